Context: an optimization exercise on an open-source flow, tuned for small area and a short achievable clock period. The choices shown serve that exercise and are no tape-out recipe.
At most, simulation tests tie the RTL to the original design; equivalence was not proved.
Order is by start time. A run may have started before the one above it ended, and the first run may already hold edits.
Not every run is shown, and edits may drop behaviour that the tests do not exercise.
Function not checked in runs 2 and 4: the RTL went through the layout flow alone.

$ cat design/flow/design.v
module floating_multiplier(input [31:0] ain, input [31:0] bin, output [31:0] result);
wire  productsign;      
wire [47:0] product;    
wire [48:0] norm_product;
wire [22:0] product_trimmed;
wire [8:0] final_exponent, exponentnormal;
wire over_exp; 
wire zero1; 
assign productsign = ain[31]^bin[31];  
assign product = {1'b1,ain[22:0]} * {1'b1,bin[22:0]};  
assign norm_product = ( product[47] == 1) ? product >> 1 : product;
assign product_trimmed = norm_product[45:23]; 
assign exponentnormal = ((ain[30:23] + bin[30:23])); 
assign final_exponent = (exponentnormal - (9'b001111111)) + {8'b0, product[47]}; 
assign over_exp = (&ain[30:23]) | (&bin[30:23]);
wire overflow; 
assign overflow = ((final_exponent[8] & !final_exponent[7]) & !zero1);
wire underflow; 
assign underflow = ((final_exponent[8] & final_exponent[7]) & !zero1) ? 1'b1 : 1'b0; 
assign zero1 = over_exp ? 1'b0 : (product_trimmed == 23'd0) ? 1'b1 : 1'b0;
assign result = (ain == 32'h0 || bin == 32'h0) ? 32'b0 : over_exp ? 32'b0 : zero1 ? {productsign, final_exponent[7:0], 23'b0} : overflow ? {productsign,8'b1,23'b0} : underflow ? {productsign,31'b0} :{productsign,final_exponent[7:0],product_trimmed};
endmodule
module floating_add_sub(
		input [31:0] dataa,			
        input [31:0] datab,			
        output [31:0] result);
wire [7:0] big_exp;
wire [7:0] small_exp;
wire [23:0] big_mant;
wire [23:0] small_mant;
wire [7:0] exp_diff_abs;
wire [8:0] exp_diff_with_carry;
wire [24:0]final_tmp;
wire [24:0]add_tmp;
wire [24:0]sub_tmp;
wire operation;
wire is_big_mant_large;
wire is_both_mant_equal;
wire output_sign;
wire [7:0]new_exp;
wire [24:0]new_mantisa;
assign exp_diff_with_carry = dataa[30:23] - datab[30:23];
assign exp_diff_abs = (exp_diff_with_carry[8] == 1'b1)? ~exp_diff_with_carry+ 1'b1: exp_diff_with_carry;
assign {big_exp, big_mant} = (exp_diff_with_carry[8] == 0)? 
                                {dataa[30:23], 1'b1, dataa[22:0]}: 
                                {datab[30:23], ({1'b1,dataa[22:0]} >> exp_diff_abs)};
assign {small_exp, small_mant} = (exp_diff_with_carry[8] == 0)? 
                                {dataa[30:23], ({1'b1,datab[22:0]} >> exp_diff_abs)} : 
                                {datab[30:23], 1'b1, datab[22:0]};
assign operation = dataa[31] ^ datab[31];
assign is_big_mant_large = big_mant > small_mant;
assign is_both_mant_equal = (big_mant == small_mant)? 1'b1 :1'b0;
assign add_tmp = !operation? {1'b0,big_mant} + {1'b0,small_mant} : 24'b0; 
assign sub_tmp = operation? is_big_mant_large? {1'b0,big_mant} - {1'b0,small_mant} : {1'b0,small_mant} - {1'b0,big_mant}: 24'b0;
assign final_tmp = add_tmp + sub_tmp;
assign output_sign = (is_both_mant_equal & operation)? 1'b0:
                     (dataa[31] & datab[31]) | (dataa[31] & is_big_mant_large) | (!dataa[31] & datab[31] & !is_big_mant_large); 
highbit_pos m1(big_exp, final_tmp, new_exp, new_mantisa);
assign result = (big_exp == 8'b11111111)? 32'b0:{output_sign, new_exp, new_mantisa[22:0]};
endmodule
module highbit_pos(input [7:0]old_exp, input [0:24]old_mantisa, output reg [7:0]new_exp, output reg [24:0]new_mantisa);
always @(*)
begin
casex (old_mantisa)
    25'b0000000000000000000000000 : begin 
                                        new_mantisa = old_mantisa; 
                                        new_exp = 8'b00000000;   
                                    end 
    25'b1xxxxxxxxxxxxxxxxxxxxxxxx : begin 
                                        if(old_exp == 8'b00000000)
                                        begin
                                            new_mantisa = old_mantisa; 
                                            new_exp = old_exp;
                                        end    
                                        else
                                        begin
                                            new_mantisa = old_mantisa >> 1; 
                                            new_exp = old_exp + 1; 
                                        end
                                    end 
    25'b01xxxxxxxxxxxxxxxxxxxxxxx :  begin 
                                        new_mantisa = old_mantisa >> 0; 
                                        new_exp = old_exp + 0; 
                                    end 
    25'b001xxxxxxxxxxxxxxxxxxxxxx :  begin 
                                        new_mantisa = old_mantisa << 1; 
                                        new_exp = old_exp - 1; 
                                    end 
    25'b0001xxxxxxxxxxxxxxxxxxxxx :  begin 
                                        new_mantisa = old_mantisa << 2; 
                                        new_exp = old_exp - 2; 
                                    end 
    25'b00001xxxxxxxxxxxxxxxxxxxx :  begin 
                                        new_mantisa = old_mantisa << 3; 
                                        new_exp = old_exp - 3; 
                                    end 
    25'b000001xxxxxxxxxxxxxxxxxxx :  begin 
                                        new_mantisa = old_mantisa << 4; 
                                        new_exp = old_exp - 4; 
                                    end 
    25'b0000001xxxxxxxxxxxxxxxxxx :  begin 
                                        new_mantisa = old_mantisa << 5; 
                                        new_exp = old_exp - 5; 
                                    end 
    25'b00000001xxxxxxxxxxxxxxxxx :  begin 
                                        new_mantisa = old_mantisa << 6; 
                                        new_exp = old_exp - 6; 
                                    end 
    25'b000000001xxxxxxxxxxxxxxxx :  begin 
                                        new_mantisa = old_mantisa << 7; 
                                        new_exp = old_exp - 7; 
                                    end 
    25'b0000000001xxxxxxxxxxxxxxx :  begin 
                                        new_mantisa = old_mantisa << 8; 
                                        new_exp = old_exp - 8; 
                                    end 
    25'b00000000001xxxxxxxxxxxxxx :  begin 
                                        new_mantisa = old_mantisa << 9; 
                                        new_exp = old_exp - 9; 
                                    end 
    25'b000000000001xxxxxxxxxxxxx :  begin 
                                        new_mantisa = old_mantisa << 10; 
                                        new_exp = old_exp - 10; 
                                    end 
    25'b0000000000001xxxxxxxxxxxx :  begin 
                                        new_mantisa = old_mantisa << 11; 
                                        new_exp = old_exp - 11; 
                                    end 
    25'b00000000000001xxxxxxxxxxx :  begin 
                                        new_mantisa = old_mantisa << 12; 
                                        new_exp = old_exp - 12; 
                                    end 
    25'b000000000000001xxxxxxxxxx :  begin 
                                        new_mantisa = old_mantisa << 13; 
                                        new_exp = old_exp - 13; 
                                    end 
    25'b0000000000000001xxxxxxxxx :  begin 
                                        new_mantisa = old_mantisa << 14; 
                                        new_exp = old_exp - 14; 
                                    end 
    25'b00000000000000001xxxxxxxx :  begin 
                                        new_mantisa = old_mantisa << 15; 
                                        new_exp = old_exp - 15; 
                                    end 
    25'b000000000000000001xxxxxxx :  begin 
                                        new_mantisa = old_mantisa << 16; 
                                        new_exp = old_exp - 16; 
                                    end 
    25'b0000000000000000001xxxxxx :  begin 
                                        new_mantisa = old_mantisa << 17; 
                                        new_exp = old_exp - 17; 
                                    end 
    25'b00000000000000000001xxxxx :  begin 
                                        new_mantisa = old_mantisa << 18; 
                                        new_exp = old_exp - 18; 
                                    end 
    25'b000000000000000000001xxxx :  begin 
                                        new_mantisa = old_mantisa << 19; 
                                        new_exp = old_exp - 19; 
                                    end 
    25'b0000000000000000000001xxx :  begin 
                                        new_mantisa = old_mantisa << 20; 
                                        new_exp = old_exp - 20; 
                                    end 
    25'b00000000000000000000001xx :  begin 
                                        new_mantisa = old_mantisa << 21; 
                                        new_exp = old_exp - 21; 
                                    end 
    25'b000000000000000000000001x :  begin 
                                        new_mantisa = old_mantisa << 22; 
                                        new_exp = old_exp - 22; 
                                    end 
    25'b0000000000000000000000001 :  begin 
                                        new_mantisa = old_mantisa << 23; 
                                        new_exp = old_exp - 23; 
                                    end 
endcase
end
endmodule
module vector_dot_dma(
				clk,
				reset,
				address,
				writedata,
				write,
				read,
				readdata,
                b_data);
input clk;				 
input reset;			 
input [1:0]address;  	 
input [31:0] writedata;  
input write;			 
input read;				 
input b_data;				
output reg [31:0] readdata;	 
localparam INPUT_BUFF_SIZE = 5;
integer i;
reg [31:0] in_data[INPUT_BUFF_SIZE-1:0];
reg [31:0] mull_in[1:0];	
reg [31:0] add_in_reg;	
reg [31:0] add_in_out_fb;
wire [31:0] mul_out;
wire [31:0] add_out;
floating_multiplier m1(mull_in[0], mull_in[1], mul_out);
floating_add_sub a1(add_in_reg, add_in_out_fb, add_out);
always @ (posedge clk)
begin
    if(reset == 1'b1)
    begin
        readdata <= 32'b0;
        {mull_in[0], mull_in[1]} <= {2{32'd0}};
        {add_in_reg, add_in_out_fb} <= {2{32'd0}};
        for(i=0; i < INPUT_BUFF_SIZE; i=i+1)
        begin
            in_data[i]<= 32'b0;
        end
    end    
    else
    begin    
        if (read == 1'b1 )
        begin
            readdata <= add_out;
            {mull_in[0], mull_in[1]} <= {2{32'd0}};
            {add_in_reg, add_in_out_fb} <= {2{32'd0}};
            for(i=0; i < INPUT_BUFF_SIZE; i=i+1)
            begin
                in_data[i]<= 32'd0;
            end
        end
        else if(write == 1'b1)
        begin
            if(b_data == 0)
                in_data[address] <= writedata; 
            else if(b_data == 1)
            begin
                mull_in[0]<= writedata;
                mull_in[1]<= in_data[address];
                add_in_reg <= mul_out; 
                add_in_out_fb <= add_out; 
            end
        end     
    end    
end	
endmodule
$ cat design/flow/run.sh
#!/bin/bash
# synth_recipe.tcl (not shown) runs the flow's synth.tcl, then flattens the netlist and writes it again
# the make line also repeats each setting of config.mk as NAME=value (left out here)
make -C /OpenROAD-flow-scripts/flow DESIGN_CONFIG=/design/flow/config.mk WORK_HOME=/design/flow/orfs CLKGATE_MAP_FILE= SYNTH_SCRIPT=/design/flow/synth_recipe.tcl finish
$ cat design/flow/config.mk
export PLATFORM = sky130hd
export DESIGN_NAME = vector_dot_dma
export DESIGN_NICKNAME = vector_dot_dma
export VERILOG_FILES = /design/flow/design.v
export SDC_FILE = /design/flow/constraint.sdc
export NUM_CORES = 4
export LEC_CHECK = 0
export CAP_MARGIN = 20
export CORE_MARGIN = 2
export CORE_UTILIZATION = 40
export SLEW_MARGIN = 20
$ cat design/flow/constraint.sdc
create_clock -name core_clock -period 11.0 [get_ports {clk}]
set_input_delay 2.2000 -clock core_clock [delete_from_list [all_inputs] [get_ports {clk}]]
set_output_delay 2.2000 -clock core_clock [all_outputs]
set_load 0.01 [all_outputs]
==> metrics.cfg, run 1 <==
[status]
status = complete, no violations

[placement]
finalWeightedCongestion = 1.03
dp.cells = 6395
hpwlAfterDp_um = 120000
io_buffers = 70

[timing]
fin_skew_ns = 0.00880
rsz0062_at_grt = no
fmax_ghz = 0.0966
tightest_slew_ns = 1.15
finalCritPeriodShare_pct = 94.1
hold_viol_final = 0
relSlewSlack_pct = 22.8
setup_viol = 0
whs_ns = 0.456
fin_crit_ns = 10.35
slew_viol_final = 0
final.setup.tns_ns = 0

[die]
design.core.area_um2 = 105000
num_rows = 119
die_w_um = 329
start_util_pct = 40.2
die-area_um2 = 108000
ios = 71
die_h_um = 329

[logic_synthesis]
syn-mean-instance-area_um2 = 8.46
synth_common_cells = 712 x nand2_1, 649 x inv_1, 489 x fa_1, 331 x and2_1, 281 x ha_1
post-synth-top-count-cell = nand2_1
yosys_register_bits = 288
synthCells = 4995
synth-async-reset-ratio_pct = 0
synth_top_area_share_pct = 23.2
ys_top_cells_by_area = fa_1 23%, edfxtp_1 9.1%, ha_1 8.3%, dfxtp_1 7.6%, nand2_1 6.3%
syn_nets = 5804
syn_area_um2 = 42300
seq_area_frac_synth_pct = 16.7
ys_dominant_reg_cell = dfxtp_1
synth_edf_count = 128
ys.warnings.count = 4
ys_types = 122
yosysTopAreaCell = fa_1

[cells_and_area]
largest_reg_flops = 128
drive_gt1_share_pct = 9.96
regArea_um2 = 7080
final_cells = 6460
multi_input_area_um2 = 31600
final_nets = 5851
fillers = 10616
reg_top3 = in_data: 128 flops, mull_in: 64 flops
fin_util_pct = 44.6
syn_to_final_growth_pct = 10.9
top_register = in_data
num_antenna_cells = 0

[setup_path]
required_ns = 11.44
criticalPathCategory = flip-flop to flip-flop
slowest_delay_ns = 0.49
crit_slowest_cell = fa_1
crit_fanout = 24
crit_path_start_kind = flip-flop
worstPathArrival_ns = 10.78
end_kind = flip-flop

[clocking]
h-tree-depth = 2
numClockSinks = 288
cts_tree = done
cts-buffers-inserted = 35
clk_pin_slew_worst_paths_ns = 0.06
clock-root-buffer = clkbuf_16
clockBufferDepth = 3
clkLatencyLatePin_ns = 0.55
ctsHoldBuffers = 0

[routing]
wirelength_um = 151000
via_count = 37668
drc = 0
drtIter0Drc = 3500
ant_nets = 0
dr.pass1.iters = 6
wl_per_cell_um = 23.4
via_per_inst = 5.83

[global_route]
grt.overflow.total = 0
grt_pass1_wl_um = 232000
grt_antenna_before_repair = 2
track_usage_pct = 27.7
grt_start_max_net_pins = 82
grt_pass1_vias = 37884

[flow_run]
drv_cap = 0

[worst_hold_path]
hold_class = flip-flop to flip-flop

==> final timing paths <==
kind / startpoint / endpoint / slack [ns] / cells past startpoint
worst min register to register: add_in_out_fb[24] / add_in_out_fb[24] / 0.46 / 2
worst max-delay path: add_in_reg[23] / add_in_out_fb[30] / 0.65 / 46
worst max register to register: add_in_reg[23] / add_in_out_fb[30] / 0.65 / 46
worst min-delay path: add_in_out_fb[24] / add_in_out_fb[24] / 0.46 / 2
==> routing by layer <==
metal	vias to the layer above	GRT usage [%]	routed length, um
met5	-	0	23
met4	4	7.76	4940
met2	1556	45.5	69800
met3	291	3.80	10600
met1	18888	38.0	65800
li1	16929	-	-
==> area by class of cell <==
class	count	area share [%]
clock buffers	45	2.04
flip-flops and latches	288	15.1
repair buffers	341	5.96
clock inverters	19	0.488
well taps	1391	3.71
multi-input cells	3723	67.5
inverters	653	5.23
==> placed cells by master (no fill, tap or decap), drive strengths merged, types with 33 or more instances in the layout <==
master and instances:
a211oi 39, a21o 63, a21oi 278, a22o 33, a22oi 34, and2 333
and3 62, buf 273, clkbuf 45, clkdlybuf4s50 68, dfxtp 160, edfxtp 128
fa 489, ha 281, inv 655, mux2i 121, mux4 37, nand2 714
nand2b 33, nand3 78, nand4 47, nor2 223, nor3 70, nor4 49
o21ai 165, xnor2 58
==> cell families (layout without fill, tap and decap cells) <==
kind of cell | count (synthesis) | in the layout | synth area share, %
AND/OR/NAND/NOR | 1728 | 1728 | 20.1
buffers and inverters | 984 | 1058 | 8.95
AO/OA/AOI/OAI | 972 | 972 | 15.8
adder cells (fa/ha/maj) | 770 | 770 | 31.5
flip-flops | 288 | 288 | 16.7
multiplexers | 170 | 170 | 5.19
XOR/XNOR | 82 | 82 | 1.81
other | 1 | 1 | 0.00887
==> per-stage QoR <==
| step | setup slack [ns] | cell area [um^2] |
|---|---|---|
| after floorplan | 0.759 | 42300 |
| after global placement | -0.0621 | 45600 |
| after detailed placement | -0.0669 | 45600 |
| after CTS | 0.0160 | 46800 |
| after global routing | 0.00656 | 46900 |
| final | 0.653 | 46900 |
==> critical path, delay by kind of cell (launching register included) <==
family          cells  cell delay [ns]
compound gates     20             4.15
fa+ha+maj           6             1.96
buf+inv             8             1.03
flops               1             0.36
mux                 3             0.59
simple gates        9             2.14
==> repair_timing <==
item,CTS,global route
pin swaps,0,3
gates resized for setup,3,44
setup buffers,0,1
setup endpoints to repair,11,47
Power of run 1 is left out: the tool's default activity adds up to more than one toggle a clock period on the data nets, which glitch-free logic cannot reach.
==> run 2, diff against run 1 <==
==> design/flow/design.v (replaced) <==
module floating_multiplier(
    input         s,
    input  [22:0] fa,
    input  [22:0] fb,
    input  [8:0]  fe0,
    input         z,
    output [31:0] result);
wire [47:0] product;
mant_mul mm({1'b1, fa}, {1'b1, fb}, product);
wire        p47 = product[47];
wire [22:0] trimmed = p47 ? product[46:24] : product[45:23];
wire [8:0]  fe = fe0 + {8'b0, p47};
wire        zero1 = (trimmed == 23'd0);
wire        overflow = fe[8] & ~fe[7] & ~zero1;
wire        underflow = fe[8] & fe[7] & ~zero1;
assign result = z         ? 32'b0 :
                overflow  ? {s, 8'h01, 23'b0} :
                underflow ? {s, 31'b0} :
                            {s, fe[7:0], trimmed};
endmodule
module mant_mul(input [23:0] x, input [23:0] y, output [47:0] p);
wire one1;
wire two2;
wire neg3;
wire bp4;
wire bp5;
wire bp6;
wire bp7;
wire bp8;
wire bp9;
wire bp10;
wire bp11;
wire bp12;
wire bp13;
wire bp14;
wire bp15;
wire bp16;
wire bp17;
wire bp18;
wire bp19;
wire bp20;
wire bp21;
wire bp22;
wire bp23;
wire bp24;
wire bp25;
wire bp26;
wire bp27;
wire bp28;
wire nn29;
wire one30;
wire two31;
wire neg32;
wire bp33;
wire bp34;
wire bp35;
wire bp36;
wire bp37;
wire bp38;
wire bp39;
wire bp40;
wire bp41;
wire bp42;
wire bp43;
wire bp44;
wire bp45;
wire bp46;
wire bp47;
wire bp48;
wire bp49;
wire bp50;
wire bp51;
wire bp52;
wire bp53;
wire bp54;
wire bp55;
wire bp56;
wire bp57;
wire nn58;
wire one59;
wire two60;
wire neg61;
wire bp62;
wire bp63;
wire bp64;
wire bp65;
wire bp66;
wire bp67;
wire bp68;
wire bp69;
wire bp70;
wire bp71;
wire bp72;
wire bp73;
wire bp74;
wire bp75;
wire bp76;
wire bp77;
wire bp78;
wire bp79;
wire bp80;
wire bp81;
wire bp82;
wire bp83;
wire bp84;
wire bp85;
wire bp86;
wire nn87;
wire one88;
wire two89;
wire neg90;
wire bp91;
wire bp92;
wire bp93;
wire bp94;
wire bp95;
wire bp96;
wire bp97;
wire bp98;
wire bp99;
wire bp100;
wire bp101;
wire bp102;
wire bp103;
wire bp104;
wire bp105;
wire bp106;
wire bp107;
wire bp108;
wire bp109;
wire bp110;
wire bp111;
wire bp112;
wire bp113;
wire bp114;
wire bp115;
wire nn116;
wire one117;
wire two118;
wire neg119;
wire bp120;
wire bp121;
wire bp122;
wire bp123;
wire bp124;
wire bp125;
wire bp126;
wire bp127;
wire bp128;
wire bp129;
wire bp130;
wire bp131;
wire bp132;
wire bp133;
wire bp134;
wire bp135;
wire bp136;
wire bp137;
wire bp138;
wire bp139;
wire bp140;
wire bp141;
wire bp142;
wire bp143;
wire bp144;
wire nn145;
wire one146;
wire two147;
wire neg148;
wire bp149;
wire bp150;
wire bp151;
wire bp152;
wire bp153;
wire bp154;
wire bp155;
wire bp156;
wire bp157;
wire bp158;
wire bp159;
wire bp160;
wire bp161;
wire bp162;
wire bp163;
wire bp164;
wire bp165;
wire bp166;
wire bp167;
wire bp168;
wire bp169;
wire bp170;
wire bp171;
wire bp172;
wire bp173;
wire nn174;
wire one175;
wire two176;
wire neg177;
wire bp178;
wire bp179;
wire bp180;
wire bp181;
wire bp182;
wire bp183;
wire bp184;
wire bp185;
wire bp186;
wire bp187;
wire bp188;
wire bp189;
wire bp190;
wire bp191;
wire bp192;
wire bp193;
wire bp194;
wire bp195;
wire bp196;
wire bp197;
wire bp198;
wire bp199;
wire bp200;
wire bp201;
wire bp202;
wire nn203;
wire one204;
wire two205;
wire neg206;
wire bp207;
wire bp208;
wire bp209;
wire bp210;
wire bp211;
wire bp212;
wire bp213;
wire bp214;
wire bp215;
wire bp216;
wire bp217;
wire bp218;
wire bp219;
wire bp220;
wire bp221;
wire bp222;
wire bp223;
wire bp224;
wire bp225;
wire bp226;
wire bp227;
wire bp228;
wire bp229;
wire bp230;
wire bp231;
wire nn232;
wire one233;
wire two234;
wire neg235;
wire bp236;
wire bp237;
wire bp238;
wire bp239;
wire bp240;
wire bp241;
wire bp242;
wire bp243;
wire bp244;
wire bp245;
wire bp246;
wire bp247;
wire bp248;
wire bp249;
wire bp250;
wire bp251;
wire bp252;
wire bp253;
wire bp254;
wire bp255;
wire bp256;
wire bp257;
wire bp258;
wire bp259;
wire bp260;
wire nn261;
wire one262;
wire two263;
wire neg264;
wire bp265;
wire bp266;
wire bp267;
wire bp268;
wire bp269;
wire bp270;
wire bp271;
wire bp272;
wire bp273;
wire bp274;
wire bp275;
wire bp276;
wire bp277;
wire bp278;
wire bp279;
wire bp280;
wire bp281;
wire bp282;
wire bp283;
wire bp284;
wire bp285;
wire bp286;
wire bp287;
wire bp288;
wire bp289;
wire nn290;
wire one291;
wire two292;
wire neg293;
wire bp294;
wire bp295;
wire bp296;
wire bp297;
wire bp298;
wire bp299;
wire bp300;
wire bp301;
wire bp302;
wire bp303;
wire bp304;
wire bp305;
wire bp306;
wire bp307;
wire bp308;
wire bp309;
wire bp310;
wire bp311;
wire bp312;
wire bp313;
wire bp314;
wire bp315;
wire bp316;
wire bp317;
wire bp318;
wire nn319;
wire one320;
wire two321;
wire neg322;
wire bp323;
wire bp324;
wire bp325;
wire bp326;
wire bp327;
wire bp328;
wire bp329;
wire bp330;
wire bp331;
wire bp332;
wire bp333;
wire bp334;
wire bp335;
wire bp336;
wire bp337;
wire bp338;
wire bp339;
wire bp340;
wire bp341;
wire bp342;
wire bp343;
wire bp344;
wire bp345;
wire bp346;
wire bp347;
wire nn348;
wire k349;
wire k350;
wire k351;
wire k352;
wire k353;
wire k354;
wire k355;
wire k356;
wire k357;
wire k358;
wire k359;
wire k360;
wire k361;
wire s362;
wire c363;
wire s364;
wire c365;
wire s366;
wire c367;
wire s368;
wire c369;
wire s370;
wire c371;
wire s372;
wire c373;
wire s374;
wire c375;
wire s376;
wire c377;
wire s378;
wire c379;
wire s380;
wire c381;
wire s382;
wire c383;
wire s384;
wire c385;
wire s386;
wire c387;
wire s388;
wire c389;
wire s390;
wire c391;
wire s392;
wire c393;
wire s394;
wire c395;
wire s396;
wire c397;
wire s398;
wire c399;
wire s400;
wire c401;
wire s402;
wire c403;
wire s404;
wire c405;
wire s406;
wire c407;
wire s408;
wire c409;
wire s410;
wire c411;
wire s412;
wire c413;
wire s414;
wire c415;
wire s416;
wire c417;
wire s418;
wire c419;
wire s420;
wire c421;
wire s422;
wire c423;
wire s424;
wire c425;
wire s426;
wire c427;
wire s428;
wire c429;
wire s430;
wire c431;
wire s432;
wire c433;
wire s434;
wire c435;
wire s436;
wire c437;
wire s438;
wire c439;
wire s440;
wire c441;
wire s442;
wire c443;
wire s444;
wire c445;
wire s446;
wire c447;
wire s448;
wire c449;
wire s450;
wire c451;
wire s452;
wire c453;
wire s454;
wire c455;
wire s456;
wire c457;
wire s458;
wire c459;
wire s460;
wire c461;
wire s462;
wire c463;
wire s464;
wire c465;
wire s466;
wire c467;
wire s468;
wire c469;
wire s470;
wire c471;
wire s472;
wire c473;
wire s474;
wire c475;
wire s476;
wire c477;
wire s478;
wire c479;
wire s480;
wire c481;
wire s482;
wire c483;
wire s484;
wire c485;
wire s486;
wire c487;
wire s488;
wire c489;
wire s490;
wire c491;
wire s492;
wire c493;
wire s494;
wire c495;
wire s496;
wire c497;
wire s498;
wire c499;
wire s500;
wire c501;
wire s502;
wire c503;
wire s504;
wire c505;
wire s506;
wire c507;
wire s508;
wire c509;
wire s510;
wire c511;
wire s512;
wire c513;
wire s514;
wire c515;
wire s516;
wire c517;
wire s518;
wire c519;
wire s520;
wire c521;
wire s522;
wire c523;
wire s524;
wire c525;
wire s526;
wire c527;
wire s528;
wire c529;
wire s530;
wire c531;
wire s532;
wire c533;
wire s534;
wire c535;
wire s536;
wire c537;
wire s538;
wire c539;
wire s540;
wire c541;
wire s542;
wire c543;
wire s544;
wire c545;
wire s546;
wire c547;
wire s548;
wire c549;
wire s550;
wire c551;
wire s552;
wire c553;
wire s554;
wire c555;
wire s556;
wire c557;
wire s558;
wire c559;
wire s560;
wire c561;
wire s562;
wire c563;
wire s564;
wire c565;
wire s566;
wire c567;
wire s568;
wire c569;
wire s570;
wire c571;
wire s572;
wire c573;
wire s574;
wire c575;
wire s576;
wire c577;
wire s578;
wire c579;
wire s580;
wire c581;
wire s582;
wire c583;
wire s584;
wire c585;
wire s586;
wire c587;
wire s588;
wire c589;
wire s590;
wire c591;
wire s592;
wire c593;
wire s594;
wire c595;
wire s596;
wire c597;
wire s598;
wire c599;
wire s600;
wire c601;
wire s602;
wire c603;
wire s604;
wire c605;
wire s606;
wire c607;
wire s608;
wire c609;
wire s610;
wire c611;
wire s612;
wire c613;
wire s614;
wire c615;
wire s616;
wire c617;
wire s618;
wire c619;
wire s620;
wire c621;
wire s622;
wire c623;
wire s624;
wire c625;
wire s626;
wire c627;
wire s628;
wire c629;
wire s630;
wire c631;
wire s632;
wire c633;
wire s634;
wire c635;
wire s636;
wire c637;
wire s638;
wire c639;
wire s640;
wire c641;
wire s642;
wire c643;
wire s644;
wire c645;
wire s646;
wire c647;
wire s648;
wire c649;
wire s650;
wire c651;
wire s652;
wire c653;
wire s654;
wire c655;
wire s656;
wire c657;
wire s658;
wire c659;
wire s660;
wire c661;
wire s662;
wire c663;
wire s664;
wire c665;
wire s666;
wire c667;
wire s668;
wire c669;
wire s670;
wire c671;
wire s672;
wire c673;
wire s674;
wire c675;
wire s676;
wire c677;
wire s678;
wire c679;
wire s680;
wire c681;
wire s682;
wire c683;
wire s684;
wire c685;
wire s686;
wire c687;
wire s688;
wire c689;
wire s690;
wire c691;
wire s692;
wire c693;
wire s694;
wire c695;
wire s696;
wire c697;
wire s698;
wire c699;
wire s700;
wire c701;
wire s702;
wire c703;
wire s704;
wire c705;
wire s706;
wire c707;
wire s708;
wire c709;
wire s710;
wire c711;
wire s712;
wire c713;
wire s714;
wire c715;
wire s716;
wire c717;
wire s718;
wire c719;
wire s720;
wire c721;
wire s722;
wire c723;
wire s724;
wire c725;
wire s726;
wire c727;
wire s728;
wire c729;
wire s730;
wire c731;
wire s732;
wire c733;
wire s734;
wire c735;
wire s736;
wire c737;
wire s738;
wire c739;
wire s740;
wire c741;
wire s742;
wire c743;
wire s744;
wire c745;
wire s746;
wire c747;
wire s748;
wire c749;
wire s750;
wire c751;
wire s752;
wire c753;
wire s754;
wire c755;
wire s756;
wire c757;
wire s758;
wire c759;
wire s760;
wire c761;
wire s762;
wire c763;
wire s764;
wire c765;
wire s766;
wire c767;
wire s768;
wire c769;
wire s770;
wire c771;
wire s772;
wire c773;
wire s774;
wire c775;
wire s776;
wire c777;
wire s778;
wire c779;
wire s780;
wire c781;
wire s782;
wire c783;
wire s784;
wire c785;
wire s786;
wire c787;
wire s788;
wire c789;
wire s790;
wire c791;
wire s792;
wire c793;
wire s794;
wire c795;
wire s796;
wire c797;
wire s798;
wire c799;
wire s800;
wire c801;
wire s802;
wire c803;
wire s804;
wire c805;
wire s806;
wire c807;
wire s808;
wire c809;
wire s810;
wire c811;
wire s812;
wire c813;
wire s814;
wire c815;
wire s816;
wire c817;
wire s818;
wire c819;
wire s820;
wire c821;
wire s822;
wire c823;
wire s824;
wire c825;
wire s826;
wire c827;
wire s828;
wire c829;
wire s830;
wire c831;
wire s832;
wire c833;
wire s834;
wire c835;
wire s836;
wire c837;
wire s838;
wire c839;
wire s840;
wire c841;
wire s842;
wire c843;
wire s844;
wire c845;
wire s846;
wire c847;
wire s848;
wire c849;
wire s850;
wire c851;
wire s852;
wire c853;
wire s854;
wire c855;
wire s856;
wire c857;
wire s858;
wire c859;
wire s860;
wire c861;
wire s862;
wire c863;
wire s864;
wire c865;
wire s866;
wire c867;
wire s868;
wire c869;
wire s870;
wire c871;
wire s872;
wire c873;
wire s874;
wire c875;
wire s876;
wire c877;
wire s878;
wire c879;
wire s880;
wire c881;
wire s882;
wire c883;
wire s884;
wire c885;
wire s886;
wire c887;
wire s888;
wire c889;
wire s890;
wire c891;
wire s892;
wire c893;
wire s894;
wire c895;
wire s896;
wire c897;
wire s898;
wire c899;
wire s900;
wire c901;
wire s902;
wire c903;
wire s904;
wire c905;
wire s906;
wire c907;
wire s908;
wire c909;
wire s910;
wire c911;
wire s912;
wire c913;
wire s914;
wire c915;
wire s916;
wire c917;
wire s918;
wire c919;
wire s920;
wire c921;
wire s922;
wire c923;
wire s924;
wire c925;
wire s926;
wire c927;
wire s928;
wire c929;
wire s930;
wire c931;
wire s932;
wire c933;
assign one1 = y[0] ^ 1'b0;
assign two2 = (y[1] & ~y[0] & ~1'b0) | (~y[1] & y[0] & 1'b0);
assign neg3 = y[1];
assign bp4 = ((one1 & x[0]) | (two2 & 1'b0)) ^ neg3;
assign bp5 = ((one1 & x[1]) | (two2 & x[0])) ^ neg3;
assign bp6 = ((one1 & x[2]) | (two2 & x[1])) ^ neg3;
assign bp7 = ((one1 & x[3]) | (two2 & x[2])) ^ neg3;
assign bp8 = ((one1 & x[4]) | (two2 & x[3])) ^ neg3;
assign bp9 = ((one1 & x[5]) | (two2 & x[4])) ^ neg3;
assign bp10 = ((one1 & x[6]) | (two2 & x[5])) ^ neg3;
assign bp11 = ((one1 & x[7]) | (two2 & x[6])) ^ neg3;
assign bp12 = ((one1 & x[8]) | (two2 & x[7])) ^ neg3;
assign bp13 = ((one1 & x[9]) | (two2 & x[8])) ^ neg3;
assign bp14 = ((one1 & x[10]) | (two2 & x[9])) ^ neg3;
assign bp15 = ((one1 & x[11]) | (two2 & x[10])) ^ neg3;
assign bp16 = ((one1 & x[12]) | (two2 & x[11])) ^ neg3;
assign bp17 = ((one1 & x[13]) | (two2 & x[12])) ^ neg3;
assign bp18 = ((one1 & x[14]) | (two2 & x[13])) ^ neg3;
assign bp19 = ((one1 & x[15]) | (two2 & x[14])) ^ neg3;
assign bp20 = ((one1 & x[16]) | (two2 & x[15])) ^ neg3;
assign bp21 = ((one1 & x[17]) | (two2 & x[16])) ^ neg3;
assign bp22 = ((one1 & x[18]) | (two2 & x[17])) ^ neg3;
assign bp23 = ((one1 & x[19]) | (two2 & x[18])) ^ neg3;
assign bp24 = ((one1 & x[20]) | (two2 & x[19])) ^ neg3;
assign bp25 = ((one1 & x[21]) | (two2 & x[20])) ^ neg3;
assign bp26 = ((one1 & x[22]) | (two2 & x[21])) ^ neg3;
assign bp27 = ((one1 & x[23]) | (two2 & x[22])) ^ neg3;
assign bp28 = ((one1 & 1'b0) | (two2 & x[23])) ^ neg3;
assign nn29 = ~neg3;
assign one30 = y[2] ^ y[1];
assign two31 = (y[3] & ~y[2] & ~y[1]) | (~y[3] & y[2] & y[1]);
assign neg32 = y[3];
assign bp33 = ((one30 & x[0]) | (two31 & 1'b0)) ^ neg32;
assign bp34 = ((one30 & x[1]) | (two31 & x[0])) ^ neg32;
assign bp35 = ((one30 & x[2]) | (two31 & x[1])) ^ neg32;
assign bp36 = ((one30 & x[3]) | (two31 & x[2])) ^ neg32;
assign bp37 = ((one30 & x[4]) | (two31 & x[3])) ^ neg32;
assign bp38 = ((one30 & x[5]) | (two31 & x[4])) ^ neg32;
assign bp39 = ((one30 & x[6]) | (two31 & x[5])) ^ neg32;
assign bp40 = ((one30 & x[7]) | (two31 & x[6])) ^ neg32;
assign bp41 = ((one30 & x[8]) | (two31 & x[7])) ^ neg32;
assign bp42 = ((one30 & x[9]) | (two31 & x[8])) ^ neg32;
assign bp43 = ((one30 & x[10]) | (two31 & x[9])) ^ neg32;
assign bp44 = ((one30 & x[11]) | (two31 & x[10])) ^ neg32;
assign bp45 = ((one30 & x[12]) | (two31 & x[11])) ^ neg32;
assign bp46 = ((one30 & x[13]) | (two31 & x[12])) ^ neg32;
assign bp47 = ((one30 & x[14]) | (two31 & x[13])) ^ neg32;
assign bp48 = ((one30 & x[15]) | (two31 & x[14])) ^ neg32;
assign bp49 = ((one30 & x[16]) | (two31 & x[15])) ^ neg32;
assign bp50 = ((one30 & x[17]) | (two31 & x[16])) ^ neg32;
assign bp51 = ((one30 & x[18]) | (two31 & x[17])) ^ neg32;
assign bp52 = ((one30 & x[19]) | (two31 & x[18])) ^ neg32;
assign bp53 = ((one30 & x[20]) | (two31 & x[19])) ^ neg32;
assign bp54 = ((one30 & x[21]) | (two31 & x[20])) ^ neg32;
assign bp55 = ((one30 & x[22]) | (two31 & x[21])) ^ neg32;
assign bp56 = ((one30 & x[23]) | (two31 & x[22])) ^ neg32;
assign bp57 = ((one30 & 1'b0) | (two31 & x[23])) ^ neg32;
assign nn58 = ~neg32;
assign one59 = y[4] ^ y[3];
assign two60 = (y[5] & ~y[4] & ~y[3]) | (~y[5] & y[4] & y[3]);
assign neg61 = y[5];
assign bp62 = ((one59 & x[0]) | (two60 & 1'b0)) ^ neg61;
assign bp63 = ((one59 & x[1]) | (two60 & x[0])) ^ neg61;
assign bp64 = ((one59 & x[2]) | (two60 & x[1])) ^ neg61;
assign bp65 = ((one59 & x[3]) | (two60 & x[2])) ^ neg61;
assign bp66 = ((one59 & x[4]) | (two60 & x[3])) ^ neg61;
assign bp67 = ((one59 & x[5]) | (two60 & x[4])) ^ neg61;
assign bp68 = ((one59 & x[6]) | (two60 & x[5])) ^ neg61;
assign bp69 = ((one59 & x[7]) | (two60 & x[6])) ^ neg61;
assign bp70 = ((one59 & x[8]) | (two60 & x[7])) ^ neg61;
assign bp71 = ((one59 & x[9]) | (two60 & x[8])) ^ neg61;
assign bp72 = ((one59 & x[10]) | (two60 & x[9])) ^ neg61;
assign bp73 = ((one59 & x[11]) | (two60 & x[10])) ^ neg61;
assign bp74 = ((one59 & x[12]) | (two60 & x[11])) ^ neg61;
assign bp75 = ((one59 & x[13]) | (two60 & x[12])) ^ neg61;
assign bp76 = ((one59 & x[14]) | (two60 & x[13])) ^ neg61;
assign bp77 = ((one59 & x[15]) | (two60 & x[14])) ^ neg61;
assign bp78 = ((one59 & x[16]) | (two60 & x[15])) ^ neg61;
assign bp79 = ((one59 & x[17]) | (two60 & x[16])) ^ neg61;
assign bp80 = ((one59 & x[18]) | (two60 & x[17])) ^ neg61;
assign bp81 = ((one59 & x[19]) | (two60 & x[18])) ^ neg61;
assign bp82 = ((one59 & x[20]) | (two60 & x[19])) ^ neg61;
assign bp83 = ((one59 & x[21]) | (two60 & x[20])) ^ neg61;
assign bp84 = ((one59 & x[22]) | (two60 & x[21])) ^ neg61;
assign bp85 = ((one59 & x[23]) | (two60 & x[22])) ^ neg61;
assign bp86 = ((one59 & 1'b0) | (two60 & x[23])) ^ neg61;
assign nn87 = ~neg61;
assign one88 = y[6] ^ y[5];
assign two89 = (y[7] & ~y[6] & ~y[5]) | (~y[7] & y[6] & y[5]);
assign neg90 = y[7];
assign bp91 = ((one88 & x[0]) | (two89 & 1'b0)) ^ neg90;
assign bp92 = ((one88 & x[1]) | (two89 & x[0])) ^ neg90;
assign bp93 = ((one88 & x[2]) | (two89 & x[1])) ^ neg90;
assign bp94 = ((one88 & x[3]) | (two89 & x[2])) ^ neg90;
assign bp95 = ((one88 & x[4]) | (two89 & x[3])) ^ neg90;
assign bp96 = ((one88 & x[5]) | (two89 & x[4])) ^ neg90;
assign bp97 = ((one88 & x[6]) | (two89 & x[5])) ^ neg90;
assign bp98 = ((one88 & x[7]) | (two89 & x[6])) ^ neg90;
assign bp99 = ((one88 & x[8]) | (two89 & x[7])) ^ neg90;
assign bp100 = ((one88 & x[9]) | (two89 & x[8])) ^ neg90;
assign bp101 = ((one88 & x[10]) | (two89 & x[9])) ^ neg90;
assign bp102 = ((one88 & x[11]) | (two89 & x[10])) ^ neg90;
assign bp103 = ((one88 & x[12]) | (two89 & x[11])) ^ neg90;
assign bp104 = ((one88 & x[13]) | (two89 & x[12])) ^ neg90;
assign bp105 = ((one88 & x[14]) | (two89 & x[13])) ^ neg90;
assign bp106 = ((one88 & x[15]) | (two89 & x[14])) ^ neg90;
assign bp107 = ((one88 & x[16]) | (two89 & x[15])) ^ neg90;
assign bp108 = ((one88 & x[17]) | (two89 & x[16])) ^ neg90;
assign bp109 = ((one88 & x[18]) | (two89 & x[17])) ^ neg90;
assign bp110 = ((one88 & x[19]) | (two89 & x[18])) ^ neg90;
assign bp111 = ((one88 & x[20]) | (two89 & x[19])) ^ neg90;
assign bp112 = ((one88 & x[21]) | (two89 & x[20])) ^ neg90;
assign bp113 = ((one88 & x[22]) | (two89 & x[21])) ^ neg90;
assign bp114 = ((one88 & x[23]) | (two89 & x[22])) ^ neg90;
assign bp115 = ((one88 & 1'b0) | (two89 & x[23])) ^ neg90;
assign nn116 = ~neg90;
assign one117 = y[8] ^ y[7];
assign two118 = (y[9] & ~y[8] & ~y[7]) | (~y[9] & y[8] & y[7]);
assign neg119 = y[9];
assign bp120 = ((one117 & x[0]) | (two118 & 1'b0)) ^ neg119;
assign bp121 = ((one117 & x[1]) | (two118 & x[0])) ^ neg119;
assign bp122 = ((one117 & x[2]) | (two118 & x[1])) ^ neg119;
assign bp123 = ((one117 & x[3]) | (two118 & x[2])) ^ neg119;
assign bp124 = ((one117 & x[4]) | (two118 & x[3])) ^ neg119;
assign bp125 = ((one117 & x[5]) | (two118 & x[4])) ^ neg119;
assign bp126 = ((one117 & x[6]) | (two118 & x[5])) ^ neg119;
assign bp127 = ((one117 & x[7]) | (two118 & x[6])) ^ neg119;
assign bp128 = ((one117 & x[8]) | (two118 & x[7])) ^ neg119;
assign bp129 = ((one117 & x[9]) | (two118 & x[8])) ^ neg119;
assign bp130 = ((one117 & x[10]) | (two118 & x[9])) ^ neg119;
assign bp131 = ((one117 & x[11]) | (two118 & x[10])) ^ neg119;
assign bp132 = ((one117 & x[12]) | (two118 & x[11])) ^ neg119;
assign bp133 = ((one117 & x[13]) | (two118 & x[12])) ^ neg119;
assign bp134 = ((one117 & x[14]) | (two118 & x[13])) ^ neg119;
assign bp135 = ((one117 & x[15]) | (two118 & x[14])) ^ neg119;
assign bp136 = ((one117 & x[16]) | (two118 & x[15])) ^ neg119;
assign bp137 = ((one117 & x[17]) | (two118 & x[16])) ^ neg119;
assign bp138 = ((one117 & x[18]) | (two118 & x[17])) ^ neg119;
assign bp139 = ((one117 & x[19]) | (two118 & x[18])) ^ neg119;
assign bp140 = ((one117 & x[20]) | (two118 & x[19])) ^ neg119;
assign bp141 = ((one117 & x[21]) | (two118 & x[20])) ^ neg119;
assign bp142 = ((one117 & x[22]) | (two118 & x[21])) ^ neg119;
assign bp143 = ((one117 & x[23]) | (two118 & x[22])) ^ neg119;
assign bp144 = ((one117 & 1'b0) | (two118 & x[23])) ^ neg119;
assign nn145 = ~neg119;
assign one146 = y[10] ^ y[9];
assign two147 = (y[11] & ~y[10] & ~y[9]) | (~y[11] & y[10] & y[9]);
assign neg148 = y[11];
assign bp149 = ((one146 & x[0]) | (two147 & 1'b0)) ^ neg148;
assign bp150 = ((one146 & x[1]) | (two147 & x[0])) ^ neg148;
assign bp151 = ((one146 & x[2]) | (two147 & x[1])) ^ neg148;
assign bp152 = ((one146 & x[3]) | (two147 & x[2])) ^ neg148;
assign bp153 = ((one146 & x[4]) | (two147 & x[3])) ^ neg148;
assign bp154 = ((one146 & x[5]) | (two147 & x[4])) ^ neg148;
assign bp155 = ((one146 & x[6]) | (two147 & x[5])) ^ neg148;
assign bp156 = ((one146 & x[7]) | (two147 & x[6])) ^ neg148;
assign bp157 = ((one146 & x[8]) | (two147 & x[7])) ^ neg148;
assign bp158 = ((one146 & x[9]) | (two147 & x[8])) ^ neg148;
assign bp159 = ((one146 & x[10]) | (two147 & x[9])) ^ neg148;
assign bp160 = ((one146 & x[11]) | (two147 & x[10])) ^ neg148;
assign bp161 = ((one146 & x[12]) | (two147 & x[11])) ^ neg148;
assign bp162 = ((one146 & x[13]) | (two147 & x[12])) ^ neg148;
assign bp163 = ((one146 & x[14]) | (two147 & x[13])) ^ neg148;
assign bp164 = ((one146 & x[15]) | (two147 & x[14])) ^ neg148;
assign bp165 = ((one146 & x[16]) | (two147 & x[15])) ^ neg148;
assign bp166 = ((one146 & x[17]) | (two147 & x[16])) ^ neg148;
assign bp167 = ((one146 & x[18]) | (two147 & x[17])) ^ neg148;
assign bp168 = ((one146 & x[19]) | (two147 & x[18])) ^ neg148;
assign bp169 = ((one146 & x[20]) | (two147 & x[19])) ^ neg148;
assign bp170 = ((one146 & x[21]) | (two147 & x[20])) ^ neg148;
assign bp171 = ((one146 & x[22]) | (two147 & x[21])) ^ neg148;
assign bp172 = ((one146 & x[23]) | (two147 & x[22])) ^ neg148;
assign bp173 = ((one146 & 1'b0) | (two147 & x[23])) ^ neg148;
assign nn174 = ~neg148;
assign one175 = y[12] ^ y[11];
assign two176 = (y[13] & ~y[12] & ~y[11]) | (~y[13] & y[12] & y[11]);
assign neg177 = y[13];
assign bp178 = ((one175 & x[0]) | (two176 & 1'b0)) ^ neg177;
assign bp179 = ((one175 & x[1]) | (two176 & x[0])) ^ neg177;
assign bp180 = ((one175 & x[2]) | (two176 & x[1])) ^ neg177;
assign bp181 = ((one175 & x[3]) | (two176 & x[2])) ^ neg177;
assign bp182 = ((one175 & x[4]) | (two176 & x[3])) ^ neg177;
assign bp183 = ((one175 & x[5]) | (two176 & x[4])) ^ neg177;
assign bp184 = ((one175 & x[6]) | (two176 & x[5])) ^ neg177;
assign bp185 = ((one175 & x[7]) | (two176 & x[6])) ^ neg177;
assign bp186 = ((one175 & x[8]) | (two176 & x[7])) ^ neg177;
assign bp187 = ((one175 & x[9]) | (two176 & x[8])) ^ neg177;
assign bp188 = ((one175 & x[10]) | (two176 & x[9])) ^ neg177;
assign bp189 = ((one175 & x[11]) | (two176 & x[10])) ^ neg177;
assign bp190 = ((one175 & x[12]) | (two176 & x[11])) ^ neg177;
assign bp191 = ((one175 & x[13]) | (two176 & x[12])) ^ neg177;
assign bp192 = ((one175 & x[14]) | (two176 & x[13])) ^ neg177;
assign bp193 = ((one175 & x[15]) | (two176 & x[14])) ^ neg177;
assign bp194 = ((one175 & x[16]) | (two176 & x[15])) ^ neg177;
assign bp195 = ((one175 & x[17]) | (two176 & x[16])) ^ neg177;
assign bp196 = ((one175 & x[18]) | (two176 & x[17])) ^ neg177;
assign bp197 = ((one175 & x[19]) | (two176 & x[18])) ^ neg177;
assign bp198 = ((one175 & x[20]) | (two176 & x[19])) ^ neg177;
assign bp199 = ((one175 & x[21]) | (two176 & x[20])) ^ neg177;
assign bp200 = ((one175 & x[22]) | (two176 & x[21])) ^ neg177;
assign bp201 = ((one175 & x[23]) | (two176 & x[22])) ^ neg177;
assign bp202 = ((one175 & 1'b0) | (two176 & x[23])) ^ neg177;
assign nn203 = ~neg177;
assign one204 = y[14] ^ y[13];
assign two205 = (y[15] & ~y[14] & ~y[13]) | (~y[15] & y[14] & y[13]);
assign neg206 = y[15];
assign bp207 = ((one204 & x[0]) | (two205 & 1'b0)) ^ neg206;
assign bp208 = ((one204 & x[1]) | (two205 & x[0])) ^ neg206;
assign bp209 = ((one204 & x[2]) | (two205 & x[1])) ^ neg206;
assign bp210 = ((one204 & x[3]) | (two205 & x[2])) ^ neg206;
assign bp211 = ((one204 & x[4]) | (two205 & x[3])) ^ neg206;
assign bp212 = ((one204 & x[5]) | (two205 & x[4])) ^ neg206;
assign bp213 = ((one204 & x[6]) | (two205 & x[5])) ^ neg206;
assign bp214 = ((one204 & x[7]) | (two205 & x[6])) ^ neg206;
assign bp215 = ((one204 & x[8]) | (two205 & x[7])) ^ neg206;
assign bp216 = ((one204 & x[9]) | (two205 & x[8])) ^ neg206;
assign bp217 = ((one204 & x[10]) | (two205 & x[9])) ^ neg206;
assign bp218 = ((one204 & x[11]) | (two205 & x[10])) ^ neg206;
assign bp219 = ((one204 & x[12]) | (two205 & x[11])) ^ neg206;
assign bp220 = ((one204 & x[13]) | (two205 & x[12])) ^ neg206;
assign bp221 = ((one204 & x[14]) | (two205 & x[13])) ^ neg206;
assign bp222 = ((one204 & x[15]) | (two205 & x[14])) ^ neg206;
assign bp223 = ((one204 & x[16]) | (two205 & x[15])) ^ neg206;
assign bp224 = ((one204 & x[17]) | (two205 & x[16])) ^ neg206;
assign bp225 = ((one204 & x[18]) | (two205 & x[17])) ^ neg206;
assign bp226 = ((one204 & x[19]) | (two205 & x[18])) ^ neg206;
assign bp227 = ((one204 & x[20]) | (two205 & x[19])) ^ neg206;
assign bp228 = ((one204 & x[21]) | (two205 & x[20])) ^ neg206;
assign bp229 = ((one204 & x[22]) | (two205 & x[21])) ^ neg206;
assign bp230 = ((one204 & x[23]) | (two205 & x[22])) ^ neg206;
assign bp231 = ((one204 & 1'b0) | (two205 & x[23])) ^ neg206;
assign nn232 = ~neg206;
assign one233 = y[16] ^ y[15];
assign two234 = (y[17] & ~y[16] & ~y[15]) | (~y[17] & y[16] & y[15]);
assign neg235 = y[17];
assign bp236 = ((one233 & x[0]) | (two234 & 1'b0)) ^ neg235;
assign bp237 = ((one233 & x[1]) | (two234 & x[0])) ^ neg235;
assign bp238 = ((one233 & x[2]) | (two234 & x[1])) ^ neg235;
assign bp239 = ((one233 & x[3]) | (two234 & x[2])) ^ neg235;
assign bp240 = ((one233 & x[4]) | (two234 & x[3])) ^ neg235;
assign bp241 = ((one233 & x[5]) | (two234 & x[4])) ^ neg235;
assign bp242 = ((one233 & x[6]) | (two234 & x[5])) ^ neg235;
assign bp243 = ((one233 & x[7]) | (two234 & x[6])) ^ neg235;
assign bp244 = ((one233 & x[8]) | (two234 & x[7])) ^ neg235;
assign bp245 = ((one233 & x[9]) | (two234 & x[8])) ^ neg235;
assign bp246 = ((one233 & x[10]) | (two234 & x[9])) ^ neg235;
assign bp247 = ((one233 & x[11]) | (two234 & x[10])) ^ neg235;
assign bp248 = ((one233 & x[12]) | (two234 & x[11])) ^ neg235;
assign bp249 = ((one233 & x[13]) | (two234 & x[12])) ^ neg235;
assign bp250 = ((one233 & x[14]) | (two234 & x[13])) ^ neg235;
assign bp251 = ((one233 & x[15]) | (two234 & x[14])) ^ neg235;
assign bp252 = ((one233 & x[16]) | (two234 & x[15])) ^ neg235;
assign bp253 = ((one233 & x[17]) | (two234 & x[16])) ^ neg235;
assign bp254 = ((one233 & x[18]) | (two234 & x[17])) ^ neg235;
assign bp255 = ((one233 & x[19]) | (two234 & x[18])) ^ neg235;
assign bp256 = ((one233 & x[20]) | (two234 & x[19])) ^ neg235;
assign bp257 = ((one233 & x[21]) | (two234 & x[20])) ^ neg235;
assign bp258 = ((one233 & x[22]) | (two234 & x[21])) ^ neg235;
assign bp259 = ((one233 & x[23]) | (two234 & x[22])) ^ neg235;
assign bp260 = ((one233 & 1'b0) | (two234 & x[23])) ^ neg235;
assign nn261 = ~neg235;
assign one262 = y[18] ^ y[17];
assign two263 = (y[19] & ~y[18] & ~y[17]) | (~y[19] & y[18] & y[17]);
assign neg264 = y[19];
assign bp265 = ((one262 & x[0]) | (two263 & 1'b0)) ^ neg264;
assign bp266 = ((one262 & x[1]) | (two263 & x[0])) ^ neg264;
assign bp267 = ((one262 & x[2]) | (two263 & x[1])) ^ neg264;
assign bp268 = ((one262 & x[3]) | (two263 & x[2])) ^ neg264;
assign bp269 = ((one262 & x[4]) | (two263 & x[3])) ^ neg264;
assign bp270 = ((one262 & x[5]) | (two263 & x[4])) ^ neg264;
assign bp271 = ((one262 & x[6]) | (two263 & x[5])) ^ neg264;
assign bp272 = ((one262 & x[7]) | (two263 & x[6])) ^ neg264;
assign bp273 = ((one262 & x[8]) | (two263 & x[7])) ^ neg264;
assign bp274 = ((one262 & x[9]) | (two263 & x[8])) ^ neg264;
assign bp275 = ((one262 & x[10]) | (two263 & x[9])) ^ neg264;
assign bp276 = ((one262 & x[11]) | (two263 & x[10])) ^ neg264;
assign bp277 = ((one262 & x[12]) | (two263 & x[11])) ^ neg264;
assign bp278 = ((one262 & x[13]) | (two263 & x[12])) ^ neg264;
assign bp279 = ((one262 & x[14]) | (two263 & x[13])) ^ neg264;
assign bp280 = ((one262 & x[15]) | (two263 & x[14])) ^ neg264;
assign bp281 = ((one262 & x[16]) | (two263 & x[15])) ^ neg264;
assign bp282 = ((one262 & x[17]) | (two263 & x[16])) ^ neg264;
assign bp283 = ((one262 & x[18]) | (two263 & x[17])) ^ neg264;
assign bp284 = ((one262 & x[19]) | (two263 & x[18])) ^ neg264;
assign bp285 = ((one262 & x[20]) | (two263 & x[19])) ^ neg264;
assign bp286 = ((one262 & x[21]) | (two263 & x[20])) ^ neg264;
assign bp287 = ((one262 & x[22]) | (two263 & x[21])) ^ neg264;
assign bp288 = ((one262 & x[23]) | (two263 & x[22])) ^ neg264;
assign bp289 = ((one262 & 1'b0) | (two263 & x[23])) ^ neg264;
assign nn290 = ~neg264;
assign one291 = y[20] ^ y[19];
assign two292 = (y[21] & ~y[20] & ~y[19]) | (~y[21] & y[20] & y[19]);
assign neg293 = y[21];
assign bp294 = ((one291 & x[0]) | (two292 & 1'b0)) ^ neg293;
assign bp295 = ((one291 & x[1]) | (two292 & x[0])) ^ neg293;
assign bp296 = ((one291 & x[2]) | (two292 & x[1])) ^ neg293;
assign bp297 = ((one291 & x[3]) | (two292 & x[2])) ^ neg293;
assign bp298 = ((one291 & x[4]) | (two292 & x[3])) ^ neg293;
assign bp299 = ((one291 & x[5]) | (two292 & x[4])) ^ neg293;
assign bp300 = ((one291 & x[6]) | (two292 & x[5])) ^ neg293;
assign bp301 = ((one291 & x[7]) | (two292 & x[6])) ^ neg293;
assign bp302 = ((one291 & x[8]) | (two292 & x[7])) ^ neg293;
assign bp303 = ((one291 & x[9]) | (two292 & x[8])) ^ neg293;
assign bp304 = ((one291 & x[10]) | (two292 & x[9])) ^ neg293;
assign bp305 = ((one291 & x[11]) | (two292 & x[10])) ^ neg293;
assign bp306 = ((one291 & x[12]) | (two292 & x[11])) ^ neg293;
assign bp307 = ((one291 & x[13]) | (two292 & x[12])) ^ neg293;
assign bp308 = ((one291 & x[14]) | (two292 & x[13])) ^ neg293;
assign bp309 = ((one291 & x[15]) | (two292 & x[14])) ^ neg293;
assign bp310 = ((one291 & x[16]) | (two292 & x[15])) ^ neg293;
assign bp311 = ((one291 & x[17]) | (two292 & x[16])) ^ neg293;
assign bp312 = ((one291 & x[18]) | (two292 & x[17])) ^ neg293;
assign bp313 = ((one291 & x[19]) | (two292 & x[18])) ^ neg293;
assign bp314 = ((one291 & x[20]) | (two292 & x[19])) ^ neg293;
assign bp315 = ((one291 & x[21]) | (two292 & x[20])) ^ neg293;
assign bp316 = ((one291 & x[22]) | (two292 & x[21])) ^ neg293;
assign bp317 = ((one291 & x[23]) | (two292 & x[22])) ^ neg293;
assign bp318 = ((one291 & 1'b0) | (two292 & x[23])) ^ neg293;
assign nn319 = ~neg293;
assign one320 = y[22] ^ y[21];
assign two321 = (y[23] & ~y[22] & ~y[21]) | (~y[23] & y[22] & y[21]);
assign neg322 = y[23];
assign bp323 = ((one320 & x[0]) | (two321 & 1'b0)) ^ neg322;
assign bp324 = ((one320 & x[1]) | (two321 & x[0])) ^ neg322;
assign bp325 = ((one320 & x[2]) | (two321 & x[1])) ^ neg322;
assign bp326 = ((one320 & x[3]) | (two321 & x[2])) ^ neg322;
assign bp327 = ((one320 & x[4]) | (two321 & x[3])) ^ neg322;
assign bp328 = ((one320 & x[5]) | (two321 & x[4])) ^ neg322;
assign bp329 = ((one320 & x[6]) | (two321 & x[5])) ^ neg322;
assign bp330 = ((one320 & x[7]) | (two321 & x[6])) ^ neg322;
assign bp331 = ((one320 & x[8]) | (two321 & x[7])) ^ neg322;
assign bp332 = ((one320 & x[9]) | (two321 & x[8])) ^ neg322;
assign bp333 = ((one320 & x[10]) | (two321 & x[9])) ^ neg322;
assign bp334 = ((one320 & x[11]) | (two321 & x[10])) ^ neg322;
assign bp335 = ((one320 & x[12]) | (two321 & x[11])) ^ neg322;
assign bp336 = ((one320 & x[13]) | (two321 & x[12])) ^ neg322;
assign bp337 = ((one320 & x[14]) | (two321 & x[13])) ^ neg322;
assign bp338 = ((one320 & x[15]) | (two321 & x[14])) ^ neg322;
assign bp339 = ((one320 & x[16]) | (two321 & x[15])) ^ neg322;
assign bp340 = ((one320 & x[17]) | (two321 & x[16])) ^ neg322;
assign bp341 = ((one320 & x[18]) | (two321 & x[17])) ^ neg322;
assign bp342 = ((one320 & x[19]) | (two321 & x[18])) ^ neg322;
assign bp343 = ((one320 & x[20]) | (two321 & x[19])) ^ neg322;
assign bp344 = ((one320 & x[21]) | (two321 & x[20])) ^ neg322;
assign bp345 = ((one320 & x[22]) | (two321 & x[21])) ^ neg322;
assign bp346 = ((one320 & x[23]) | (two321 & x[22])) ^ neg322;
assign bp347 = ((one320 & 1'b0) | (two321 & x[23])) ^ neg322;
assign nn348 = ~neg322;
assign k349 = ~nn29;
assign k350 = ~x[2];
assign k351 = ~x[4];
assign k352 = ~x[6];
assign k353 = ~x[8];
assign k354 = ~x[10];
assign k355 = ~x[12];
assign k356 = ~x[14];
assign k357 = ~x[16];
assign k358 = ~x[18];
assign k359 = ~x[20];
assign k360 = ~x[22];
assign k361 = ~nn348;
assign s362 = neg235 ^ bp20;
assign c363 = neg235 & bp20;
assign s364 = bp21 ^ bp48;
assign c365 = bp21 & bp48;
assign s366 = neg264 ^ bp22 ^ bp49;
assign c367 = (neg264 & bp22) | (neg264 & bp49) | (bp22 & bp49);
assign s368 = bp76 ^ bp103;
assign c369 = bp76 & bp103;
assign s370 = bp23 ^ bp50 ^ bp77;
assign c371 = (bp23 & bp50) | (bp23 & bp77) | (bp50 & bp77);
assign s372 = bp104 ^ bp131;
assign c373 = bp104 & bp131;
assign s374 = neg293 ^ bp24 ^ bp51;
assign c375 = (neg293 & bp24) | (neg293 & bp51) | (bp24 & bp51);
assign s376 = bp78 ^ bp105 ^ bp132;
assign c377 = (bp78 & bp105) | (bp78 & bp132) | (bp105 & bp132);
assign s378 = bp159 ^ bp186;
assign c379 = bp159 & bp186;
assign s380 = bp25 ^ bp52 ^ bp79;
assign c381 = (bp25 & bp52) | (bp25 & bp79) | (bp52 & bp79);
assign s382 = bp106 ^ bp133 ^ bp160;
assign c383 = (bp106 & bp133) | (bp106 & bp160) | (bp133 & bp160);
assign s384 = bp187 ^ bp214;
assign c385 = bp187 & bp214;
assign s386 = neg322 ^ bp26 ^ bp53;
assign c387 = (neg322 & bp26) | (neg322 & bp53) | (bp26 & bp53);
assign s388 = bp80 ^ bp107 ^ bp134;
assign c389 = (bp80 & bp107) | (bp80 & bp134) | (bp107 & bp134);
assign s390 = bp161 ^ bp188 ^ bp215;
assign c391 = (bp161 & bp188) | (bp161 & bp215) | (bp188 & bp215);
assign s392 = bp242 ^ bp269;
assign c393 = bp242 & bp269;
assign s394 = bp27 ^ bp54 ^ bp81;
assign c395 = (bp27 & bp54) | (bp27 & bp81) | (bp54 & bp81);
assign s396 = bp108 ^ bp135 ^ bp162;
assign c397 = (bp108 & bp135) | (bp108 & bp162) | (bp135 & bp162);
assign s398 = bp189 ^ bp216 ^ bp243;
assign c399 = (bp189 & bp216) | (bp189 & bp243) | (bp216 & bp243);
assign s400 = bp270 ^ bp297;
assign c401 = bp270 & bp297;
assign s402 = x[0] ^ bp28 ^ bp55;
assign c403 = (x[0] & bp28) | (x[0] & bp55) | (bp28 & bp55);
assign s404 = bp82 ^ bp109 ^ bp136;
assign c405 = (bp82 & bp109) | (bp82 & bp136) | (bp109 & bp136);
assign s406 = bp163 ^ bp190 ^ bp217;
assign c407 = (bp163 & bp190) | (bp163 & bp217) | (bp190 & bp217);
assign s408 = bp244 ^ bp271 ^ bp298;
assign c409 = (bp244 & bp271) | (bp244 & bp298) | (bp271 & bp298);
assign s410 = x[1] ^ k349 ^ bp56;
assign c411 = (x[1] & k349) | (x[1] & bp56) | (k349 & bp56);
assign s412 = bp83 ^ bp110 ^ bp137;
assign c413 = (bp83 & bp110) | (bp83 & bp137) | (bp110 & bp137);
assign s414 = bp164 ^ bp191 ^ bp218;
assign c415 = (bp164 & bp191) | (bp164 & bp218) | (bp191 & bp218);
assign s416 = bp245 ^ bp272 ^ bp299;
assign c417 = (bp245 & bp272) | (bp245 & bp299) | (bp272 & bp299);
assign s418 = k350 ^ nn29 ^ bp57;
assign c419 = (k350 & nn29) | (k350 & bp57) | (nn29 & bp57);
assign s420 = bp84 ^ bp111 ^ bp138;
assign c421 = (bp84 & bp111) | (bp84 & bp138) | (bp111 & bp138);
assign s422 = bp165 ^ bp192 ^ bp219;
assign c423 = (bp165 & bp192) | (bp165 & bp219) | (bp192 & bp219);
assign s424 = bp246 ^ bp273 ^ bp300;
assign c425 = (bp246 & bp273) | (bp246 & bp300) | (bp273 & bp300);
assign s426 = x[3] ^ x[2] ^ nn58;
assign c427 = (x[3] & x[2]) | (x[3] & nn58) | (x[2] & nn58);
assign s428 = bp85 ^ bp112 ^ bp139;
assign c429 = (bp85 & bp112) | (bp85 & bp139) | (bp112 & bp139);
assign s430 = bp166 ^ bp193 ^ bp220;
assign c431 = (bp166 & bp193) | (bp166 & bp220) | (bp193 & bp220);
assign s432 = bp247 ^ bp274 ^ bp301;
assign c433 = (bp247 & bp274) | (bp247 & bp301) | (bp274 & bp301);
assign s434 = k351 ^ bp86 ^ bp113;
assign c435 = (k351 & bp86) | (k351 & bp113) | (bp86 & bp113);
assign s436 = bp140 ^ bp167 ^ bp194;
assign c437 = (bp140 & bp167) | (bp140 & bp194) | (bp167 & bp194);
assign s438 = bp221 ^ bp248 ^ bp275;
assign c439 = (bp221 & bp248) | (bp221 & bp275) | (bp248 & bp275);
assign s440 = x[5] ^ x[4] ^ nn87;
assign c441 = (x[5] & x[4]) | (x[5] & nn87) | (x[4] & nn87);
assign s442 = bp114 ^ bp141 ^ bp168;
assign c443 = (bp114 & bp141) | (bp114 & bp168) | (bp141 & bp168);
assign s444 = bp195 ^ bp222 ^ bp249;
assign c445 = (bp195 & bp222) | (bp195 & bp249) | (bp222 & bp249);
assign s446 = k352 ^ bp115 ^ bp142;
assign c447 = (k352 & bp115) | (k352 & bp142) | (bp115 & bp142);
assign s448 = bp169 ^ bp196 ^ bp223;
assign c449 = (bp169 & bp196) | (bp169 & bp223) | (bp196 & bp223);
assign s450 = x[7] ^ x[6] ^ nn116;
assign c451 = (x[7] & x[6]) | (x[7] & nn116) | (x[6] & nn116);
assign s452 = bp143 ^ bp170 ^ bp197;
assign c453 = (bp143 & bp170) | (bp143 & bp197) | (bp170 & bp197);
assign s454 = k353 ^ bp144 ^ bp171;
assign c455 = (k353 & bp144) | (k353 & bp171) | (bp144 & bp171);
assign s456 = x[9] ^ x[8] ^ nn145;
assign c457 = (x[9] & x[8]) | (x[9] & nn145) | (x[8] & nn145);
assign s458 = neg148 ^ bp14;
assign c459 = neg148 & bp14;
assign s460 = bp15 ^ bp42;
assign c461 = bp15 & bp42;
assign s462 = neg177 ^ bp16 ^ bp43;
assign c463 = (neg177 & bp16) | (neg177 & bp43) | (bp16 & bp43);
assign s464 = bp70 ^ bp97;
assign c465 = bp70 & bp97;
assign s466 = bp17 ^ bp44 ^ bp71;
assign c467 = (bp17 & bp44) | (bp17 & bp71) | (bp44 & bp71);
assign s468 = bp98 ^ bp125;
assign c469 = bp98 & bp125;
assign s470 = neg206 ^ bp18 ^ bp45;
assign c471 = (neg206 & bp18) | (neg206 & bp45) | (bp18 & bp45);
assign s472 = bp72 ^ bp99 ^ bp126;
assign c473 = (bp72 & bp99) | (bp72 & bp126) | (bp99 & bp126);
assign s474 = bp153 ^ bp180;
assign c475 = bp153 & bp180;
assign s476 = bp19 ^ bp46 ^ bp73;
assign c477 = (bp19 & bp46) | (bp19 & bp73) | (bp46 & bp73);
assign s478 = bp100 ^ bp127 ^ bp154;
assign c479 = (bp100 & bp127) | (bp100 & bp154) | (bp127 & bp154);
assign s480 = bp181 ^ bp208;
assign c481 = bp181 & bp208;
assign s482 = bp47 ^ bp74 ^ bp101;
assign c483 = (bp47 & bp74) | (bp47 & bp101) | (bp74 & bp101);
assign s484 = bp128 ^ bp155 ^ bp182;
assign c485 = (bp128 & bp155) | (bp128 & bp182) | (bp155 & bp182);
assign s486 = bp209 ^ bp236 ^ s362;
assign c487 = (bp209 & bp236) | (bp209 & s362) | (bp236 & s362);
assign s488 = bp75 ^ bp102 ^ bp129;
assign c489 = (bp75 & bp102) | (bp75 & bp129) | (bp102 & bp129);
assign s490 = bp156 ^ bp183 ^ bp210;
assign c491 = (bp156 & bp183) | (bp156 & bp210) | (bp183 & bp210);
assign s492 = bp237 ^ c363 ^ s364;
assign c493 = (bp237 & c363) | (bp237 & s364) | (c363 & s364);
assign s494 = bp130 ^ bp157 ^ bp184;
assign c495 = (bp130 & bp157) | (bp130 & bp184) | (bp157 & bp184);
assign s496 = bp211 ^ bp238 ^ bp265;
assign c497 = (bp211 & bp238) | (bp211 & bp265) | (bp238 & bp265);
assign s498 = c365 ^ s368 ^ s366;
assign c499 = (c365 & s368) | (c365 & s366) | (s368 & s366);
assign s500 = bp158 ^ bp185 ^ bp212;
assign c501 = (bp158 & bp185) | (bp158 & bp212) | (bp185 & bp212);
assign s502 = bp239 ^ bp266 ^ c369;
assign c503 = (bp239 & bp266) | (bp239 & c369) | (bp266 & c369);
assign s504 = s372 ^ c367 ^ s370;
assign c505 = (s372 & c367) | (s372 & s370) | (c367 & s370);
assign s506 = bp213 ^ bp240 ^ bp267;
assign c507 = (bp213 & bp240) | (bp213 & bp267) | (bp240 & bp267);
assign s508 = bp294 ^ c373 ^ s378;
assign c509 = (bp294 & c373) | (bp294 & s378) | (c373 & s378);
assign s510 = c371 ^ s374 ^ s376;
assign c511 = (c371 & s374) | (c371 & s376) | (s374 & s376);
assign s512 = bp241 ^ bp268 ^ bp295;
assign c513 = (bp241 & bp268) | (bp241 & bp295) | (bp268 & bp295);
assign s514 = c379 ^ s384 ^ c375;
assign c515 = (c379 & s384) | (c379 & c375) | (s384 & c375);
assign s516 = c377 ^ s380 ^ s382;
assign c517 = (c377 & s380) | (c377 & s382) | (s380 & s382);
assign s518 = bp296 ^ bp323 ^ c385;
assign c519 = (bp296 & bp323) | (bp296 & c385) | (bp323 & c385);
assign s520 = s392 ^ c381 ^ c383;
assign c521 = (s392 & c381) | (s392 & c383) | (c381 & c383);
assign s522 = s386 ^ s388 ^ s390;
assign c523 = (s386 & s388) | (s386 & s390) | (s388 & s390);
assign s524 = bp324 ^ c393 ^ s400;
assign c525 = (bp324 & c393) | (bp324 & s400) | (c393 & s400);
assign s526 = c387 ^ c389 ^ c391;
assign c527 = (c387 & c389) | (c387 & c391) | (c389 & c391);
assign s528 = s394 ^ s396 ^ s398;
assign c529 = (s394 & s396) | (s394 & s398) | (s396 & s398);
assign s530 = bp325 ^ c401 ^ c395;
assign c531 = (bp325 & c401) | (bp325 & c395) | (c401 & c395);
assign s532 = c397 ^ c399 ^ s402;
assign c533 = (c397 & c399) | (c397 & s402) | (c399 & s402);
assign s534 = s404 ^ s406 ^ s408;
assign c535 = (s404 & s406) | (s404 & s408) | (s406 & s408);
assign s536 = bp326 ^ c403 ^ c405;
assign c537 = (bp326 & c403) | (bp326 & c405) | (c403 & c405);
assign s538 = c407 ^ c409 ^ s410;
assign c539 = (c407 & c409) | (c407 & s410) | (c409 & s410);
assign s540 = s412 ^ s414 ^ s416;
assign c541 = (s412 & s414) | (s412 & s416) | (s414 & s416);
assign s542 = bp327 ^ c411 ^ c413;
assign c543 = (bp327 & c411) | (bp327 & c413) | (c411 & c413);
assign s544 = c415 ^ c417 ^ s418;
assign c545 = (c415 & c417) | (c415 & s418) | (c417 & s418);
assign s546 = s420 ^ s422 ^ s424;
assign c547 = (s420 & s422) | (s420 & s424) | (s422 & s424);
assign s548 = s426 ^ bp328 ^ c419;
assign c549 = (s426 & bp328) | (s426 & c419) | (bp328 & c419);
assign s550 = c421 ^ c423 ^ c425;
assign c551 = (c421 & c423) | (c421 & c425) | (c423 & c425);
assign s552 = s428 ^ s430 ^ s432;
assign c553 = (s428 & s430) | (s428 & s432) | (s430 & s432);
assign s554 = c427 ^ bp302 ^ bp329;
assign c555 = (c427 & bp302) | (c427 & bp329) | (bp302 & bp329);
assign s556 = c429 ^ c431 ^ c433;
assign c557 = (c429 & c431) | (c429 & c433) | (c431 & c433);
assign s558 = s434 ^ s436 ^ s438;
assign c559 = (s434 & s436) | (s434 & s438) | (s436 & s438);
assign s560 = s440 ^ bp276 ^ bp303;
assign c561 = (s440 & bp276) | (s440 & bp303) | (bp276 & bp303);
assign s562 = bp330 ^ c435 ^ c437;
assign c563 = (bp330 & c435) | (bp330 & c437) | (c435 & c437);
assign s564 = c439 ^ s442 ^ s444;
assign c565 = (c439 & s442) | (c439 & s444) | (s442 & s444);
assign s566 = c441 ^ bp250 ^ bp277;
assign c567 = (c441 & bp250) | (c441 & bp277) | (bp250 & bp277);
assign s568 = bp304 ^ bp331 ^ c443;
assign c569 = (bp304 & bp331) | (bp304 & c443) | (bp331 & c443);
assign s570 = c445 ^ s446 ^ s448;
assign c571 = (c445 & s446) | (c445 & s448) | (s446 & s448);
assign s572 = s450 ^ bp224 ^ bp251;
assign c573 = (s450 & bp224) | (s450 & bp251) | (bp224 & bp251);
assign s574 = bp278 ^ bp305 ^ bp332;
assign c575 = (bp278 & bp305) | (bp278 & bp332) | (bp305 & bp332);
assign s576 = c447 ^ c449 ^ s452;
assign c577 = (c447 & c449) | (c447 & s452) | (c449 & s452);
assign s578 = c451 ^ bp198 ^ bp225;
assign c579 = (c451 & bp198) | (c451 & bp225) | (bp198 & bp225);
assign s580 = bp252 ^ bp279 ^ bp306;
assign c581 = (bp252 & bp279) | (bp252 & bp306) | (bp279 & bp306);
assign s582 = bp333 ^ c453 ^ s454;
assign c583 = (bp333 & c453) | (bp333 & s454) | (c453 & s454);
assign s584 = s456 ^ bp172 ^ bp199;
assign c585 = (s456 & bp172) | (s456 & bp199) | (bp172 & bp199);
assign s586 = bp226 ^ bp253 ^ bp280;
assign c587 = (bp226 & bp253) | (bp226 & bp280) | (bp253 & bp280);
assign s588 = bp307 ^ bp334 ^ c455;
assign c589 = (bp307 & bp334) | (bp307 & c455) | (bp334 & c455);
assign s590 = k354 ^ c457 ^ bp173;
assign c591 = (k354 & c457) | (k354 & bp173) | (c457 & bp173);
assign s592 = bp200 ^ bp227 ^ bp254;
assign c593 = (bp200 & bp227) | (bp200 & bp254) | (bp227 & bp254);
assign s594 = bp281 ^ bp308 ^ bp335;
assign c595 = (bp281 & bp308) | (bp281 & bp335) | (bp308 & bp335);
assign s596 = x[11] ^ x[10] ^ nn174;
assign c597 = (x[11] & x[10]) | (x[11] & nn174) | (x[10] & nn174);
assign s598 = bp201 ^ bp228 ^ bp255;
assign c599 = (bp201 & bp228) | (bp201 & bp255) | (bp228 & bp255);
assign s600 = bp282 ^ bp309 ^ bp336;
assign c601 = (bp282 & bp309) | (bp282 & bp336) | (bp309 & bp336);
assign s602 = k355 ^ bp202 ^ bp229;
assign c603 = (k355 & bp202) | (k355 & bp229) | (bp202 & bp229);
assign s604 = bp256 ^ bp283 ^ bp310;
assign c605 = (bp256 & bp283) | (bp256 & bp310) | (bp283 & bp310);
assign s606 = x[13] ^ x[12] ^ nn203;
assign c607 = (x[13] & x[12]) | (x[13] & nn203) | (x[12] & nn203);
assign s608 = bp230 ^ bp257 ^ bp284;
assign c609 = (bp230 & bp257) | (bp230 & bp284) | (bp257 & bp284);
assign s610 = k356 ^ bp231 ^ bp258;
assign c611 = (k356 & bp231) | (k356 & bp258) | (bp231 & bp258);
assign s612 = x[15] ^ x[14] ^ nn232;
assign c613 = (x[15] & x[14]) | (x[15] & nn232) | (x[14] & nn232);
assign s614 = neg90 ^ bp10;
assign c615 = neg90 & bp10;
assign s616 = bp11 ^ bp38;
assign c617 = bp11 & bp38;
assign s618 = neg119 ^ bp12 ^ bp39;
assign c619 = (neg119 & bp12) | (neg119 & bp39) | (bp12 & bp39);
assign s620 = bp66 ^ bp93;
assign c621 = bp66 & bp93;
assign s622 = bp13 ^ bp40 ^ bp67;
assign c623 = (bp13 & bp40) | (bp13 & bp67) | (bp40 & bp67);
assign s624 = bp94 ^ bp121;
assign c625 = bp94 & bp121;
assign s626 = bp41 ^ bp68 ^ bp95;
assign c627 = (bp41 & bp68) | (bp41 & bp95) | (bp68 & bp95);
assign s628 = bp122 ^ bp149 ^ s458;
assign c629 = (bp122 & bp149) | (bp122 & s458) | (bp149 & s458);
assign s630 = bp69 ^ bp96 ^ bp123;
assign c631 = (bp69 & bp96) | (bp69 & bp123) | (bp96 & bp123);
assign s632 = bp150 ^ c459 ^ s460;
assign c633 = (bp150 & c459) | (bp150 & s460) | (c459 & s460);
assign s634 = bp124 ^ bp151 ^ bp178;
assign c635 = (bp124 & bp151) | (bp124 & bp178) | (bp151 & bp178);
assign s636 = c461 ^ s464 ^ s462;
assign c637 = (c461 & s464) | (c461 & s462) | (s464 & s462);
assign s638 = bp152 ^ bp179 ^ c465;
assign c639 = (bp152 & bp179) | (bp152 & c465) | (bp179 & c465);
assign s640 = s468 ^ c463 ^ s466;
assign c641 = (s468 & c463) | (s468 & s466) | (c463 & s466);
assign s642 = bp207 ^ c469 ^ s474;
assign c643 = (bp207 & c469) | (bp207 & s474) | (c469 & s474);
assign s644 = c467 ^ s470 ^ s472;
assign c645 = (c467 & s470) | (c467 & s472) | (s470 & s472);
assign s646 = c475 ^ s480 ^ c471;
assign c647 = (c475 & s480) | (c475 & c471) | (s480 & c471);
assign s648 = c473 ^ s476 ^ s478;
assign c649 = (c473 & s476) | (c473 & s478) | (s476 & s478);
assign s650 = c481 ^ c477 ^ c479;
assign c651 = (c481 & c477) | (c481 & c479) | (c477 & c479);
assign s652 = s482 ^ s484 ^ s486;
assign c653 = (s482 & s484) | (s482 & s486) | (s484 & s486);
assign s654 = c483 ^ c485 ^ s488;
assign c655 = (c483 & c485) | (c483 & s488) | (c485 & s488);
assign s656 = s490 ^ c487 ^ s492;
assign c657 = (s490 & c487) | (s490 & s492) | (c487 & s492);
assign s658 = c489 ^ c491 ^ s494;
assign c659 = (c489 & c491) | (c489 & s494) | (c491 & s494);
assign s660 = s496 ^ c493 ^ s498;
assign c661 = (s496 & c493) | (s496 & s498) | (c493 & s498);
assign s662 = c495 ^ c497 ^ s500;
assign c663 = (c495 & c497) | (c495 & s500) | (c497 & s500);
assign s664 = s502 ^ c499 ^ s504;
assign c665 = (s502 & c499) | (s502 & s504) | (c499 & s504);
assign s666 = c501 ^ s506 ^ c503;
assign c667 = (c501 & s506) | (c501 & c503) | (s506 & c503);
assign s668 = s508 ^ c505 ^ s510;
assign c669 = (s508 & c505) | (s508 & s510) | (c505 & s510);
assign s670 = c507 ^ s512 ^ c509;
assign c671 = (c507 & s512) | (c507 & c509) | (s512 & c509);
assign s672 = c511 ^ s514 ^ s516;
assign c673 = (c511 & s514) | (c511 & s516) | (s514 & s516);
assign s674 = c513 ^ s518 ^ c515;
assign c675 = (c513 & s518) | (c513 & c515) | (s518 & c515);
assign s676 = c517 ^ s520 ^ s522;
assign c677 = (c517 & s520) | (c517 & s522) | (s520 & s522);
assign s678 = c519 ^ s524 ^ c521;
assign c679 = (c519 & s524) | (c519 & c521) | (s524 & c521);
assign s680 = c523 ^ s526 ^ s528;
assign c681 = (c523 & s526) | (c523 & s528) | (s526 & s528);
assign s682 = c525 ^ c527 ^ c529;
assign c683 = (c525 & c527) | (c525 & c529) | (c527 & c529);
assign s684 = s530 ^ s532 ^ s534;
assign c685 = (s530 & s532) | (s530 & s534) | (s532 & s534);
assign s686 = c531 ^ c533 ^ c535;
assign c687 = (c531 & c533) | (c531 & c535) | (c533 & c535);
assign s688 = s536 ^ s538 ^ s540;
assign c689 = (s536 & s538) | (s536 & s540) | (s538 & s540);
assign s690 = c537 ^ c539 ^ c541;
assign c691 = (c537 & c539) | (c537 & c541) | (c539 & c541);
assign s692 = s542 ^ s544 ^ s546;
assign c693 = (s542 & s544) | (s542 & s546) | (s544 & s546);
assign s694 = c543 ^ c545 ^ c547;
assign c695 = (c543 & c545) | (c543 & c547) | (c545 & c547);
assign s696 = s548 ^ s550 ^ s552;
assign c697 = (s548 & s550) | (s548 & s552) | (s550 & s552);
assign s698 = s554 ^ c549 ^ c551;
assign c699 = (s554 & c549) | (s554 & c551) | (c549 & c551);
assign s700 = c553 ^ s556 ^ s558;
assign c701 = (c553 & s556) | (c553 & s558) | (s556 & s558);
assign s702 = c555 ^ s560 ^ c557;
assign c703 = (c555 & s560) | (c555 & c557) | (s560 & c557);
assign s704 = c559 ^ s562 ^ s564;
assign c705 = (c559 & s562) | (c559 & s564) | (s562 & s564);
assign s706 = c561 ^ s566 ^ c563;
assign c707 = (c561 & s566) | (c561 & c563) | (s566 & c563);
assign s708 = c565 ^ s568 ^ s570;
assign c709 = (c565 & s568) | (c565 & s570) | (s568 & s570);
assign s710 = c567 ^ s572 ^ s574;
assign c711 = (c567 & s572) | (c567 & s574) | (s572 & s574);
assign s712 = c569 ^ c571 ^ s576;
assign c713 = (c569 & c571) | (c569 & s576) | (c571 & s576);
assign s714 = c573 ^ c575 ^ s578;
assign c715 = (c573 & c575) | (c573 & s578) | (c575 & s578);
assign s716 = s580 ^ c577 ^ s582;
assign c717 = (s580 & c577) | (s580 & s582) | (c577 & s582);
assign s718 = c579 ^ c581 ^ s584;
assign c719 = (c579 & c581) | (c579 & s584) | (c581 & s584);
assign s720 = s586 ^ c583 ^ s588;
assign c721 = (s586 & c583) | (s586 & s588) | (c583 & s588);
assign s722 = c585 ^ c587 ^ s590;
assign c723 = (c585 & c587) | (c585 & s590) | (c587 & s590);
assign s724 = s592 ^ s594 ^ c589;
assign c725 = (s592 & s594) | (s592 & c589) | (s594 & c589);
assign s726 = s596 ^ c591 ^ c593;
assign c727 = (s596 & c591) | (s596 & c593) | (c591 & c593);
assign s728 = c595 ^ s598 ^ s600;
assign c729 = (c595 & s598) | (c595 & s600) | (s598 & s600);
assign s730 = c597 ^ bp337 ^ c599;
assign c731 = (c597 & bp337) | (c597 & c599) | (bp337 & c599);
assign s732 = c601 ^ s602 ^ s604;
assign c733 = (c601 & s602) | (c601 & s604) | (s602 & s604);
assign s734 = s606 ^ bp311 ^ bp338;
assign c735 = (s606 & bp311) | (s606 & bp338) | (bp311 & bp338);
assign s736 = c603 ^ c605 ^ s608;
assign c737 = (c603 & c605) | (c603 & s608) | (c605 & s608);
assign s738 = c607 ^ bp285 ^ bp312;
assign c739 = (c607 & bp285) | (c607 & bp312) | (bp285 & bp312);
assign s740 = bp339 ^ c609 ^ s610;
assign c741 = (bp339 & c609) | (bp339 & s610) | (c609 & s610);
assign s742 = s612 ^ bp259 ^ bp286;
assign c743 = (s612 & bp259) | (s612 & bp286) | (bp259 & bp286);
assign s744 = bp313 ^ bp340 ^ c611;
assign c745 = (bp313 & bp340) | (bp313 & c611) | (bp340 & c611);
assign s746 = k357 ^ c613 ^ bp260;
assign c747 = (k357 & c613) | (k357 & bp260) | (c613 & bp260);
assign s748 = bp287 ^ bp314 ^ bp341;
assign c749 = (bp287 & bp314) | (bp287 & bp341) | (bp314 & bp341);
assign s750 = x[17] ^ x[16] ^ nn261;
assign c751 = (x[17] & x[16]) | (x[17] & nn261) | (x[16] & nn261);
assign s752 = bp288 ^ bp315 ^ bp342;
assign c753 = (bp288 & bp315) | (bp288 & bp342) | (bp315 & bp342);
assign s754 = k358 ^ bp289 ^ bp316;
assign c755 = (k358 & bp289) | (k358 & bp316) | (bp289 & bp316);
assign s756 = x[19] ^ x[18] ^ nn290;
assign c757 = (x[19] & x[18]) | (x[19] & nn290) | (x[18] & nn290);
assign s758 = neg61 ^ bp8;
assign c759 = neg61 & bp8;
assign s760 = bp9 ^ bp36;
assign c761 = bp9 & bp36;
assign s762 = bp37 ^ bp64 ^ bp91;
assign c763 = (bp37 & bp64) | (bp37 & bp91) | (bp64 & bp91);
assign s764 = bp65 ^ bp92 ^ c615;
assign c765 = (bp65 & bp92) | (bp65 & c615) | (bp92 & c615);
assign s766 = bp120 ^ c617 ^ s620;
assign c767 = (bp120 & c617) | (bp120 & s620) | (c617 & s620);
assign s768 = c621 ^ s624 ^ c619;
assign c769 = (c621 & s624) | (c621 & c619) | (s624 & c619);
assign s770 = c625 ^ c623 ^ s626;
assign c771 = (c625 & c623) | (c625 & s626) | (c623 & s626);
assign s772 = c627 ^ s630 ^ c629;
assign c773 = (c627 & s630) | (c627 & c629) | (s630 & c629);
assign s774 = c631 ^ s634 ^ c633;
assign c775 = (c631 & s634) | (c631 & c633) | (s634 & c633);
assign s776 = c635 ^ s638 ^ c637;
assign c777 = (c635 & s638) | (c635 & c637) | (s638 & c637);
assign s778 = c639 ^ s642 ^ c641;
assign c779 = (c639 & s642) | (c639 & c641) | (s642 & c641);
assign s780 = c643 ^ c645 ^ s646;
assign c781 = (c643 & c645) | (c643 & s646) | (c645 & s646);
assign s782 = c647 ^ c649 ^ s650;
assign c783 = (c647 & c649) | (c647 & s650) | (c649 & s650);
assign s784 = c651 ^ s654 ^ c653;
assign c785 = (c651 & s654) | (c651 & c653) | (s654 & c653);
assign s786 = c655 ^ s658 ^ c657;
assign c787 = (c655 & s658) | (c655 & c657) | (s658 & c657);
assign s788 = c659 ^ s662 ^ c661;
assign c789 = (c659 & s662) | (c659 & c661) | (s662 & c661);
assign s790 = c663 ^ s666 ^ c665;
assign c791 = (c663 & s666) | (c663 & c665) | (s666 & c665);
assign s792 = c667 ^ s670 ^ c669;
assign c793 = (c667 & s670) | (c667 & c669) | (s670 & c669);
assign s794 = c671 ^ c673 ^ s674;
assign c795 = (c671 & c673) | (c671 & s674) | (c673 & s674);
assign s796 = c675 ^ c677 ^ s678;
assign c797 = (c675 & c677) | (c675 & s678) | (c677 & s678);
assign s798 = c679 ^ c681 ^ s682;
assign c799 = (c679 & c681) | (c679 & s682) | (c681 & s682);
assign s800 = c683 ^ c685 ^ s686;
assign c801 = (c683 & c685) | (c683 & s686) | (c685 & s686);
assign s802 = c687 ^ c689 ^ s690;
assign c803 = (c687 & c689) | (c687 & s690) | (c689 & s690);
assign s804 = c691 ^ c693 ^ s694;
assign c805 = (c691 & c693) | (c691 & s694) | (c693 & s694);
assign s806 = c695 ^ c697 ^ s698;
assign c807 = (c695 & c697) | (c695 & s698) | (c697 & s698);
assign s808 = c699 ^ c701 ^ s702;
assign c809 = (c699 & c701) | (c699 & s702) | (c701 & s702);
assign s810 = c703 ^ c705 ^ s706;
assign c811 = (c703 & c705) | (c703 & s706) | (c705 & s706);
assign s812 = s710 ^ c707 ^ c709;
assign c813 = (s710 & c707) | (s710 & c709) | (c707 & c709);
assign s814 = c711 ^ s714 ^ c713;
assign c815 = (c711 & s714) | (c711 & c713) | (s714 & c713);
assign s816 = c715 ^ s718 ^ c717;
assign c817 = (c715 & s718) | (c715 & c717) | (s718 & c717);
assign s818 = c719 ^ s722 ^ c721;
assign c819 = (c719 & s722) | (c719 & c721) | (s722 & c721);
assign s820 = c723 ^ s726 ^ s728;
assign c821 = (c723 & s726) | (c723 & s728) | (s726 & s728);
assign s822 = c727 ^ c729 ^ s730;
assign c823 = (c727 & c729) | (c727 & s730) | (c729 & s730);
assign s824 = s734 ^ c731 ^ c733;
assign c825 = (s734 & c731) | (s734 & c733) | (c731 & c733);
assign s826 = c735 ^ s738 ^ c737;
assign c827 = (c735 & s738) | (c735 & c737) | (s738 & c737);
assign s828 = c739 ^ s742 ^ c741;
assign c829 = (c739 & s742) | (c739 & c741) | (s742 & c741);
assign s830 = c743 ^ s746 ^ s748;
assign c831 = (c743 & s746) | (c743 & s748) | (s746 & s748);
assign s832 = s750 ^ c747 ^ c749;
assign c833 = (s750 & c747) | (s750 & c749) | (c747 & c749);
assign s834 = c751 ^ bp343 ^ c753;
assign c835 = (c751 & bp343) | (c751 & c753) | (bp343 & c753);
assign s836 = s756 ^ bp317 ^ bp344;
assign c837 = (s756 & bp317) | (s756 & bp344) | (bp317 & bp344);
assign s838 = k359 ^ c757 ^ bp318;
assign c839 = (k359 & c757) | (k359 & bp318) | (c757 & bp318);
assign s840 = x[21] ^ x[20] ^ nn319;
assign c841 = (x[21] & x[20]) | (x[21] & nn319) | (x[20] & nn319);
assign s842 = neg32 ^ bp6;
assign c843 = neg32 & bp6;
assign s844 = bp7 ^ bp34;
assign c845 = bp7 & bp34;
assign s846 = bp35 ^ bp62 ^ s758;
assign c847 = (bp35 & bp62) | (bp35 & s758) | (bp62 & s758);
assign s848 = bp63 ^ c759 ^ s760;
assign c849 = (bp63 & c759) | (bp63 & s760) | (c759 & s760);
assign s850 = c761 ^ s614 ^ s762;
assign c851 = (c761 & s614) | (c761 & s762) | (s614 & s762);
assign s852 = s616 ^ c763 ^ s764;
assign c853 = (s616 & c763) | (s616 & s764) | (c763 & s764);
assign s854 = s618 ^ c765 ^ s766;
assign c855 = (s618 & c765) | (s618 & s766) | (c765 & s766);
assign s856 = s622 ^ c767 ^ s768;
assign c857 = (s622 & c767) | (s622 & s768) | (c767 & s768);
assign s858 = s628 ^ c769 ^ s770;
assign c859 = (s628 & c769) | (s628 & s770) | (c769 & s770);
assign s860 = s632 ^ c771 ^ s772;
assign c861 = (s632 & c771) | (s632 & s772) | (c771 & s772);
assign s862 = s636 ^ c773 ^ s774;
assign c863 = (s636 & c773) | (s636 & s774) | (c773 & s774);
assign s864 = s640 ^ c775 ^ s776;
assign c865 = (s640 & c775) | (s640 & s776) | (c775 & s776);
assign s866 = s644 ^ c777 ^ s778;
assign c867 = (s644 & c777) | (s644 & s778) | (c777 & s778);
assign s868 = s648 ^ c779 ^ s780;
assign c869 = (s648 & c779) | (s648 & s780) | (c779 & s780);
assign s870 = s652 ^ c781 ^ s782;
assign c871 = (s652 & c781) | (s652 & s782) | (c781 & s782);
assign s872 = s656 ^ c783 ^ s784;
assign c873 = (s656 & c783) | (s656 & s784) | (c783 & s784);
assign s874 = s660 ^ c785 ^ s786;
assign c875 = (s660 & c785) | (s660 & s786) | (c785 & s786);
assign s876 = s664 ^ c787 ^ s788;
assign c877 = (s664 & c787) | (s664 & s788) | (c787 & s788);
assign s878 = s668 ^ c789 ^ s790;
assign c879 = (s668 & c789) | (s668 & s790) | (c789 & s790);
assign s880 = s672 ^ c791 ^ s792;
assign c881 = (s672 & c791) | (s672 & s792) | (c791 & s792);
assign s882 = s676 ^ c793 ^ s794;
assign c883 = (s676 & c793) | (s676 & s794) | (c793 & s794);
assign s884 = s680 ^ c795 ^ s796;
assign c885 = (s680 & c795) | (s680 & s796) | (c795 & s796);
assign s886 = s684 ^ c797 ^ s798;
assign c887 = (s684 & c797) | (s684 & s798) | (c797 & s798);
assign s888 = s688 ^ c799 ^ s800;
assign c889 = (s688 & c799) | (s688 & s800) | (c799 & s800);
assign s890 = s692 ^ c801 ^ s802;
assign c891 = (s692 & c801) | (s692 & s802) | (c801 & s802);
assign s892 = s696 ^ c803 ^ s804;
assign c893 = (s696 & c803) | (s696 & s804) | (c803 & s804);
assign s894 = s700 ^ c805 ^ s806;
assign c895 = (s700 & c805) | (s700 & s806) | (c805 & s806);
assign s896 = s704 ^ c807 ^ s808;
assign c897 = (s704 & c807) | (s704 & s808) | (c807 & s808);
assign s898 = s708 ^ c809 ^ s810;
assign c899 = (s708 & c809) | (s708 & s810) | (c809 & s810);
assign s900 = s712 ^ c811 ^ s812;
assign c901 = (s712 & c811) | (s712 & s812) | (c811 & s812);
assign s902 = s716 ^ c813 ^ s814;
assign c903 = (s716 & c813) | (s716 & s814) | (c813 & s814);
assign s904 = s720 ^ c815 ^ s816;
assign c905 = (s720 & c815) | (s720 & s816) | (c815 & s816);
assign s906 = s724 ^ c817 ^ s818;
assign c907 = (s724 & c817) | (s724 & s818) | (c817 & s818);
assign s908 = s820 ^ c725 ^ c819;
assign c909 = (s820 & c725) | (s820 & c819) | (c725 & c819);
assign s910 = s732 ^ c821 ^ s822;
assign c911 = (s732 & c821) | (s732 & s822) | (c821 & s822);
assign s912 = s736 ^ c823 ^ s824;
assign c913 = (s736 & c823) | (s736 & s824) | (c823 & s824);
assign s914 = s740 ^ c825 ^ s826;
assign c915 = (s740 & c825) | (s740 & s826) | (c825 & s826);
assign s916 = s744 ^ c827 ^ s828;
assign c917 = (s744 & c827) | (s744 & s828) | (c827 & s828);
assign s918 = s830 ^ c745 ^ c829;
assign c919 = (s830 & c745) | (s830 & c829) | (c745 & c829);
assign s920 = s752 ^ c831 ^ s832;
assign c921 = (s752 & c831) | (s752 & s832) | (c831 & s832);
assign s922 = s754 ^ c833 ^ s834;
assign c923 = (s754 & c833) | (s754 & s834) | (c833 & s834);
assign s924 = s836 ^ c755 ^ c835;
assign c925 = (s836 & c755) | (s836 & c835) | (c755 & c835);
assign s926 = bp345 ^ c837 ^ s838;
assign c927 = (bp345 & c837) | (bp345 & s838) | (c837 & s838);
assign s928 = s840 ^ bp346 ^ c839;
assign c929 = (s840 & bp346) | (s840 & c839) | (bp346 & c839);
assign s930 = k360 ^ c841 ^ bp347;
assign c931 = (k360 & c841) | (k360 & bp347) | (c841 & bp347);
assign s932 = x[22] ^ k361;
assign c933 = x[22] & k361;
wire [47:0] ra = {c931, c929, c927, c925, c923, c921, c919, c917, c915, c913, c911, c909, c907, c905, c903, c901, c899, c897, c895, c893, c891, c889, c887, c885, c883, c881, c879, c877, c875, c873, c871, c869, c867, c865, c863, c861, c859, c857, c855, c853, c851, c849, c847, c845, c843, s842, bp5, neg3};
wire [47:0] rb = {s932, s930, s928, s926, s924, s922, s920, s918, s916, s914, s912, s910, s908, s906, s904, s902, s900, s898, s896, s894, s892, s890, s888, s886, s884, s882, s880, s878, s876, s874, s872, s870, s868, s866, s864, s862, s860, s858, s856, s854, s852, s850, s848, s846, s844, bp33, 1'b0, bp4};
assign p = ra + rb;
endmodule
module floating_add_sub(
    input  [31:0] dataa,
    input  [31:0] datab,
    output [31:0] result);
wire        sa = dataa[31];
wire        sb = datab[31];
wire [7:0]  ea = dataa[30:23];
wire [7:0]  eb = datab[30:23];
wire [23:0] ma = {1'b1, dataa[22:0]};
wire [23:0] mb = {1'b1, datab[22:0]};
wire        op = sa ^ sb;
wire [8:0]  dab = {1'b0, ea} - {1'b0, eb};
wire [8:0]  dba = {1'b0, eb} - {1'b0, ea};
wire        a_ge = ~dab[8];
wire [7:0]  dabs = a_ge ? dab[7:0] : dba[7:0];
wire [7:0]  E = a_ge ? ea : eb;
wire        e_max = (E == 8'hff);
wire        d0 = (ea == eb);
wire        d1a = (dab[7:0] == 8'd1) & a_ge;      
wire        d1b = (dba[7:0] == 8'd1) & ~a_ge;     
wire        near = op & (d0 | d1a | d1b);
wire [23:0] fl = a_ge ? ma : mb;
wire [23:0] fs0 = a_ge ? mb : ma;
wire [23:0] fs = (dabs >= 8'd24) ? 24'd0 : (fs0 >> dabs[4:0]);
wire [24:0] fsum = op ? ({1'b0, fl} - {1'b0, fs}) : ({1'b0, fl} + {1'b0, fs});
reg  [7:0]  f_exp;
reg  [22:0] f_man;
always @(*) begin
    if (fsum[24]) begin
        if (E == 8'd0) begin
            f_exp = 8'd0;
            f_man = fsum[22:0];
        end else begin
            f_exp = E + 8'd1;
            f_man = fsum[23:1];
        end
    end else if (fsum[23]) begin
        f_exp = E;
        f_man = fsum[22:0];
    end else begin
        f_exp = E - 8'd1;
        f_man = {fsum[21:0], 1'b0};
    end
end
wire        f_sign = op ? (a_ge ? sa : sb) : sa;
wire [24:0] n_ab0 = {1'b0, ma} - {1'b0, mb};
wire [24:0] n_ba0 = {1'b0, mb} - {1'b0, ma};
wire [23:0] n_ab1 = ma - {1'b0, mb[23:1]};
wire [23:0] n_ba1 = mb - {1'b0, ma[23:1]};
wire        a_gt = ~n_ab0[24] & (n_ab0[23:0] != 24'd0);
wire        m_eq = (n_ab0[23:0] == 24'd0);
wire [23:0] nd = d1a ? n_ab1 :
                 d1b ? n_ba1 :
                 n_ab0[24] ? n_ba0[23:0] : n_ab0[23:0];
wire        n_sign = d1a ? sa : d1b ? sb : (m_eq ? 1'b0 : (a_gt ? sa : sb));
reg  [4:0]  lz;
integer     i;
always @(*) begin
    lz = 5'd0;
    for (i = 0; i < 24; i = i + 1)
        if (nd[i]) lz = 5'd23 - i[4:0];
end
wire [23:0] n_sh = nd << lz;
wire        n_zero = (nd == 24'd0);
wire [7:0]  n_exp = n_zero ? 8'd0 : E - {3'b0, lz};
wire [22:0] n_man = n_sh[22:0];
assign result = e_max ? 32'b0 :
                near  ? {n_sign, n_exp, n_man} :
                        {f_sign, f_exp, f_man};
endmodule
module vector_dot_dma(
				clk,
				reset,
				address,
				writedata,
				write,
				read,
				readdata,
                b_data);
input clk;
input reset;                 
input [1:0] address;
input [31:0] writedata;
input write;
input read;
input b_data;                
output reg [31:0] readdata;
reg [31:0] a_buf [0:3];
reg [3:0]  a_valid;
reg        m_s;
reg [22:0] m_fa;
reg [22:0] m_fb;
reg [8:0]  m_fe0;
reg        m_z;
reg [31:0] p;       
reg [31:0] acc;     
wire clr   = reset | read;
wire a_wr  = write & ~b_data;
wire b_wr  = write & b_data;
wire [31:0] a_sel = a_buf[address];
wire        a_ok  = a_valid[address];
wire [31:0] mul_out;
wire [31:0] add_out;
floating_multiplier m1(m_s, m_fa, m_fb, m_fe0, m_z, mul_out);
floating_add_sub a1(p, acc, add_out);
wire [8:0] e_sum = {1'b0, writedata[30:23]} + {1'b0, a_sel[30:23]} - 9'd127;
wire       z_in  = ~a_ok | (writedata == 32'd0) | (a_sel == 32'd0) |
                   (&writedata[30:23]) | (&a_sel[30:23]);
always @(posedge clk) begin
    if (reset)
        readdata <= 32'b0;
    else if (read)
        readdata <= add_out;
    if (clr)
        a_valid <= 4'b0;
    else if (a_wr)
        a_valid[address] <= 1'b1;
    if (a_wr)
        a_buf[address] <= writedata;
    if (clr)
        m_z <= 1'b1;
    else if (b_wr)
        m_z <= z_in;
    if (b_wr) begin
        m_s   <= writedata[31] ^ a_sel[31];
        m_fa  <= writedata[22:0];
        m_fb  <= a_sel[22:0];
        m_fe0 <= e_sum;
    end
    if (clr) begin
        p   <= 32'b0;
        acc <= 32'b0;
    end else if (b_wr) begin
        p   <= mul_out;
        acc <= add_out;
    end
end
endmodule
--- a/design/flow/config.mk
+++ b/design/flow/config.mk
@@ -5,6 +5,7 @@
 export SDC_FILE = /design/flow/constraint.sdc
 export NUM_CORES = 4
 export LEC_CHECK = 0
+export ABC_AREA = 1
 export CAP_MARGIN = 20
 export CORE_MARGIN = 2
 export CORE_UTILIZATION = 40
==> run 2 against run 1 <==
  * Still clean
  * Global-route usage shrank 1.6 points
  * Clock-buffer cell count down 1
  * Non-clock buffer count fell by 206
  * Cell area decreased by 16%
  * Wire length decreased by 18%
  * Sequential share of layout area rose by 4.0 points
  * Synthesized cell count down 1.8%
  * Worst hold slack improved by 0.00087 ns
  * Critical path depth decreased by 7
  * Clock skew increased by 0.026 ns
  * Highest routed layer unchanged
==> metrics.cfg, run 2 <==
[timing]
fin_skew_ns = 0.0351
rsz0062_at_grt = no
fin_crit_ns = 9.72
slew_viol_final = 0
worst_slack_ns = 1.28
finalCritPeriodShare_pct = 88.3
setup_viol = 0
tightest_slew_ns = 1.09
fmax_ghz = 0.103
hold_viol_final = 0
relSlewSlack_pct = 26.4
final.setup.tns_ns = 0

[logic_synthesis]
synth-async-reset-ratio_pct = 0
syn_nets = 5437
ys.warnings.count = 2
yosys_register_bits = 285
ys_top_cells_by_area = edfxtp_1 15%, fa_1 15%, nand2_1 9.9%, xor2_1 8.8%, ha_1 7.7%
synth_edf_count = 184
synth_top_area_share_pct = 15.1
syn-mean-instance-area_um2 = 7.45
ys_dominant_reg_cell = edfxtp_1
synthCells = 4903
seq_area_frac_synth_pct = 20.7
syn_area_um2 = 36500
synth_common_cells = 959 x nand2_1, 652 x inv_1, 368 x xor2_1, 283 x o21ai_0, 282 x nor2_1
ys_types = 63
yosysTopAreaCell = edfxtp_1
post-synth-top-count-cell = nand2_1

[routing]
dr.pass1.iters = 6
wl_per_cell_um = 20.6
ant_nets = 0
via_count = 33706
drtIter0Drc = 3430
wirelength_um = 124000
via_per_inst = 5.60
drc = 0

[cells_and_area]
top_register = a_buf
drive_gt1_share_pct = 4.46
final_nets = 5344
fin_util_pct = 43.7
final_cells = 6014
layout_common_cells = 957 x nand2_1, 651 x inv_1, 367 x xor2_1
regArea_um2 = 7550
fillers = 9235
num_antenna_cells = 0
largest_reg_flops = 128
multi_input_area_um2 = 25300
layout_commonest_cell = nand2_1
syn_to_final_growth_pct = 7.94

[placement]
hpwlAfterDp_um = 96000
pre_cts_slack_ns = 1.16
dp.cells = 5943
io_buffers = 70
finalWeightedCongestion = 0.978

[clocking]
numClockSinks = 285
cts_tree = done
ctsHoldBuffers = 0
clock-root-buffer = clkbuf_16
clockBufferDepth = 3
cts-buffers-inserted = 36
clkLatencyLatePin_ns = 0.58
cts.repair.resized = 0
post-cts-setup-buffers = 0
h-tree-depth = 2
clk_pin_slew_worst_paths_ns = 0.06

[die]
design.core.area_um2 = 90300
start_util_pct = 40.5
die_h_um = 306
die_w_um = 306
ios = 71
num_rows = 110
die-area_um2 = 93800

[global_route]
track_usage_pct = 26.1
grt_util_met2_pct = 39.5
use_met3_pct = 3.93
grt_pass1_vias = 31954
grt_start_max_net_pins = 86
grt_antenna_before_repair = 2
use_met1_pct = 38.3
grt.overflow.total = 0
grt_pass1_wl_um = 191000
busiest_layer = met2

[setup_path]
worstPathArrival_ns = 10.14
required_ns = 11.43
critPathMostFrequentCell = nand2_1
crit_fanout = 30
crit_slowest_cell = edfxtp_1
slowest_delay_ns = 0.85
crit_path_start_kind = flip-flop
criticalPathCategory = flip-flop to flip-flop
end_kind = flip-flop

[worst_hold_path]
hold_class = flip-flop to flip-flop

[status]
status = complete, no violations

[flow_run]
drv_cap = 0

-- run 2: cells by family (layout without fill, tap and decap cells) --
kind of cell / count (synthesis) / after routing / synth area share, %
compound gates: 1125 / 1125 / 17.8
xor+xnor: 409 / 409 / 9.80
fa+ha+maj: 495 / 495 / 22.5
buf+inv: 951 / 886 / 10.3
flops: 285 / 285 / 20.7
mux: 4 / 4 / 0.120
simple gates: 1634 / 1634 / 18.8
-- run 2: stage by stage --
stage | hold WS (ns) | instance area (um^2)
2_1_floorplan | 0.440 | 36500
3_3_place_gp | 0.443 | 38000
3_5_place_dp | 0.451 | 38000
4_1_cts | 0.460 | 39300
5_1_grt | 0.480 | 39400
6_report | 0.457 | 39400
-- run 2: worst paths after layout --
kind                                    from  cells after the start           end  slack [ns]
worst max-delay path                 m_fb[5]                     39          p[4]        1.28
worst min register to register  readdata[10]                      2  readdata[10]        0.46
worst max register to register       m_fb[5]                     39          p[4]        1.28
worst min-delay path            readdata[10]                      2  readdata[10]        0.46
-- run 2: area by class of cell --
| type | count | area share [%] |
|---|---|---|
| clock inverters | 22 | 0.673 |
| flip-flops and latches | 285 | 19.1 |
| multi-input cells | 3667 | 64.2 |
| inverters | 685 | 6.54 |
| clock buffers | 44 | 2.52 |
| repair buffers | 135 | 3.20 |
| well taps | 1176 | 3.73 |
-- run 2: worst max-delay path: cells and delay by family (launching register included) --
| family | cells | cell delay, ns |
|---|---|---|
| and+or+nand+nor | 15 | 2.88 |
| DFF | 1 | 0.85 |
| adders and majority gates | 8 | 2.82 |
| buffers and inverters | 6 | 1.04 |
| xor gates and xnor gates | 3 | 0.61 |
| AOI/OAI and AO/OA | 7 | 1.36 |
-- run 2: per-layer routing --
metal / vias to the layer above / routed length (um)
met4: 2 / 3580
met3: 210 / 10400
li1: 16127 / -
met1: 15968 / 56400
met2: 1399 / 53300
met5: - / 13
Power of run 2 is left out for the same reason.
==> run 3, diff against run 2 <==
==> design/flow/design.v (replaced) <==
module floating_multiplier(
    input         s,
    input  [22:0] fa,
    input  [11:0] bone,
    input  [11:0] btwo,
    input  [10:0] bneg,
    input  [8:0]  fe0,
    input         z,
    output [31:0] result);
wire [47:0] product;
mant_mul mm({1'b1, fa}, bone, btwo, bneg, product);
wire        p47 = product[47];
wire [22:0] trimmed = p47 ? product[46:24] : product[45:23];
wire [8:0]  fe1 = fe0 + 9'd1;
wire [8:0]  fe = p47 ? fe1 : fe0;
wire        zero1 = (product[47:23] == 25'h0800000) | (product[47:24] == 24'h800000);
wire        special = fe[8] & ~zero1;
wire [7:0]  r_exp = special ? {7'b0, ~fe[7]} : fe[7:0];
wire [22:0] r_man = fe[8] ? 23'b0 : trimmed;
assign result = z ? 32'b0 : {s, r_exp, r_man};
endmodule
module mant_mul(input [23:0] x, input [11:0] bone, input [11:0] btwo, input [10:0] bneg, output [47:0] p);
wire bp1;
wire bp2;
wire bp3;
wire bp4;
wire bp5;
wire bp6;
wire bp7;
wire bp8;
wire bp9;
wire bp10;
wire bp11;
wire bp12;
wire bp13;
wire bp14;
wire bp15;
wire bp16;
wire bp17;
wire bp18;
wire bp19;
wire bp20;
wire bp21;
wire bp22;
wire bp23;
wire bp24;
wire bp25;
wire nn26;
wire bp27;
wire bp28;
wire bp29;
wire bp30;
wire bp31;
wire bp32;
wire bp33;
wire bp34;
wire bp35;
wire bp36;
wire bp37;
wire bp38;
wire bp39;
wire bp40;
wire bp41;
wire bp42;
wire bp43;
wire bp44;
wire bp45;
wire bp46;
wire bp47;
wire bp48;
wire bp49;
wire bp50;
wire bp51;
wire nn52;
wire bp53;
wire bp54;
wire bp55;
wire bp56;
wire bp57;
wire bp58;
wire bp59;
wire bp60;
wire bp61;
wire bp62;
wire bp63;
wire bp64;
wire bp65;
wire bp66;
wire bp67;
wire bp68;
wire bp69;
wire bp70;
wire bp71;
wire bp72;
wire bp73;
wire bp74;
wire bp75;
wire bp76;
wire bp77;
wire nn78;
wire bp79;
wire bp80;
wire bp81;
wire bp82;
wire bp83;
wire bp84;
wire bp85;
wire bp86;
wire bp87;
wire bp88;
wire bp89;
wire bp90;
wire bp91;
wire bp92;
wire bp93;
wire bp94;
wire bp95;
wire bp96;
wire bp97;
wire bp98;
wire bp99;
wire bp100;
wire bp101;
wire bp102;
wire bp103;
wire nn104;
wire bp105;
wire bp106;
wire bp107;
wire bp108;
wire bp109;
wire bp110;
wire bp111;
wire bp112;
wire bp113;
wire bp114;
wire bp115;
wire bp116;
wire bp117;
wire bp118;
wire bp119;
wire bp120;
wire bp121;
wire bp122;
wire bp123;
wire bp124;
wire bp125;
wire bp126;
wire bp127;
wire bp128;
wire bp129;
wire nn130;
wire bp131;
wire bp132;
wire bp133;
wire bp134;
wire bp135;
wire bp136;
wire bp137;
wire bp138;
wire bp139;
wire bp140;
wire bp141;
wire bp142;
wire bp143;
wire bp144;
wire bp145;
wire bp146;
wire bp147;
wire bp148;
wire bp149;
wire bp150;
wire bp151;
wire bp152;
wire bp153;
wire bp154;
wire bp155;
wire nn156;
wire bp157;
wire bp158;
wire bp159;
wire bp160;
wire bp161;
wire bp162;
wire bp163;
wire bp164;
wire bp165;
wire bp166;
wire bp167;
wire bp168;
wire bp169;
wire bp170;
wire bp171;
wire bp172;
wire bp173;
wire bp174;
wire bp175;
wire bp176;
wire bp177;
wire bp178;
wire bp179;
wire bp180;
wire bp181;
wire nn182;
wire bp183;
wire bp184;
wire bp185;
wire bp186;
wire bp187;
wire bp188;
wire bp189;
wire bp190;
wire bp191;
wire bp192;
wire bp193;
wire bp194;
wire bp195;
wire bp196;
wire bp197;
wire bp198;
wire bp199;
wire bp200;
wire bp201;
wire bp202;
wire bp203;
wire bp204;
wire bp205;
wire bp206;
wire bp207;
wire nn208;
wire bp209;
wire bp210;
wire bp211;
wire bp212;
wire bp213;
wire bp214;
wire bp215;
wire bp216;
wire bp217;
wire bp218;
wire bp219;
wire bp220;
wire bp221;
wire bp222;
wire bp223;
wire bp224;
wire bp225;
wire bp226;
wire bp227;
wire bp228;
wire bp229;
wire bp230;
wire bp231;
wire bp232;
wire bp233;
wire nn234;
wire bp235;
wire bp236;
wire bp237;
wire bp238;
wire bp239;
wire bp240;
wire bp241;
wire bp242;
wire bp243;
wire bp244;
wire bp245;
wire bp246;
wire bp247;
wire bp248;
wire bp249;
wire bp250;
wire bp251;
wire bp252;
wire bp253;
wire bp254;
wire bp255;
wire bp256;
wire bp257;
wire bp258;
wire bp259;
wire nn260;
wire bp261;
wire bp262;
wire bp263;
wire bp264;
wire bp265;
wire bp266;
wire bp267;
wire bp268;
wire bp269;
wire bp270;
wire bp271;
wire bp272;
wire bp273;
wire bp274;
wire bp275;
wire bp276;
wire bp277;
wire bp278;
wire bp279;
wire bp280;
wire bp281;
wire bp282;
wire bp283;
wire bp284;
wire bp285;
wire nn286;
wire bp287;
wire bp288;
wire bp289;
wire bp290;
wire bp291;
wire bp292;
wire bp293;
wire bp294;
wire bp295;
wire bp296;
wire bp297;
wire bp298;
wire bp299;
wire bp300;
wire bp301;
wire bp302;
wire bp303;
wire bp304;
wire bp305;
wire bp306;
wire bp307;
wire bp308;
wire bp309;
wire bp310;
wire bp311;
wire nn312;
wire k313;
wire k314;
wire k315;
wire k316;
wire k317;
wire k318;
wire k319;
wire k320;
wire k321;
wire k322;
wire k323;
wire k324;
wire k325;
wire s326;
wire c327;
wire s328;
wire c329;
wire s330;
wire c331;
wire s332;
wire c333;
wire s334;
wire c335;
wire s336;
wire c337;
wire s338;
wire c339;
wire s340;
wire c341;
wire s342;
wire c343;
wire s344;
wire c345;
wire s346;
wire c347;
wire s348;
wire c349;
wire s350;
wire c351;
wire s352;
wire c353;
wire s354;
wire c355;
wire s356;
wire c357;
wire s358;
wire c359;
wire s360;
wire c361;
wire s362;
wire c363;
wire s364;
wire c365;
wire s366;
wire c367;
wire s368;
wire c369;
wire s370;
wire c371;
wire s372;
wire c373;
wire s374;
wire c375;
wire s376;
wire c377;
wire s378;
wire c379;
wire s380;
wire c381;
wire s382;
wire c383;
wire s384;
wire c385;
wire s386;
wire c387;
wire s388;
wire c389;
wire s390;
wire c391;
wire s392;
wire c393;
wire s394;
wire c395;
wire s396;
wire c397;
wire s398;
wire c399;
wire s400;
wire c401;
wire s402;
wire c403;
wire s404;
wire c405;
wire s406;
wire c407;
wire s408;
wire c409;
wire s410;
wire c411;
wire s412;
wire c413;
wire s414;
wire c415;
wire s416;
wire c417;
wire s418;
wire c419;
wire s420;
wire c421;
wire s422;
wire c423;
wire s424;
wire c425;
wire s426;
wire c427;
wire s428;
wire c429;
wire s430;
wire c431;
wire s432;
wire c433;
wire s434;
wire c435;
wire s436;
wire c437;
wire s438;
wire c439;
wire s440;
wire c441;
wire s442;
wire c443;
wire s444;
wire c445;
wire s446;
wire c447;
wire s448;
wire c449;
wire s450;
wire c451;
wire s452;
wire c453;
wire s454;
wire c455;
wire s456;
wire c457;
wire s458;
wire c459;
wire s460;
wire c461;
wire s462;
wire c463;
wire s464;
wire c465;
wire s466;
wire c467;
wire s468;
wire c469;
wire s470;
wire c471;
wire s472;
wire c473;
wire s474;
wire c475;
wire s476;
wire c477;
wire s478;
wire c479;
wire s480;
wire c481;
wire s482;
wire c483;
wire s484;
wire c485;
wire s486;
wire c487;
wire s488;
wire c489;
wire s490;
wire c491;
wire s492;
wire c493;
wire s494;
wire c495;
wire s496;
wire c497;
wire s498;
wire c499;
wire s500;
wire c501;
wire s502;
wire c503;
wire s504;
wire c505;
wire s506;
wire c507;
wire s508;
wire c509;
wire s510;
wire c511;
wire s512;
wire c513;
wire s514;
wire c515;
wire s516;
wire c517;
wire s518;
wire c519;
wire s520;
wire c521;
wire s522;
wire c523;
wire s524;
wire c525;
wire s526;
wire c527;
wire s528;
wire c529;
wire s530;
wire c531;
wire s532;
wire c533;
wire s534;
wire c535;
wire s536;
wire c537;
wire s538;
wire c539;
wire s540;
wire c541;
wire s542;
wire c543;
wire s544;
wire c545;
wire s546;
wire c547;
wire s548;
wire c549;
wire s550;
wire c551;
wire s552;
wire c553;
wire s554;
wire c555;
wire s556;
wire c557;
wire s558;
wire c559;
wire s560;
wire c561;
wire s562;
wire c563;
wire s564;
wire c565;
wire s566;
wire c567;
wire s568;
wire c569;
wire s570;
wire c571;
wire s572;
wire c573;
wire s574;
wire c575;
wire s576;
wire c577;
wire s578;
wire c579;
wire s580;
wire c581;
wire s582;
wire c583;
wire s584;
wire c585;
wire s586;
wire c587;
wire s588;
wire c589;
wire s590;
wire c591;
wire s592;
wire c593;
wire s594;
wire c595;
wire s596;
wire c597;
wire s598;
wire c599;
wire s600;
wire c601;
wire s602;
wire c603;
wire s604;
wire c605;
wire s606;
wire c607;
wire s608;
wire c609;
wire s610;
wire c611;
wire s612;
wire c613;
wire s614;
wire c615;
wire s616;
wire c617;
wire s618;
wire c619;
wire s620;
wire c621;
wire s622;
wire c623;
wire s624;
wire c625;
wire s626;
wire c627;
wire s628;
wire c629;
wire s630;
wire c631;
wire s632;
wire c633;
wire s634;
wire c635;
wire s636;
wire c637;
wire s638;
wire c639;
wire s640;
wire c641;
wire s642;
wire c643;
wire s644;
wire c645;
wire s646;
wire c647;
wire s648;
wire c649;
wire s650;
wire c651;
wire s652;
wire c653;
wire s654;
wire c655;
wire s656;
wire c657;
wire s658;
wire c659;
wire s660;
wire c661;
wire s662;
wire c663;
wire s664;
wire c665;
wire s666;
wire c667;
wire s668;
wire c669;
wire s670;
wire c671;
wire s672;
wire c673;
wire s674;
wire c675;
wire s676;
wire c677;
wire s678;
wire c679;
wire s680;
wire c681;
wire s682;
wire c683;
wire s684;
wire c685;
wire s686;
wire c687;
wire s688;
wire c689;
wire s690;
wire c691;
wire s692;
wire c693;
wire s694;
wire c695;
wire s696;
wire c697;
wire s698;
wire c699;
wire s700;
wire c701;
wire s702;
wire c703;
wire s704;
wire c705;
wire s706;
wire c707;
wire s708;
wire c709;
wire s710;
wire c711;
wire s712;
wire c713;
wire s714;
wire c715;
wire s716;
wire c717;
wire s718;
wire c719;
wire s720;
wire c721;
wire s722;
wire c723;
wire s724;
wire c725;
wire s726;
wire c727;
wire s728;
wire c729;
wire s730;
wire c731;
wire s732;
wire c733;
wire s734;
wire c735;
wire s736;
wire c737;
wire s738;
wire c739;
wire s740;
wire c741;
wire s742;
wire c743;
wire s744;
wire c745;
wire s746;
wire c747;
wire s748;
wire c749;
wire s750;
wire c751;
wire s752;
wire c753;
wire s754;
wire c755;
wire s756;
wire c757;
wire s758;
wire c759;
wire s760;
wire c761;
wire s762;
wire c763;
wire s764;
wire c765;
wire s766;
wire c767;
wire s768;
wire c769;
wire s770;
wire c771;
wire s772;
wire c773;
wire s774;
wire c775;
wire s776;
wire c777;
wire s778;
wire c779;
wire s780;
wire c781;
wire s782;
wire c783;
wire s784;
wire c785;
wire s786;
wire c787;
wire s788;
wire c789;
wire s790;
wire c791;
wire s792;
wire c793;
wire s794;
wire c795;
wire s796;
wire c797;
wire s798;
wire c799;
wire s800;
wire c801;
wire s802;
wire c803;
wire s804;
wire c805;
wire s806;
wire c807;
wire s808;
wire c809;
wire s810;
wire c811;
wire s812;
wire c813;
wire s814;
wire c815;
wire s816;
wire c817;
wire s818;
wire c819;
wire s820;
wire c821;
wire s822;
wire c823;
wire s824;
wire c825;
wire s826;
wire c827;
wire s828;
wire c829;
wire s830;
wire c831;
wire s832;
wire c833;
wire s834;
wire c835;
wire s836;
wire c837;
wire s838;
wire c839;
wire s840;
wire c841;
wire s842;
wire c843;
wire s844;
wire c845;
wire s846;
wire c847;
wire s848;
wire c849;
wire s850;
wire c851;
wire s852;
wire c853;
wire s854;
wire c855;
wire s856;
wire c857;
wire s858;
wire c859;
wire s860;
wire c861;
wire s862;
wire c863;
wire s864;
wire c865;
wire s866;
wire c867;
wire s868;
wire c869;
wire s870;
wire c871;
wire s872;
wire c873;
wire s874;
wire c875;
wire s876;
wire c877;
wire s878;
wire c879;
wire s880;
wire c881;
wire s882;
wire c883;
wire s884;
wire c885;
wire s886;
wire c887;
wire s888;
wire c889;
wire s890;
wire c891;
wire s892;
wire c893;
wire s894;
wire c895;
wire s896;
wire c897;
assign bp1 = ((bone[0] & x[0]) | (btwo[0] & 1'b0)) ^ bneg[0];
assign bp2 = ((bone[0] & x[1]) | (btwo[0] & x[0])) ^ bneg[0];
assign bp3 = ((bone[0] & x[2]) | (btwo[0] & x[1])) ^ bneg[0];
assign bp4 = ((bone[0] & x[3]) | (btwo[0] & x[2])) ^ bneg[0];
assign bp5 = ((bone[0] & x[4]) | (btwo[0] & x[3])) ^ bneg[0];
assign bp6 = ((bone[0] & x[5]) | (btwo[0] & x[4])) ^ bneg[0];
assign bp7 = ((bone[0] & x[6]) | (btwo[0] & x[5])) ^ bneg[0];
assign bp8 = ((bone[0] & x[7]) | (btwo[0] & x[6])) ^ bneg[0];
assign bp9 = ((bone[0] & x[8]) | (btwo[0] & x[7])) ^ bneg[0];
assign bp10 = ((bone[0] & x[9]) | (btwo[0] & x[8])) ^ bneg[0];
assign bp11 = ((bone[0] & x[10]) | (btwo[0] & x[9])) ^ bneg[0];
assign bp12 = ((bone[0] & x[11]) | (btwo[0] & x[10])) ^ bneg[0];
assign bp13 = ((bone[0] & x[12]) | (btwo[0] & x[11])) ^ bneg[0];
assign bp14 = ((bone[0] & x[13]) | (btwo[0] & x[12])) ^ bneg[0];
assign bp15 = ((bone[0] & x[14]) | (btwo[0] & x[13])) ^ bneg[0];
assign bp16 = ((bone[0] & x[15]) | (btwo[0] & x[14])) ^ bneg[0];
assign bp17 = ((bone[0] & x[16]) | (btwo[0] & x[15])) ^ bneg[0];
assign bp18 = ((bone[0] & x[17]) | (btwo[0] & x[16])) ^ bneg[0];
assign bp19 = ((bone[0] & x[18]) | (btwo[0] & x[17])) ^ bneg[0];
assign bp20 = ((bone[0] & x[19]) | (btwo[0] & x[18])) ^ bneg[0];
assign bp21 = ((bone[0] & x[20]) | (btwo[0] & x[19])) ^ bneg[0];
assign bp22 = ((bone[0] & x[21]) | (btwo[0] & x[20])) ^ bneg[0];
assign bp23 = ((bone[0] & x[22]) | (btwo[0] & x[21])) ^ bneg[0];
assign bp24 = ((bone[0] & x[23]) | (btwo[0] & x[22])) ^ bneg[0];
assign bp25 = ((bone[0] & 1'b0) | (btwo[0] & x[23])) ^ bneg[0];
assign nn26 = ~bneg[0];
assign bp27 = ((bone[1] & x[0]) | (btwo[1] & 1'b0)) ^ bneg[1];
assign bp28 = ((bone[1] & x[1]) | (btwo[1] & x[0])) ^ bneg[1];
assign bp29 = ((bone[1] & x[2]) | (btwo[1] & x[1])) ^ bneg[1];
assign bp30 = ((bone[1] & x[3]) | (btwo[1] & x[2])) ^ bneg[1];
assign bp31 = ((bone[1] & x[4]) | (btwo[1] & x[3])) ^ bneg[1];
assign bp32 = ((bone[1] & x[5]) | (btwo[1] & x[4])) ^ bneg[1];
assign bp33 = ((bone[1] & x[6]) | (btwo[1] & x[5])) ^ bneg[1];
assign bp34 = ((bone[1] & x[7]) | (btwo[1] & x[6])) ^ bneg[1];
assign bp35 = ((bone[1] & x[8]) | (btwo[1] & x[7])) ^ bneg[1];
assign bp36 = ((bone[1] & x[9]) | (btwo[1] & x[8])) ^ bneg[1];
assign bp37 = ((bone[1] & x[10]) | (btwo[1] & x[9])) ^ bneg[1];
assign bp38 = ((bone[1] & x[11]) | (btwo[1] & x[10])) ^ bneg[1];
assign bp39 = ((bone[1] & x[12]) | (btwo[1] & x[11])) ^ bneg[1];
assign bp40 = ((bone[1] & x[13]) | (btwo[1] & x[12])) ^ bneg[1];
assign bp41 = ((bone[1] & x[14]) | (btwo[1] & x[13])) ^ bneg[1];
assign bp42 = ((bone[1] & x[15]) | (btwo[1] & x[14])) ^ bneg[1];
assign bp43 = ((bone[1] & x[16]) | (btwo[1] & x[15])) ^ bneg[1];
assign bp44 = ((bone[1] & x[17]) | (btwo[1] & x[16])) ^ bneg[1];
assign bp45 = ((bone[1] & x[18]) | (btwo[1] & x[17])) ^ bneg[1];
assign bp46 = ((bone[1] & x[19]) | (btwo[1] & x[18])) ^ bneg[1];
assign bp47 = ((bone[1] & x[20]) | (btwo[1] & x[19])) ^ bneg[1];
assign bp48 = ((bone[1] & x[21]) | (btwo[1] & x[20])) ^ bneg[1];
assign bp49 = ((bone[1] & x[22]) | (btwo[1] & x[21])) ^ bneg[1];
assign bp50 = ((bone[1] & x[23]) | (btwo[1] & x[22])) ^ bneg[1];
assign bp51 = ((bone[1] & 1'b0) | (btwo[1] & x[23])) ^ bneg[1];
assign nn52 = ~bneg[1];
assign bp53 = ((bone[2] & x[0]) | (btwo[2] & 1'b0)) ^ bneg[2];
assign bp54 = ((bone[2] & x[1]) | (btwo[2] & x[0])) ^ bneg[2];
assign bp55 = ((bone[2] & x[2]) | (btwo[2] & x[1])) ^ bneg[2];
assign bp56 = ((bone[2] & x[3]) | (btwo[2] & x[2])) ^ bneg[2];
assign bp57 = ((bone[2] & x[4]) | (btwo[2] & x[3])) ^ bneg[2];
assign bp58 = ((bone[2] & x[5]) | (btwo[2] & x[4])) ^ bneg[2];
assign bp59 = ((bone[2] & x[6]) | (btwo[2] & x[5])) ^ bneg[2];
assign bp60 = ((bone[2] & x[7]) | (btwo[2] & x[6])) ^ bneg[2];
assign bp61 = ((bone[2] & x[8]) | (btwo[2] & x[7])) ^ bneg[2];
assign bp62 = ((bone[2] & x[9]) | (btwo[2] & x[8])) ^ bneg[2];
assign bp63 = ((bone[2] & x[10]) | (btwo[2] & x[9])) ^ bneg[2];
assign bp64 = ((bone[2] & x[11]) | (btwo[2] & x[10])) ^ bneg[2];
assign bp65 = ((bone[2] & x[12]) | (btwo[2] & x[11])) ^ bneg[2];
assign bp66 = ((bone[2] & x[13]) | (btwo[2] & x[12])) ^ bneg[2];
assign bp67 = ((bone[2] & x[14]) | (btwo[2] & x[13])) ^ bneg[2];
assign bp68 = ((bone[2] & x[15]) | (btwo[2] & x[14])) ^ bneg[2];
assign bp69 = ((bone[2] & x[16]) | (btwo[2] & x[15])) ^ bneg[2];
assign bp70 = ((bone[2] & x[17]) | (btwo[2] & x[16])) ^ bneg[2];
assign bp71 = ((bone[2] & x[18]) | (btwo[2] & x[17])) ^ bneg[2];
assign bp72 = ((bone[2] & x[19]) | (btwo[2] & x[18])) ^ bneg[2];
assign bp73 = ((bone[2] & x[20]) | (btwo[2] & x[19])) ^ bneg[2];
assign bp74 = ((bone[2] & x[21]) | (btwo[2] & x[20])) ^ bneg[2];
assign bp75 = ((bone[2] & x[22]) | (btwo[2] & x[21])) ^ bneg[2];
assign bp76 = ((bone[2] & x[23]) | (btwo[2] & x[22])) ^ bneg[2];
assign bp77 = ((bone[2] & 1'b0) | (btwo[2] & x[23])) ^ bneg[2];
assign nn78 = ~bneg[2];
assign bp79 = ((bone[3] & x[0]) | (btwo[3] & 1'b0)) ^ bneg[3];
assign bp80 = ((bone[3] & x[1]) | (btwo[3] & x[0])) ^ bneg[3];
assign bp81 = ((bone[3] & x[2]) | (btwo[3] & x[1])) ^ bneg[3];
assign bp82 = ((bone[3] & x[3]) | (btwo[3] & x[2])) ^ bneg[3];
assign bp83 = ((bone[3] & x[4]) | (btwo[3] & x[3])) ^ bneg[3];
assign bp84 = ((bone[3] & x[5]) | (btwo[3] & x[4])) ^ bneg[3];
assign bp85 = ((bone[3] & x[6]) | (btwo[3] & x[5])) ^ bneg[3];
assign bp86 = ((bone[3] & x[7]) | (btwo[3] & x[6])) ^ bneg[3];
assign bp87 = ((bone[3] & x[8]) | (btwo[3] & x[7])) ^ bneg[3];
assign bp88 = ((bone[3] & x[9]) | (btwo[3] & x[8])) ^ bneg[3];
assign bp89 = ((bone[3] & x[10]) | (btwo[3] & x[9])) ^ bneg[3];
assign bp90 = ((bone[3] & x[11]) | (btwo[3] & x[10])) ^ bneg[3];
assign bp91 = ((bone[3] & x[12]) | (btwo[3] & x[11])) ^ bneg[3];
assign bp92 = ((bone[3] & x[13]) | (btwo[3] & x[12])) ^ bneg[3];
assign bp93 = ((bone[3] & x[14]) | (btwo[3] & x[13])) ^ bneg[3];
assign bp94 = ((bone[3] & x[15]) | (btwo[3] & x[14])) ^ bneg[3];
assign bp95 = ((bone[3] & x[16]) | (btwo[3] & x[15])) ^ bneg[3];
assign bp96 = ((bone[3] & x[17]) | (btwo[3] & x[16])) ^ bneg[3];
assign bp97 = ((bone[3] & x[18]) | (btwo[3] & x[17])) ^ bneg[3];
assign bp98 = ((bone[3] & x[19]) | (btwo[3] & x[18])) ^ bneg[3];
assign bp99 = ((bone[3] & x[20]) | (btwo[3] & x[19])) ^ bneg[3];
assign bp100 = ((bone[3] & x[21]) | (btwo[3] & x[20])) ^ bneg[3];
assign bp101 = ((bone[3] & x[22]) | (btwo[3] & x[21])) ^ bneg[3];
assign bp102 = ((bone[3] & x[23]) | (btwo[3] & x[22])) ^ bneg[3];
assign bp103 = ((bone[3] & 1'b0) | (btwo[3] & x[23])) ^ bneg[3];
assign nn104 = ~bneg[3];
assign bp105 = ((bone[4] & x[0]) | (btwo[4] & 1'b0)) ^ bneg[4];
assign bp106 = ((bone[4] & x[1]) | (btwo[4] & x[0])) ^ bneg[4];
assign bp107 = ((bone[4] & x[2]) | (btwo[4] & x[1])) ^ bneg[4];
assign bp108 = ((bone[4] & x[3]) | (btwo[4] & x[2])) ^ bneg[4];
assign bp109 = ((bone[4] & x[4]) | (btwo[4] & x[3])) ^ bneg[4];
assign bp110 = ((bone[4] & x[5]) | (btwo[4] & x[4])) ^ bneg[4];
assign bp111 = ((bone[4] & x[6]) | (btwo[4] & x[5])) ^ bneg[4];
assign bp112 = ((bone[4] & x[7]) | (btwo[4] & x[6])) ^ bneg[4];
assign bp113 = ((bone[4] & x[8]) | (btwo[4] & x[7])) ^ bneg[4];
assign bp114 = ((bone[4] & x[9]) | (btwo[4] & x[8])) ^ bneg[4];
assign bp115 = ((bone[4] & x[10]) | (btwo[4] & x[9])) ^ bneg[4];
assign bp116 = ((bone[4] & x[11]) | (btwo[4] & x[10])) ^ bneg[4];
assign bp117 = ((bone[4] & x[12]) | (btwo[4] & x[11])) ^ bneg[4];
assign bp118 = ((bone[4] & x[13]) | (btwo[4] & x[12])) ^ bneg[4];
assign bp119 = ((bone[4] & x[14]) | (btwo[4] & x[13])) ^ bneg[4];
assign bp120 = ((bone[4] & x[15]) | (btwo[4] & x[14])) ^ bneg[4];
assign bp121 = ((bone[4] & x[16]) | (btwo[4] & x[15])) ^ bneg[4];
assign bp122 = ((bone[4] & x[17]) | (btwo[4] & x[16])) ^ bneg[4];
assign bp123 = ((bone[4] & x[18]) | (btwo[4] & x[17])) ^ bneg[4];
assign bp124 = ((bone[4] & x[19]) | (btwo[4] & x[18])) ^ bneg[4];
assign bp125 = ((bone[4] & x[20]) | (btwo[4] & x[19])) ^ bneg[4];
assign bp126 = ((bone[4] & x[21]) | (btwo[4] & x[20])) ^ bneg[4];
assign bp127 = ((bone[4] & x[22]) | (btwo[4] & x[21])) ^ bneg[4];
assign bp128 = ((bone[4] & x[23]) | (btwo[4] & x[22])) ^ bneg[4];
assign bp129 = ((bone[4] & 1'b0) | (btwo[4] & x[23])) ^ bneg[4];
assign nn130 = ~bneg[4];
assign bp131 = ((bone[5] & x[0]) | (btwo[5] & 1'b0)) ^ bneg[5];
assign bp132 = ((bone[5] & x[1]) | (btwo[5] & x[0])) ^ bneg[5];
assign bp133 = ((bone[5] & x[2]) | (btwo[5] & x[1])) ^ bneg[5];
assign bp134 = ((bone[5] & x[3]) | (btwo[5] & x[2])) ^ bneg[5];
assign bp135 = ((bone[5] & x[4]) | (btwo[5] & x[3])) ^ bneg[5];
assign bp136 = ((bone[5] & x[5]) | (btwo[5] & x[4])) ^ bneg[5];
assign bp137 = ((bone[5] & x[6]) | (btwo[5] & x[5])) ^ bneg[5];
assign bp138 = ((bone[5] & x[7]) | (btwo[5] & x[6])) ^ bneg[5];
assign bp139 = ((bone[5] & x[8]) | (btwo[5] & x[7])) ^ bneg[5];
assign bp140 = ((bone[5] & x[9]) | (btwo[5] & x[8])) ^ bneg[5];
assign bp141 = ((bone[5] & x[10]) | (btwo[5] & x[9])) ^ bneg[5];
assign bp142 = ((bone[5] & x[11]) | (btwo[5] & x[10])) ^ bneg[5];
assign bp143 = ((bone[5] & x[12]) | (btwo[5] & x[11])) ^ bneg[5];
assign bp144 = ((bone[5] & x[13]) | (btwo[5] & x[12])) ^ bneg[5];
assign bp145 = ((bone[5] & x[14]) | (btwo[5] & x[13])) ^ bneg[5];
assign bp146 = ((bone[5] & x[15]) | (btwo[5] & x[14])) ^ bneg[5];
assign bp147 = ((bone[5] & x[16]) | (btwo[5] & x[15])) ^ bneg[5];
assign bp148 = ((bone[5] & x[17]) | (btwo[5] & x[16])) ^ bneg[5];
assign bp149 = ((bone[5] & x[18]) | (btwo[5] & x[17])) ^ bneg[5];
assign bp150 = ((bone[5] & x[19]) | (btwo[5] & x[18])) ^ bneg[5];
assign bp151 = ((bone[5] & x[20]) | (btwo[5] & x[19])) ^ bneg[5];
assign bp152 = ((bone[5] & x[21]) | (btwo[5] & x[20])) ^ bneg[5];
assign bp153 = ((bone[5] & x[22]) | (btwo[5] & x[21])) ^ bneg[5];
assign bp154 = ((bone[5] & x[23]) | (btwo[5] & x[22])) ^ bneg[5];
assign bp155 = ((bone[5] & 1'b0) | (btwo[5] & x[23])) ^ bneg[5];
assign nn156 = ~bneg[5];
assign bp157 = ((bone[6] & x[0]) | (btwo[6] & 1'b0)) ^ bneg[6];
assign bp158 = ((bone[6] & x[1]) | (btwo[6] & x[0])) ^ bneg[6];
assign bp159 = ((bone[6] & x[2]) | (btwo[6] & x[1])) ^ bneg[6];
assign bp160 = ((bone[6] & x[3]) | (btwo[6] & x[2])) ^ bneg[6];
assign bp161 = ((bone[6] & x[4]) | (btwo[6] & x[3])) ^ bneg[6];
assign bp162 = ((bone[6] & x[5]) | (btwo[6] & x[4])) ^ bneg[6];
assign bp163 = ((bone[6] & x[6]) | (btwo[6] & x[5])) ^ bneg[6];
assign bp164 = ((bone[6] & x[7]) | (btwo[6] & x[6])) ^ bneg[6];
assign bp165 = ((bone[6] & x[8]) | (btwo[6] & x[7])) ^ bneg[6];
assign bp166 = ((bone[6] & x[9]) | (btwo[6] & x[8])) ^ bneg[6];
assign bp167 = ((bone[6] & x[10]) | (btwo[6] & x[9])) ^ bneg[6];
assign bp168 = ((bone[6] & x[11]) | (btwo[6] & x[10])) ^ bneg[6];
assign bp169 = ((bone[6] & x[12]) | (btwo[6] & x[11])) ^ bneg[6];
assign bp170 = ((bone[6] & x[13]) | (btwo[6] & x[12])) ^ bneg[6];
assign bp171 = ((bone[6] & x[14]) | (btwo[6] & x[13])) ^ bneg[6];
assign bp172 = ((bone[6] & x[15]) | (btwo[6] & x[14])) ^ bneg[6];
assign bp173 = ((bone[6] & x[16]) | (btwo[6] & x[15])) ^ bneg[6];
assign bp174 = ((bone[6] & x[17]) | (btwo[6] & x[16])) ^ bneg[6];
assign bp175 = ((bone[6] & x[18]) | (btwo[6] & x[17])) ^ bneg[6];
assign bp176 = ((bone[6] & x[19]) | (btwo[6] & x[18])) ^ bneg[6];
assign bp177 = ((bone[6] & x[20]) | (btwo[6] & x[19])) ^ bneg[6];
assign bp178 = ((bone[6] & x[21]) | (btwo[6] & x[20])) ^ bneg[6];
assign bp179 = ((bone[6] & x[22]) | (btwo[6] & x[21])) ^ bneg[6];
assign bp180 = ((bone[6] & x[23]) | (btwo[6] & x[22])) ^ bneg[6];
assign bp181 = ((bone[6] & 1'b0) | (btwo[6] & x[23])) ^ bneg[6];
assign nn182 = ~bneg[6];
assign bp183 = ((bone[7] & x[0]) | (btwo[7] & 1'b0)) ^ bneg[7];
assign bp184 = ((bone[7] & x[1]) | (btwo[7] & x[0])) ^ bneg[7];
assign bp185 = ((bone[7] & x[2]) | (btwo[7] & x[1])) ^ bneg[7];
assign bp186 = ((bone[7] & x[3]) | (btwo[7] & x[2])) ^ bneg[7];
assign bp187 = ((bone[7] & x[4]) | (btwo[7] & x[3])) ^ bneg[7];
assign bp188 = ((bone[7] & x[5]) | (btwo[7] & x[4])) ^ bneg[7];
assign bp189 = ((bone[7] & x[6]) | (btwo[7] & x[5])) ^ bneg[7];
assign bp190 = ((bone[7] & x[7]) | (btwo[7] & x[6])) ^ bneg[7];
assign bp191 = ((bone[7] & x[8]) | (btwo[7] & x[7])) ^ bneg[7];
assign bp192 = ((bone[7] & x[9]) | (btwo[7] & x[8])) ^ bneg[7];
assign bp193 = ((bone[7] & x[10]) | (btwo[7] & x[9])) ^ bneg[7];
assign bp194 = ((bone[7] & x[11]) | (btwo[7] & x[10])) ^ bneg[7];
assign bp195 = ((bone[7] & x[12]) | (btwo[7] & x[11])) ^ bneg[7];
assign bp196 = ((bone[7] & x[13]) | (btwo[7] & x[12])) ^ bneg[7];
assign bp197 = ((bone[7] & x[14]) | (btwo[7] & x[13])) ^ bneg[7];
assign bp198 = ((bone[7] & x[15]) | (btwo[7] & x[14])) ^ bneg[7];
assign bp199 = ((bone[7] & x[16]) | (btwo[7] & x[15])) ^ bneg[7];
assign bp200 = ((bone[7] & x[17]) | (btwo[7] & x[16])) ^ bneg[7];
assign bp201 = ((bone[7] & x[18]) | (btwo[7] & x[17])) ^ bneg[7];
assign bp202 = ((bone[7] & x[19]) | (btwo[7] & x[18])) ^ bneg[7];
assign bp203 = ((bone[7] & x[20]) | (btwo[7] & x[19])) ^ bneg[7];
assign bp204 = ((bone[7] & x[21]) | (btwo[7] & x[20])) ^ bneg[7];
assign bp205 = ((bone[7] & x[22]) | (btwo[7] & x[21])) ^ bneg[7];
assign bp206 = ((bone[7] & x[23]) | (btwo[7] & x[22])) ^ bneg[7];
assign bp207 = ((bone[7] & 1'b0) | (btwo[7] & x[23])) ^ bneg[7];
assign nn208 = ~bneg[7];
assign bp209 = ((bone[8] & x[0]) | (btwo[8] & 1'b0)) ^ bneg[8];
assign bp210 = ((bone[8] & x[1]) | (btwo[8] & x[0])) ^ bneg[8];
assign bp211 = ((bone[8] & x[2]) | (btwo[8] & x[1])) ^ bneg[8];
assign bp212 = ((bone[8] & x[3]) | (btwo[8] & x[2])) ^ bneg[8];
assign bp213 = ((bone[8] & x[4]) | (btwo[8] & x[3])) ^ bneg[8];
assign bp214 = ((bone[8] & x[5]) | (btwo[8] & x[4])) ^ bneg[8];
assign bp215 = ((bone[8] & x[6]) | (btwo[8] & x[5])) ^ bneg[8];
assign bp216 = ((bone[8] & x[7]) | (btwo[8] & x[6])) ^ bneg[8];
assign bp217 = ((bone[8] & x[8]) | (btwo[8] & x[7])) ^ bneg[8];
assign bp218 = ((bone[8] & x[9]) | (btwo[8] & x[8])) ^ bneg[8];
assign bp219 = ((bone[8] & x[10]) | (btwo[8] & x[9])) ^ bneg[8];
assign bp220 = ((bone[8] & x[11]) | (btwo[8] & x[10])) ^ bneg[8];
assign bp221 = ((bone[8] & x[12]) | (btwo[8] & x[11])) ^ bneg[8];
assign bp222 = ((bone[8] & x[13]) | (btwo[8] & x[12])) ^ bneg[8];
assign bp223 = ((bone[8] & x[14]) | (btwo[8] & x[13])) ^ bneg[8];
assign bp224 = ((bone[8] & x[15]) | (btwo[8] & x[14])) ^ bneg[8];
assign bp225 = ((bone[8] & x[16]) | (btwo[8] & x[15])) ^ bneg[8];
assign bp226 = ((bone[8] & x[17]) | (btwo[8] & x[16])) ^ bneg[8];
assign bp227 = ((bone[8] & x[18]) | (btwo[8] & x[17])) ^ bneg[8];
assign bp228 = ((bone[8] & x[19]) | (btwo[8] & x[18])) ^ bneg[8];
assign bp229 = ((bone[8] & x[20]) | (btwo[8] & x[19])) ^ bneg[8];
assign bp230 = ((bone[8] & x[21]) | (btwo[8] & x[20])) ^ bneg[8];
assign bp231 = ((bone[8] & x[22]) | (btwo[8] & x[21])) ^ bneg[8];
assign bp232 = ((bone[8] & x[23]) | (btwo[8] & x[22])) ^ bneg[8];
assign bp233 = ((bone[8] & 1'b0) | (btwo[8] & x[23])) ^ bneg[8];
assign nn234 = ~bneg[8];
assign bp235 = ((bone[9] & x[0]) | (btwo[9] & 1'b0)) ^ bneg[9];
assign bp236 = ((bone[9] & x[1]) | (btwo[9] & x[0])) ^ bneg[9];
assign bp237 = ((bone[9] & x[2]) | (btwo[9] & x[1])) ^ bneg[9];
assign bp238 = ((bone[9] & x[3]) | (btwo[9] & x[2])) ^ bneg[9];
assign bp239 = ((bone[9] & x[4]) | (btwo[9] & x[3])) ^ bneg[9];
assign bp240 = ((bone[9] & x[5]) | (btwo[9] & x[4])) ^ bneg[9];
assign bp241 = ((bone[9] & x[6]) | (btwo[9] & x[5])) ^ bneg[9];
assign bp242 = ((bone[9] & x[7]) | (btwo[9] & x[6])) ^ bneg[9];
assign bp243 = ((bone[9] & x[8]) | (btwo[9] & x[7])) ^ bneg[9];
assign bp244 = ((bone[9] & x[9]) | (btwo[9] & x[8])) ^ bneg[9];
assign bp245 = ((bone[9] & x[10]) | (btwo[9] & x[9])) ^ bneg[9];
assign bp246 = ((bone[9] & x[11]) | (btwo[9] & x[10])) ^ bneg[9];
assign bp247 = ((bone[9] & x[12]) | (btwo[9] & x[11])) ^ bneg[9];
assign bp248 = ((bone[9] & x[13]) | (btwo[9] & x[12])) ^ bneg[9];
assign bp249 = ((bone[9] & x[14]) | (btwo[9] & x[13])) ^ bneg[9];
assign bp250 = ((bone[9] & x[15]) | (btwo[9] & x[14])) ^ bneg[9];
assign bp251 = ((bone[9] & x[16]) | (btwo[9] & x[15])) ^ bneg[9];
assign bp252 = ((bone[9] & x[17]) | (btwo[9] & x[16])) ^ bneg[9];
assign bp253 = ((bone[9] & x[18]) | (btwo[9] & x[17])) ^ bneg[9];
assign bp254 = ((bone[9] & x[19]) | (btwo[9] & x[18])) ^ bneg[9];
assign bp255 = ((bone[9] & x[20]) | (btwo[9] & x[19])) ^ bneg[9];
assign bp256 = ((bone[9] & x[21]) | (btwo[9] & x[20])) ^ bneg[9];
assign bp257 = ((bone[9] & x[22]) | (btwo[9] & x[21])) ^ bneg[9];
assign bp258 = ((bone[9] & x[23]) | (btwo[9] & x[22])) ^ bneg[9];
assign bp259 = ((bone[9] & 1'b0) | (btwo[9] & x[23])) ^ bneg[9];
assign nn260 = ~bneg[9];
assign bp261 = ((bone[10] & x[0]) | (btwo[10] & 1'b0)) ^ bneg[10];
assign bp262 = ((bone[10] & x[1]) | (btwo[10] & x[0])) ^ bneg[10];
assign bp263 = ((bone[10] & x[2]) | (btwo[10] & x[1])) ^ bneg[10];
assign bp264 = ((bone[10] & x[3]) | (btwo[10] & x[2])) ^ bneg[10];
assign bp265 = ((bone[10] & x[4]) | (btwo[10] & x[3])) ^ bneg[10];
assign bp266 = ((bone[10] & x[5]) | (btwo[10] & x[4])) ^ bneg[10];
assign bp267 = ((bone[10] & x[6]) | (btwo[10] & x[5])) ^ bneg[10];
assign bp268 = ((bone[10] & x[7]) | (btwo[10] & x[6])) ^ bneg[10];
assign bp269 = ((bone[10] & x[8]) | (btwo[10] & x[7])) ^ bneg[10];
assign bp270 = ((bone[10] & x[9]) | (btwo[10] & x[8])) ^ bneg[10];
assign bp271 = ((bone[10] & x[10]) | (btwo[10] & x[9])) ^ bneg[10];
assign bp272 = ((bone[10] & x[11]) | (btwo[10] & x[10])) ^ bneg[10];
assign bp273 = ((bone[10] & x[12]) | (btwo[10] & x[11])) ^ bneg[10];
assign bp274 = ((bone[10] & x[13]) | (btwo[10] & x[12])) ^ bneg[10];
assign bp275 = ((bone[10] & x[14]) | (btwo[10] & x[13])) ^ bneg[10];
assign bp276 = ((bone[10] & x[15]) | (btwo[10] & x[14])) ^ bneg[10];
assign bp277 = ((bone[10] & x[16]) | (btwo[10] & x[15])) ^ bneg[10];
assign bp278 = ((bone[10] & x[17]) | (btwo[10] & x[16])) ^ bneg[10];
assign bp279 = ((bone[10] & x[18]) | (btwo[10] & x[17])) ^ bneg[10];
assign bp280 = ((bone[10] & x[19]) | (btwo[10] & x[18])) ^ bneg[10];
assign bp281 = ((bone[10] & x[20]) | (btwo[10] & x[19])) ^ bneg[10];
assign bp282 = ((bone[10] & x[21]) | (btwo[10] & x[20])) ^ bneg[10];
assign bp283 = ((bone[10] & x[22]) | (btwo[10] & x[21])) ^ bneg[10];
assign bp284 = ((bone[10] & x[23]) | (btwo[10] & x[22])) ^ bneg[10];
assign bp285 = ((bone[10] & 1'b0) | (btwo[10] & x[23])) ^ bneg[10];
assign nn286 = ~bneg[10];
assign bp287 = ((bone[11] & x[0]) | (btwo[11] & 1'b0)) ^ 1'b1;
assign bp288 = ((bone[11] & x[1]) | (btwo[11] & x[0])) ^ 1'b1;
assign bp289 = ((bone[11] & x[2]) | (btwo[11] & x[1])) ^ 1'b1;
assign bp290 = ((bone[11] & x[3]) | (btwo[11] & x[2])) ^ 1'b1;
assign bp291 = ((bone[11] & x[4]) | (btwo[11] & x[3])) ^ 1'b1;
assign bp292 = ((bone[11] & x[5]) | (btwo[11] & x[4])) ^ 1'b1;
assign bp293 = ((bone[11] & x[6]) | (btwo[11] & x[5])) ^ 1'b1;
assign bp294 = ((bone[11] & x[7]) | (btwo[11] & x[6])) ^ 1'b1;
assign bp295 = ((bone[11] & x[8]) | (btwo[11] & x[7])) ^ 1'b1;
assign bp296 = ((bone[11] & x[9]) | (btwo[11] & x[8])) ^ 1'b1;
assign bp297 = ((bone[11] & x[10]) | (btwo[11] & x[9])) ^ 1'b1;
assign bp298 = ((bone[11] & x[11]) | (btwo[11] & x[10])) ^ 1'b1;
assign bp299 = ((bone[11] & x[12]) | (btwo[11] & x[11])) ^ 1'b1;
assign bp300 = ((bone[11] & x[13]) | (btwo[11] & x[12])) ^ 1'b1;
assign bp301 = ((bone[11] & x[14]) | (btwo[11] & x[13])) ^ 1'b1;
assign bp302 = ((bone[11] & x[15]) | (btwo[11] & x[14])) ^ 1'b1;
assign bp303 = ((bone[11] & x[16]) | (btwo[11] & x[15])) ^ 1'b1;
assign bp304 = ((bone[11] & x[17]) | (btwo[11] & x[16])) ^ 1'b1;
assign bp305 = ((bone[11] & x[18]) | (btwo[11] & x[17])) ^ 1'b1;
assign bp306 = ((bone[11] & x[19]) | (btwo[11] & x[18])) ^ 1'b1;
assign bp307 = ((bone[11] & x[20]) | (btwo[11] & x[19])) ^ 1'b1;
assign bp308 = ((bone[11] & x[21]) | (btwo[11] & x[20])) ^ 1'b1;
assign bp309 = ((bone[11] & x[22]) | (btwo[11] & x[21])) ^ 1'b1;
assign bp310 = ((bone[11] & x[23]) | (btwo[11] & x[22])) ^ 1'b1;
assign bp311 = ((bone[11] & 1'b0) | (btwo[11] & x[23])) ^ 1'b1;
assign nn312 = ~1'b1;
assign k313 = ~nn26;
assign k314 = ~x[2];
assign k315 = ~x[4];
assign k316 = ~x[6];
assign k317 = ~x[8];
assign k318 = ~x[10];
assign k319 = ~x[12];
assign k320 = ~x[14];
assign k321 = ~x[16];
assign k322 = ~x[18];
assign k323 = ~x[20];
assign k324 = ~x[22];
assign k325 = ~nn312;
assign s326 = bneg[8] ^ bp17;
assign c327 = bneg[8] & bp17;
assign s328 = bp18 ^ bp42;
assign c329 = bp18 & bp42;
assign s330 = bneg[9] ^ bp19 ^ bp43;
assign c331 = (bneg[9] & bp19) | (bneg[9] & bp43) | (bp19 & bp43);
assign s332 = bp67 ^ bp91;
assign c333 = bp67 & bp91;
assign s334 = bp20 ^ bp44 ^ bp68;
assign c335 = (bp20 & bp44) | (bp20 & bp68) | (bp44 & bp68);
assign s336 = bp92 ^ bp116;
assign c337 = bp92 & bp116;
assign s338 = bneg[10] ^ bp21 ^ bp45;
assign c339 = (bneg[10] & bp21) | (bneg[10] & bp45) | (bp21 & bp45);
assign s340 = bp69 ^ bp93 ^ bp117;
assign c341 = (bp69 & bp93) | (bp69 & bp117) | (bp93 & bp117);
assign s342 = bp141 ^ bp165;
assign c343 = bp141 & bp165;
assign s344 = bp22 ^ bp46 ^ bp70;
assign c345 = (bp22 & bp46) | (bp22 & bp70) | (bp46 & bp70);
assign s346 = bp94 ^ bp118 ^ bp142;
assign c347 = (bp94 & bp118) | (bp94 & bp142) | (bp118 & bp142);
assign s348 = bp166 ^ bp190;
assign c349 = bp166 & bp190;
assign s350 = 1'b1 ^ bp23 ^ bp47;
assign c351 = (1'b1 & bp23) | (1'b1 & bp47) | (bp23 & bp47);
assign s352 = bp71 ^ bp95 ^ bp119;
assign c353 = (bp71 & bp95) | (bp71 & bp119) | (bp95 & bp119);
assign s354 = bp143 ^ bp167 ^ bp191;
assign c355 = (bp143 & bp167) | (bp143 & bp191) | (bp167 & bp191);
assign s356 = bp215 ^ bp239;
assign c357 = bp215 & bp239;
assign s358 = bp24 ^ bp48 ^ bp72;
assign c359 = (bp24 & bp48) | (bp24 & bp72) | (bp48 & bp72);
assign s360 = bp96 ^ bp120 ^ bp144;
assign c361 = (bp96 & bp120) | (bp96 & bp144) | (bp120 & bp144);
assign s362 = bp168 ^ bp192 ^ bp216;
assign c363 = (bp168 & bp192) | (bp168 & bp216) | (bp192 & bp216);
assign s364 = bp240 ^ bp264;
assign c365 = bp240 & bp264;
assign s366 = x[0] ^ bp25 ^ bp49;
assign c367 = (x[0] & bp25) | (x[0] & bp49) | (bp25 & bp49);
assign s368 = bp73 ^ bp97 ^ bp121;
assign c369 = (bp73 & bp97) | (bp73 & bp121) | (bp97 & bp121);
assign s370 = bp145 ^ bp169 ^ bp193;
assign c371 = (bp145 & bp169) | (bp145 & bp193) | (bp169 & bp193);
assign s372 = bp217 ^ bp241 ^ bp265;
assign c373 = (bp217 & bp241) | (bp217 & bp265) | (bp241 & bp265);
assign s374 = x[1] ^ k313 ^ bp50;
assign c375 = (x[1] & k313) | (x[1] & bp50) | (k313 & bp50);
assign s376 = bp74 ^ bp98 ^ bp122;
assign c377 = (bp74 & bp98) | (bp74 & bp122) | (bp98 & bp122);
assign s378 = bp146 ^ bp170 ^ bp194;
assign c379 = (bp146 & bp170) | (bp146 & bp194) | (bp170 & bp194);
assign s380 = bp218 ^ bp242 ^ bp266;
assign c381 = (bp218 & bp242) | (bp218 & bp266) | (bp242 & bp266);
assign s382 = k314 ^ nn26 ^ bp51;
assign c383 = (k314 & nn26) | (k314 & bp51) | (nn26 & bp51);
assign s384 = bp75 ^ bp99 ^ bp123;
assign c385 = (bp75 & bp99) | (bp75 & bp123) | (bp99 & bp123);
assign s386 = bp147 ^ bp171 ^ bp195;
assign c387 = (bp147 & bp171) | (bp147 & bp195) | (bp171 & bp195);
assign s388 = bp219 ^ bp243 ^ bp267;
assign c389 = (bp219 & bp243) | (bp219 & bp267) | (bp243 & bp267);
assign s390 = x[3] ^ x[2] ^ nn52;
assign c391 = (x[3] & x[2]) | (x[3] & nn52) | (x[2] & nn52);
assign s392 = bp76 ^ bp100 ^ bp124;
assign c393 = (bp76 & bp100) | (bp76 & bp124) | (bp100 & bp124);
assign s394 = bp148 ^ bp172 ^ bp196;
assign c395 = (bp148 & bp172) | (bp148 & bp196) | (bp172 & bp196);
assign s396 = bp220 ^ bp244 ^ bp268;
assign c397 = (bp220 & bp244) | (bp220 & bp268) | (bp244 & bp268);
assign s398 = k315 ^ bp77 ^ bp101;
assign c399 = (k315 & bp77) | (k315 & bp101) | (bp77 & bp101);
assign s400 = bp125 ^ bp149 ^ bp173;
assign c401 = (bp125 & bp149) | (bp125 & bp173) | (bp149 & bp173);
assign s402 = bp197 ^ bp221 ^ bp245;
assign c403 = (bp197 & bp221) | (bp197 & bp245) | (bp221 & bp245);
assign s404 = x[5] ^ x[4] ^ nn78;
assign c405 = (x[5] & x[4]) | (x[5] & nn78) | (x[4] & nn78);
assign s406 = bp102 ^ bp126 ^ bp150;
assign c407 = (bp102 & bp126) | (bp102 & bp150) | (bp126 & bp150);
assign s408 = bp174 ^ bp198 ^ bp222;
assign c409 = (bp174 & bp198) | (bp174 & bp222) | (bp198 & bp222);
assign s410 = k316 ^ bp103 ^ bp127;
assign c411 = (k316 & bp103) | (k316 & bp127) | (bp103 & bp127);
assign s412 = bp151 ^ bp175 ^ bp199;
assign c413 = (bp151 & bp175) | (bp151 & bp199) | (bp175 & bp199);
assign s414 = x[7] ^ x[6] ^ nn104;
assign c415 = (x[7] & x[6]) | (x[7] & nn104) | (x[6] & nn104);
assign s416 = bp128 ^ bp152 ^ bp176;
assign c417 = (bp128 & bp152) | (bp128 & bp176) | (bp152 & bp176);
assign s418 = k317 ^ bp129 ^ bp153;
assign c419 = (k317 & bp129) | (k317 & bp153) | (bp129 & bp153);
assign s420 = x[9] ^ x[8] ^ nn130;
assign c421 = (x[9] & x[8]) | (x[9] & nn130) | (x[8] & nn130);
assign s422 = bneg[5] ^ bp11;
assign c423 = bneg[5] & bp11;
assign s424 = bp12 ^ bp36;
assign c425 = bp12 & bp36;
assign s426 = bneg[6] ^ bp13 ^ bp37;
assign c427 = (bneg[6] & bp13) | (bneg[6] & bp37) | (bp13 & bp37);
assign s428 = bp61 ^ bp85;
assign c429 = bp61 & bp85;
assign s430 = bp14 ^ bp38 ^ bp62;
assign c431 = (bp14 & bp38) | (bp14 & bp62) | (bp38 & bp62);
assign s432 = bp86 ^ bp110;
assign c433 = bp86 & bp110;
assign s434 = bneg[7] ^ bp15 ^ bp39;
assign c435 = (bneg[7] & bp15) | (bneg[7] & bp39) | (bp15 & bp39);
assign s436 = bp63 ^ bp87 ^ bp111;
assign c437 = (bp63 & bp87) | (bp63 & bp111) | (bp87 & bp111);
assign s438 = bp135 ^ bp159;
assign c439 = bp135 & bp159;
assign s440 = bp16 ^ bp40 ^ bp64;
assign c441 = (bp16 & bp40) | (bp16 & bp64) | (bp40 & bp64);
assign s442 = bp88 ^ bp112 ^ bp136;
assign c443 = (bp88 & bp112) | (bp88 & bp136) | (bp112 & bp136);
assign s444 = bp160 ^ bp184;
assign c445 = bp160 & bp184;
assign s446 = bp41 ^ bp65 ^ bp89;
assign c447 = (bp41 & bp65) | (bp41 & bp89) | (bp65 & bp89);
assign s448 = bp113 ^ bp137 ^ bp161;
assign c449 = (bp113 & bp137) | (bp113 & bp161) | (bp137 & bp161);
assign s450 = bp185 ^ bp209 ^ s326;
assign c451 = (bp185 & bp209) | (bp185 & s326) | (bp209 & s326);
assign s452 = bp66 ^ bp90 ^ bp114;
assign c453 = (bp66 & bp90) | (bp66 & bp114) | (bp90 & bp114);
assign s454 = bp138 ^ bp162 ^ bp186;
assign c455 = (bp138 & bp162) | (bp138 & bp186) | (bp162 & bp186);
assign s456 = bp210 ^ c327 ^ s328;
assign c457 = (bp210 & c327) | (bp210 & s328) | (c327 & s328);
assign s458 = bp115 ^ bp139 ^ bp163;
assign c459 = (bp115 & bp139) | (bp115 & bp163) | (bp139 & bp163);
assign s460 = bp187 ^ bp211 ^ bp235;
assign c461 = (bp187 & bp211) | (bp187 & bp235) | (bp211 & bp235);
assign s462 = c329 ^ s332 ^ s330;
assign c463 = (c329 & s332) | (c329 & s330) | (s332 & s330);
assign s464 = bp140 ^ bp164 ^ bp188;
assign c465 = (bp140 & bp164) | (bp140 & bp188) | (bp164 & bp188);
assign s466 = bp212 ^ bp236 ^ c333;
assign c467 = (bp212 & bp236) | (bp212 & c333) | (bp236 & c333);
assign s468 = s336 ^ c331 ^ s334;
assign c469 = (s336 & c331) | (s336 & s334) | (c331 & s334);
assign s470 = bp189 ^ bp213 ^ bp237;
assign c471 = (bp189 & bp213) | (bp189 & bp237) | (bp213 & bp237);
assign s472 = bp261 ^ c337 ^ s342;
assign c473 = (bp261 & c337) | (bp261 & s342) | (c337 & s342);
assign s474 = c335 ^ s338 ^ s340;
assign c475 = (c335 & s338) | (c335 & s340) | (s338 & s340);
assign s476 = bp214 ^ bp238 ^ bp262;
assign c477 = (bp214 & bp238) | (bp214 & bp262) | (bp238 & bp262);
assign s478 = c343 ^ s348 ^ c339;
assign c479 = (c343 & s348) | (c343 & c339) | (s348 & c339);
assign s480 = c341 ^ s344 ^ s346;
assign c481 = (c341 & s344) | (c341 & s346) | (s344 & s346);
assign s482 = bp263 ^ bp287 ^ c349;
assign c483 = (bp263 & bp287) | (bp263 & c349) | (bp287 & c349);
assign s484 = s356 ^ c345 ^ c347;
assign c485 = (s356 & c345) | (s356 & c347) | (c345 & c347);
assign s486 = s350 ^ s352 ^ s354;
assign c487 = (s350 & s352) | (s350 & s354) | (s352 & s354);
assign s488 = bp288 ^ c357 ^ s364;
assign c489 = (bp288 & c357) | (bp288 & s364) | (c357 & s364);
assign s490 = c351 ^ c353 ^ c355;
assign c491 = (c351 & c353) | (c351 & c355) | (c353 & c355);
assign s492 = s358 ^ s360 ^ s362;
assign c493 = (s358 & s360) | (s358 & s362) | (s360 & s362);
assign s494 = bp289 ^ c365 ^ c359;
assign c495 = (bp289 & c365) | (bp289 & c359) | (c365 & c359);
assign s496 = c361 ^ c363 ^ s366;
assign c497 = (c361 & c363) | (c361 & s366) | (c363 & s366);
assign s498 = s368 ^ s370 ^ s372;
assign c499 = (s368 & s370) | (s368 & s372) | (s370 & s372);
assign s500 = bp290 ^ c367 ^ c369;
assign c501 = (bp290 & c367) | (bp290 & c369) | (c367 & c369);
assign s502 = c371 ^ c373 ^ s374;
assign c503 = (c371 & c373) | (c371 & s374) | (c373 & s374);
assign s504 = s376 ^ s378 ^ s380;
assign c505 = (s376 & s378) | (s376 & s380) | (s378 & s380);
assign s506 = bp291 ^ c375 ^ c377;
assign c507 = (bp291 & c375) | (bp291 & c377) | (c375 & c377);
assign s508 = c379 ^ c381 ^ s382;
assign c509 = (c379 & c381) | (c379 & s382) | (c381 & s382);
assign s510 = s384 ^ s386 ^ s388;
assign c511 = (s384 & s386) | (s384 & s388) | (s386 & s388);
assign s512 = s390 ^ bp292 ^ c383;
assign c513 = (s390 & bp292) | (s390 & c383) | (bp292 & c383);
assign s514 = c385 ^ c387 ^ c389;
assign c515 = (c385 & c387) | (c385 & c389) | (c387 & c389);
assign s516 = s392 ^ s394 ^ s396;
assign c517 = (s392 & s394) | (s392 & s396) | (s394 & s396);
assign s518 = c391 ^ bp269 ^ bp293;
assign c519 = (c391 & bp269) | (c391 & bp293) | (bp269 & bp293);
assign s520 = c393 ^ c395 ^ c397;
assign c521 = (c393 & c395) | (c393 & c397) | (c395 & c397);
assign s522 = s398 ^ s400 ^ s402;
assign c523 = (s398 & s400) | (s398 & s402) | (s400 & s402);
assign s524 = s404 ^ bp246 ^ bp270;
assign c525 = (s404 & bp246) | (s404 & bp270) | (bp246 & bp270);
assign s526 = bp294 ^ c399 ^ c401;
assign c527 = (bp294 & c399) | (bp294 & c401) | (c399 & c401);
assign s528 = c403 ^ s406 ^ s408;
assign c529 = (c403 & s406) | (c403 & s408) | (s406 & s408);
assign s530 = c405 ^ bp223 ^ bp247;
assign c531 = (c405 & bp223) | (c405 & bp247) | (bp223 & bp247);
assign s532 = bp271 ^ bp295 ^ c407;
assign c533 = (bp271 & bp295) | (bp271 & c407) | (bp295 & c407);
assign s534 = c409 ^ s410 ^ s412;
assign c535 = (c409 & s410) | (c409 & s412) | (s410 & s412);
assign s536 = s414 ^ bp200 ^ bp224;
assign c537 = (s414 & bp200) | (s414 & bp224) | (bp200 & bp224);
assign s538 = bp248 ^ bp272 ^ bp296;
assign c539 = (bp248 & bp272) | (bp248 & bp296) | (bp272 & bp296);
assign s540 = c411 ^ c413 ^ s416;
assign c541 = (c411 & c413) | (c411 & s416) | (c413 & s416);
assign s542 = c415 ^ bp177 ^ bp201;
assign c543 = (c415 & bp177) | (c415 & bp201) | (bp177 & bp201);
assign s544 = bp225 ^ bp249 ^ bp273;
assign c545 = (bp225 & bp249) | (bp225 & bp273) | (bp249 & bp273);
assign s546 = bp297 ^ c417 ^ s418;
assign c547 = (bp297 & c417) | (bp297 & s418) | (c417 & s418);
assign s548 = s420 ^ bp154 ^ bp178;
assign c549 = (s420 & bp154) | (s420 & bp178) | (bp154 & bp178);
assign s550 = bp202 ^ bp226 ^ bp250;
assign c551 = (bp202 & bp226) | (bp202 & bp250) | (bp226 & bp250);
assign s552 = bp274 ^ bp298 ^ c419;
assign c553 = (bp274 & bp298) | (bp274 & c419) | (bp298 & c419);
assign s554 = k318 ^ c421 ^ bp155;
assign c555 = (k318 & c421) | (k318 & bp155) | (c421 & bp155);
assign s556 = bp179 ^ bp203 ^ bp227;
assign c557 = (bp179 & bp203) | (bp179 & bp227) | (bp203 & bp227);
assign s558 = bp251 ^ bp275 ^ bp299;
assign c559 = (bp251 & bp275) | (bp251 & bp299) | (bp275 & bp299);
assign s560 = x[11] ^ x[10] ^ nn156;
assign c561 = (x[11] & x[10]) | (x[11] & nn156) | (x[10] & nn156);
assign s562 = bp180 ^ bp204 ^ bp228;
assign c563 = (bp180 & bp204) | (bp180 & bp228) | (bp204 & bp228);
assign s564 = bp252 ^ bp276 ^ bp300;
assign c565 = (bp252 & bp276) | (bp252 & bp300) | (bp276 & bp300);
assign s566 = k319 ^ bp181 ^ bp205;
assign c567 = (k319 & bp181) | (k319 & bp205) | (bp181 & bp205);
assign s568 = bp229 ^ bp253 ^ bp277;
assign c569 = (bp229 & bp253) | (bp229 & bp277) | (bp253 & bp277);
assign s570 = x[13] ^ x[12] ^ nn182;
assign c571 = (x[13] & x[12]) | (x[13] & nn182) | (x[12] & nn182);
assign s572 = bp206 ^ bp230 ^ bp254;
assign c573 = (bp206 & bp230) | (bp206 & bp254) | (bp230 & bp254);
assign s574 = k320 ^ bp207 ^ bp231;
assign c575 = (k320 & bp207) | (k320 & bp231) | (bp207 & bp231);
assign s576 = x[15] ^ x[14] ^ nn208;
assign c577 = (x[15] & x[14]) | (x[15] & nn208) | (x[14] & nn208);
assign s578 = bneg[3] ^ bp7;
assign c579 = bneg[3] & bp7;
assign s580 = bp8 ^ bp32;
assign c581 = bp8 & bp32;
assign s582 = bneg[4] ^ bp9 ^ bp33;
assign c583 = (bneg[4] & bp9) | (bneg[4] & bp33) | (bp9 & bp33);
assign s584 = bp57 ^ bp81;
assign c585 = bp57 & bp81;
assign s586 = bp10 ^ bp34 ^ bp58;
assign c587 = (bp10 & bp34) | (bp10 & bp58) | (bp34 & bp58);
assign s588 = bp82 ^ bp106;
assign c589 = bp82 & bp106;
assign s590 = bp35 ^ bp59 ^ bp83;
assign c591 = (bp35 & bp59) | (bp35 & bp83) | (bp59 & bp83);
assign s592 = bp107 ^ bp131 ^ s422;
assign c593 = (bp107 & bp131) | (bp107 & s422) | (bp131 & s422);
assign s594 = bp60 ^ bp84 ^ bp108;
assign c595 = (bp60 & bp84) | (bp60 & bp108) | (bp84 & bp108);
assign s596 = bp132 ^ c423 ^ s424;
assign c597 = (bp132 & c423) | (bp132 & s424) | (c423 & s424);
assign s598 = bp109 ^ bp133 ^ bp157;
assign c599 = (bp109 & bp133) | (bp109 & bp157) | (bp133 & bp157);
assign s600 = c425 ^ s428 ^ s426;
assign c601 = (c425 & s428) | (c425 & s426) | (s428 & s426);
assign s602 = bp134 ^ bp158 ^ c429;
assign c603 = (bp134 & bp158) | (bp134 & c429) | (bp158 & c429);
assign s604 = s432 ^ c427 ^ s430;
assign c605 = (s432 & c427) | (s432 & s430) | (c427 & s430);
assign s606 = bp183 ^ c433 ^ s438;
assign c607 = (bp183 & c433) | (bp183 & s438) | (c433 & s438);
assign s608 = c431 ^ s434 ^ s436;
assign c609 = (c431 & s434) | (c431 & s436) | (s434 & s436);
assign s610 = c439 ^ s444 ^ c435;
assign c611 = (c439 & s444) | (c439 & c435) | (s444 & c435);
assign s612 = c437 ^ s440 ^ s442;
assign c613 = (c437 & s440) | (c437 & s442) | (s440 & s442);
assign s614 = c445 ^ c441 ^ c443;
assign c615 = (c445 & c441) | (c445 & c443) | (c441 & c443);
assign s616 = s446 ^ s448 ^ s450;
assign c617 = (s446 & s448) | (s446 & s450) | (s448 & s450);
assign s618 = c447 ^ c449 ^ s452;
assign c619 = (c447 & c449) | (c447 & s452) | (c449 & s452);
assign s620 = s454 ^ c451 ^ s456;
assign c621 = (s454 & c451) | (s454 & s456) | (c451 & s456);
assign s622 = c453 ^ c455 ^ s458;
assign c623 = (c453 & c455) | (c453 & s458) | (c455 & s458);
assign s624 = s460 ^ c457 ^ s462;
assign c625 = (s460 & c457) | (s460 & s462) | (c457 & s462);
assign s626 = c459 ^ c461 ^ s464;
assign c627 = (c459 & c461) | (c459 & s464) | (c461 & s464);
assign s628 = s466 ^ c463 ^ s468;
assign c629 = (s466 & c463) | (s466 & s468) | (c463 & s468);
assign s630 = c465 ^ s470 ^ c467;
assign c631 = (c465 & s470) | (c465 & c467) | (s470 & c467);
assign s632 = s472 ^ c469 ^ s474;
assign c633 = (s472 & c469) | (s472 & s474) | (c469 & s474);
assign s634 = c471 ^ s476 ^ c473;
assign c635 = (c471 & s476) | (c471 & c473) | (s476 & c473);
assign s636 = c475 ^ s478 ^ s480;
assign c637 = (c475 & s478) | (c475 & s480) | (s478 & s480);
assign s638 = c477 ^ s482 ^ c479;
assign c639 = (c477 & s482) | (c477 & c479) | (s482 & c479);
assign s640 = c481 ^ s484 ^ s486;
assign c641 = (c481 & s484) | (c481 & s486) | (s484 & s486);
assign s642 = c483 ^ s488 ^ c485;
assign c643 = (c483 & s488) | (c483 & c485) | (s488 & c485);
assign s644 = c487 ^ s490 ^ s492;
assign c645 = (c487 & s490) | (c487 & s492) | (s490 & s492);
assign s646 = c489 ^ c491 ^ c493;
assign c647 = (c489 & c491) | (c489 & c493) | (c491 & c493);
assign s648 = s494 ^ s496 ^ s498;
assign c649 = (s494 & s496) | (s494 & s498) | (s496 & s498);
assign s650 = c495 ^ c497 ^ c499;
assign c651 = (c495 & c497) | (c495 & c499) | (c497 & c499);
assign s652 = s500 ^ s502 ^ s504;
assign c653 = (s500 & s502) | (s500 & s504) | (s502 & s504);
assign s654 = c501 ^ c503 ^ c505;
assign c655 = (c501 & c503) | (c501 & c505) | (c503 & c505);
assign s656 = s506 ^ s508 ^ s510;
assign c657 = (s506 & s508) | (s506 & s510) | (s508 & s510);
assign s658 = c507 ^ c509 ^ c511;
assign c659 = (c507 & c509) | (c507 & c511) | (c509 & c511);
assign s660 = s512 ^ s514 ^ s516;
assign c661 = (s512 & s514) | (s512 & s516) | (s514 & s516);
assign s662 = s518 ^ c513 ^ c515;
assign c663 = (s518 & c513) | (s518 & c515) | (c513 & c515);
assign s664 = c517 ^ s520 ^ s522;
assign c665 = (c517 & s520) | (c517 & s522) | (s520 & s522);
assign s666 = c519 ^ s524 ^ c521;
assign c667 = (c519 & s524) | (c519 & c521) | (s524 & c521);
assign s668 = c523 ^ s526 ^ s528;
assign c669 = (c523 & s526) | (c523 & s528) | (s526 & s528);
assign s670 = c525 ^ s530 ^ c527;
assign c671 = (c525 & s530) | (c525 & c527) | (s530 & c527);
assign s672 = c529 ^ s532 ^ s534;
assign c673 = (c529 & s532) | (c529 & s534) | (s532 & s534);
assign s674 = c531 ^ s536 ^ s538;
assign c675 = (c531 & s536) | (c531 & s538) | (s536 & s538);
assign s676 = c533 ^ c535 ^ s540;
assign c677 = (c533 & c535) | (c533 & s540) | (c535 & s540);
assign s678 = c537 ^ c539 ^ s542;
assign c679 = (c537 & c539) | (c537 & s542) | (c539 & s542);
assign s680 = s544 ^ c541 ^ s546;
assign c681 = (s544 & c541) | (s544 & s546) | (c541 & s546);
assign s682 = c543 ^ c545 ^ s548;
assign c683 = (c543 & c545) | (c543 & s548) | (c545 & s548);
assign s684 = s550 ^ c547 ^ s552;
assign c685 = (s550 & c547) | (s550 & s552) | (c547 & s552);
assign s686 = c549 ^ c551 ^ s554;
assign c687 = (c549 & c551) | (c549 & s554) | (c551 & s554);
assign s688 = s556 ^ s558 ^ c553;
assign c689 = (s556 & s558) | (s556 & c553) | (s558 & c553);
assign s690 = s560 ^ c555 ^ c557;
assign c691 = (s560 & c555) | (s560 & c557) | (c555 & c557);
assign s692 = c559 ^ s562 ^ s564;
assign c693 = (c559 & s562) | (c559 & s564) | (s562 & s564);
assign s694 = c561 ^ bp301 ^ c563;
assign c695 = (c561 & bp301) | (c561 & c563) | (bp301 & c563);
assign s696 = c565 ^ s566 ^ s568;
assign c697 = (c565 & s566) | (c565 & s568) | (s566 & s568);
assign s698 = s570 ^ bp278 ^ bp302;
assign c699 = (s570 & bp278) | (s570 & bp302) | (bp278 & bp302);
assign s700 = c567 ^ c569 ^ s572;
assign c701 = (c567 & c569) | (c567 & s572) | (c569 & s572);
assign s702 = c571 ^ bp255 ^ bp279;
assign c703 = (c571 & bp255) | (c571 & bp279) | (bp255 & bp279);
assign s704 = bp303 ^ c573 ^ s574;
assign c705 = (bp303 & c573) | (bp303 & s574) | (c573 & s574);
assign s706 = s576 ^ bp232 ^ bp256;
assign c707 = (s576 & bp232) | (s576 & bp256) | (bp232 & bp256);
assign s708 = bp280 ^ bp304 ^ c575;
assign c709 = (bp280 & bp304) | (bp280 & c575) | (bp304 & c575);
assign s710 = k321 ^ c577 ^ bp233;
assign c711 = (k321 & c577) | (k321 & bp233) | (c577 & bp233);
assign s712 = bp257 ^ bp281 ^ bp305;
assign c713 = (bp257 & bp281) | (bp257 & bp305) | (bp281 & bp305);
assign s714 = x[17] ^ x[16] ^ nn234;
assign c715 = (x[17] & x[16]) | (x[17] & nn234) | (x[16] & nn234);
assign s716 = bp258 ^ bp282 ^ bp306;
assign c717 = (bp258 & bp282) | (bp258 & bp306) | (bp282 & bp306);
assign s718 = k322 ^ bp259 ^ bp283;
assign c719 = (k322 & bp259) | (k322 & bp283) | (bp259 & bp283);
assign s720 = x[19] ^ x[18] ^ nn260;
assign c721 = (x[19] & x[18]) | (x[19] & nn260) | (x[18] & nn260);
assign s722 = bneg[2] ^ bp5;
assign c723 = bneg[2] & bp5;
assign s724 = bp6 ^ bp30;
assign c725 = bp6 & bp30;
assign s726 = bp31 ^ bp55 ^ bp79;
assign c727 = (bp31 & bp55) | (bp31 & bp79) | (bp55 & bp79);
assign s728 = bp56 ^ bp80 ^ c579;
assign c729 = (bp56 & bp80) | (bp56 & c579) | (bp80 & c579);
assign s730 = bp105 ^ c581 ^ s584;
assign c731 = (bp105 & c581) | (bp105 & s584) | (c581 & s584);
assign s732 = c585 ^ s588 ^ c583;
assign c733 = (c585 & s588) | (c585 & c583) | (s588 & c583);
assign s734 = c589 ^ c587 ^ s590;
assign c735 = (c589 & c587) | (c589 & s590) | (c587 & s590);
assign s736 = c591 ^ s594 ^ c593;
assign c737 = (c591 & s594) | (c591 & c593) | (s594 & c593);
assign s738 = c595 ^ s598 ^ c597;
assign c739 = (c595 & s598) | (c595 & c597) | (s598 & c597);
assign s740 = c599 ^ s602 ^ c601;
assign c741 = (c599 & s602) | (c599 & c601) | (s602 & c601);
assign s742 = c603 ^ s606 ^ c605;
assign c743 = (c603 & s606) | (c603 & c605) | (s606 & c605);
assign s744 = c607 ^ c609 ^ s610;
assign c745 = (c607 & c609) | (c607 & s610) | (c609 & s610);
assign s746 = c611 ^ c613 ^ s614;
assign c747 = (c611 & c613) | (c611 & s614) | (c613 & s614);
assign s748 = c615 ^ s618 ^ c617;
assign c749 = (c615 & s618) | (c615 & c617) | (s618 & c617);
assign s750 = c619 ^ s622 ^ c621;
assign c751 = (c619 & s622) | (c619 & c621) | (s622 & c621);
assign s752 = c623 ^ s626 ^ c625;
assign c753 = (c623 & s626) | (c623 & c625) | (s626 & c625);
assign s754 = c627 ^ s630 ^ c629;
assign c755 = (c627 & s630) | (c627 & c629) | (s630 & c629);
assign s756 = c631 ^ s634 ^ c633;
assign c757 = (c631 & s634) | (c631 & c633) | (s634 & c633);
assign s758 = c635 ^ c637 ^ s638;
assign c759 = (c635 & c637) | (c635 & s638) | (c637 & s638);
assign s760 = c639 ^ c641 ^ s642;
assign c761 = (c639 & c641) | (c639 & s642) | (c641 & s642);
assign s762 = c643 ^ c645 ^ s646;
assign c763 = (c643 & c645) | (c643 & s646) | (c645 & s646);
assign s764 = c647 ^ c649 ^ s650;
assign c765 = (c647 & c649) | (c647 & s650) | (c649 & s650);
assign s766 = c651 ^ c653 ^ s654;
assign c767 = (c651 & c653) | (c651 & s654) | (c653 & s654);
assign s768 = c655 ^ c657 ^ s658;
assign c769 = (c655 & c657) | (c655 & s658) | (c657 & s658);
assign s770 = c659 ^ c661 ^ s662;
assign c771 = (c659 & c661) | (c659 & s662) | (c661 & s662);
assign s772 = c663 ^ c665 ^ s666;
assign c773 = (c663 & c665) | (c663 & s666) | (c665 & s666);
assign s774 = c667 ^ c669 ^ s670;
assign c775 = (c667 & c669) | (c667 & s670) | (c669 & s670);
assign s776 = s674 ^ c671 ^ c673;
assign c777 = (s674 & c671) | (s674 & c673) | (c671 & c673);
assign s778 = c675 ^ s678 ^ c677;
assign c779 = (c675 & s678) | (c675 & c677) | (s678 & c677);
assign s780 = c679 ^ s682 ^ c681;
assign c781 = (c679 & s682) | (c679 & c681) | (s682 & c681);
assign s782 = c683 ^ s686 ^ c685;
assign c783 = (c683 & s686) | (c683 & c685) | (s686 & c685);
assign s784 = c687 ^ s690 ^ s692;
assign c785 = (c687 & s690) | (c687 & s692) | (s690 & s692);
assign s786 = c691 ^ c693 ^ s694;
assign c787 = (c691 & c693) | (c691 & s694) | (c693 & s694);
assign s788 = s698 ^ c695 ^ c697;
assign c789 = (s698 & c695) | (s698 & c697) | (c695 & c697);
assign s790 = c699 ^ s702 ^ c701;
assign c791 = (c699 & s702) | (c699 & c701) | (s702 & c701);
assign s792 = c703 ^ s706 ^ c705;
assign c793 = (c703 & s706) | (c703 & c705) | (s706 & c705);
assign s794 = c707 ^ s710 ^ s712;
assign c795 = (c707 & s710) | (c707 & s712) | (s710 & s712);
assign s796 = s714 ^ c711 ^ c713;
assign c797 = (s714 & c711) | (s714 & c713) | (c711 & c713);
assign s798 = c715 ^ bp307 ^ c717;
assign c799 = (c715 & bp307) | (c715 & c717) | (bp307 & c717);
assign s800 = s720 ^ bp284 ^ bp308;
assign c801 = (s720 & bp284) | (s720 & bp308) | (bp284 & bp308);
assign s802 = k323 ^ c721 ^ bp285;
assign c803 = (k323 & c721) | (k323 & bp285) | (c721 & bp285);
assign s804 = x[21] ^ x[20] ^ nn286;
assign c805 = (x[21] & x[20]) | (x[21] & nn286) | (x[20] & nn286);
assign s806 = bneg[1] ^ bp3;
assign c807 = bneg[1] & bp3;
assign s808 = bp4 ^ bp28;
assign c809 = bp4 & bp28;
assign s810 = bp29 ^ bp53 ^ s722;
assign c811 = (bp29 & bp53) | (bp29 & s722) | (bp53 & s722);
assign s812 = bp54 ^ c723 ^ s724;
assign c813 = (bp54 & c723) | (bp54 & s724) | (c723 & s724);
assign s814 = c725 ^ s578 ^ s726;
assign c815 = (c725 & s578) | (c725 & s726) | (s578 & s726);
assign s816 = s580 ^ c727 ^ s728;
assign c817 = (s580 & c727) | (s580 & s728) | (c727 & s728);
assign s818 = s582 ^ c729 ^ s730;
assign c819 = (s582 & c729) | (s582 & s730) | (c729 & s730);
assign s820 = s586 ^ c731 ^ s732;
assign c821 = (s586 & c731) | (s586 & s732) | (c731 & s732);
assign s822 = s592 ^ c733 ^ s734;
assign c823 = (s592 & c733) | (s592 & s734) | (c733 & s734);
assign s824 = s596 ^ c735 ^ s736;
assign c825 = (s596 & c735) | (s596 & s736) | (c735 & s736);
assign s826 = s600 ^ c737 ^ s738;
assign c827 = (s600 & c737) | (s600 & s738) | (c737 & s738);
assign s828 = s604 ^ c739 ^ s740;
assign c829 = (s604 & c739) | (s604 & s740) | (c739 & s740);
assign s830 = s608 ^ c741 ^ s742;
assign c831 = (s608 & c741) | (s608 & s742) | (c741 & s742);
assign s832 = s612 ^ c743 ^ s744;
assign c833 = (s612 & c743) | (s612 & s744) | (c743 & s744);
assign s834 = s616 ^ c745 ^ s746;
assign c835 = (s616 & c745) | (s616 & s746) | (c745 & s746);
assign s836 = s620 ^ c747 ^ s748;
assign c837 = (s620 & c747) | (s620 & s748) | (c747 & s748);
assign s838 = s624 ^ c749 ^ s750;
assign c839 = (s624 & c749) | (s624 & s750) | (c749 & s750);
assign s840 = s628 ^ c751 ^ s752;
assign c841 = (s628 & c751) | (s628 & s752) | (c751 & s752);
assign s842 = s632 ^ c753 ^ s754;
assign c843 = (s632 & c753) | (s632 & s754) | (c753 & s754);
assign s844 = s636 ^ c755 ^ s756;
assign c845 = (s636 & c755) | (s636 & s756) | (c755 & s756);
assign s846 = s640 ^ c757 ^ s758;
assign c847 = (s640 & c757) | (s640 & s758) | (c757 & s758);
assign s848 = s644 ^ c759 ^ s760;
assign c849 = (s644 & c759) | (s644 & s760) | (c759 & s760);
assign s850 = s648 ^ c761 ^ s762;
assign c851 = (s648 & c761) | (s648 & s762) | (c761 & s762);
assign s852 = s652 ^ c763 ^ s764;
assign c853 = (s652 & c763) | (s652 & s764) | (c763 & s764);
assign s854 = s656 ^ c765 ^ s766;
assign c855 = (s656 & c765) | (s656 & s766) | (c765 & s766);
assign s856 = s660 ^ c767 ^ s768;
assign c857 = (s660 & c767) | (s660 & s768) | (c767 & s768);
assign s858 = s664 ^ c769 ^ s770;
assign c859 = (s664 & c769) | (s664 & s770) | (c769 & s770);
assign s860 = s668 ^ c771 ^ s772;
assign c861 = (s668 & c771) | (s668 & s772) | (c771 & s772);
assign s862 = s672 ^ c773 ^ s774;
assign c863 = (s672 & c773) | (s672 & s774) | (c773 & s774);
assign s864 = s676 ^ c775 ^ s776;
assign c865 = (s676 & c775) | (s676 & s776) | (c775 & s776);
assign s866 = s680 ^ c777 ^ s778;
assign c867 = (s680 & c777) | (s680 & s778) | (c777 & s778);
assign s868 = s684 ^ c779 ^ s780;
assign c869 = (s684 & c779) | (s684 & s780) | (c779 & s780);
assign s870 = s688 ^ c781 ^ s782;
assign c871 = (s688 & c781) | (s688 & s782) | (c781 & s782);
assign s872 = s784 ^ c689 ^ c783;
assign c873 = (s784 & c689) | (s784 & c783) | (c689 & c783);
assign s874 = s696 ^ c785 ^ s786;
assign c875 = (s696 & c785) | (s696 & s786) | (c785 & s786);
assign s876 = s700 ^ c787 ^ s788;
assign c877 = (s700 & c787) | (s700 & s788) | (c787 & s788);
assign s878 = s704 ^ c789 ^ s790;
assign c879 = (s704 & c789) | (s704 & s790) | (c789 & s790);
assign s880 = s708 ^ c791 ^ s792;
assign c881 = (s708 & c791) | (s708 & s792) | (c791 & s792);
assign s882 = s794 ^ c709 ^ c793;
assign c883 = (s794 & c709) | (s794 & c793) | (c709 & c793);
assign s884 = s716 ^ c795 ^ s796;
assign c885 = (s716 & c795) | (s716 & s796) | (c795 & s796);
assign s886 = s718 ^ c797 ^ s798;
assign c887 = (s718 & c797) | (s718 & s798) | (c797 & s798);
assign s888 = s800 ^ c719 ^ c799;
assign c889 = (s800 & c719) | (s800 & c799) | (c719 & c799);
assign s890 = bp309 ^ c801 ^ s802;
assign c891 = (bp309 & c801) | (bp309 & s802) | (c801 & s802);
assign s892 = s804 ^ bp310 ^ c803;
assign c893 = (s804 & bp310) | (s804 & c803) | (bp310 & c803);
assign s894 = k324 ^ c805 ^ bp311;
assign c895 = (k324 & c805) | (k324 & bp311) | (c805 & bp311);
assign s896 = x[22] ^ k325;
assign c897 = x[22] & k325;
wire [47:0] ra = {c895, c893, c891, c889, c887, c885, c883, c881, c879, c877, c875, c873, c871, c869, c867, c865, c863, c861, c859, c857, c855, c853, c851, c849, c847, c845, c843, c841, c839, c837, c835, c833, c831, c829, c827, c825, c823, c821, c819, c817, c815, c813, c811, c809, c807, s806, bp2, bneg[0]};
wire [47:0] rb = {s896, s894, s892, s890, s888, s886, s884, s882, s880, s878, s876, s874, s872, s870, s868, s866, s864, s862, s860, s858, s856, s854, s852, s850, s848, s846, s844, s842, s840, s838, s836, s834, s832, s830, s828, s826, s824, s822, s820, s818, s816, s814, s812, s810, s808, bp27, 1'b0, bp1};
assign p = ra + rb;
endmodule
module floating_add_sub(
    input  [31:0] dataa,
    input  [31:0] datab,
    output [31:0] result);
wire        sa = dataa[31];
wire        sb = datab[31];
wire [7:0]  ea = dataa[30:23];
wire [7:0]  eb = datab[30:23];
wire [23:0] ma = {1'b1, dataa[22:0]};
wire [23:0] mb = {1'b1, datab[22:0]};
wire        op = sa ^ sb;
wire [8:0]  dab = {1'b0, ea} - {1'b0, eb};
wire [8:0]  dba = {1'b0, eb} - {1'b0, ea};
wire        a_ge = ~dab[8];
wire        e_eq = (ea == eb);
wire        m_ge = (ma >= mb);
wire        a_big = e_eq ? m_ge : a_ge;
wire [7:0]  dabs = a_ge ? dab[7:0] : dba[7:0];
wire [7:0]  E = a_ge ? ea : eb;
wire        d1 = a_ge ? (dab[7:0] == 8'd1) : (dba[7:0] == 8'd1);
wire        near = op & (e_eq | d1);
wire        sign_big = a_big ? sa : sb;
wire [23:0] L = a_big ? ma : mb;
wire [23:0] S0 = a_big ? mb : ma;
wire [23:0] fs = (dabs >= 8'd24) ? 24'd0 : (S0 >> dabs[4:0]);
wire [24:0] fr = op ? ({1'b0, L} - {1'b0, fs}) : ({1'b0, L} + {1'b0, fs});
reg  [7:0]  f_exp;
reg  [22:0] f_man;
always @(*) begin
    if (fr[24]) begin
        if (E == 8'd0) begin
            f_exp = 8'd0;
            f_man = fr[22:0];
        end else begin
            f_exp = E + 8'd1;
            f_man = fr[23:1];
        end
    end else if (fr[23]) begin
        f_exp = E;
        f_man = fr[22:0];
    end else begin
        f_exp = E - 8'd1;
        f_man = {fr[21:0], 1'b0};
    end
end
wire        f_sign = op ? sign_big : sa;
wire [23:0] ns = e_eq ? S0 : {1'b0, S0[23:1]};
wire [23:0] nr = L - ns;
reg  [4:0]  lz;
integer     i;
always @(*) begin
    lz = 5'd0;
    for (i = 0; i < 24; i = i + 1)
        if (nr[i]) lz = 5'd23 - i[4:0];
end
wire [23:0] n_sh = nr << lz;
wire        n_zero = (nr == 24'd0);
wire [7:0]  n_exp = n_zero ? 8'd0 : E - {3'b0, lz};
wire        n_sign = ~n_zero & sign_big;
assign result = (E == 8'hff) ? 32'b0 :
                near ? {n_sign, n_exp, n_sh[22:0]} :
                       {f_sign, f_exp, f_man};
endmodule
module vector_dot_dma(
				clk,
				reset,
				address,
				writedata,
				write,
				read,
				readdata,
                b_data);
input clk;
input reset;                 
input [1:0] address;
input [31:0] writedata;
input write;
input read;
input b_data;                
output reg [31:0] readdata;
reg [31:0] a_buf [0:3];
reg [3:0]  a_valid;
reg        m_s;
reg [22:0] m_fa;
reg [11:0] m_bone;    
reg [11:0] m_btwo;
reg [10:0] m_bneg;
reg [8:0]  m_fe0;
reg        m_z;
reg [31:0] p;       
reg [31:0] acc;     
wire clr   = reset | read;
wire a_wr  = write & ~b_data;
wire b_wr  = write & b_data;
wire [31:0] a_sel = a_buf[address];
wire        a_ok  = a_valid[address];
wire [31:0] mul_out;
wire [31:0] add_out;
floating_multiplier m1(m_s, m_fa, m_bone, m_btwo, m_bneg, m_fe0, m_z, mul_out);
floating_add_sub a1(p, acc, add_out);
wire [8:0] e_sum = {1'b0, writedata[30:23]} + {1'b0, a_sel[30:23]} - 9'd127;
wire       z_in  = ~a_ok | (writedata == 32'd0) | (a_sel == 32'd0) |
                   (&writedata[30:23]) | (&a_sel[30:23]);
wire [24:0] y_ext = {1'b1, a_sel[22:0], 1'b0};
wire [11:0] b_one, b_two, b_neg;
genvar g;
generate
    for (g = 0; g < 12; g = g + 1) begin : booth
        wire [2:0] t = y_ext[2*g+2:2*g];
        assign b_one[g] = t[1] ^ t[0];
        assign b_two[g] = (t[2] & ~t[1] & ~t[0]) | (~t[2] & t[1] & t[0]);
        assign b_neg[g] = t[2];
    end
endgenerate
always @(posedge clk) begin
    if (reset)
        readdata <= 32'b0;
    else if (read)
        readdata <= add_out;
    if (clr)
        a_valid <= 4'b0;
    else if (a_wr)
        a_valid[address] <= 1'b1;
    if (a_wr)
        a_buf[address] <= writedata;
    if (clr)
        m_z <= 1'b1;
    else if (b_wr)
        m_z <= z_in;
    if (b_wr) begin
        m_s   <= writedata[31] ^ a_sel[31];
        m_fa  <= writedata[22:0];
        m_bone <= b_one;
        m_btwo <= b_two;
        m_bneg <= b_neg[10:0];
        m_fe0 <= e_sum;
    end
    if (clr) begin
        p   <= 32'b0;
        acc <= 32'b0;
    end else if (b_wr) begin
        p   <= mul_out;
        acc <= add_out;
    end
end
endmodule
--- a/design/flow/config.mk
+++ b/design/flow/config.mk
@@ -8,5 +8,7 @@
 export ABC_AREA = 1
 export CAP_MARGIN = 20
 export CORE_MARGIN = 2
-export CORE_UTILIZATION = 40
+export CORE_UTILIZATION = 60
+export PLACE_DENSITY = 0.75
+export SETUP_SLACK_MARGIN = 5
 export SLEW_MARGIN = 20
==> run 3 against run 2 <==
  * Largest cell class unchanged
  * Sequential share of layout area down 0.24 points
  * First-iteration DRC count up 53%
  * Critical path depth up 14
  * Fmax is 28% higher
  * Critical endpoint is now readdata[30]
  * Global-route usage increased by 15 points
==> metrics.cfg, run 3 <==
[routing]
drc = 0
via_per_inst = 6.49
via_count = 34589
drtIter0Drc = 5255
dr.pass1.iters = 11
wl_per_cell_um = 23.5
ant_nets = 0
wirelength_um = 125000

[cells_and_area]
multi_input_area_um2 = 25200
final_nets = 5039
drive_gt1_share_pct = 23.4
largest_reg_flops = 128
top_register = a_buf
layout_common_cells = 627 x nand2_1, 496 x inv_1, 341 x xor2_1
syn_to_final_growth_pct = 25.7
fillers = 3838
layout_commonest_cell = nand2_1
regArea_um2 = 7980

[setup_path]
reg2reg_depth = 53
rrSetupSlack_ns = 3.38
slowest_delay_ns = 0.40
end_kind = flip-flop
endpoint = readdata[30]
required_ns = 11.48
crit_fanout = 7
crit_slowest_cell = a2111oi_4
crit_path_start_kind = flip-flop
critPathLaunch = acc[14]
r2r-start = acc[14]
criticalPathCategory = flip-flop to flip-flop
worstPathArrival_ns = 8.10
reg2reg_to = readdata[30]

[logic_synthesis]
ys_top_cells_by_area = edfxtp_1 18%, fa_1 16%, xor2_1 9.3%, nand2_1 8.0%, ha_1 6.6%
synth_top_area_share_pct = 17.5
synthCells = 4237
seq_area_frac_synth_pct = 23.5
post-synth-top-count-cell = nand2_1
synth-async-reset-ratio_pct = 0
ys_dominant_reg_cell = edfxtp_1
ys_types = 66
ys.warnings.count = 2
syn_nets = 4721
yosysTopAreaCell = edfxtp_1
syn_area_um2 = 33600
yosys_register_bits = 297
synth_edf_count = 196
synth_common_cells = 719 x nand2_1, 568 x inv_1, 356 x xor2_1, 269 x o22ai_1, 268 x fa_1
syn-mean-instance-area_um2 = 7.93

[clocking]
clkLatencyLatePin_ns = 0.63
numClockSinks = 297
cts_tree = done
clockBufferDepth = 3
cts-buffers-inserted = 31
clock-root-buffer = clkbuf_16
h-tree-depth = 1
ctsHoldBuffers = 0
clk_pin_slew_worst_paths_ns = 0.07

[timing]
rsz0062_at_grt = yes
slew_viol_final = 0
tightest_slew_ns = 1.16
final.setup.tns_ns = 0
fin_crit_ns = 7.62
relSlewSlack_pct = 21.9
setup_viol = 0
finalCritPeriodShare_pct = 69.3
hold_viol_final = 0
fmax_ghz = 0.131
fin_skew_ns = 0.0426

[die]
start_util_pct = 60.9
design.core.area_um2 = 55200
die-area_um2 = 57900
die_w_um = 241
ios = 71
die_h_um = 241
num_rows = 86

[global_route]
grt_pass1_wl_um = 185000
grt.overflow.total = 0
grt_pass1_vias = 32224
grt_antenna_before_repair = 0
grt_start_max_net_pins = 70
track_usage_pct = 41.4

[flow_run]
drv_cap = 0

[placement]
io_buffers = 70
finalWeightedCongestion = 1.02
hpwlAfterDp_um = 77300

[worst_hold_path]
hold_class = flip-flop to flip-flop

[status]
status = complete, no violations

[run 3: repair_timing]
item / in CTS / in global routing
setup buffers: 282 / 75
endpoints found under the setup margin: 95 / 95
gates resized for setup: 449 / 235
pin swaps: 173 / 149
cloned: 56 / 2
endpoints found under the hold margin: 0 / 0
[run 3: layout make-up]
cell class,count,area share [%]
multi-input cells,3117,59.7
flip-flops and latches,297,18.9
repair buffers,466,10.0
inverters,608,6.07
well taps,748,2.22
clock buffers,38,1.95
clock inverters,20,0.607
repair inverters,34,0.518
diodes,1,0.00592
[run 3: worst min-delay path by stage]
stage	startpoint	slack [ns]	to	depth (start not counted)
detailed placement	readdata[24]	0.45	readdata[24]	2
global route	readdata[5]	0.47	readdata[5]	2
CTS	readdata[29]	0.46	readdata[29]	2
global placement	readdata[25]	0.44	readdata[25]	2
finish	readdata[29]	0.46	readdata[29]	2
floorplan	a_valid[2]	0.44	a_valid[2]	2
[run 3: logic make-up after synthesis]
logic type | share of synthesized area, %
compound gates | 16.8
mux | 0.279
xor+xnor | 10.4
fa+ha+maj | 22.6
simple gates | 16.7
buf+inv | 9.70
flops | 23.5
[run 3: metrics by stage]
stage | instances | setup slack, ns | utilization (%) | hold slack, ns | area [um^2]
after floorplan | 4237 | 4.50 | - | 0.441 | 34300
after CTS | 5251 | 3.96 | 73.5 | 0.460 | 40600
after global routing | 5328 | 3.14 | 76.5 | 0.473 | 42200
after detailed placement | 4855 | 1.94 | 63.3 | 0.448 | 34900
after global placement | 4855 | 1.96 | 63.3 | 0.443 | 34900
final | 5329 | 3.38 | 76.5 | 0.457 | 42200
[run 3: metal layers]
layer	GRT usage, %	vias to the layer above	share of wire [%]
met1	55.5	16170	37
met2	59.0	2781	41
met4	19.8	0	6.6
met5	0	-	0
li1	-	14868	-
met3	15.6	770	15
[run 3: worst max-delay path: cells and delay by family (launching register included)]
kind	cells	cell delay (ns)
fa+ha+maj	3	0.69
xor+xnor	2	0.42
flops	1	0.37
compound gates	11	1.63
buf+inv	11	1.23
simple gates	26	3.12
Power of run 3 is left out for the same reason.
==> run 4, diff against run 3 <==
--- a/design/flow/design.v
+++ b/design/flow/design.v
@@ -1837,49 +1837,40 @@
 wire        a_big = e_eq ? m_ge : a_ge;
 wire [7:0]  dabs = a_ge ? dab[7:0] : dba[7:0];
 wire [7:0]  E = a_ge ? ea : eb;
-wire        d1 = a_ge ? (dab[7:0] == 8'd1) : (dba[7:0] == 8'd1);
-wire        near = op & (e_eq | d1);
-wire        sign_big = a_big ? sa : sb;
 wire [23:0] L = a_big ? ma : mb;
 wire [23:0] S0 = a_big ? mb : ma;
-wire [23:0] fs = (dabs >= 8'd24) ? 24'd0 : (S0 >> dabs[4:0]);
-wire [24:0] fr = op ? ({1'b0, L} - {1'b0, fs}) : ({1'b0, L} + {1'b0, fs});
-reg  [7:0]  f_exp;
-reg  [22:0] f_man;
+wire [23:0] S = (dabs >= 8'd24) ? 24'd0 : (S0 >> dabs[4:0]);
+wire [24:0] r = op ? ({1'b0, L} - {1'b0, S}) : ({1'b0, L} + {1'b0, S});
+reg  [4:0]  lz;
+integer     i;
+always @(*) begin
+    lz = 5'd0;
+    for (i = 0; i < 24; i = i + 1)
+        if (r[i]) lz = 5'd23 - i[4:0];
+end
+wire [23:0] r_sh = r[23:0] << lz;
+wire        r_zero = (r == 25'd0);
+reg  [7:0]  n_exp;
+reg  [22:0] n_man;
 always @(*) begin
-    if (fr[24]) begin
+    if (r[24]) begin
         if (E == 8'd0) begin
-            f_exp = 8'd0;
-            f_man = fr[22:0];
+            n_exp = 8'd0;
+            n_man = r[22:0];
         end else begin
-            f_exp = E + 8'd1;
-            f_man = fr[23:1];
+            n_exp = E + 8'd1;
+            n_man = r[23:1];
         end
-    end else if (fr[23]) begin
-        f_exp = E;
-        f_man = fr[22:0];
+    end else if (r_zero) begin
+        n_exp = 8'd0;
+        n_man = 23'd0;
     end else begin
-        f_exp = E - 8'd1;
-        f_man = {fr[21:0], 1'b0};
+        n_exp = E - {3'b0, lz};
+        n_man = r_sh[22:0];
     end
 end
-wire        f_sign = op ? sign_big : sa;
-wire [23:0] ns = e_eq ? S0 : {1'b0, S0[23:1]};
-wire [23:0] nr = L - ns;
-reg  [4:0]  lz;
-integer     i;
-always @(*) begin
-    lz = 5'd0;
-    for (i = 0; i < 24; i = i + 1)
-        if (nr[i]) lz = 5'd23 - i[4:0];
-end
-wire [23:0] n_sh = nr << lz;
-wire        n_zero = (nr == 24'd0);
-wire [7:0]  n_exp = n_zero ? 8'd0 : E - {3'b0, lz};
-wire        n_sign = ~n_zero & sign_big;
-assign result = (E == 8'hff) ? 32'b0 :
-                near ? {n_sign, n_exp, n_sh[22:0]} :
-                       {f_sign, f_exp, f_man};
+wire        sign = op ? (~r_zero & (a_big ? sa : sb)) : sa;
+assign result = (E == 8'hff) ? 32'b0 : {sign, n_exp, n_man};
 endmodule
 module vector_dot_dma(
 				clk,
==> run 4 against run 3 <==
  * Register-to-register slack got worse by 0.20 ns
  * Worst hold slack better by 0.0026 ns
  * Die area is 3.6% lower
  * Cell count fell by 5.3%
  * Flip-flop and latch count did not move
  * Non-clock buffer count is 23 lower
  * Critical path type unchanged
  * Largest cell class unchanged
==> metrics.cfg, run 4 <==
[clocking]
ctsHoldBuffers = 0
clkLatencyLatePin_ns = 0.63
clock-root-buffer = clkbuf_16
cts_tree = done
clockBufferDepth = 3
cts-buffers-inserted = 30
h-tree-depth = 1
clk_pin_slew_worst_paths_ns = 0.06
numClockSinks = 297

[routing]
via_per_inst = 6.64
dr.pass1.iters = 13
drc = 0
drtIter0Drc = 5892
wl_per_cell_um = 24.2
via_count = 33498
wirelength_um = 122000
ant_nets = 0

[logic_synthesis]
ys.warnings.count = 2
syn_nets = 4505
synth-async-reset-ratio_pct = 0
muxShareOfSynthArea_pct = 0
yosysTopAreaCell = edfxtp_1
syn_area_um2 = 32400
seq_area_frac_synth_pct = 24.4
ys_top_cells_by_area = edfxtp_1 18%, fa_1 17%, xor2_1 9.1%, nand2_1 7.4%, inv_1 6.3%
synth_xor_area_share_pct = 10.1
synth_compound_area_share_pct = 15.2
ys_dominant_reg_cell = edfxtp_1
synth_top_family_by_area = adder cells
post-synth-top-count-cell = nand2_1
synthCells = 4044
syn-mean-instance-area_um2 = 8.00
synth_edf_count = 196
synth_common_cells = 638 x nand2_1, 547 x inv_1, 351 x nand3_1, 336 x xor2_1
synthSimpleGateAreaFrac_pct = 17.8
synth_top_area_share_pct = 18.2
synthAdderAreaFrac_pct = 22.5
ys_types = 62
yosys_register_bits = 297

[status]
status = complete, no violations

[setup_path]
criticalPathCategory = flip-flop to flip-flop
reg2reg_depth = 51
slowest_delay_ns = 0.56
endpoint = readdata[30]
crit_slowest_cell = dfxtp_1
reg2reg_to = readdata[30]
worstPathArrival_ns = 8.34
end_kind = flip-flop
critPathLaunch = p[20]
crit_fanout = 8
crit_path_start_kind = flip-flop
critPathBufInv = 7
worst-path-stages = 51
rrSetupSlack_ns = 3.18
required_ns = 11.52
critPathMostFrequentCell = nand2_1
r2r-start = p[20]
path_delay_family = simple AND/OR/NAND/NOR gates

[die]
ios = 71
die_h_um = 236
num_rows = 85
start_util_pct = 60.4
design.core.area_um2 = 53600
die-area_um2 = 55800
die_w_um = 236

[placement]
hpwlAfterDp_um = 72400
io_buffers = 70
finalWeightedCongestion = 1.05

[cells_and_area]
fillers = 3514
syn_to_final_growth_pct = 26.9
top_register = a_buf
final_nets = 4790
layout_common_cells = 535 x nand2_1, 499 x inv_1, 306 x xor2_1
drive_gt1_share_pct = 25.1
layout_commonest_cell = nand2_1
largest_reg_flops = 128
num_antenna_cells = 0

[worst_hold_path]
min-delay-start = readdata[20]
hold_class = flip-flop to flip-flop
hold_depth = 2

[timing]
slew_viol_final = 0
fmax_ghz = 0.128
finalCritPeriodShare_pct = 71.1
hold_viol_final = 0
rsz0062_at_grt = yes
setup_viol = 0
final.setup.tns_ns = 0
fin_skew_ns = 0.0438
tightest_slew_ns = 1.13
relSlewSlack_pct = 23.0
fin_crit_ns = 7.82

[global_route]
grt_start_max_net_pins = 70
grt.overflow.total = 0
track_usage_pct = 40.1
grt_antenna_before_repair = 1
grt_pass1_wl_um = 175000
grt_pass1_vias = 30713

[flow_run]
drv_cap = 0

run 4: cell count changes in the layout (fill, tap and decap cells not counted), moves of 32 or more:
cell,previous run,this run
nand3_1,193,225
nand3_2,26,116
buf_4,327,295
nor2_1,193,149
xor2_1,341,306
nand2_1,627,535
run 4: layout make-up:
class / instances / area, um^2 / area share, %
timing repair inverter: 24 / 183 / 0.445
clock inverter: 15 / 140 / 0.341
inverter: 586 / 2500 / 6.09
clock buffer: 36 / 773 / 1.88
timing repair buffer: 443 / 4060 / 9.88
tap: 696 / 871 / 2.12
sequential: 297 / 7950 / 19.4
multi-input combinational: 2947 / 24600 / 59.9
run 4: per-layer routing:
metal  GRT usage [%]  wire [um]
met2            57.6      50100
met5               0         41
met4            16.2       7950
met1            55.8      45200
met3            13.0      18600
run 4: through the flow:
| step | worst slack, ns | hold slack [ns] | cell area [um^2] | util [%] | cells |
|---|---|---|---|---|---|
| after floorplan | 4.13 | 0.441 | 32900 | - | 4044 |
| after global placement | 2.01 | 0.444 | 33700 | 62.8 | 4620 |
| after detailed placement | 1.88 | 0.449 | 33700 | 62.8 | 4620 |
| after CTS | 3.64 | 0.458 | 38500 | 71.8 | 4931 |
| after global routing | 2.85 | 0.466 | 41100 | 76.6 | 5044 |
| final | 3.18 | 0.460 | 41100 | 76.6 | 5044 |
run 4: worst min-delay path by stage:
| stage | to | slack, ns |
|---|---|---|
| final | readdata[20] | 0.46 |
| after global routing | readdata[20] | 0.47 |
| after CTS | readdata[20] | 0.46 |
| after detailed placement | readdata[20] | 0.45 |
| after global placement | readdata[3] | 0.44 |
| after floorplan | a_valid[2] | 0.44 |
run 4: kinds of logic after synthesis:
kind of cell	Yosys count
AO/OA/AOI/OAI	830
XOR/XNOR	373
adder cells (fa/ha/maj)	422
buffers and inverters	819
flip-flops	297
AND/OR/NAND/NOR	1303
run 4: repair_timing:
item	CTS	global route
setup endpoints to repair	95	95
gates resized for setup	435	378
cloned	38	7
setup buffers	222	106
pin swaps	152	155
run 4: worst min-delay path: cells and delay by family, from the launching register on:
family             cells  cell delay [ns]
AOI/OAI and AO/OA      1             0.05
DFF                    1             0.31
and+or+nand+nor        1             0.05
Power of run 4 is left out for the same reason.
==> run 5, diff against run 4 <==
--- a/design/flow/design.v
+++ b/design/flow/design.v
@@ -1837,40 +1837,49 @@
 wire        a_big = e_eq ? m_ge : a_ge;
 wire [7:0]  dabs = a_ge ? dab[7:0] : dba[7:0];
 wire [7:0]  E = a_ge ? ea : eb;
+wire        d1 = a_ge ? (dab[7:0] == 8'd1) : (dba[7:0] == 8'd1);
+wire        near = op & (e_eq | d1);
+wire        sign_big = a_big ? sa : sb;
 wire [23:0] L = a_big ? ma : mb;
 wire [23:0] S0 = a_big ? mb : ma;
-wire [23:0] S = (dabs >= 8'd24) ? 24'd0 : (S0 >> dabs[4:0]);
-wire [24:0] r = op ? ({1'b0, L} - {1'b0, S}) : ({1'b0, L} + {1'b0, S});
-reg  [4:0]  lz;
-integer     i;
-always @(*) begin
-    lz = 5'd0;
-    for (i = 0; i < 24; i = i + 1)
-        if (r[i]) lz = 5'd23 - i[4:0];
-end
-wire [23:0] r_sh = r[23:0] << lz;
-wire        r_zero = (r == 25'd0);
-reg  [7:0]  n_exp;
-reg  [22:0] n_man;
+wire [23:0] fs = (dabs >= 8'd24) ? 24'd0 : (S0 >> dabs[4:0]);
+wire [24:0] fr = op ? ({1'b0, L} - {1'b0, fs}) : ({1'b0, L} + {1'b0, fs});
+reg  [7:0]  f_exp;
+reg  [22:0] f_man;
 always @(*) begin
-    if (r[24]) begin
+    if (fr[24]) begin
         if (E == 8'd0) begin
-            n_exp = 8'd0;
-            n_man = r[22:0];
+            f_exp = 8'd0;
+            f_man = fr[22:0];
         end else begin
-            n_exp = E + 8'd1;
-            n_man = r[23:1];
+            f_exp = E + 8'd1;
+            f_man = fr[23:1];
         end
-    end else if (r_zero) begin
-        n_exp = 8'd0;
-        n_man = 23'd0;
+    end else if (fr[23]) begin
+        f_exp = E;
+        f_man = fr[22:0];
     end else begin
-        n_exp = E - {3'b0, lz};
-        n_man = r_sh[22:0];
+        f_exp = E - 8'd1;
+        f_man = {fr[21:0], 1'b0};
     end
 end
-wire        sign = op ? (~r_zero & (a_big ? sa : sb)) : sa;
-assign result = (E == 8'hff) ? 32'b0 : {sign, n_exp, n_man};
+wire        f_sign = op ? sign_big : sa;
+wire [23:0] ns = e_eq ? S0 : {1'b0, S0[23:1]};
+wire [23:0] nr = L - ns;
+reg  [4:0]  lz;
+integer     i;
+always @(*) begin
+    lz = 5'd0;
+    for (i = 0; i < 24; i = i + 1)
+        if (nr[i]) lz = 5'd23 - i[4:0];
+end
+wire [23:0] n_sh = nr << lz;
+wire        n_zero = (nr == 24'd0);
+wire [7:0]  n_exp = n_zero ? 8'd0 : E - {3'b0, lz};
+wire        n_sign = ~n_zero & sign_big;
+assign result = (E == 8'hff) ? 32'b0 :
+                near ? {n_sign, n_exp, n_sh[22:0]} :
+                       {f_sign, f_exp, f_man};
 endmodule
 module vector_dot_dma(
 				clk,
--- a/design/flow/config.mk
+++ b/design/flow/config.mk
@@ -10,5 +10,5 @@
 export CORE_MARGIN = 2
 export CORE_UTILIZATION = 60
 export PLACE_DENSITY = 0.75
-export SETUP_SLACK_MARGIN = 5
+export SETUP_SLACK_MARGIN = 4
 export SLEW_MARGIN = 20
==> run 5 against run 4 <==
  * The layout now fails its checks (max-capacitance violations, max-slew violations)
  * First-iteration DRC count decreased by 11%
  * Wire length is 0.69% higher
  * Via count up 1.7%
  * Synthesized cell count increased by 4.8%
  * Worst hold slack got worse by 0.0058 ns
  * Clock-buffer cell count down 4
  * Flip-flop and latch count unchanged
  * Synthesized area is 3.9% higher
  * Clock skew down 0.022 ns
  * Critical path type unchanged
  * Largest cell class unchanged
==> metrics.cfg, run 5 <==
[status]
status = finished with violations
check.faults = max-capacitance violations, max-slew violations

[setup_path]
r2r-start = m_bone[2]
rrSetupSlack_ns = 3.60
reg2reg_to = p[26]
crit_fanout = 13
slowest_delay_ns = 0.52
worstPathArrival_ns = 7.92
reg2reg_depth = 39
required_ns = 11.52
end_kind = flip-flop
critPathLaunch = m_bone[2]
crit_slowest_cell = fa_1
criticalPathCategory = flip-flop to flip-flop
crit_path_start_kind = flip-flop
endpoint = p[26]

[cells_and_area]
drive_gt1_share_pct = 20.9
top_register = a_buf
layout_commonest_cell = nand2_1
final_nets = 4973
layout_common_cells = 656 x nand2_1, 509 x inv_1, 347 x xor2_1
largest_reg_flops = 128
syn_to_final_growth_pct = 23.1

[timing]
final.setup.tns_ns = 0
slew_viol_final = 13
tightest_slew_ns = 1.53
relSlewSlack_pct = -2.10
finalCritPeriodShare_pct = 67.3
setup_viol = 0
hold_viol_final = 0
fmax_ghz = 0.135
rsz0062_at_grt = yes
fin_crit_ns = 7.40
fin_skew_ns = 0.0218

[logic_synthesis]
yosys_register_bits = 297
synth_top_area_share_pct = 17.5
synth_edf_count = 196
ys_top_cells_by_area = edfxtp_1 18%, fa_1 16%, xor2_1 9.3%, nand2_1 8.0%, ha_1 6.6%
ys_dominant_reg_cell = edfxtp_1
ys.warnings.count = 2
synth-async-reset-ratio_pct = 0
synth_common_cells = 719 x nand2_1, 568 x inv_1, 356 x xor2_1, 269 x o22ai_1, 268 x fa_1
syn_area_um2 = 33600
post-synth-top-count-cell = nand2_1
syn-mean-instance-area_um2 = 7.93
yosysTopAreaCell = edfxtp_1
seq_area_frac_synth_pct = 23.5
syn_nets = 4721
ys_types = 66
synthCells = 4237

[routing]
via_per_inst = 6.48
ant_nets = 0
via_count = 34078
dr.pass1.iters = 14
wirelength_um = 123000
drtIter0Drc = 5273
drc = 0
wl_per_cell_um = 23.3

[die]
num_rows = 86
die_w_um = 241
start_util_pct = 60.9
die_h_um = 241
design.core.area_um2 = 55200
die-area_um2 = 57900
ios = 71

[clocking]
clock-root-buffer = clkbuf_16
cts-buffers-inserted = 31
cts_tree = done
numClockSinks = 297
clockBufferDepth = 3
h-tree-depth = 1
clkLatencyLatePin_ns = 0.62
clk_pin_slew_worst_paths_ns = 0.06

[global_route]
track_usage_pct = 40.0
grt_antenna_before_repair = 1
grt_pass1_vias = 30825
grt_start_max_net_pins = 72
grt.overflow.total = 0
grt_pass1_wl_um = 178000

[placement]
finalWeightedCongestion = 1.03
io_buffers = 70
hpwlAfterDp_um = 78000

[worst_hold_path]
hold_class = flip-flop to flip-flop

[flow_run]
drv_cap = 1

-- run 5: cell types whose count changed after synthesis, sizes merged, moves of 8 or more --
cell	change
a32oi	+13
xor2	+23
nand3	-133
nor3	+8
ha	+22
inv	+25
nor2	+44
o211ai	+14
o21ai	+66
mux2i	+9
nand2	+77
-- run 5: logic make-up after synthesis --
| group | count (synthesis) | synth area share (%) |
|---|---|---|
| xor+xnor | 396 | 10.4 |
| simple gates | 1309 | 16.7 |
| fa+ha+maj | 445 | 22.6 |
| compound gates | 943 | 16.8 |
| buf+inv | 838 | 9.70 |
| flops | 297 | 23.5 |
| mux | 9 | 0.279 |
-- run 5: per-layer routing --
metal  part of all wire [%]  track usage [%]  vias up
met2                     41             57.1     2716
met1                     38             56.0    16013
li1                       -                -    14711
met3                     16             14.0      636
met4                    5.3             14.9        2
met5                 0.0073                0        -
-- run 5: what timing repair did --
item / 4_1_cts / 5_1_grt
pin swaps: 78 / 178
setup buffers: 182 / 99
gates cloned: 37 / 6
endpoints found under the setup margin: 95 / 95
resized for setup: 361 / 320
hold endpoints to repair: 0 / 0
hold buffers: 0 / 0
-- run 5: critical path, delay by kind of cell (launching register included) --
family	cells	cell delay, ns
AO/OA/AOI/OAI	7	1.12
XOR/XNOR	1	0.20
adder cells (fa/ha/maj)	6	2.38
buffers and inverters	9	1.32
flip-flops	1	0.41
AND/OR/NAND/NOR	16	1.86
-- run 5: how the worst min path moves through the flow --
stage                      start            to  cells after the start
floorplan             a_valid[2]    a_valid[2]                      2
global placement    readdata[20]  readdata[20]                      2
detailed placement  readdata[21]  readdata[21]                      2
CTS                 readdata[21]  readdata[21]                      2
global route        readdata[16]  readdata[16]                      2
finish               readdata[9]   readdata[9]                      2
-- run 5: per-stage QoR --
stage	util, %	instance area (um^2)	worst slack, ns	instances	hold slack [ns]
after floorplan	-	33600	4.01	4237	0.441
after global placement	62.9	34700	1.74	4878	0.445
after detailed placement	62.9	34700	1.64	4878	0.448
after CTS	71.1	39300	3.94	5154	0.457
after global routing	75.0	41400	3.32	5261	0.474
final	75.0	41400	3.60	5262	0.454
-- run 5: final cells by class --
cell class,count,area (um^2)
sequential,297,7970
fill,3922,13800
timing repair buffer,425,4280
timing repair inverter,18,130
tap,748,936
antenna,1,2.50
clock buffer,32,779
inverter,608,2490
clock inverter,25,278
multi-input combinational,3108,24500
Power of run 5 is left out for the same reason.
==> run 6, diff against run 5 <==
--- a/design/flow/design.v
+++ b/design/flow/design.v
@@ -10,14 +10,16 @@
 wire [47:0] product;
 mant_mul mm({1'b1, fa}, bone, btwo, bneg, product);
 wire        p47 = product[47];
-wire [22:0] trimmed = p47 ? product[46:24] : product[45:23];
 wire [8:0]  fe1 = fe0 + 9'd1;
-wire [8:0]  fe = p47 ? fe1 : fe0;
-wire        zero1 = (product[47:23] == 25'h0800000) | (product[47:24] == 24'h800000);
-wire        special = fe[8] & ~zero1;
-wire [7:0]  r_exp = special ? {7'b0, ~fe[7]} : fe[7:0];
-wire [22:0] r_man = fe[8] ? 23'b0 : trimmed;
-assign result = z ? 32'b0 : {s, r_exp, r_man};
+wire        zero_0 = (product[45:23] == 23'd0);
+wire        zero_1 = (product[46:24] == 23'd0);
+wire [7:0]  exp_0 = (fe0[8] & ~zero_0) ? {7'b0, ~fe0[7]} : fe0[7:0];
+wire [7:0]  exp_1 = (fe1[8] & ~zero_1) ? {7'b0, ~fe1[7]} : fe1[7:0];
+wire [22:0] man_0 = product[45:23] & {23{~fe0[8]}};
+wire [22:0] man_1 = product[46:24] & {23{~fe1[8]}};
+assign result = z   ? 32'b0 :
+                p47 ? {s, exp_1, man_1} :
+                      {s, exp_0, man_0};
 endmodule
 module mant_mul(input [23:0] x, input [11:0] bone, input [11:0] btwo, input [10:0] bneg, output [47:0] p);
 wire bp1;
@@ -1843,7 +1845,9 @@
 wire [23:0] L = a_big ? ma : mb;
 wire [23:0] S0 = a_big ? mb : ma;
 wire [23:0] fs = (dabs >= 8'd24) ? 24'd0 : (S0 >> dabs[4:0]);
-wire [24:0] fr = op ? ({1'b0, L} - {1'b0, fs}) : ({1'b0, L} + {1'b0, fs});
+wire [23:0] fsx = fs ^ {24{op}};
+wire [25:0] fsum2 = {1'b0, L, 1'b1} + {op, fsx, op};
+wire [24:0] fr = fsum2[25:1];
 reg  [7:0]  f_exp;
 reg  [22:0] f_man;
 always @(*) begin
==> design/flow/config.mk (replaced) <==
export PLATFORM = sky130hd
export DESIGN_NAME = vector_dot_dma
export DESIGN_NICKNAME = vector_dot_dma
export VERILOG_FILES = /design/flow/design.v
export SDC_FILE = /design/flow/constraint.sdc
export NUM_CORES = 4
export LEC_CHECK = 0
export ABC_AREA = 1
export CAP_MARGIN = 30
export CORE_MARGIN = 2
export CORE_UTILIZATION = 50
export PLACE_DENSITY = 0.65
export SETUP_SLACK_MARGIN = 5
export SLEW_MARGIN = 30
export TNS_END_PERCENT = 0
==> run 6 against run 5 <==
  * The run now finishes clean
  * Global-route usage decreased by 5.7 points
  * Clock skew grew 0.014 ns
  * Register-to-register slack better by 0.60 ns
  * Wire length shrank 3.0%
  * Die area increased by 18%
  * Critical endpoint is now acc[22]
  * Highest routed layer unchanged
==> metrics.cfg, run 6 <==
[logic_synthesis]
synthCells = 4127
seq_area_frac_synth_pct = 23.9
synth-async-reset-ratio_pct = 0
synth_edf_count = 196
ys_types = 61
yosys_register_bits = 297
synth_top_area_share_pct = 17.8
syn-mean-instance-area_um2 = 8.02
synth_common_cells = 687 x nand2_1, 561 x inv_1, 360 x xor2_1, 268 x o22ai_1, 267 x fa_1
yosysTopAreaCell = edfxtp_1
post-synth-top-count-cell = nand2_1
ys_top_cells_by_area = edfxtp_1 18%, fa_1 16%, xor2_1 9.5%, nand2_1 7.8%, ha_1 6.7%
ys.warnings.count = 2
syn_nets = 4609
syn_area_um2 = 33100
ys_dominant_reg_cell = edfxtp_1

[clocking]
clk_pin_slew_worst_paths_ns = 0.06
cts_tree = done
clkLatencyLatePin_ns = 0.61
ctsHoldBuffers = 0
h-tree-depth = 1
numClockSinks = 297
clockBufferDepth = 3
cts-buffers-inserted = 31
clock-root-buffer = clkbuf_16

[status]
status = complete, no violations

[routing]
via_count = 31915
via_per_inst = 6.10
drc = 0
dr.pass1.iters = 9
wl_per_cell_um = 22.8
wirelength_um = 119000
drtIter0Drc = 4533
ant_nets = 0

[setup_path]
crit_fanout = 35
worstPathArrival_ns = 7.26
critPathMostFrequentCell = nand2_1
criticalPathCategory = flip-flop to flip-flop
crit_slowest_cell = ha_1
slowest_delay_ns = 0.43
required_ns = 11.46
crit_path_start_kind = flip-flop
end_kind = flip-flop

[die]
die-area_um2 = 68300
ios = 71
design.core.area_um2 = 65600
num_rows = 94
die_w_um = 261
start_util_pct = 50.4
die_h_um = 261

[cells_and_area]
largest_reg_flops = 128
layout_commonest_cell = nand2_1
top_register = a_buf
drive_gt1_share_pct = 18.2
final_nets = 4824
layout_common_cells = 647 x nand2_1, 506 x inv_1, 351 x xor2_1
fillers = 5741
syn_to_final_growth_pct = 19.5

[timing]
fin_crit_ns = 6.80
final.setup.tns_ns = 0
fin_skew_ns = 0.0357
hold_viol_final = 0
fmax_ghz = 0.147
relSlewSlack_pct = 37.5
setup_viol = 0
rsz0062_at_grt = yes
tightest_slew_ns = 0.932
finalCritPeriodShare_pct = 61.8
slew_viol_final = 0

[placement]
finalWeightedCongestion = 1.00
io_buffers = 70
hpwlAfterDp_um = 78800

[global_route]
track_usage_pct = 34.3
grt_start_max_net_pins = 72
grt.overflow.total = 0
grt_pass1_wl_um = 179000
grt_pass1_vias = 30020
grt_antenna_before_repair = 1

[worst_hold_path]
hold_class = flip-flop to flip-flop

[flow_run]
drv_cap = 0

## run 6: changes by cell type in the layout (fill, tap and decap cells not counted), moves of 20 or more
cell,change
a21oi_1,+39
nor2_1,-45
inv_2,-22
o32ai_1,+20
o21ai_2,-42
o21ai_0,+51
buf_6,-23
## run 6: routing by layer
layer / vias to the layer above / part of all wire, % / GRT usage (%)
li1: 14270 / - / -
met1: 15120 / 42 / 48.6
met2: 2038 / 40 / 48.1
met3: 483 / 13 / 11.5
met4: 4 / 4.8 / 13.0
met5: - / 0.091 / 0.972
## run 6: area by class of cell
class                           instances  area [um^2]  share of cell area (%)
Clock inverter                         16          149                   0.376
Inverter                              598         2450                    6.20
Timing Repair Buffer                  372         3240                    8.18
Antenna cell                            1         2.50                 0.00633
Clock buffer                           40          820                    2.07
Tap cell                              864         1080                    2.73
Timing Repair inverter                 25          184                   0.465
Multi-Input combinational cell       3017        23600                    59.8
Sequential cell                       297         7980                    20.2
## run 6: metrics by stage
step / setup slack (ns) / utilization (%) / hold slack [ns] / std cells / cell area [um^2]
global placement: 1.57 / 52.4 / 0.443 / 4868 / 34400
global route: 3.97 / 60.3 / 0.472 / 5230 / 39600
detailed placement: 1.63 / 52.5 / 0.448 / 4871 / 34400
floorplan: 4.69 / - / 0.441 / 4127 / 33300
CTS: 4.49 / 58.7 / 0.460 / 5169 / 38500
finish: 4.20 / 60.3 / 0.457 / 5230 / 39600
## run 6: kinds of logic (layout without fill, tap and decap cells)
family | Yosys count | count (layout) | synth area share [%]
flip-flops | 297 | 297 | 23.9
AO/OA/AOI/OAI | 946 | 946 | 16.9
AND/OR/NAND/NOR | 1214 | 1227 | 16.0
multiplexers | 7 | 7 | 0.212
adder cells (fa/ha/maj) | 443 | 443 | 22.8
other | 0 | 1 | 0
buffers and inverters | 826 | 1051 | 9.73
XOR/XNOR | 394 | 394 | 10.4
## run 6: critical path: cells and delay by family, from the launching register on
family	cells	cell delay, ns
AOI/OAI and AO/OA	5	0.97
xor gates and xnor gates	1	0.38
adders and majority gates	2	0.71
buffers and inverters	8	1.03
DFF	1	0.35
and+or+nand+nor	29	3.16
## run 6: final timing paths
path                start            to  slack (ns)  depth (start not counted)
min reg2reg  readdata[24]  readdata[24]        0.46                          2
min          readdata[24]  readdata[24]        0.46                          2
max               acc[23]       acc[22]        4.20                         45
max reg2reg       acc[23]       acc[22]        4.20                         45
## run 6: timing repair
action                                  CTS  global route
endpoints found under the setup margin   95            95
gates cloned                             39             1
pin swaps                                91            76
buffers inserted                        203            58
resized for setup                       317           126
Power of run 6 is left out for the same reason.
==> run 7, diff against run 6 <==
--- a/design/flow/config.mk
+++ b/design/flow/config.mk
@@ -8,8 +8,8 @@
 export ABC_AREA = 1
 export CAP_MARGIN = 30
 export CORE_MARGIN = 2
-export CORE_UTILIZATION = 50
-export PLACE_DENSITY = 0.65
+export CORE_UTILIZATION = 45
+export PLACE_DENSITY = 0.6
 export SETUP_SLACK_MARGIN = 5
 export SLEW_MARGIN = 30
 export TNS_END_PERCENT = 0
==> run 7 against run 6 <==
  * Clock-buffer cell count is 5 lower
  * Synthesized area stayed put
  * Still clean on timing, DRC and antenna
  * Worst hold slack worse by 0.0017 ns
  * Cell count is 0.27% higher
  * Cell area is 1.2% lower
  * Register-to-register slack worse by 0.26 ns
  * Critical path depth is 14 lower
  * Global-route usage is 4.0 points lower
  * Clock skew is 0.024 ns lower
  * Sequential share of layout area is 0.23 points higher
  * Core utilization is 6.6 points lower
==> metrics.cfg, run 7 <==
[status]
status = complete, no violations

[routing]
via_per_inst = 5.92
drc = 0
wl_per_cell_um = 22.2
wirelength_um = 117000
ant_nets = 0
drtIter0Drc = 3747
via_count = 31063
dr.pass1.iters = 8

[logic_synthesis]
synth_edf_count = 196
post-synth-top-count-cell = nand2_1
synth-async-reset-ratio_pct = 0
synthCells = 4127
ys.warnings.count = 2
ys_types = 61
synth_common_cells = 687 x nand2_1, 561 x inv_1, 360 x xor2_1, 268 x o22ai_1, 267 x fa_1
yosys_register_bits = 297
synth_top_area_share_pct = 17.8
ys_dominant_reg_cell = edfxtp_1
seq_area_frac_synth_pct = 23.9
syn-mean-instance-area_um2 = 8.02
syn_nets = 4609
yosysTopAreaCell = edfxtp_1
ys_top_cells_by_area = edfxtp_1 18%, fa_1 16%, xor2_1 9.5%, nand2_1 7.8%, ha_1 6.7%
syn_area_um2 = 33100

[die]
die_h_um = 275
start_util_pct = 45.4
die_w_um = 275
ios = 71
num_rows = 99
die-area_um2 = 75700
design.core.area_um2 = 72800

[global_route]
grt_antenna_before_repair = 1
grt_start_max_net_pins = 70
grt_pass1_wl_um = 177000
track_usage_pct = 30.3
grt.overflow.total = 0
grt_pass1_vias = 29185

[clocking]
clk_pin_slew_worst_paths_ns = 0.06
clockBufferDepth = 3
clkLatencyLatePin_ns = 0.59
cts_tree = done
h-tree-depth = 1
numClockSinks = 297
cts-buffers-inserted = 30
ctsHoldBuffers = 0
clock-root-buffer = clkbuf_16

[timing]
slew_viol_final = 0
fin_crit_ns = 7.06
hold_viol_final = 0
fmax_ghz = 0.142
fin_skew_ns = 0.0116
final.setup.tns_ns = 0
setup_viol = 0
rsz0062_at_grt = yes
relSlewSlack_pct = 38.0
tightest_slew_ns = 0.931
finalCritPeriodShare_pct = 64.2

[placement]
io_buffers = 70
finalWeightedCongestion = 0.998
hpwlAfterDp_um = 81000

[worst_hold_path]
hold_class = flip-flop to flip-flop

[cells_and_area]
fillers = 6869
final_nets = 4744
drive_gt1_share_pct = 16.4
syn_to_final_growth_pct = 18.0
layout_common_cells = 654 x nand2_1, 507 x inv_1, 348 x xor2_1
layout_commonest_cell = nand2_1
top_register = a_buf
largest_reg_flops = 128

[setup_path]
required_ns = 11.50
end_kind = flip-flop
critPathMostFrequentCell = fa_2
criticalPathCategory = flip-flop to flip-flop
crit_slowest_cell = fa_1
slowest_delay_ns = 0.59
crit_fanout = 6
crit_path_start_kind = flip-flop
worstPathArrival_ns = 7.56

[flow_run]
drv_cap = 0

run 7: cell types whose count changed in the layout (fill, tap and decap cells not counted), sizes merged:
| cell | before | now |
|---|---|---|
| buf | 299 | 233 |
| bufbuf | 2 | 1 |
| bufinv | 2 | 3 |
| clkbuf | 41 | 36 |
| clkinv | 22 | 21 |
| clkinvlp | 54 | 46 |
| inv | 561 | 568 |
| nand2 | 730 | 724 |
| or2 | 17 | 15 |
run 7: routing by layer:
layer	global-route usage [%]	vias up	part of all wire (%)
met5	0	-	0
met4	9.80	0	3.8
met2	43.4	1781	41
met1	44.8	14867	44
li1	-	14106	-
met3	7.06	309	11
run 7: worst paths after layout:
kind | end | slack [ns] | cells past startpoint | startpoint
min reg2reg | readdata[22] | 0.46 | 2 | readdata[22]
max | p[29] | 3.94 | 31 | m_bone[5]
max reg2reg | p[29] | 3.94 | 31 | m_bone[5]
min | readdata[22] | 0.46 | 2 | readdata[22]
run 7: cells by family (layout without fill, tap and decap cells):
kind of cell               count (synthesis)  in the layout  synth area share [%]
AOI/OAI and AO/OA                        946            946                  16.9
and+or+nand+nor                         1214           1219                  16.0
buffers and inverters                    826            978                  9.73
adders and majority gates                443            443                  22.8
DFF                                      297            297                  23.9
other                                      0              1                     0
xor gates and xnor gates                 394            394                  10.4
muxes                                      7              7                 0.212
run 7: layout make-up:
class | count | area, um^2 | area share, %
well taps | 959 | 1200 | 3.07
flip-flops and latches | 297 | 7980 | 20.4
repair inverters | 21 | 161 | 0.413
clock buffers | 35 | 769 | 1.97
clock inverters | 19 | 198 | 0.506
multi-input cells | 3009 | 23500 | 60.1
diodes | 1 | 2.50 | 0.00641
repair buffers | 305 | 2820 | 7.23
inverters | 598 | 2440 | 6.25
run 7: what timing repair did:
item,CTS,global route
gates resized for setup,254,173
pin swaps,64,80
setup endpoints to repair,95,95
gates cloned,27,2
buffers inserted,140,49
run 7: metrics by stage:
step	hold WS, ns	std cells	util, %	cell area [um^2]	setup slack, ns
6_report	0.456	5244	53.6	39100	3.94
5_1_grt	0.482	5244	53.6	39100	3.65
4_1_cts	0.458	5192	52.1	38000	4.19
3_5_place_dp	0.447	4971	47.5	34600	2.22
3_3_place_gp	0.445	4968	47.4	34500	2.32
2_1_floorplan	0.441	4127	-	33300	4.69
run 7: worst max-delay path: cells and delay by family (launching register included):
family                     cells  cell delay [ns]
DFF                            1             0.51
and+or+nand+nor               12             1.73
AOI/OAI and AO/OA              5             0.83
buffers and inverters          6             0.89
adders and majority gates      6             2.65
xor gates and xnor gates       2             0.33
Power of run 7 is left out for the same reason.
==> run 8, diff against run 7 <==
==> design/flow/flow/run.sh (new file) <==
#!/bin/bash
# Own layout flow:
#  1. the standard synthesis, unchanged (standard.sh synth);
#  2. its combinational logic re-mapped by ABC (ORFS's area script) as whole
#     register-to-register paths: the standard netlist's full/half adder
#     cells are turned back into logic first, so that ABC sees each path
#     whole (flow/remap.ys.in, flow/remap.abc); the registers keep their
#     instances, names and cell types;
#  3. the standard layout steps on that netlist (standard.sh finish).
# Each tool's output goes to a log file of its own in this folder.
set -euo pipefail
W=$(pwd)
R=$W/orfs/results/$FLOW_PLATFORM/vector_dot_dma/base
LIB=$FLOW_HOME/platforms/$FLOW_PLATFORM/lib/sky130_fd_sc_hd__tt_025C_1v80.lib
YOSYS=$FLOW_HOME/../tools/install/yosys/bin/yosys
[[ -x $YOSYS ]] || YOSYS=$(command -v yosys)

bash standard.sh synth > $W/log_1_standard_synth.log 2>&1

cp $R/1_2_yosys.v $W/standard_synth.v
sed -e "s|@LIB@|$LIB|g" -e "s|@IN@|$W/standard_synth.v|" -e "s|@TOP@|$FLOW_TOP|g" \
    -e "s|@ABC@|$W/flow/remap.abc|" -e "s|@CONSTR@|$W/flow/abc.constr|" \
    -e "s|@OUT@|$W/remapped.v|" $W/flow/remap.ys.in > $W/remap.ys
$YOSYS -s $W/remap.ys > $W/log_2_remap_yosys.log 2>&1
cp $W/remapped.v $R/1_2_yosys.v
rm -f $R/1_synth.odb $R/1_synth.sdc

bash standard.sh finish > $W/log_3_standard_layout.log 2>&1
==> design/flow/flow/abc.constr (new file) <==
set_driving_cell sky130_fd_sc_hd__buf_1
set_load 5
==> design/flow/flow/remap.abc (new file) <==
strash
dch
map -B 0.9
topo
stime -c
buffer -c
upsize -c
dnsize -c
stime -p
==> design/flow/flow/remap.ys.in (new file) <==
# Re-map the combinational logic of the standard synthesis netlist with ABC,
# seeing whole register-to-register paths (the standard netlist's full/half
# adder cells are turned back into logic). Registers are kept as they are:
# same instances, names and cell types.
read_liberty -ignore_miss_func @LIB@
read_verilog @IN@
hierarchy -top @TOP@
setattr -mod -set keep_hierarchy 1 sky130_fd_sc_hd__df* sky130_fd_sc_hd__edf* sky130_fd_sc_hd__sdf* sky130_fd_sc_hd__dl* sky130_fd_sc_hd__conb_1
flatten
blackbox sky130_fd_sc_hd__df* sky130_fd_sc_hd__edf* sky130_fd_sc_hd__sdf* sky130_fd_sc_hd__dl* sky130_fd_sc_hd__conb_1
select -module @TOP@
techmap
opt -fast
abc -script @ABC@ -liberty @LIB@ -dont_use sky130_fd_sc_hd__lpflow_bleeder_1 -dont_use sky130_fd_sc_hd__lpflow_clkbufkapwr_1 -dont_use sky130_fd_sc_hd__lpflow_clkbufkapwr_16 -dont_use sky130_fd_sc_hd__lpflow_clkbufkapwr_2 -dont_use sky130_fd_sc_hd__lpflow_clkbufkapwr_4 -dont_use sky130_fd_sc_hd__lpflow_clkbufkapwr_8 -dont_use sky130_fd_sc_hd__lpflow_clkinvkapwr_1 -dont_use sky130_fd_sc_hd__lpflow_clkinvkapwr_16 -dont_use sky130_fd_sc_hd__lpflow_clkinvkapwr_2 -dont_use sky130_fd_sc_hd__lpflow_clkinvkapwr_4 -dont_use sky130_fd_sc_hd__lpflow_clkinvkapwr_8 -dont_use sky130_fd_sc_hd__lpflow_decapkapwr_12 -dont_use sky130_fd_sc_hd__lpflow_decapkapwr_3 -dont_use sky130_fd_sc_hd__lpflow_decapkapwr_4 -dont_use sky130_fd_sc_hd__lpflow_decapkapwr_6 -dont_use sky130_fd_sc_hd__lpflow_decapkapwr_8 -dont_use sky130_fd_sc_hd__lpflow_inputiso0n_1 -dont_use sky130_fd_sc_hd__lpflow_inputiso0p_1 -dont_use sky130_fd_sc_hd__lpflow_inputiso1n_1 -dont_use sky130_fd_sc_hd__lpflow_inputiso1p_1 -dont_use sky130_fd_sc_hd__lpflow_inputisolatch_1 -dont_use sky130_fd_sc_hd__lpflow_isobufsrc_1 -dont_use sky130_fd_sc_hd__lpflow_isobufsrc_16 -dont_use sky130_fd_sc_hd__lpflow_isobufsrc_2 -dont_use sky130_fd_sc_hd__lpflow_isobufsrc_4 -dont_use sky130_fd_sc_hd__lpflow_isobufsrc_8 -dont_use sky130_fd_sc_hd__lpflow_isobufsrckapwr_16 -dont_use sky130_fd_sc_hd__lpflow_lsbuf_lh_hl_isowell_tap_1 -dont_use sky130_fd_sc_hd__lpflow_lsbuf_lh_hl_isowell_tap_2 -dont_use sky130_fd_sc_hd__lpflow_lsbuf_lh_hl_isowell_tap_4 -dont_use sky130_fd_sc_hd__lpflow_lsbuf_lh_isowell_4 -dont_use sky130_fd_sc_hd__lpflow_lsbuf_lh_isowell_tap_1 -dont_use sky130_fd_sc_hd__lpflow_lsbuf_lh_isowell_tap_2 -dont_use sky130_fd_sc_hd__lpflow_lsbuf_lh_isowell_tap_4 -dont_use sky130_fd_sc_hd__probe_p_8 -dont_use sky130_fd_sc_hd__probec_p_8 -constr @CONSTR@
select -clear
opt_clean -purge
rename -hide w:*.*
opt_clean -purge
hilomap -singleton -hicell sky130_fd_sc_hd__conb_1 HI -locell sky130_fd_sc_hd__conb_1 LO
splitnets
opt_clean -purge
insbuf -buf sky130_fd_sc_hd__buf_4 A X
stat -liberty @LIB@
check
write_verilog -noattr -noexpr -nohex -nodec @OUT@
==> design/flow/standard.sh (new file) <==
#!/bin/bash
# synth_recipe.tcl (not shown) runs the flow's synth.tcl, then flattens the netlist and writes it again
# the make line also repeats each setting of config.mk as NAME=value (left out here)
make -C /OpenROAD-flow-scripts/flow DESIGN_CONFIG=/design/flow/config.mk WORK_HOME=/design/flow/orfs CLKGATE_MAP_FILE= SYNTH_SCRIPT=/design/flow/synth_recipe.tcl "${@:-finish}"
--- a/design/flow/config.mk
+++ b/design/flow/config.mk
@@ -8,8 +8,8 @@
 export ABC_AREA = 1
 export CAP_MARGIN = 30
 export CORE_MARGIN = 2
-export CORE_UTILIZATION = 45
-export PLACE_DENSITY = 0.6
+export CORE_UTILIZATION = 50
+export PLACE_DENSITY = 0.65
 export SETUP_SLACK_MARGIN = 5
 export SLEW_MARGIN = 30
 export TNS_END_PERCENT = 0
removed: design/flow/run.sh
==> run 8 against run 7 <==
  * Still clean
  * Clock skew rose by 0.028 ns
  * Worst setup slack improved by 1.3 ns
  * Global-route usage rose by 3.7 points
  * Non-clock buffer count fell by 48
  * Register-to-register slack improved by 1.3 ns
  * Largest cell class unchanged
  * Highest routed layer is now met5
==> metrics.cfg, run 8 <==
[placement]
dpl-instance-area_um2 = 38900
finalWeightedCongestion = 1.03
hpwlAfterDp_um = 102000
io_buffers = 70

[setup_path]
crit_fanout = 6
end_kind = flip-flop
criticalPathCategory = flip-flop to flip-flop
critPathMostFrequentCell = nand2_1
critPathBufInv = 6
slowest_delay_ns = 0.36
path_delay_family = simple AND/OR/NAND/NOR gates
required_ns = 11.44
crit_path_start_kind = flip-flop
worstPathArrival_ns = 6.23
crit_slowest_cell = dfxtp_2

[cells_and_area]
layout_commonest_cell = nand2_1
drive_gt1_share_pct = 11.2
top_register = a_buf
layout_common_cells = 2254 x nand2_1, 723 x inv_1, 465 x xor2_1
regArea_um2 = 7950
final_nets = 6461
largest_reg_flops = 128
finish.instance_area_um2 = 43000
multi_input_area_um2 = 27000
num_antenna_cells = 0
syn_to_final_growth_pct = 14.7
fillers = 7416

[die]
ios = 71
die_h_um = 278
start_util_pct = 50.4
design.core.area_um2 = 74300
num_rows = 100
die_w_um = 278
die-area_um2 = 77200

[routing]
wl_per_cell_um = 18.6
via_per_inst = 5.68
dr.pass1.iters = 7
drtIter0Drc = 4868
wirelength_um = 138000
via_count = 42132
drc = 0
ant_nets = 0

[timing]
hold_viol_final = 0
relSlewSlack_pct = 31.2
rsz0062_at_grt = yes
finalCritPeriodShare_pct = 52.7
setup_viol = 0
fmax_ghz = 0.173
slew_viol_final = 0
final.setup.tns_ns = 0
fin_crit_ns = 5.80
fin_skew_ns = 0.0392
tightest_slew_ns = 1.02

[clocking]
clockBufferDepth = 3
h-tree-depth = 2
clk_pin_slew_worst_paths_ns = 0.06
numClockSinks = 297
cts_tree = done
cts-buffers-inserted = 34
clock-root-buffer = clkbuf_16
clkLatencyLatePin_ns = 0.55

[worst_hold_path]
hold_class = flip-flop to flip-flop

[global_route]
grt_pass1_wl_um = 207000
grt_start_max_net_pins = 72
grt.overflow.total = 0
grt_pass1_vias = 36979
grt_antenna_before_repair = 3
track_usage_pct = 34.0

[logic_synthesis]
synthCells = 6337
ys.warnings.count = 2
syn-mean-instance-area_um2 = 5.91
syn_area_um2 = 37500
syn_nets = 6376

[flow_run]
drv_cap = 0

[status]
status = complete, no violations

run 8: changes by cell type in the layout (fill, tap and decap cells not counted), sizes merged, moves of 50 or more:
| cell | before | now |
|---|---|---|
| nand3 | 211 | 492 |
| xor2 | 360 | 502 |
| nand3b | 4 | 59 |
| fa | 267 | 0 |
| buf | 233 | 183 |
| nor2 | 173 | 437 |
| a21oi | 233 | 171 |
| ha | 176 | 0 |
| inv | 568 | 772 |
| nand2 | 724 | 2375 |
run 8: metrics by stage:
step                utilization (%)  cells  worst slack (ns)  hold WS (ns)
finish                         57.8   7415              5.20         0.452
detailed placement             52.3   7224              3.68         0.445
global placement               52.2   7223              3.74         0.441
global route                   57.8   7415              4.93         0.474
CTS                            54.6   7319              4.98         0.457
floorplan                         -   6337              5.92         0.440
run 8: final timing paths:
path	startpoint	endpoint	slack (ns)	depth (start not counted)
max reg2reg	acc[25]	acc[22]	5.20	36
min	readdata[30]	readdata[30]	0.45	2
max	acc[25]	acc[22]	5.20	36
min reg2reg	readdata[30]	readdata[30]	0.45	2
run 8: timing repair:
| item | in CTS | in global routing |
|---|---|---|
| buffers inserted | 28 | 85 |
| gates resized for setup | 71 | 412 |
| pin swaps | 7 | 56 |
| gates cloned | 7 | 11 |
| endpoints found under the setup margin | 95 | 95 |
| hold buffers | 0 | 0 |
run 8: tightest hold or removal path, cell delays in order (launching register included):
cell	delay, ns
dfxtp_1	0.30
nand2_1	0.06
nand2_1	0.05
run 8: area by class of cell:
cell class | instances | share of cell area, %
inverter | 792 | 7.35
tap | 969 | 2.82
clock inverter | 17 | 0.489
clock buffer | 43 | 2.13
timing repair inverter | 3 | 0.0466
multi-input combinational | 5037 | 62.9
timing repair buffer | 257 | 5.82
sequential | 297 | 18.5
run 8: per-layer routing:
metal / wire length [um] / vias up / track usage [%]
met3: 16300 / 339 / 8.16
li1: - / 20650 / -
met4: 4150 / 2 / 9.49
met2: 57100 / 2109 / 51.0
met1: 60400 / 19032 / 48.3
met5: 13 / - / 0
Power of run 8 is not shown: the default activity estimate is doubtful for this run.
==> run 9, diff against run 8 <==
--- a/design/flow/flow/run.sh
+++ b/design/flow/flow/run.sh
@@ -6,8 +6,6 @@
 #     cells are turned back into logic first, so that ABC sees each path
 #     whole (flow/remap.ys.in, flow/remap.abc); the registers keep their
 #     instances, names and cell types;
-#  3. the standard layout steps on that netlist (standard.sh finish).
-# Each tool's output goes to a log file of its own in this folder.
 set -euo pipefail
 W=$(pwd)
 R=$W/orfs/results/$FLOW_PLATFORM/vector_dot_dma/base
@@ -25,4 +23,4 @@
 cp $W/remapped.v $R/1_2_yosys.v
 rm -f $R/1_synth.odb $R/1_synth.sdc
 
-bash standard.sh finish > $W/log_3_standard_layout.log 2>&1
+bash standard.sh finish SETUP_SLACK_MARGIN=6 > $W/log_3_standard_layout.log 2>&1
--- a/design/flow/config.mk
+++ b/design/flow/config.mk
@@ -10,6 +10,5 @@
 export CORE_MARGIN = 2
 export CORE_UTILIZATION = 50
 export PLACE_DENSITY = 0.65
-export SETUP_SLACK_MARGIN = 5
 export SLEW_MARGIN = 30
 export TNS_END_PERCENT = 0
==> run 9 against run 8 <==
  * Synthesized cell count is the same
  * Die area unchanged
  * Worst setup slack better by 0.13 ns
  * Register-to-register slack gained 0.13 ns
  * Still clean on timing, DRC and antenna
  * Via count grew 1.1%
  * Fmax up 2.2%
  * Critical path depth down 1
  * Core utilization increased by 1.9 points
  * Critical endpoint is now acc[12]
  * Cell area up 3.3%
==> metrics.cfg, run 9 <==
[status]
status = complete, no violations

[die]
die_w_um = 278
die_h_um = 278
ios = 71
design.core.area_um2 = 74300
die-area_um2 = 77200
num_rows = 100
start_util_pct = 50.4

[cells_and_area]
layout_common_cells = 2215 x nand2_1, 713 x inv_1, 452 x xor2_1
multi_input_area_um2 = 27700
final_cells = 7473
largest_reg_flops = 128
syn_to_final_growth_pct = 18.5
final_nets = 6518
top_register = a_buf
drive_gt1_share_pct = 13.8
regArea_um2 = 7980
layout_commonest_cell = nand2_1
fillers = 7284

[logic_synthesis]
syn_nets = 6376
synthCells = 6337
syn-mean-instance-area_um2 = 5.91
syn_area_um2 = 37500
ys.warnings.count = 2

[global_route]
grt_pass1_vias = 38223
track_usage_pct = 35.1
grt_antenna_before_repair = 3
grt_start_max_net_pins = 72
grt_pass1_wl_um = 214000
grt.overflow.total = 0

[setup_path]
required_ns = 11.44
critPathMostFrequentCell = nand2_1
crit_fanout = 14
reg2reg_depth = 35
crit_path_start_kind = flip-flop
criticalPathCategory = flip-flop to flip-flop
crit_slowest_cell = dfxtp_1
end_kind = flip-flop
slowest_delay_ns = 0.56
worstPathArrival_ns = 6.11

[routing]
drc = 0
ant_nets = 0
drtIter0Drc = 4938
via_per_inst = 5.70
dr.pass1.iters = 8
via_count = 42614
wirelength_um = 141000
wl_per_cell_um = 18.9

[worst_hold_path]
hold_class = flip-flop to flip-flop
hold_depth = 2

[clocking]
numClockSinks = 297
clock-root-buffer = clkbuf_16
clockBufferDepth = 3
cts-buffers-inserted = 34
clk_pin_slew_worst_paths_ns = 0.06
h-tree-depth = 2
cts_tree = done
ctsHoldBuffers = 0
clkLatencyLatePin_ns = 0.55

[timing]
rsz0062_at_grt = yes
setup_viol = 0
fmax_ghz = 0.176
final.setup.tns_ns = 0
finalCritPeriodShare_pct = 51.5
fin_crit_ns = 5.67
fin_skew_ns = 0.0366
slew_viol_final = 0
relSlewSlack_pct = 34.9
tightest_slew_ns = 0.967
hold_viol_final = 0

[placement]
finalWeightedCongestion = 1.03
hpwlAfterDp_um = 102000
io_buffers = 70
dp.cells = 7224

[flow_run]
drv_cap = 0

[run 9: repair_timing]
action                                  in CTS  in global routing
cloned                                      22                  6
gates resized for setup                    512                198
pin swaps                                   74                 69
endpoints found under the setup margin      97                 99
setup buffers                              107                 53
[run 9: through the flow]
step	worst slack (ns)	cell area [um^2]	utilization, %	hold slack (ns)
3_3_place_gp	3.74	38800	52.2	0.441
6_report	5.33	44400	59.8	0.452
5_1_grt	5.06	44400	59.8	0.474
3_5_place_dp	3.68	38900	52.3	0.445
2_1_floorplan	5.92	37500	-	0.440
4_1_cts	5.63	43100	58.0	0.457
[run 9: layout make-up]
type                       count  area share [%]
multi-input combinational   5041            62.3
sequential                   297            18.0
inverter                     792            7.26
timing repair buffer         306            7.10
tap                          969            2.73
clock buffer                  43            2.06
clock inverter                17           0.473
timing repair inverter         7           0.113
antenna                        1         0.00563
[run 9: critical path: cells and delay by family (launching register included)]
family                    cells  cell delay, ns
DFF                           1            0.56
AOI/OAI and AO/OA            11            1.62
and+or+nand+nor              18            1.89
xor gates and xnor gates      2            0.94
buffers and inverters         4            0.55
[run 9: path summary, 6_finish.rpt]
check	startpoint	endpoint	slack [ns]
hold reg to reg	readdata[30]	readdata[30]	0.45
setup reg to reg	acc[0]	acc[12]	5.33
hold / removal	readdata[30]	readdata[30]	0.45
setup / recovery	acc[0]	acc[12]	5.33
[run 9: per-layer routing]
metal	routed length [um]	up-vias	global-route usage [%]	part of all wire [%]
li1	-	20782	-	-
met1	61000	19325	49.2	43
met2	58500	2144	52.8	41
met3	16900	361	8.79	12
met4	4640	2	10.5	3.3
met5	11	-	0	0.0078
Power of run 9 is not shown: the default activity estimate is doubtful for this run.
==> run 10, diff against run 9 <==
--- a/design/flow/flow/run.sh
+++ b/design/flow/flow/run.sh
@@ -23,4 +23,4 @@
 cp $W/remapped.v $R/1_2_yosys.v
 rm -f $R/1_synth.odb $R/1_synth.sdc
 
-bash standard.sh finish SETUP_SLACK_MARGIN=6 > $W/log_3_standard_layout.log 2>&1
+bash standard.sh finish SETUP_SLACK_MARGIN=7 > $W/log_3_standard_layout.log 2>&1
==> run 10 against run 9 <==
  * Cell count grew 1.6%
  * Flip-flop and latch count unchanged
  * Critical path type unchanged
  * Wire length up 5.5%
  * Synthesized cell count stayed put
  * Via count is 2.1% higher
  * Clock-buffer cell count unchanged
  * Fmax up 3.2%
  * Non-clock buffer count increased by 111
  * Sequential share of layout area is 1.3 points lower
  * Cell area up 8.4%
  * Worst hold slack got worse by 0.0022 ns
==> metrics.cfg, run 10 <==
[cells_and_area]
multi_input_area_um2 = 30100
final_nets = 6629
regArea_um2 = 8030
final_cells = 7590
syn_to_final_growth_pct = 28.4
drive_gt1_share_pct = 22.6
top_register = a_buf
layout_common_cells = 2015 x nand2_1, 682 x inv_1, 427 x xor2_1
fillers = 6885
layout_commonest_cell = nand2_1
largest_reg_flops = 128
finish.instance_area_um2 = 48100

[routing]
drc = 0
dr.pass1.iters = 7
via_count = 43527
via_per_inst = 5.73
wl_per_cell_um = 19.6
drtIter0Drc = 4590
ant_nets = 0
wirelength_um = 149000

[die]
num_rows = 100
start_util_pct = 50.4
ios = 71
die_w_um = 278
die_h_um = 278
die-area_um2 = 77200
design.core.area_um2 = 74300

[timing]
tightest_slew_ns = 0.991
relSlewSlack_pct = 33.7
hold_viol_final = 0
fmax_ghz = 0.182
fin_crit_ns = 5.50
fin_skew_ns = 0.0555
final.setup.tns_ns = 0
setup_viol = 0
slew_viol_final = 0
worst_slack_ns = 5.50
rsz0062_at_grt = yes
finalCritPeriodShare_pct = 50.0

[clocking]
cts_tree = done
clkLatencyLatePin_ns = 0.58
clock-root-buffer = clkbuf_16
clk_pin_slew_worst_paths_ns = 0.06
cts-buffers-inserted = 35
clockBufferDepth = 3
h-tree-depth = 2
ctsHoldBuffers = 0
numClockSinks = 297

[logic_synthesis]
syn-mean-instance-area_um2 = 5.91
syn_nets = 6376
syn_area_um2 = 37500
ys.warnings.count = 2
synthCells = 6337

[global_route]
grt_pass1_wl_um = 219000
use_met3_pct = 9.75
track_usage_pct = 36.1
grt_antenna_before_repair = 4
use_met1_pct = 51.0
busiest_layer = met2
grt_util_met2_pct = 53.3
grt.overflow.total = 0
grt_pass1_vias = 38404
grt_start_max_net_pins = 77

[placement]
io_buffers = 70
hpwlAfterDp_um = 102000
dpl-instance-area_um2 = 38900
finalWeightedCongestion = 1.03
dp.cells = 7220
pre_cts_slack_ns = 3.61

[setup_path]
end_kind = flip-flop
crit_path_start_kind = flip-flop
criticalPathCategory = flip-flop to flip-flop
critPathMostFrequentCell = nand3_2
crit_fanout = 8
crit_slowest_cell = edfxtp_1
slowest_delay_ns = 0.53
worstPathArrival_ns = 5.97
required_ns = 11.48

[worst_hold_path]
hold_class = flip-flop to flip-flop

[flow_run]
drv_cap = 0

[status]
status = complete, no violations

run 10: cell types whose count changed in the layout (fill, tap and decap cells not counted), moves of 31 or more:
cell     previous run  this run
nand2_4            33        77
inv_1             713       682
nand2_1          2215      2015
o22ai_1           273       231
nand2_2           115       266
nor2_1            382       344
buf_4             159       249
o22ai_2            23        54
nand3_2            50        95
nand3_1           428       363
run 10: final timing paths:
kind / slack [ns] / end / from / cells past startpoint
worst max-delay path: 5.50 / p[27] / m_btwo[2] / 39
worst min-delay path: 0.45 / readdata[28] / readdata[28] / 2
worst max register to register: 5.50 / p[27] / m_btwo[2] / 39
worst min register to register: 0.45 / readdata[28] / readdata[28] / 2
run 10: metal layers:
metal  wire length [um]  part of all wire [%]
met4               5130                   3.5
met3              19300                    13
met2              61600                    41
met5                 26                 0.017
met1              62700                    42
run 10: area by class of cell:
| cell class | instances | share of cell area, % |
|---|---|---|
| Antenna cell | 4 | 0.0208 |
| Clock buffer | 43 | 1.99 |
| Clock inverter | 21 | 0.572 |
| Inverter | 792 | 6.72 |
| Multi-Input combinational cell | 5040 | 62.6 |
| Sequential cell | 297 | 16.7 |
| Tap cell | 969 | 2.52 |
| Timing Repair Buffer | 417 | 8.77 |
| Timing Repair inverter | 7 | 0.101 |
run 10: repair_timing:
item                       4_1_cts  5_1_grt
resized for setup              626      738
setup endpoints to repair      163      175
setup buffers                  143      125
pin swaps                      138      280
cloned                          27        7
run 10: per-stage QoR:
stage               hold slack [ns]  utilization, %
detailed placement            0.441            52.4
CTS                           0.456            59.3
finish                        0.450            64.8
global placement              0.439            52.4
floorplan                     0.440               -
global route                  0.488            64.7
run 10: critical path: cells and delay by family (launching register included):
kind | cells | cell delay (ns)
compound gates | 3 | 0.37
flops | 1 | 0.53
simple gates | 27 | 3.07
buf+inv | 6 | 0.81
xor+xnor | 3 | 0.62
Power of run 10 is not shown: the default activity estimate is doubtful for this run.
==> run 11, diff against run 10 <==
--- a/design/flow/flow/run.sh
+++ b/design/flow/flow/run.sh
@@ -23,4 +23,5 @@
 cp $W/remapped.v $R/1_2_yosys.v
 rm -f $R/1_synth.odb $R/1_synth.sdc
 
-bash standard.sh finish SETUP_SLACK_MARGIN=7 > $W/log_3_standard_layout.log 2>&1
+bash standard.sh cts SETUP_SLACK_MARGIN=5.5 > $W/log_3_standard_layout_to_cts.log 2>&1
+bash standard.sh finish SETUP_SLACK_MARGIN=5 > $W/log_4_standard_layout_finish.log 2>&1
==> run 11 against run 10 <==
  * Critical path type unchanged
  * Worst setup slack worse by 0.23 ns
  * Highest routed layer unchanged
  * Synthesized cell count stayed put
  * Largest cell class unchanged
  * Via count is 3.3% lower
  * Flip-flop and latch count stayed put
==> metrics.cfg, run 11 <==
[routing]
via_per_inst = 5.68
dr.pass1.iters = 9
drtIter0Drc = 4900
wl_per_cell_um = 18.7
drc = 0
wirelength_um = 139000
ant_nets = 0
via_count = 42102

[timing]
setup_viol = 0
tightest_slew_ns = 1.05
fin_crit_ns = 5.72
relSlewSlack_pct = 29.5
fin_skew_ns = 0.0371
finalCritPeriodShare_pct = 52.0
fmax_ghz = 0.175
slew_viol_final = 0
rsz0062_at_grt = yes
final.setup.tns_ns = 0
hold_viol_final = 0

[global_route]
grt_pass1_vias = 37745
grt_pass1_wl_um = 211000
grt_start_max_net_pins = 72
grt_antenna_before_repair = 3
grt.overflow.total = 0
track_usage_pct = 34.5

[placement]
hpwlAfterDp_um = 102000
finalWeightedCongestion = 1.03
io_buffers = 70

[cells_and_area]
largest_reg_flops = 128
drive_gt1_share_pct = 11.9
top_register = a_buf
layout_commonest_cell = nand2_1
layout_common_cells = 2232 x nand2_1, 718 x inv_1, 466 x xor2_1
fillers = 7391
final_nets = 6459
num_antenna_cells = 0
syn_to_final_growth_pct = 15.8

[die]
design.core.area_um2 = 74300
ios = 71
start_util_pct = 50.4
die_w_um = 278
num_rows = 100
die_h_um = 278
die-area_um2 = 77200

[setup_path]
required_ns = 11.49
worstPathArrival_ns = 6.21
criticalPathCategory = flip-flop to flip-flop
crit_fanout = 18
end_kind = flip-flop
crit_path_start_kind = flip-flop

[clocking]
cts_tree = done
numClockSinks = 297
clkLatencyLatePin_ns = 0.55
clk_pin_slew_worst_paths_ns = 0.06
clockBufferDepth = 3
h-tree-depth = 2
clock-root-buffer = clkbuf_16
cts-buffers-inserted = 34

[logic_synthesis]
ys.warnings.count = 2
syn_nets = 6376
syn-mean-instance-area_um2 = 5.91
syn_area_um2 = 37500
synthCells = 6337

[worst_hold_path]
hold_class = flip-flop to flip-flop

[flow_run]
drv_cap = 0

[status]
status = complete, no violations

==> run 11: changes by cell type in the layout (fill, tap and decap cells not counted), moves of 33 or more <==
cell	before	now
nand2_1	2015	2232
nand2_2	266	106
buf_4	249	117
nand3_1	363	440
nand2_4	77	22
nand3_2	95	42
nor2_1	344	390
o22ai_1	231	273
xor2_1	427	466
inv_1	682	718
nor2_2	60	27
==> run 11: final timing paths <==
kind	from	to	slack [ns]	cells past startpoint
max	p[30]	acc[12]	5.28	26
min	readdata[30]	readdata[30]	0.45	2
max reg2reg	p[30]	acc[12]	5.28	26
min reg2reg	readdata[30]	readdata[30]	0.45	2
==> run 11: critical path: stages, from the launching register on <==
cell and delay, ns:
dfxtp_1 0.36, inv_2 0.05, nand2_2 0.10, nand2_1 0.13, nor2_4 0.14, nand2_4 0.12, inv_1 0.12, nand2_4 0.09
nand2_8 0.12, nand3_1 0.08, o21ai_1 0.16, xor2_2 0.22, buf_4 0.21, nor2_2 0.24, nand2_1 0.15, nor2_1 0.31
nand2_1 0.11, a21oi_2 0.14, buf_4 0.30, clkinv_1 0.65, nor2_1 0.55, clkinv_1 0.48, nor2_2 0.35, o211ai_1 0.14
nand3_1 0.13, nor2_1 0.05, nor2_1 0.09
==> run 11: routing by layer <==
layer	share of wire, %	track usage (%)	wire (um)
met2	41	51.9	57200
met5	0.019	0	26
met4	3.3	10.3	4650
met3	11	8.12	15600
met1	44	48.9	61500
==> run 11: timing repair <==
action,CTS,global route
gates cloned,15,6
pin swaps,36,49
setup buffers,68,40
endpoints found under the setup margin,95,94
hold buffers,0,0
gates resized for setup,303,270
==> run 11: area by class of cell <==
type,instances,area [um^2],area share (%)
clock inverters,17,210,0.484
repair buffers,254,2620,6.03
multi-input cells,5037,27300,62.8
repair inverters,4,32.5,0.0750
clock buffers,43,916,2.11
well taps,969,1210,2.79
flip-flops and latches,297,7960,18.3
inverters,792,3170,7.31
==> run 11: per-stage QoR <==
step	hold WS (ns)	cell area (um^2)	util [%]	instances	setup WS, ns
6_report	0.452	43400	58.4	7413	5.28
3_5_place_dp	0.445	38900	52.3	7224	3.68
5_1_grt	0.474	43400	58.4	7413	4.93
2_1_floorplan	0.440	37500	-	6337	5.92
3_3_place_gp	0.441	38800	52.2	7223	3.74
4_1_cts	0.457	41900	56.4	7367	5.44
Power of run 11 is not shown: the default activity estimate is doubtful for this run.
==> run 12, diff against run 11 <==
--- a/design/flow/config.mk
+++ b/design/flow/config.mk
@@ -8,7 +8,7 @@
 export ABC_AREA = 1
 export CAP_MARGIN = 30
 export CORE_MARGIN = 2
-export CORE_UTILIZATION = 50
-export PLACE_DENSITY = 0.65
+export CORE_UTILIZATION = 45
+export PLACE_DENSITY = 0.6
 export SLEW_MARGIN = 30
 export TNS_END_PERCENT = 0
==> run 12 against run 11 <==
  * Fmax up 0.44%
  * First-iteration DRC count down 17%
  * Non-clock buffer count up 8
  * Flip-flop and latch count unchanged
  * Wire length up 3.6%
  * Critical path depth up 17
  * Sequential share of layout area about the same
  * Critical endpoint is now acc[19]
==> metrics.cfg, run 12 <==
[setup_path]
critPathMostFrequentCell = nand2_1
crit_slowest_cell = dfxtp_2
crit_path_start_kind = flip-flop
r2r-start = acc[26]
worstPathArrival_ns = 6.15
critPathLaunch = acc[26]
critPathBufInv = 6
rrSetupSlack_ns = 5.30
reg2reg_depth = 43
required_ns = 11.45
worst-path-stages = 43
path_delay_family = simple AND/OR/NAND/NOR gates
reg2reg_to = acc[19]
crit_fanout = 15
criticalPathCategory = flip-flop to flip-flop
end_kind = flip-flop
endpoint = acc[19]
slowest_delay_ns = 0.38

[clocking]
cts_tree = done
clockBufferDepth = 3
cts-buffers-inserted = 36
clkLatencyLatePin_ns = 0.57
numClockSinks = 297
ctsHoldBuffers = 0
clk_pin_slew_worst_paths_ns = 0.06
h-tree-depth = 2
clock-root-buffer = clkbuf_16

[timing]
relSlewSlack_pct = 39.6
setup_viol = 0
hold_viol_final = 0
tightest_slew_ns = 0.900
fmax_ghz = 0.176
whs_ns = 0.452
fin_skew_ns = 0.0410
slew_viol_final = 0
final.setup.tns_ns = 0
fin_crit_ns = 5.70
finalCritPeriodShare_pct = 51.8
worst_slack_ns = 5.30
rsz0062_at_grt = yes

[routing]
drc = 0
dr.pass1.iters = 10
wl_per_cell_um = 19.1
ant_nets = 0
via_count = 41912
via_per_inst = 5.57
wirelength_um = 144000
drtIter0Drc = 4073

[global_route]
grt_pass1_vias = 37563
grt_start_max_net_pins = 72
grt_antenna_before_repair = 3
track_usage_pct = 32.7
grt_pass1_wl_um = 219000
grt.overflow.total = 0

[worst_hold_path]
hold_class = flip-flop to flip-flop
hold_depth = 2

[die]
ios = 71
die-area_um2 = 85600
num_rows = 105
die_h_um = 293
design.core.area_um2 = 82200
die_w_um = 293
start_util_pct = 45.6

[cells_and_area]
final_nets = 6469
layout_common_cells = 2217 x nand2_1, 721 x inv_1, 471 x xor2_1
syn_to_final_growth_pct = 15.7
layout_commonest_cell = nand2_1
largest_reg_flops = 128
drive_gt1_share_pct = 11.9
top_register = a_buf

[logic_synthesis]
ys.warnings.count = 2
syn-mean-instance-area_um2 = 5.91
synthCells = 6337
syn_area_um2 = 37500
syn_nets = 6376

[placement]
finalWeightedCongestion = 1.03
io_buffers = 70
hpwlAfterDp_um = 105000
pre_cts_slack_ns = 3.47

[status]
status = complete, no violations

[flow_run]
drv_cap = 0

## run 12: changes by cell type in the layout (fill, tap and decap cells not counted), moves of 6 or more
| cell | before | now |
|---|---|---|
| o21ai_1 | 96 | 103 |
| nand2_2 | 106 | 120 |
| nand2_1 | 2232 | 2217 |
| xor2_2 | 35 | 29 |
| nand3_2 | 42 | 48 |
| o22ai_2 | 23 | 14 |
| buf_6 | 30 | 36 |
| buf_4 | 117 | 130 |
| o22ai_1 | 273 | 284 |
| buf_8 | 14 | 8 |
| o21ai_0 | 163 | 157 |
## run 12: area by class of cell
| cell class | count | area [um^2] |
|---|---|---|
| fill | 8440 | 38900 |
| multi-input combinational | 5037 | 27200 |
| clock buffer | 42 | 945 |
| timing repair inverter | 4 | 26.3 |
| sequential | 297 | 7960 |
| timing repair buffer | 262 | 2550 |
| inverter | 792 | 3120 |
| clock inverter | 22 | 282 |
| tap | 1070 | 1340 |
| antenna | 2 | 5.00 |
## run 12: per-stage QoR
stage,util [%],cells,instance area (um^2)
3_5_place_dp,47.4,7329,39000
4_1_cts,51.7,7505,42500
5_1_grt,52.7,7526,43400
2_1_floorplan,-,6337,37500
6_report,52.7,7528,43400
3_3_place_gp,47.4,7329,39000
## run 12: worst min-delay path by stage
stage	from	to	slack, ns
CTS	readdata[29]	readdata[29]	0.46
floorplan	a_valid[3]	a_valid[3]	0.44
global route	readdata[28]	readdata[28]	0.48
finish	readdata[15]	readdata[15]	0.45
global placement	readdata[29]	readdata[29]	0.44
detailed placement	readdata[29]	readdata[29]	0.44
## run 12: routing by layer
| layer | track usage [%] | vias up | routed length [um] |
|---|---|---|---|
| met4 | 7.80 | 0 | 3680 |
| met5 | 0 | - | 0 |
| met3 | 7.00 | 265 | 15500 |
| met2 | 48.0 | 1805 | 58700 |
| li1 | - | 20672 | - |
| met1 | 48.2 | 19170 | 66100 |
## run 12: timing repair
item,in CTS,in global routing
pin swaps,52,44
endpoints found under the setup margin,95,93
setup buffers,93,19
gates resized for setup,349,175
cloned,19,2
## run 12: worst reg2reg max path: cells and delay by family (launching register included)
kind / cells / cell delay [ns]
AO/OA/AOI/OAI: 6 / 0.82
flip-flops: 1 / 0.38
AND/OR/NAND/NOR: 31 / 3.69
buffers and inverters: 6 / 0.67
Power of run 12 is not shown: the default activity estimate is doubtful for this run.
==> run 13, diff against run 12 <==
--- a/design/flow/config.mk
+++ b/design/flow/config.mk
@@ -8,7 +8,7 @@
 export ABC_AREA = 1
 export CAP_MARGIN = 30
 export CORE_MARGIN = 2
-export CORE_UTILIZATION = 45
-export PLACE_DENSITY = 0.6
+export CORE_UTILIZATION = 40
+export PLACE_DENSITY = 0.55
 export SLEW_MARGIN = 30
 export TNS_END_PERCENT = 0
==> run 13 against run 12 <==
  * Core utilization down 5.9 points
  * Sequential share of layout area shrank 0.11 points
  * Non-clock buffer count down 7
  * Die area up 12%
  * Worst setup slack worse by 0.041 ns
  * Synthesized cell count stayed put
  * Synthesized area stayed put
  * Global-route usage decreased by 3.0 points
  * Highest routed layer unchanged
==> metrics.cfg, run 13 <==
[status]
status = complete, no violations

[routing]
wl_met3_um = 13800
met1_length_um = 68300
wl_met2_um = 59600
wl_per_cell_um = 18.9
drtIter0Drc = 3990
ant_nets = 0
via_per_inst = 5.43
via_count = 41796
drc = 0
dr.pass1.iters = 6
routed.top_layer = met4
wirelength_um = 146000

[cells_and_area]
fillers = 9866
largest_reg_flops = 128
final_nets = 6461
layout_common_cells = 2251 x nand2_1, 713 x inv_1, 463 x xor2_1
layout_commonest_cell = nand2_1
syn_to_final_growth_pct = 16.3
top_register = a_buf
drive_gt1_share_pct = 11.8
num_antenna_cells = 0

[worst_hold_path]
hold_depth = 2
hold_class = flip-flop to flip-flop

[timing]
fin_skew_ns = 0.0410
relSlewSlack_pct = 41.8
slew_viol_final = 0
rsz0062_at_grt = yes
fin_crit_ns = 5.74
finalCritPeriodShare_pct = 52.2
hold_viol_final = 0
setup_viol = 0
tightest_slew_ns = 0.873
fmax_ghz = 0.174
final.setup.tns_ns = 0

[die]
die_h_um = 310
die_w_um = 310
design.core.area_um2 = 93000
die-area_um2 = 96200
ios = 71
num_rows = 112
start_util_pct = 40.3

[placement]
finalWeightedCongestion = 0.990
hpwlAfterDp_um = 107000
io_buffers = 70

[setup_path]
criticalPathCategory = flip-flop to flip-flop
worstPathArrival_ns = 6.21
crit_slowest_cell = dfxtp_1
reg2reg_depth = 33
crit_fanout = 9
crit_path_start_kind = flip-flop
end_kind = flip-flop
critPathMostFrequentCell = nand2_1
slowest_delay_ns = 0.38
required_ns = 11.47

[logic_synthesis]
synthCells = 6337
syn_nets = 6376
syn-mean-instance-area_um2 = 5.91
ys.warnings.count = 2
syn_area_um2 = 37500

[clocking]
clkLatencyLatePin_ns = 0.57
cts-buffers-inserted = 35
h-tree-depth = 2
clock-root-buffer = clkbuf_16
cts_tree = done
numClockSinks = 297
clockBufferDepth = 3
clk_pin_slew_worst_paths_ns = 0.06

[global_route]
grt.overflow.total = 0
track_usage_pct = 29.7
grt_pass1_wl_um = 221000
grt_antenna_before_repair = 2
grt_pass1_vias = 37738
grt_start_max_net_pins = 71

[flow_run]
drv_cap = 0

-- run 13: final timing paths --
kind | from | end | slack [ns]
setup reg to reg | acc[28] | readdata[25] | 5.26
hold / removal | readdata[28] | readdata[28] | 0.45
setup / recovery | acc[28] | readdata[25] | 5.26
hold reg to reg | readdata[28] | readdata[28] | 0.45
-- run 13: area by class of cell --
cell class | count | area (um^2) | area share, %
Multi-Input combinational cell | 5035 | 27200 | 62.3
Sequential cell | 297 | 7950 | 18.2
Tap cell | 1254 | 1570 | 3.60
Clock inverter | 19 | 234 | 0.537
Clock buffer | 45 | 955 | 2.19
Timing Repair Buffer | 255 | 2500 | 5.74
Inverter | 792 | 3170 | 7.27
Timing Repair inverter | 6 | 42.5 | 0.0976
-- run 13: worst max-delay path: cells and delay by family (launching register included) --
kind                   cells  cell delay (ns)
buffers and inverters      7             0.91
AND/OR/NAND/NOR           17             2.39
flip-flops                 1             0.38
AO/OA/AOI/OAI              7             1.27
XOR/XNOR                   2             0.71
-- run 13: timing repair --
action / 4_1_cts / 5_1_grt
endpoints found under the hold margin: 0 / 0
resized for setup: 316 / 208
pin swaps: 41 / 44
hold buffers: 0 / 0
cloned: 18 / 2
setup buffers: 83 / 28
endpoints found under the setup margin: 95 / 93
-- run 13: layer usage --
layer / GRT usage (%) / vias to the layer above
met2: 43.6 / 1634
met1: 43.8 / 19246
li1: - / 20669
met4: 8.47 / 0
met3: 5.57 / 247
met5: 0.354 / -
-- run 13: stage by stage --
step | setup WS (ns) | hold slack, ns | cells | area, um^2 | utilization [%]
detailed placement | 3.69 | 0.443 | 7508 | 39200 | 42.1
global placement | 3.63 | 0.445 | 7507 | 39200 | 42.1
finish | 5.26 | 0.454 | 7703 | 43600 | 46.8
floorplan | 5.92 | 0.440 | 6337 | 37500 | -
global route | 4.93 | 0.472 | 7703 | 43600 | 46.8
CTS | 5.46 | 0.460 | 7673 | 42500 | 45.7
Power of run 13 is not shown: the default activity estimate is doubtful for this run.
==> run 14, diff against run 13 <==
--- a/design/flow/flow/run.sh
+++ b/design/flow/flow/run.sh
@@ -1,7 +1,7 @@
 #!/bin/bash
 # Own layout flow:
 #  1. the standard synthesis, unchanged (standard.sh synth);
-#  2. its combinational logic re-mapped by ABC (ORFS's area script) as whole
+#  2. its combinational logic re-mapped by ABC (delay target 4.5 ns) as whole
 #     register-to-register paths: the standard netlist's full/half adder
 #     cells are turned back into logic first, so that ABC sees each path
 #     whole (flow/remap.ys.in, flow/remap.abc); the registers keep their
==> design/flow/flow/remap.abc (replaced) <==
strash
dch
map -D 4500
topo
buffer -c
upsize -c
dnsize -c
stime -p
--- a/design/flow/config.mk
+++ b/design/flow/config.mk
@@ -8,7 +8,7 @@
 export ABC_AREA = 1
 export CAP_MARGIN = 30
 export CORE_MARGIN = 2
-export CORE_UTILIZATION = 40
-export PLACE_DENSITY = 0.55
+export CORE_UTILIZATION = 45
+export PLACE_DENSITY = 0.6
 export SLEW_MARGIN = 30
 export TNS_END_PERCENT = 0
==> run 14 against run 13 <==
  * Critical endpoint is now readdata[21]
  * Synthesized cell count fell by 9.6%
  * Global-route usage grew 2.5 points
  * Clock skew down 0.0047 ns
  * Core utilization up 7.3 points
  * Worst hold slack improved by 0.0078 ns
  * Wire length down 5.8%
  * Cell area decreased by 2.2%
  * Die area shrank 15%
  * Synthesized area is 4.8% lower
  * Fmax down 18%
==> metrics.cfg, run 14 <==
[timing]
worst_slack_ns = 4.02
hold_viol_final = 0
rsz0062_at_grt = yes
setup_viol = 0
fin_skew_ns = 0.0363
slew_viol_final = 0
fmax_ghz = 0.143
relSlewSlack_pct = 38.9
final.setup.tns_ns = 0
finalCritPeriodShare_pct = 63.5
tightest_slew_ns = 0.914
fin_crit_ns = 6.98

[setup_path]
worstPathArrival_ns = 7.41
rrSetupSlack_ns = 4.02
reg2reg_depth = 41
required_ns = 11.43
slowest_delay_ns = 0.39
crit_fanout = 20
criticalPathCategory = flip-flop to flip-flop
crit_slowest_cell = o311ai_2
crit_path_start_kind = flip-flop
r2r-start = p[23]
reg2reg_to = readdata[21]
end_kind = flip-flop

[cells_and_area]
syn_to_final_growth_pct = 19.5
layout_commonest_cell = nand2_1
num_antenna_cells = 0
final_nets = 5952
top_register = a_buf
largest_reg_flops = 128
drive_gt1_share_pct = 16.6
finish.instance_area_um2 = 42600
layout_common_cells = 1263 x nand2_1, 690 x nor2_1, 682 x inv_1

[global_route]
busiest_layer = met2
grt_util_met2_pct = 47.9
grt.overflow.total = 0
use_met3_pct = 8.68
use_met1_pct = 45.2
grt_antenna_before_repair = 1
track_usage_pct = 32.1
grt_pass1_vias = 35898
grt_start_max_net_pins = 69
grt_pass1_wl_um = 206000

[clocking]
h-tree-depth = 2
clock-root-buffer = clkbuf_16
clkLatencyLatePin_ns = 0.58
clockBufferDepth = 3
cts_tree = done
numClockSinks = 297
ctsHoldBuffers = 0
cts-buffers-inserted = 35
clk_pin_slew_worst_paths_ns = 0.06

[die]
design.core.area_um2 = 78700
start_util_pct = 45.3
ios = 71
num_rows = 103
die_w_um = 286
die-area_um2 = 81500
die_h_um = 286

[logic_synthesis]
synthCells = 5726
syn_nets = 5765
syn_area_um2 = 35700
syn-mean-instance-area_um2 = 6.23
ys.warnings.count = 2

[placement]
finalWeightedCongestion = 1.07
io_buffers = 70
dpl-instance-area_um2 = 37300
pre_cts_slack_ns = 2.03
hpwlAfterDp_um = 99300

[routing]
dr.pass1.iters = 6
ant_nets = 0
wl_per_cell_um = 19.6
drtIter0Drc = 4294
via_per_inst = 5.67
wirelength_um = 137000
via_count = 39598
drc = 0

[worst_hold_path]
hold_class = flip-flop to flip-flop
min-delay-start = readdata[18]
hold_end = readdata[18]
hold_depth = 2

[status]
status = complete, no violations

[flow_run]
drv_cap = 0

-- run 14: changes by cell type in the layout (fill, tap and decap cells not counted), sizes merged, moves of 98 or more --
cell | before | now
nor2 | 437 | 760
buf | 183 | 281
a21oi | 171 | 307
nand2 | 2373 | 1332
nand3 | 492 | 174
or2 | 52 | 163
-- run 14: cell type report --
class / count / area, um^2
clock buffers: 43 / 956
clock inverters: 20 / 240
fillers: 7828 / 36100
inverters: 770 / 3040
multi-input cells: 4436 / 25900
flip-flops and latches: 297 / 7940
well taps: 1050 / 1310
repair buffers: 357 / 3140
repair inverters: 16 / 119
-- run 14: critical path: cells and delay by family, from the launching register on --
family,cells,cell delay (ns)
AOI/OAI and AO/OA,19,3.04
xor gates and xnor gates,1,0.17
buffers and inverters,8,1.24
DFF,1,0.35
and+or+nand+nor,13,2.00
-- run 14: worst max path at each step --
stage | start | to | slack, ns | depth (start not counted)
after floorplan | p[25] | acc[7] | 5.24 | 44
after global placement | p[26] | readdata[21] | 2.20 | 47
after detailed placement | p[26] | readdata[21] | 2.03 | 47
after global routing | acc[30] | readdata[16] | 3.81 | 47
after CTS | p[25] | acc[27] | 4.17 | 47
final | p[23] | readdata[21] | 4.02 | 41
-- run 14: repair_timing --
item | 4_1_cts | 5_1_grt
hold endpoints to repair | 0 | 0
pin swaps | 56 | 146
setup endpoints to repair | 95 | 95
cloned | 24 | 6
buffers inserted | 109 | 97
gates resized for setup | 259 | 313
-- run 14: layer usage --
metal	wire (um)	vias up
met5	48	-
met4	4210	4
met3	15700	327
met2	56600	1883
met1	60800	18161
li1	-	19223
-- run 14: stage by stage --
stage | hold WS (ns) | cells | util (%)
after floorplan | 0.441 | 5726 | -
after global placement | 0.447 | 6690 | 47.4
after detailed placement | 0.450 | 6690 | 47.4
after CTS | 0.460 | 6886 | 51.5
after global routing | 0.478 | 6989 | 54.1
final | 0.462 | 6989 | 54.1
Power of run 14 is not shown: the default activity estimate is doubtful for this run.

-- re-timing with driven ports --
In the flow no input, the clock included, has a driving cell. The finished layouts below were timed again as built, in two steps. Step 1 (the two cells are an assumption about what drives the block):
set clk [get_ports {clk}]
set_driving_cell -lib_cell sky130_fd_sc_hd__clkbuf_16 $clk
set_driving_cell -lib_cell sky130_fd_sc_hd__buf_2 [delete_from_list [all_inputs] $clk]
Step 2 times the ports against the registers' clock, not the clock port: input delays grow and output delays shrink by t, the midpoint of the rising clock arrivals with the driver on. Slacks: ideal ports / drivers / drivers and shift; pairs: ideal ports / drivers.
run | t, ns | slack for setup (ns) | pins driven straight from the clock port
run 1 | 0.605 | 0.653 / 0.653 / 0.653 | 1
run 2 | 0.629 | 1.283 / 1.283 / 1.283 | 1
run 3 | 0.664 | 3.382 / 3.382 / 3.382 | 1
run 4 | 0.668 | 3.180 / 3.180 / 3.180 | 1
run 5 | 0.665 | 3.596 / 3.596 / 3.596 | 1
run 6 | 0.651 | 4.199 / 4.199 / 4.199 | 1
run 7 | 0.641 | 3.939 / 3.939 / 3.939 | 1
run 8 | 0.605 | 5.205 / 5.205 / 5.205 | 1
run 9 | 0.601 | 5.331 / 5.331 / 5.253 | 1
run 10 | 0.627 | 5.505 / 5.505 / 5.280 | 1
run 11 | 0.598 | 5.278 / 5.278 / 5.228 | 1
run 12 | 0.617 | 5.303 / 5.303 / 5.256 | 1
run 13 | 0.615 | 5.262 / 5.262 / 5.262 | 1
run 14 | 0.631 | 4.018 / 4.018 / 4.018 | 1
The setup slack of run 10, which loses most, moves by 0.000 ns with the drivers and by -0.225 ns with both steps.
